What follows belongs to an exercise in optimizing a design on an open flow for a short achievable clock period and few clock cycles; a production flow would make more cautious choices. In this exercise RTL edits were held to simulation tests only and were not proved equivalent to the original. Runs are listed by start time; runs that overlapped did not see each other's results, and the first one shown may already differ from the original design. The series may have gaps, and a smaller design here may also do less where the tests do not look. Power is estimated from default activity; no workload was simulated.

### flow/config.mk
export PLATFORM = sky130hd
export DESIGN_NAME = processor
export DESIGN_NICKNAME = processor
export VERILOG_FILES = /design/flow/design.v
export SDC_FILE = /design/flow/constraint.sdc
export NUM_CORES = 4
export LEC_CHECK = 0
export CAP_MARGIN = 20
export CORE_MARGIN = 2
export CORE_UTILIZATION = 40
export SETUP_SLACK_MARGIN = 0.5
export SLEW_MARGIN = 20
### flow/constraint.sdc
create_clock -name core_clock -period 11.0 [get_ports {clk}]
set_input_delay 2.2000 -clock core_clock [delete_from_list [all_inputs] [get_ports {clk}]]
set_output_delay 2.2000 -clock core_clock [all_outputs]
set_load 0.01 [all_outputs]
### flow/design.v
module adder(a,b,out);
input [31:0]  a,b;
output [31:0] out;
assign out=a+b;
endmodule
module shift(shout,shin);
output [31:0] shout;
input [31:0] shin;
assign shout=shin<<2;
endmodule
module signext(in1,out1);
input [15:0] in1;
output [31:0] out1;
assign 	 out1 = {{ 16 {in1[15]}}, in1};
endmodule
module zeroext(in1,out1);
input [15:0] in1;
output [31:0] out1;
assign 	 out1 = {{ 16'b0}, in1};
endmodule
module mult2_to_1_32(out, i0,i1,s0);
output [31:0] out;
input [31:0]i0,i1;
input s0;
assign out = s0 ? i1:i0;
endmodule
module mult2_to_1_5(out, i0,i1,s0);
output [4:0] out;
input [4:0]i0,i1;
input s0;
assign out = s0 ? i1:i0;
endmodule
module mult4_to_1_32(out, i0, i1, i2, i3, s0, s1);
    output [31:0] out;
    input [31:0] i0, i1, i2, i3;
    input s0, s1;
    assign out = (s1 == 0 && s0 == 0) ? i0 :
                 (s1 == 0 && s0 == 1) ? i1 :
                 (s1 == 1 && s0 == 0) ? i2 :
                                        i3;
endmodule
module mult4_to_1_5(out, i0, i1, i2, i3, s0, s1);
    output [4:0] out;
    input [4:0] i0, i1, i2, i3;
    input s0, s1;
    assign out = (s1 == 0 && s0 == 0) ? i0 :
                 (s1 == 0 && s0 == 1) ? i1 :
                 (s1 == 1 && s0 == 0) ? i2 :
                                        i3;
endmodule
module control(in,func,regdest,alusrc,memtoreg,regwrite,memread,memwrite,branch,aluop1,aluop2,aluop3,brvControl,jmxorControl,jalpcControl,balnControl,blezalControl,noriControl);  
input [5:0] in; 
input [5:0] func; 
output regdest,alusrc,memtoreg,regwrite,memread,memwrite,branch,aluop1,aluop2,aluop3;
output brvControl,jmxorControl,jalpcControl,balnControl,blezalControl,noriControl;  
wire rformat,lw,sw,beq;
wire nori,blezal,jalpc,baln;
wire jmxor,brv;
assign rformat=~|in;
assign jmxor=(~|in) & (func[5] & (~func[4]) & (~func[3]) & (~func[2]) & (~func[1]) & (func[0]));  
assign brv=(~|in) & ((~func[5]) & (func[4]) & (~func[3]) & func[2] & (~func[1]) & (~func[0]));  
assign lw=in[5]& (~in[4])&(~in[3])&(~in[2])&in[1]&in[0];
assign sw=in[5]& (~in[4])&in[3]&(~in[2])&in[1]&in[0];
assign beq=~in[5]& (~in[4])&(~in[3])&in[2]&(~in[1])&(~in[0]);
assign nori=(~in[5]) & (~in[4]) & in[3] & in[2] & in[1] & in[0];  
assign blezal=in[5] & (~in[4]) & (~in[3]) & in[2] & (~in[1]) & (~in[0]);  
assign jalpc=(~in[5]) & in[4] & in[3] & in[2] & in[1] & in[0];  
assign baln=(~in[5]) & in[4] & in[3] & (~in[2]) & in[1] & in[0];  
assign regdest=rformat;
assign alusrc=lw|sw|nori;  
assign memtoreg=lw;
assign regwrite=rformat|lw|nori|blezal|jalpc|baln|jmxor;  
assign memread=lw;
assign memwrite=sw;
assign branch=beq;
assign aluop1=beq|nori;
assign aluop2=rformat|nori|brv|jmxor;  
assign aluop3=blezal;
assign noriControl=nori;
assign blezalControl=blezal; 
assign jalpcControl=jalpc;
assign balnControl=baln;
assign jmxorControl=jmxor;
assign brvControl=brv;
endmodule
module alucont(aluop2,aluop1,aluop0,f5,f4,f3,f2,f1,f0,gout); 
input aluop2,aluop1,aluop0,f5,f4,f3,f2,f1,f0;
output [3:0] gout;
reg [3:0] gout;
always @(aluop2 or aluop1 or aluop0 or f5 or f4 or f3 or f2 or f1 or f0)
begin
gout = 4'b0010;  
if(aluop2) gout = 4'b1111;
if(~aluop2 & ~aluop1 & ~aluop0)  gout=4'b0010;
if(~aluop2 & ~aluop1 & aluop0)gout=4'b0110;  
if(~aluop2 & aluop1 & aluop0)gout=4'b1010;  
if(~aluop2 & aluop1 & ~aluop0) 
begin
	if (f5&(~(f4|f3|f2|f1|f0)))gout=4'b0010; 	 
	if ((f5)&(~f4)&(~f3)&(~f2)&(f1)&(~f0))gout=4'b0110;		 
	if ((f5)&(~f4)&(~f3)&(f2)&(~f1)&(~f0))gout=4'b0000;		 
	if ((f5)&(~f4)&(~f3)&(f2)&(~f1)&(f0))gout=4'b0001;			 
	if ((f5)&(~f4)&(f3)&(~f2)&(f1)&(~f0))gout=4'b0111;			 
	if ((~f5)&(f4)&(~f3)&(f2)&(~f1)&(~f0))gout=4'b1000;   
	if ((f5)&(~f4)&(~f3)&(~f2)&(~f1)&(f0))gout=4'b1001;	 
end
end
endmodule
module alu32(sum,a,b,zout,gin, statusN,statusV,statusZ,nORv); 
output [31:0] sum;
output nORv;
input [31:0] a,b; 
input [3:0] gin; 
reg [31:0] sum;
reg [31:0] less;
output zout;
reg zout, nORv;
reg nORv_1;
output reg statusZ, statusN, statusV;
reg tempZ, tempN, tempV;
always @(a or b or gin)
begin
    tempZ = 0;
    tempN = 0;
    tempV = 0;
    nORv_1 = 0;
    less = 0;
    case(gin)
    4'b0010: begin
        sum=a+b;          
		if ((a[31]&b[31]&(~sum[31]) )| ((~a[31])&(~b[31])&(sum[31]))) tempV=1;
        end
    4'b0110: begin
        sum=a+1+(~b);     
		if ((a[31]&(~b[31])&(~sum[31])) | ((~a[31])&(b[31])&(sum[31]))) tempV=1;
        end
    4'b0111: begin 
        less=a+1+(~b);     
        if (less[31]) sum=1;
        else sum=0;
        end
    4'b1111: begin
        if (a[31] || a == 0) 
        begin
            sum = a;  
            nORv_1 = 1;
        end
        else sum = 1;
        end 
    4'b0000: sum=a & b;     
    4'b0001: sum=a|b;         
    4'b1010: sum=~(a | b);  
    4'b1001: sum=a^b;         
	4'b1000: sum=a;           
    default: sum=32'b0;
    endcase
    tempZ = (sum == 0) ? 1 : 0;
    tempN = sum[31];
zout=~(|sum);
nORv = nORv_1;
statusZ = tempZ;
statusN = tempN;
statusV = tempV;
end
endmodule
module processor(
input clk,                
input rst,                
output [31:0] imem_addr,  
input  [31:0] imem_data,  
output [31:0] dmem_addr,  
output [31:0] dmem_wdata, 
output dmem_we,           
output dmem_re,           
input  [31:0] dmem_rdata, 
output ret_valid,         
output [31:0] ret_pc,     
output ret_we,            
output [4:0] ret_waddr,   
output [31:0] ret_wdata   
);
reg [31:0] pc;  
wire [31:0] 
dataa,	 
datab,	 
out2,		 
out3,		 
out4, 		 
out4_1, 		 
sum,		 
extad,		 
zextad,		 
adder1out,	 
adder2out,	 
sextad;	 
wire [5:0] inst31_26, inst5_0;	 
wire [4:0] 
inst25_21,	 
inst20_16,	 
inst15_11,	 
out1_1,      
out1;		 
wire [15:0] inst15_0;	 
wire [25:0] inst25_0;	 
wire [31:0] instruc,	 
dpack;	 
wire [3:0] gout;	 
wire zout,	 
regdest,alusrc,memtoreg,regwrite,memread,memwrite,branch,aluop2,aluop1,aluop0,
noriControl, blezalControl, balnControl, jalpcControl, brvControl, jmxorControl,nORv;  
reg statusN, statusV;	 
wire jmxorcORbalnc;
assign jmxorcORbalnc = jmxorControl || balnControl;
wire blezalANDnorv;
wire jmxorcORblezalORjalpcORbaln;
assign jmxorcORblezalORjalpcORbaln = jmxorControl || blezalANDnorv || jalpcControl || balnControl;
wire statusvANDbrv;
assign statusvANDbrv = statusV && brvControl;
assign blezalANDnorv = blezalControl && nORv;
wire pcsrc1;
assign pcsrc1= jmxorControl || statusvANDbrv ;
wire branchANDzout;
assign branchANDzout=branch && zout; 
wire pcsrc0;
assign pcsrc0 = branchANDzout || jalpcControl || blezalANDnorv;
wire statusnANDbaln;
assign statusnANDbaln = statusN && balnControl; 
reg [31:0] registerfile[0:31];
wire rfwrite;
assign rfwrite = regwrite && !(blezalControl && !nORv) && !rst;
assign dmem_addr = sum;
assign dmem_wdata = datab;
assign dmem_we = memwrite && !rst;
assign dmem_re = memread && !rst;
 assign imem_addr = pc;
 assign instruc = imem_data;
 assign inst31_26=instruc[31:26]; 
 assign inst25_21=instruc[25:21];
 assign inst20_16=instruc[20:16];
 assign inst15_11=instruc[15:11];
 assign inst15_0=instruc[15:0];
 assign inst5_0=instruc[5:0];
 assign inst25_0=instruc[25:0];
wire [3:0] first4BitsOfPC;
wire [31:0] pseudoAddress;
wire [27:0] extendedLabelAddress;
assign first4BitsOfPC = adder1out[31:28];
assign extendedLabelAddress = {inst25_0, 2'b00};  
assign pseudoAddress = {first4BitsOfPC,extendedLabelAddress};
assign dataa=registerfile[inst25_21]; 
assign datab=registerfile[inst20_16]; 
always @(posedge clk)
 if (rfwrite) registerfile[out1] <= out3; 
assign dpack = dmem_rdata;
assign ret_valid = !rst;
assign ret_pc = pc;
assign ret_we = rfwrite;
assign ret_waddr = out1;
assign ret_wdata = out3;
wire [4:0] thirtyone;
assign thirtyone=5'b11111;
mult4_to_1_5  mult1(out1_1, inst20_16,inst15_11,thirtyone,thirtyone,regdest,jmxorcORbalnc);
wire [4:0] twentyfive;
assign twentyfive=5'b11001;
mult2_to_1_5 mult5(out1, out1_1, twentyfive, blezalANDnorv);
mult4_to_1_32 mult2(out2, datab,extad,zextad, zextad, alusrc, noriControl);
mult4_to_1_32 mult3(out3, sum,dpack,adder1out,adder1out,memtoreg,jmxorcORblezalORjalpcORbaln);
mult4_to_1_32 mult4(out4_1, adder1out,adder2out,sum, sum ,pcsrc0, pcsrc1);
mult2_to_1_32 mult6(out4, out4_1, pseudoAddress ,statusnANDbaln);
always @(posedge clk)
 if (rst) pc <= 32'b0;
 else pc <= out4;
wire statusN_t, statusV_t, statusZ_t;
alu32 alu1(sum,dataa,out2,zout,gout, statusN_t,statusV_t,statusZ_t,nORv);
always @(posedge clk)
 if (!rst)
 begin
  statusN <= statusN_t;
  statusV <= statusV_t;
 end
adder add1(pc,32'h4,adder1out);
adder add2(adder1out,sextad,adder2out);
control cont(inst31_26,inst5_0,regdest,alusrc,memtoreg,regwrite,memread,memwrite,branch,aluop0,
aluop1,aluop2,brvControl,jmxorControl,jalpcControl,balnControl,blezalControl,noriControl);
signext sext(inst15_0,extad);
zeroext zext(inst15_0,zextad);
alucont acont(aluop2,aluop1,aluop0,instruc[5],instruc[4],instruc[3],instruc[2], instruc[1], instruc[0] ,gout);
shift shift2(sextad,extad);
endmodule
### flow/run.sh
#!/bin/bash
# synth_recipe.tcl (not shown) runs the flow's synth.tcl, then flattens the netlist and writes it again
# the make line also repeats each setting of config.mk as NAME=value (left out here)
make -C /OpenROAD-flow-scripts/flow DESIGN_CONFIG=/design/flow/config.mk WORK_HOME=/design/flow/orfs CLKGATE_MAP_FILE= SYNTH_SCRIPT=/design/flow/synth_recipe.tcl finish
==> results of run 1 <==
cells in the final DEF, fill, tap and decap left out, drive strengths merged, types with 18 or more instances in the layout:
cell type      count
mux4             563
edfxtp          1026
xor2              24
a21oi            137
mux2i            104
a22oi             97
and3              18
o211ai            23
o21ai            120
clkdlybuf4s50    222
a221oi            26
nor4              25
clkinv            46
clkbuf           135
xnor2             54
a21o              31
nand3             59
dfxtp             32
o22ai             28
nor2             250
or3               20
nor3              53
a211oi            30
nor2b             22
buf              413
mux2              34
inv              157
nand4             26
ha               130
nand2            171
nand2b            23
stage by stage:
step	instance area [sq um]	cells	total power (W)	hold WS (ns)	setup slack [ns]
6_report	69000	6267	0.0120	0.557	0.547
5_1_grt	69000	6263	0.0124	0.594	0.302
4_1_cts	68600	6245	0.0120	0.560	0.406
3_5_place_dp	65000	6043	0.00824	0.552	0.0644
3_3_place_gp	65000	6041	0.00823	0.542	0.0419
2_1_floorplan	58000	3798	0.00658	0.541	0.345
report_power, final:
| part | total, W | switching (W) | internal [W] |
|---|---|---|---|
| Sequential | 0.00502 | 0.0000128 | 0.00501 |
| Combinational | 0.00324 | 0.00205 | 0.00118 |
| Clock | 0.00377 | 0.00164 | 0.00213 |
cell type report:
| type | count | area (sq um) | area share [%] |
|---|---|---|---|
| Multi-Input combinational cell | 2303 | 25000 | 36.3 |
| Tap cell | 1903 | 2380 | 3.45 |
| Sequential cell | 1058 | 31500 | 45.6 |
| Clock buffer | 132 | 2840 | 4.11 |
| Clock inverter | 70 | 752 | 1.09 |
| Antenna cell | 7 | 17.5 | 0.0254 |
| Inverter | 153 | 574 | 0.832 |
| Timing Repair Buffer | 641 | 5960 | 8.63 |
sequential cells by signal (all words and copies together), names as in the netlist, named ones only:
signal,count
pc,30
statusV,1
statusN,1
registerfile,1024
what timing repair did:
| item | CTS | global route |
|---|---|---|
| gates cloned | 0 | 2 |
| setup endpoints to repair | 18 | 26 |
| buffers inserted | 0 | 10 |
| pin swaps | 1 | 4 |
| hold buffers | 0 | 0 |
| endpoints found under the hold margin | 0 | 0 |
| gates resized for setup | 8 | 31 |
metal layers:
metal / global-route usage, % / share of wire [%] / routed length [um] / up-vias
li1: - / - / - / 16500
met3: 8.56 / 12 / 28400 / 573
met1: 40.4 / 37 / 84900 / 21500
met5: 0 / 0.050 / 115 / -
met2: 46.9 / 45 / 104000 / 3156
met4: 14.3 / 5.5 / 12600 / 18
final timing paths:
kind,end,slack [ns],cells after the start
hold / removal,flip-flop,0.56,2
hold reg to reg,flip-flop,0.56,2
setup / recovery,ret_wdata[20],0.55,25
setup reg to reg,pc[28],3.57,24
cell families after synthesis:
logic type | after synthesis | synth area share [%]
AOI/OAI and AO/OA | 660 | 7.88
xor gates and xnor gates | 78 | 1.18
adders and majority gates | 133 | 2.91
buffers and inverters | 437 | 3.40
DFF | 1058 | 54.2
muxes | 701 | 24.3
and+or+nand+nor | 731 | 6.06
worst min-delay path: stages, from the launching register on:
cell and delay (ns):
dfxtp_1 0.35, nor2_1 0.11, nor4_1 0.05
==> results.yml, run 1 <==
synthesis:
  syn_inst: 3798
  syn-cell-area_sq_um: 58000
  synth_most_common_cell: "edfxtp_1"
  ys_top_cells_by_count: "edfxtp_1, mux4_2, nor2_1"
  synth_cell_types: 89
  ys_async_sr_fraction_pct: 0
  yosys-top-cells-area: "edfxtp_1, mux4_2, ha_1"
  avgSynthCellArea_sq_um: 15.3
  synth_nets: 3997
  synth_warnings: 3
  ys.flop_type: "edfxtp_1"
  yosysTopAreaCellShare_pct: 53.1
  synth_edf_count: 1026
  synth_seq_cells: 1058
  yosysTopAreaCell: "edfxtp_1"
  ys_seq_area_share_pct: 54.2
final_layout:
  area_growth_pct: 19.0
  fin_nets: 4466
  fin_util_pct: 48.0
  nFillCells: 12300
  drive_above_1_share_pct: 29.6
clock_tree:
  insertion_delay_ns: 0.78
  cts.path.max_buffers: 3
  h-tree-depth: 3
  cts_inserted_buffers: 110
  cts_tree: "built"
  clk_pin_slew_ns: 0.06
  root_buffer: "clkbuf_16"
  cts_sinks: 1058
worst_hold_path:
  hold_class: "flip-flop to flip-flop"
flow_run:
  cap_violations: 0
power_and_ir_drop:
  power.density_nw_per_um2: 174
  p_leak_nw: 23.4
  vdd_drop_max_v: 0.000146
critical_path:
  r2r_start: "registerfile[31][6]"
  critPathSlowestCell: "mux4_2"
  critPathLaunchType: "input port"
  critPathBufInv: 9
  critPathKind: "input port to primary output"
  crit_path_frequent_cell: "buf_4"
  critPathTopFamily: "buffers and inverters"
  cpPeakStageDelay_ns: 0.60
  crit_start: "imem_data[23]"
  critPathMaxFanout: 33
  endpoint_kind: "primary output"
  cp_data_required_time_ns: 8.80
  crit_arrival_ns: 8.25
sta:
  rsz0062_at_grt: "yes"
  timing.final.crit_share_pct: 95.0
  fmax_ghz: 0.0957
  worst_slew_pin_slew_ns: 1.25
  setup_viol: 0
  tns_ns: 0
  worst_clock_skew_ns: 0.0620
  hold_viol: 0
  drv_slew: 0
  slew-limit-headroom_pct: 16.1
  period_minus_slack_ns: 10.45
placement:
  gp_congestion: 0.984
  port_buffers: 234
  dp_hpwl_um: 158000
floorplanning:
  fp.dieW_um: 385
  initial_core_util_pct: 40.4
  rows: 139
  die_area_sq_um: 148000
  fp.coreArea_sq_um: 144000
  ios: 235
  fp.dieH_um: 385
route:
  vias: 41800
  dr.pass1.iters: 7
  drc: 0
  wl_per_cell_um: 36.6
  antenna_left: 0
  viasPerCell: 6.67
  drt_iter0_drc: 6800
  routed_wl_um: 230000
run_status:
  status: "timing/DRC/antenna clean"
grt:
  first_global_vias: 40000
  grt_max_degree: 60
  grt_use_total_pct: 30.6
  antenna_found_initial: 12
  grt_pass1_wl_um: 315000
  overflow: 0
Testbench counts, summed over its fixed seeds: cycles 128,000.
==> run 2: changes to the inputs <==
--- a/flow/design.v
+++ b/flow/design.v
@@ -164,126 +164,171 @@
 end
 endmodule
 module processor(
-input clk,                
-input rst,                
-output [31:0] imem_addr,  
-input  [31:0] imem_data,  
-output [31:0] dmem_addr,  
-output [31:0] dmem_wdata, 
-output dmem_we,           
-output dmem_re,           
-input  [31:0] dmem_rdata, 
-output ret_valid,         
-output [31:0] ret_pc,     
-output ret_we,            
-output [4:0] ret_waddr,   
-output [31:0] ret_wdata   
+input clk,
+input rst,
+output [31:0] imem_addr,
+input  [31:0] imem_data,
+output [31:0] dmem_addr,
+output [31:0] dmem_wdata,
+output dmem_we,
+output dmem_re,
+input  [31:0] dmem_rdata,
+output ret_valid,
+output [31:0] ret_pc,
+output ret_we,
+output [4:0] ret_waddr,
+output [31:0] ret_wdata
 );
-reg [31:0] pc;  
-wire [31:0] 
-dataa,	 
-datab,	 
-out2,		 
-out3,		 
-out4, 		 
-out4_1, 		 
-sum,		 
-extad,		 
-zextad,		 
-adder1out,	 
-adder2out,	 
-sextad;	 
-wire [5:0] inst31_26, inst5_0;	 
-wire [4:0] 
-inst25_21,	 
-inst20_16,	 
-inst15_11,	 
-out1_1,      
-out1;		 
-wire [15:0] inst15_0;	 
-wire [25:0] inst25_0;	 
-wire [31:0] instruc,	 
-dpack;	 
-wire [3:0] gout;	 
-wire zout,	 
-regdest,alusrc,memtoreg,regwrite,memread,memwrite,branch,aluop2,aluop1,aluop0,
-noriControl, blezalControl, balnControl, jalpcControl, brvControl, jmxorControl,nORv;  
-reg statusN, statusV;	 
-wire jmxorcORbalnc;
-assign jmxorcORbalnc = jmxorControl || balnControl;
-wire blezalANDnorv;
-wire jmxorcORblezalORjalpcORbaln;
-assign jmxorcORblezalORjalpcORbaln = jmxorControl || blezalANDnorv || jalpcControl || balnControl;
-wire statusvANDbrv;
-assign statusvANDbrv = statusV && brvControl;
-assign blezalANDnorv = blezalControl && nORv;
-wire pcsrc1;
-assign pcsrc1= jmxorControl || statusvANDbrv ;
-wire branchANDzout;
-assign branchANDzout=branch && zout; 
-wire pcsrc0;
-assign pcsrc0 = branchANDzout || jalpcControl || blezalANDnorv;
-wire statusnANDbaln;
-assign statusnANDbaln = statusN && balnControl; 
-reg [31:0] registerfile[0:31];
-wire rfwrite;
-assign rfwrite = regwrite && !(blezalControl && !nORv) && !rst;
-assign dmem_addr = sum;
-assign dmem_wdata = datab;
-assign dmem_we = memwrite && !rst;
-assign dmem_re = memread && !rst;
- assign imem_addr = pc;
- assign instruc = imem_data;
- assign inst31_26=instruc[31:26]; 
- assign inst25_21=instruc[25:21];
- assign inst20_16=instruc[20:16];
- assign inst15_11=instruc[15:11];
- assign inst15_0=instruc[15:0];
- assign inst5_0=instruc[5:0];
- assign inst25_0=instruc[25:0];
-wire [3:0] first4BitsOfPC;
-wire [31:0] pseudoAddress;
-wire [27:0] extendedLabelAddress;
-assign first4BitsOfPC = adder1out[31:28];
-assign extendedLabelAddress = {inst25_0, 2'b00};  
-assign pseudoAddress = {first4BitsOfPC,extendedLabelAddress};
-assign dataa=registerfile[inst25_21]; 
-assign datab=registerfile[inst20_16]; 
-always @(posedge clk)
- if (rfwrite) registerfile[out1] <= out3; 
-assign dpack = dmem_rdata;
-assign ret_valid = !rst;
-assign ret_pc = pc;
-assign ret_we = rfwrite;
-assign ret_waddr = out1;
-assign ret_wdata = out3;
-wire [4:0] thirtyone;
-assign thirtyone=5'b11111;
-mult4_to_1_5  mult1(out1_1, inst20_16,inst15_11,thirtyone,thirtyone,regdest,jmxorcORbalnc);
-wire [4:0] twentyfive;
-assign twentyfive=5'b11001;
-mult2_to_1_5 mult5(out1, out1_1, twentyfive, blezalANDnorv);
-mult4_to_1_32 mult2(out2, datab,extad,zextad, zextad, alusrc, noriControl);
-mult4_to_1_32 mult3(out3, sum,dpack,adder1out,adder1out,memtoreg,jmxorcORblezalORjalpcORbaln);
-mult4_to_1_32 mult4(out4_1, adder1out,adder2out,sum, sum ,pcsrc0, pcsrc1);
-mult2_to_1_32 mult6(out4, out4_1, pseudoAddress ,statusnANDbaln);
-always @(posedge clk)
- if (rst) pc <= 32'b0;
- else pc <= out4;
-wire statusN_t, statusV_t, statusZ_t;
-alu32 alu1(sum,dataa,out2,zout,gout, statusN_t,statusV_t,statusZ_t,nORv);
-always @(posedge clk)
- if (!rst)
- begin
-  statusN <= statusN_t;
-  statusV <= statusV_t;
- end
-adder add1(pc,32'h4,adder1out);
-adder add2(adder1out,sextad,adder2out);
-control cont(inst31_26,inst5_0,regdest,alusrc,memtoreg,regwrite,memread,memwrite,branch,aluop0,
-aluop1,aluop2,brvControl,jmxorControl,jalpcControl,balnControl,blezalControl,noriControl);
-signext sext(inst15_0,extad);
-zeroext zext(inst15_0,zextad);
-alucont acont(aluop2,aluop1,aluop0,instruc[5],instruc[4],instruc[3],instruc[2], instruc[1], instruc[0] ,gout);
-shift shift2(sextad,extad);
+reg [31:0] pc_f;
+reg        v_d;
+reg [31:0] ir_d, pc_d, pc4_d;
+reg        v_e;
+reg [31:0] a_e, b_e, sd_e, pc_e, pc4_e;
+reg        we_e, lw_e, sw_e, link_e;
+reg [4:0]  wa_e;
+reg        sub_e, s_ar_e, s_and_e, s_or_e, s_xor_e, s_nor_e, s_slt_e, s_pass_e, s_one_e;
+reg        v_m;
+reg [31:0] res_m, sd_m, pc_m;
+reg        we_m, lw_m, dwe_m, dre_m;
+reg [4:0]  wa_m;
+reg        v_w;
+reg [31:0] res_w, pc_w;
+reg        we_w;
+reg [4:0]  wa_w;
+reg        flag_n, flag_v;
+reg [31:0] rf [0:31];
+assign imem_addr = pc_f;
+wire [31:0] pc4_f = pc_f + 32'd4;
+wire [5:0] op_d = ir_d[31:26];
+wire [5:0] fn_d = ir_d[5:0];
+wire [4:0] rs_d = ir_d[25:21];
+wire [4:0] rt_d = ir_d[20:16];
+wire [4:0] rd_d = ir_d[15:11];
+wire rtype_d  = (op_d == 6'h00);
+wire i_brv    = rtype_d & (fn_d == 6'h14);
+wire i_jmxor  = rtype_d & (fn_d == 6'h21);
+wire i_sub    = rtype_d & (fn_d == 6'h22);
+wire i_and    = rtype_d & (fn_d == 6'h24);
+wire i_or     = rtype_d & (fn_d == 6'h25);
+wire i_slt    = rtype_d & (fn_d == 6'h2a);
+wire i_lw     = (op_d == 6'h23);
+wire i_sw     = (op_d == 6'h2b);
+wire i_beq    = (op_d == 6'h04);
+wire i_nori   = (op_d == 6'h0f);
+wire i_blezal = (op_d == 6'h24);
+wire i_jalpc  = (op_d == 6'h1f);
+wire i_baln   = (op_d == 6'h1b);
+wire need_b  = ~(i_lw | i_nori | i_blezal | i_brv);
+wire br_a    = i_beq | i_blezal | i_brv | i_jmxor;   
+wire br_b    = i_beq | i_jmxor;                      
+wire [31:0] bx_e  = sub_e ? ~b_e : b_e;
+wire [31:0] sum_e = a_e + bx_e + {31'd0, sub_e};
+wire [31:0] r_e =
+      ({32{s_ar_e}}   & sum_e)
+    | ({32{s_and_e}}  & (a_e & b_e))
+    | ({32{s_or_e}}   & (a_e | b_e))
+    | ({32{s_xor_e}}  & (a_e ^ b_e))
+    | ({32{s_nor_e}}  & ~(a_e | b_e))
+    | ({32{s_pass_e}} & a_e)
+    | {31'd0, (s_slt_e & sum_e[31]) | s_one_e};
+wire n_e = r_e[31];
+wire v_e_flag = s_ar_e & (a_e[31] == bx_e[31]) & (sum_e[31] != a_e[31]);
+wire [31:0] res_e = link_e ? pc4_e : r_e;
+wire hit_e_a = v_e & we_e & (wa_e == rs_d);
+wire hit_m_a = v_m & we_m & (wa_m == rs_d);
+wire hit_w_a = v_w & we_w & (wa_w == rs_d);
+wire hit_e_b = v_e & we_e & (wa_e == rt_d);
+wire hit_m_b = v_m & we_m & (wa_m == rt_d);
+wire hit_w_b = v_w & we_w & (wa_w == rt_d);
+wire [31:0] m_val = lw_m ? dmem_rdata : res_m;
+wire [31:0] a_old = hit_m_a ? res_m : hit_w_a ? res_w : rf[rs_d];
+wire [31:0] b_old = hit_m_b ? res_m : hit_w_b ? res_w : rf[rt_d];
+wire [31:0] a_fwd = hit_e_a ? res_e : hit_m_a ? m_val : hit_w_a ? res_w : rf[rs_d];
+wire [31:0] b_fwd = hit_e_b ? res_e : hit_m_b ? m_val : hit_w_b ? res_w : rf[rt_d];
+wire load_use = v_e & lw_e & (hit_e_a | (need_b & hit_e_b));
+wire br_haz   = (br_a & (hit_e_a | (hit_m_a & lw_m))) | (br_b & (hit_e_b | (hit_m_b & lw_m)));
+wire stall    = v_d & (load_use | br_haz);
+wire prev_n = v_e ? n_e : flag_n;
+wire prev_v = v_e ? v_e_flag : flag_v;
+wire blez_c = a_old[31] | (a_old == 32'd0);
+wire eq_c   = (a_old == b_old);
+wire [31:0] sext_d = {{16{ir_d[15]}}, ir_d[15:0]};
+wire [31:0] zext_d = {16'd0, ir_d[15:0]};
+wire [31:0] bta_d  = pc4_d + {sext_d[29:0], 2'b00};
+wire [31:0] jta_d  = {pc4_d[31:28], ir_d[25:0], 2'b00};
+wire take_d = v_d & ~stall & (i_jalpc | (i_baln & prev_n) | (i_blezal & blez_c) |
+                               (i_beq & eq_c) | (i_brv & prev_v) | i_jmxor);
+wire [31:0] tgt_d = i_jmxor ? (a_old ^ b_old) : i_brv ? a_old : i_baln ? jta_d : bta_d;
+wire go_d = v_d & ~stall;
+always @(posedge clk) begin
+  if (rst) begin
+    pc_f <= 32'd0;
+    v_d  <= 1'b0;
+  end else if (!stall) begin
+    if (take_d) begin
+      pc_f <= tgt_d;
+      v_d  <= 1'b0;
+    end else begin
+      pc_f  <= pc4_f;
+      v_d   <= 1'b1;
+      ir_d  <= imem_data;
+      pc_d  <= pc_f;
+      pc4_d <= pc4_f;
+    end
+  end
+  v_e <= go_d & ~rst;
+  if (go_d) begin
+    a_e    <= a_fwd;
+    b_e    <= (i_lw | i_sw) ? sext_d : i_nori ? zext_d : b_fwd;
+    sd_e   <= b_fwd;
+    pc_e   <= pc_d;
+    pc4_e  <= pc4_d;
+    we_e   <= rtype_d | i_lw | i_nori | (i_blezal & blez_c) | i_jalpc | i_baln;
+    wa_e   <= i_blezal ? 5'd25 : (i_jmxor | i_baln) ? 5'd31 : rtype_d ? rd_d : rt_d;
+    lw_e   <= i_lw;
+    sw_e   <= i_sw;
+    link_e <= i_jmxor | i_blezal | i_jalpc | i_baln;
+    sub_e  <= i_sub | i_slt | i_beq;
+    s_ar_e <= ~(i_and | i_or | i_slt | i_brv | i_jmxor | i_nori | i_blezal);
+    s_and_e  <= i_and;
+    s_or_e   <= i_or;
+    s_xor_e  <= i_jmxor;
+    s_nor_e  <= i_nori;
+    s_slt_e  <= i_slt;
+    s_pass_e <= i_brv | (i_blezal & blez_c);
+    s_one_e  <= i_blezal & ~blez_c;
+  end
+  v_m   <= v_e & ~rst;
+  dwe_m <= v_e & sw_e & ~rst;
+  dre_m <= v_e & lw_e & ~rst;
+  if (v_e) begin
+    res_m <= res_e;
+    sd_m  <= sd_e;
+    pc_m  <= pc_e;
+    we_m  <= we_e;
+    wa_m  <= wa_e;
+    lw_m  <= lw_e;
+  end
+  if (v_e & ~rst) begin
+    flag_n <= n_e;
+    flag_v <= v_e_flag;
+  end
+  v_w <= v_m & ~rst;
+  if (v_m) begin
+    res_w <= m_val;
+    pc_w  <= pc_m;
+    we_w  <= we_m;
+    wa_w  <= wa_m;
+  end
+  if (v_w & we_w & ~rst) rf[wa_w] <= res_w;
+end
+assign dmem_addr  = res_m;
+assign dmem_wdata = sd_m;
+assign dmem_we    = dwe_m;
+assign dmem_re    = dre_m;
+assign ret_valid = v_w;
+assign ret_pc    = pc_w;
+assign ret_we    = we_w;
+assign ret_waddr = wa_w;
+assign ret_wdata = res_w;
 endmodule
==> results.yml, run 2 <==
critical_path:
  reg2reg_depth: 15
  r2r_slack_ns: 3.65
  cp_data_required_time_ns: 11.70
  critPathMaxFanout: 99
  endpoint_kind: "flip-flop"
  crit_arrival_ns: 8.05
  critPathLaunchType: "flip-flop"
  critPathKind: "flip-flop to flip-flop"
synthesis:
  ys_top_cells_by_count: "edfxtp_1, mux4_2, mux2i_1"
  ys_async_sr_fraction_pct: 0
  synth_top_family_by_area: "multiplexers"
  yosys.area_share.xor_xnor_pct: 1.95
  ys_seq_area_share_pct: 59.3
  ys.flop_type: "edfxtp_1"
  synth_seq_cells: 1517
  synth_most_common_cell: "edfxtp_1"
  muxShareOfSynthArea_pct: 16.7
  yosysTopAreaCellShare_pct: 58.1
  avgSynthCellArea_sq_um: 14.7
  yosys.area_share.simple_pct: 6.32
  syn_inst: 5153
  syn-cell-area_sq_um: 76000
  synth_edf_count: 1469
  synth_warnings: 1
  synth_cell_types: 104
  yosys-top-cells-area: "edfxtp_1, mux4_2, mux2i_1"
  synth-compound-area-share_pct: 10.3
  synth_nets: 5346
  synth_fa_ha_area_share_pct: 2.11
  yosysTopAreaCell: "edfxtp_1"
placement:
  port_buffers: 234
  dp_hpwl_um: 191000
  gp_congestion: 0.994
  placed_cell_area_sq_um: 81200
power_and_ir_drop:
  vdd_drop_max_v: 0.000172
  p_leak_nw: 29.4
  power.density_nw_per_um2: 166
final_layout:
  fin_util_pct: 45.9
  fin_nets: 5573
  nFillCells: 16400
  seq_area_sq_um: 45100
  multi_input_area_sq_um: 28700
  final_cell_mix: "edfxtp_1, mux4_2, mux2i_1"
  largest_register: "rf"
  fin_area_sq_um: 86300
  drive_above_1_share_pct: 17.4
  area_growth_pct: 13.6
  largest_reg_flops: 1024
  mostFrequentLayoutCell: "edfxtp_1"
floorplanning:
  initial_core_util_pct: 40.4
  die_area_sq_um: 193000
  rows: 159
  fp.dieH_um: 440
  fp.dieW_um: 440
  ios: 235
  fp.coreArea_sq_um: 188000
clock_tree:
  root_buffer: "clkbuf_16"
  cts_inserted_buffers: 163
  postCtsSetupBuffers: 0
  cts_resized: 0
  h-tree-depth: 4
  cts_hold_buf: 0
  clk_pin_slew_ns: 0.06
  cts_sinks: 1517
  cts.path.max_buffers: 3
  insertion_delay_ns: 0.85
  cts_tree: "built"
sta:
  fmax_ghz: 0.136
  period_minus_slack_ns: 7.35
  tns_ns: 0
  worst_slew_pin_slew_ns: 1.22
  worst_clock_skew_ns: 0.0461
  hold_viol: 0
  slew-limit-headroom_pct: 18.9
  holdWs_ns: 0.415
  timing.final.crit_share_pct: 66.8
  drv_slew: 0
  rsz0062_at_grt: "no"
  setup_viol: 0
grt:
  first_global_vias: 50500
  overflow: 0
  antenna_found_initial: 9
  grt_use_total_pct: 30.0
  grt_max_degree: 129
  grt_pass1_wl_um: 405000
worst_hold_path:
  hold_class: "flip-flop to flip-flop"
  hold_start: "pc_m[4]"
  min_path_cells: 0
route:
  drt_iter0_drc: 8737
  antenna_left: 0
  vias: 52900
  dr.pass1.iters: 6
  routed_wl_um: 295000
  wl_per_cell_um: 36.9
  drc: 0
  viasPerCell: 6.61
flow_run:
  cap_violations: 0
run_status:
  status: "timing/DRC/antenna clean"
run 2: changes by cell type in the layout (fill, tap and decap cells not counted), sizes merged, moves of 34 or more:
| cell | previous run | this run |
|---|---|---|
| a22oi | 97 | 155 |
| xor2 | 24 | 98 |
| nand3 | 59 | 123 |
| a22o | 3 | 63 |
| edfxtp | 1026 | 1469 |
| mux4 | 563 | 400 |
| a31oi | 10 | 44 |
| clkbuf | 135 | 201 |
| nand2 | 171 | 274 |
| mux2i | 104 | 320 |
| a21oi | 137 | 215 |
| buf | 413 | 178 |
run 2: per-layer routing:
metal | part of all wire (%) | vias up | routed length (um) | global-route usage (%)
met4 | 7.3 | 4 | 21400 | 18.3
met3 | 11 | 804 | 32700 | 6.96
li1 | - | 21300 | - | -
met5 | 0.0085 | - | 25 | 0
met1 | 37 | 27100 | 108000 | 38.7
met2 | 45 | 3743 | 133000 | 46.0
run 2: area by class of cell:
type	count	share of cell area [%]
clock buffers	201	4.94
inverters	139	0.613
multi-input cells	3147	33.3
flip-flops and latches	1517	52.3
diodes	1	0.00290
clock inverters	93	0.876
well taps	2495	3.62
repair buffers	412	4.40
run 2: worst paths after layout:
path,end
setup / recovery,flip-flop
hold / removal,pc_w[4]
setup reg to reg,flip-flop
hold reg to reg,pc_w[4]
run 2: cells by family after synthesis:
| family | Yosys count |
|---|---|
| XOR/XNOR | 169 |
| multiplexers | 759 |
| AO/OA/AOI/OAI | 1092 |
| AND/OR/NAND/NOR | 1000 |
| flip-flops | 1517 |
| buffers and inverters | 489 |
| adder cells (fa/ha/maj) | 127 |
run 2: power by group:
part / leakage, nW / internal, W / total (W) / switching [W]
clock network: 2.45 / 0.00296 / 0.00532 / 0.00236
logic: 13.0 / 0.000878 / 0.00236 / 0.00148
registers: 13.9 / 0.00648 / 0.00666 / 0.000177
run 2: critical path, cell delays in order (launching register included):
cell and delay (ns):
dfxtp_4 0.60, buf_12 0.48, and3_1 1.06, a22oi_1 0.23, a41oi_1 0.79, o221ai_1 0.26, a221oi_1 0.56, a2111oi_0 0.20
nand4_1 0.16, nor4_1 0.08, a211o_2 0.40, o31a_1 0.28, buf_4 0.25, nor2_4 0.51, buf_4 0.59, mux2_2 0.41
run 2: per-stage QoR:
stage / power (W) / cells / worst slack [ns]
5_1_grt: 0.0147 / 8004 / 3.50
4_1_cts: 0.0143 / 8003 / 3.89
3_3_place_gp: 0.00905 / 7708 / 3.80
6_report: 0.0143 / 8005 / 3.65
3_5_place_dp: 0.00906 / 7709 / 3.90
2_1_floorplan: 0.00817 / 5153 / 2.81
Testbench counts for the RTL of run 2, summed over its fixed seeds: cycles 147,831.
==> run 3: changes to the inputs <==
--- a/flow/design.v
+++ b/flow/design.v
@@ -180,8 +180,15 @@
 output [31:0] ret_wdata
 );
 reg [31:0] pc_f;
-reg        v_d;
+reg        v_d, hit_d;
 reg [31:0] ir_d, pc_d, pc4_d;
+reg        btb_v   [0:31];
+reg [6:0]  btb_tag [0:31];
+reg [31:0] btb_tgt [0:31];
+reg        bu_set, bu_clr;
+reg [4:0]  bu_idx;
+reg [6:0]  bu_tag;
+reg [31:0] bu_tgt;
 reg        v_e;
 reg [31:0] a_e, b_e, sd_e, pc_e, pc4_e;
 reg        we_e, lw_e, sw_e, link_e;
@@ -199,6 +206,9 @@
 reg [31:0] rf [0:31];
 assign imem_addr = pc_f;
 wire [31:0] pc4_f = pc_f + 32'd4;
+wire [4:0]  idx_f = pc_f[6:2];
+wire        hit_f = btb_v[idx_f] & (btb_tag[idx_f] == {pc_f[11:7], pc_f[1:0]});
+wire [31:0] pred_f = hit_f ? btb_tgt[idx_f] : pc4_f;
 wire [5:0] op_d = ir_d[31:26];
 wire [5:0] fn_d = ir_d[5:0];
 wire [4:0] rs_d = ir_d[25:21];
@@ -259,23 +269,35 @@
 wire take_d = v_d & ~stall & (i_jalpc | (i_baln & prev_n) | (i_blezal & blez_c) |
                                (i_beq & eq_c) | (i_brv & prev_v) | i_jmxor);
 wire [31:0] tgt_d = i_jmxor ? (a_old ^ b_old) : i_brv ? a_old : i_baln ? jta_d : bta_d;
+wire [31:0] next_d = take_d ? tgt_d : pc4_d;
+wire mis_d = v_d & ~stall & (next_d != pc_f);
 wire go_d = v_d & ~stall;
 always @(posedge clk) begin
   if (rst) begin
     pc_f <= 32'd0;
     v_d  <= 1'b0;
   end else if (!stall) begin
-    if (take_d) begin
-      pc_f <= tgt_d;
+    if (mis_d) begin
+      pc_f <= next_d;
       v_d  <= 1'b0;
     end else begin
-      pc_f  <= pc4_f;
+      pc_f  <= pred_f;
       v_d   <= 1'b1;
+      hit_d <= hit_f;
       ir_d  <= imem_data;
       pc_d  <= pc_f;
       pc4_d <= pc4_f;
     end
   end
+  bu_set <= go_d & take_d & ~rst;
+  bu_clr <= go_d & ~take_d & hit_d & ~rst;
+  bu_idx <= pc_d[6:2];
+  bu_tag <= {pc_d[11:7], pc_d[1:0]};
+  bu_tgt <= tgt_d;
+  if (bu_set) begin
+    btb_tag[bu_idx] <= bu_tag;
+    btb_tgt[bu_idx] <= bu_tgt;
+  end
   v_e <= go_d & ~rst;
   if (go_d) begin
     a_e    <= a_fwd;
@@ -322,6 +344,15 @@
   end
   if (v_w & we_w & ~rst) rf[wa_w] <= res_w;
 end
+integer i;
+always @(posedge clk)
+  if (rst) begin
+    for (i = 0; i < 32; i = i + 1) btb_v[i] <= 1'b0;
+  end else if (bu_set) begin
+    btb_v[bu_idx] <= 1'b1;
+  end else if (bu_clr) begin
+    btb_v[bu_idx] <= 1'b0;
+  end
 assign dmem_addr  = res_m;
 assign dmem_wdata = sd_m;
 assign dmem_we    = dwe_m;
==> flow/flow/run.sh (new file) <==
#!/bin/bash
# Standard ORFS layout (standard.sh, unchanged synthesis), with timing repair
# asked for a larger setup margin so that it keeps shortening the worst paths.
set -euo pipefail
cd "$(dirname "$0")/.."
bash standard.sh SETUP_SLACK_MARGIN=7 TNS_END_PERCENT=20 finish > standard_flow.log 2>&1
==> flow/standard.sh (new file) <==
#!/bin/bash
# synth_recipe.tcl (not shown) runs the flow's synth.tcl, then flattens the netlist and writes it again
# the make line also repeats each setting of config.mk as NAME=value (left out here)
make -C /OpenROAD-flow-scripts/flow DESIGN_CONFIG=/design/flow/config.mk WORK_HOME=/design/flow/orfs CLKGATE_MAP_FILE= SYNTH_SCRIPT=/design/flow/synth_recipe.tcl "${@:-finish}"
removed: flow/run.sh
==> results.yml, run 3 <==
run_status:
  status: "timing/DRC/antenna clean"
synthesis:
  syn-cell-area_sq_um: 127000
  synth_seq_cells: 2849
  ys_top_cells_by_count: "edfxtp_1, mux4_2, mux2i_1, nor2_1, clkbuf_1"
  syn_inst: 7275
  avgSynthCellArea_sq_um: 17.4
  ys_seq_area_share_pct: 66.6
  yosysTopAreaCellShare_pct: 65.1
  synth_warnings: 1
  ys_async_sr_fraction_pct: 0
  synth_most_common_cell: "edfxtp_1"
  synth_edf_count: 2750
  synth_nets: 7468
  yosysTopAreaCell: "edfxtp_1"
  yosys-top-cells-area: "edfxtp_1, mux4_2, mux2i_1"
  synth_cell_types: 101
  ys.flop_type: "edfxtp_1"
worst_hold_path:
  holdPathEnd: "bu_idx[2]"
  hold_class: "flip-flop to flip-flop"
  min_path_cells: 0
  hold_start: "pc_d[4]"
critical_path:
  r2r_slack_ns: 4.16
  critPathMaxFanout: 14
  cp_data_required_time_ns: 11.62
  endpoint_kind: "flip-flop"
  critPathLaunchType: "flip-flop"
  crit_arrival_ns: 7.46
  reg2reg_depth: 26
  reg2reg_to: "pc_d[26]"
  critPathKind: "flip-flop to flip-flop"
grt:
  antenna_found_initial: 29
  grt_max_degree: 118
  grt_use_total_pct: 27.8
  grt_pass1_wl_um: 626000
  overflow: 0
  first_global_vias: 77500
floorplanning:
  fp.dieW_um: 567
  ios: 235
  rows: 206
  fp.dieH_um: 567
  initial_core_util_pct: 40.3
  die_area_sq_um: 322000
  fp.coreArea_sq_um: 315000
final_layout:
  nFillCells: 25900
  seq_area_sq_um: 84600
  multi_input_area_sq_um: 41900
  largest_registers: "btb_tgt x1024, rf x1024, btb_tag x224"
  fin_area_sq_um: 152000
  area_growth_pct: 19.8
  mostFrequentLayoutCell: "edfxtp_1"
  fin_nets: 8132
  final_cell_mix: "edfxtp_1, mux4_2, buf_4"
  drive_above_1_share_pct: 29.4
sta:
  tns_ns: 0
  fmax_ghz: 0.146
  period_minus_slack_ns: 6.84
  timing.final.crit_share_pct: 62.2
  hold_viol: 0
  worst_clock_skew_ns: 0.0910
  setup_viol: 0
  slew-limit-headroom_pct: 24.3
  worst_slew_pin_slew_ns: 1.14
  rsz0062_at_grt: "yes"
  drv_slew: 0
route:
  vias: 80400
  dr.pass1.iters: 8
  drt_iter0_drc: 12300
  drc: 0
  antenna_left: 0
  viasPerCell: 6.51
  routed_wl_um: 463000
  wl_per_cell_um: 37.5
clock_tree:
  insertion_delay_ns: 0.93
  cts_sinks: 2849
  h-tree-depth: 5
  cts_inserted_buffers: 311
  clk_pin_slew_ns: 0.06
  cts_tree: "built"
  root_buffer: "clkbuf_16"
  cts.path.max_buffers: 4
placement:
  placed_cell_area_sq_um: 135000
  gp_congestion: 0.975
  dp_hpwl_um: 271000
  port_buffers: 234
flow_run:
  cap_violations: 0
power_and_ir_drop:
  p_leak_nw: 50.1
  fin_total_pwr_w: 0.0270
  vdd_drop_max_v: 0.000121
  power.density_nw_per_um2: 177
run 3: cell count changes in the layout (fill, tap and decap cells not counted), moves of 40 or more:
| cell | before | now |
|---|---|---|
| buf_6 | 0 | 51 |
| edfxtp_1 | 1469 | 2750 |
| clkbuf_16 | 164 | 331 |
| mux4_2 | 400 | 826 |
| buf_4 | 167 | 386 |
| buf_16 | 0 | 40 |
| a22oi_1 | 155 | 202 |
| buf_12 | 9 | 67 |
| mux2_2 | 30 | 87 |
run 3: cell type report:
class,count,area share [%]
flip-flops and latches,2849,55.6
repair buffers,815,6.07
clock inverters,157,1.23
repair inverters,2,0.0115
clock buffers,409,5.57
inverters,180,0.465
multi-input cells,3780,27.6
diodes,9,0.0148
well taps,4160,3.42
run 3: power breakdown:
group / leakage, nW / switching (W) / internal (W)
Sequential: 25.8 / 0.000384 / 0.0122
Combinational: 19.2 / 0.00216 / 0.00154
Clock: 5.02 / 0.00441 / 0.00623
run 3: critical path, cell delays in order, from the launching register on:
cell and delay, ns:
dfxtp_4 0.43, buf_12 0.20, buf_12 0.18, buf_16 0.17, mux4_2 0.51, mux4_2 0.62
nor4_4 0.47, nor3_2 0.12, buf_4 0.17, o21a_4 0.12, xnor2_2 0.16, or4b_4 0.52
or4_4 0.47, a31oi_4 0.25, buf_12 0.15, buf_16 0.13, mux2i_4 0.24, o2111ai_2 0.13
and4bb_1 0.34, and4_4 0.24, buf_12 0.12, o211ai_4 0.07, buf_6 0.13, clkinvlp_4 0.10
buf_6 0.16, buf_12 0.16, buf_16 0.16
run 3: through the flow:
| step | hold slack, ns | cells | setup slack, ns | utilization [%] |
|---|---|---|---|---|
| 2_1_floorplan | 0.343 | 7275 | 4.10 | - |
| 3_3_place_gp | 0.358 | 11500 | 1.16 | 42.9 |
| 3_5_place_dp | 0.361 | 11500 | 2.07 | 42.9 |
| 4_1_cts | 0.374 | 12200 | 4.44 | 47.4 |
| 5_1_grt | 0.381 | 12400 | 4.19 | 48.2 |
| 6_report | 0.375 | 12400 | 4.16 | 48.2 |
run 3: cell families (layout without fill, tap and decap cells):
family                     after synthesis  in the layout  share of synthesized area (%)
AOI/OAI and AO/OA                     1117           1118                           6.12
xor gates and xnor gates               192            192                           1.32
adders and majority gates              127            127                           1.26
buffers and inverters                  649           1563                           2.35
DFF                                   2849           2849                           66.6
muxes                                 1249           1249                           18.1
other                                    0              9                              0
and+or+nand+nor                       1092           1094                           4.18
run 3: how the worst max path moves through the flow:
stage	slack, ns	startpoint	cells after the start	endpoint
floorplan	4.10	flip-flop	24	hit_d
global placement	1.16	flip-flop	22	pc_d[8]
detailed placement	2.07	ir_d[25]	22	pc_d[8]
CTS	4.44	flip-flop	23	ir_d[19]
global route	4.19	flip-flop	27	pc_d[22]
finish	4.16	flip-flop	26	pc_d[26]
run 3: routing by layer:
metal  vias to the layer above  wire (um)  GRT usage (%)
met1                     42100     172000           37.3
met3                      1266      53200           6.13
met2                      5812     205000           41.8
met5                         -         74              0
li1                      31300          -              -
met4                        10      33000           16.4
run 3: timing repair:
| action | in CTS | in global routing |
|---|---|---|
| endpoints found under the setup margin | 1118 | 1197 |
| hold endpoints to repair | 0 | 0 |
| setup buffers | 140 | 107 |
| resized for setup | 319 | 328 |
| gates cloned | 40 | 20 |
| pin swaps | 76 | 72 |
| hold buffers | 0 | 0 |
Testbench counts for the RTL of run 3, summed over its fixed seeds: cycles 133,758.
==> run 4: changes to the inputs <==
--- a/flow/design.v
+++ b/flow/design.v
@@ -182,18 +182,12 @@
 reg [31:0] pc_f;
 reg        v_d, hit_d;
 reg [31:0] ir_d, pc_d, pc4_d;
-reg        btb_v   [0:31];
-reg [6:0]  btb_tag [0:31];
-reg [31:0] btb_tgt [0:31];
-reg        bu_set, bu_clr;
-reg [4:0]  bu_idx;
-reg [6:0]  bu_tag;
-reg [31:0] bu_tgt;
-reg        v_e;
-reg [31:0] a_e, b_e, sd_e, pc_e, pc4_e;
+reg        v_e, hit_e;
+reg [31:0] a_e, b_e, sd_e, pc_e, pc4_e, st_e, pnx_e;
 reg        we_e, lw_e, sw_e, link_e;
 reg [4:0]  wa_e;
-reg        sub_e, s_ar_e, s_and_e, s_or_e, s_xor_e, s_nor_e, s_slt_e, s_pass_e, s_one_e;
+reg        sub_e, s_ar_e, s_and_e, s_or_e, s_xor_e, s_nor_e, s_slt_e, s_pass_e;
+reg        j_e, jx_e, brv_e, baln_e, blez_e, beq_e, pnx4_e, pnxst_e;
 reg        v_m;
 reg [31:0] res_m, sd_m, pc_m;
 reg        we_m, lw_m, dwe_m, dre_m;
@@ -204,10 +198,17 @@
 reg [4:0]  wa_w;
 reg        flag_n, flag_v;
 reg [31:0] rf [0:31];
+reg        btb_v   [0:31];
+reg [6:0]  btb_tag [0:31];
+reg [31:0] btb_tgt [0:31];
+reg        bu_set, bu_clr;
+reg [4:0]  bu_idx;
+reg [6:0]  bu_tag;
+reg [31:0] bu_tgt;
 assign imem_addr = pc_f;
-wire [31:0] pc4_f = pc_f + 32'd4;
-wire [4:0]  idx_f = pc_f[6:2];
-wire        hit_f = btb_v[idx_f] & (btb_tag[idx_f] == {pc_f[11:7], pc_f[1:0]});
+wire [31:0] pc4_f  = pc_f + 32'd4;
+wire [4:0]  idx_f  = pc_f[6:2];
+wire        hit_f  = btb_v[idx_f] & (btb_tag[idx_f] == {pc_f[11:7], pc_f[1:0]});
 wire [31:0] pred_f = hit_f ? btb_tgt[idx_f] : pc4_f;
 wire [5:0] op_d = ir_d[31:26];
 wire [5:0] fn_d = ir_d[5:0];
@@ -228,9 +229,7 @@
 wire i_blezal = (op_d == 6'h24);
 wire i_jalpc  = (op_d == 6'h1f);
 wire i_baln   = (op_d == 6'h1b);
-wire need_b  = ~(i_lw | i_nori | i_blezal | i_brv);
-wire br_a    = i_beq | i_blezal | i_brv | i_jmxor;   
-wire br_b    = i_beq | i_jmxor;                      
+wire need_b = ~(i_lw | i_nori | i_blezal | i_brv);
 wire [31:0] bx_e  = sub_e ? ~b_e : b_e;
 wire [31:0] sum_e = a_e + bx_e + {31'd0, sub_e};
 wire [31:0] r_e =
@@ -240,10 +239,17 @@
     | ({32{s_xor_e}}  & (a_e ^ b_e))
     | ({32{s_nor_e}}  & ~(a_e | b_e))
     | ({32{s_pass_e}} & a_e)
-    | {31'd0, (s_slt_e & sum_e[31]) | s_one_e};
+    | {31'd0, s_slt_e & sum_e[31]};
 wire n_e = r_e[31];
 wire v_e_flag = s_ar_e & (a_e[31] == bx_e[31]) & (sum_e[31] != a_e[31]);
 wire [31:0] res_e = link_e ? pc4_e : r_e;
+wire blez_c = a_e[31] | (a_e == 32'd0);
+wire take_e = j_e | (baln_e & flag_n) | (brv_e & flag_v) | (blez_e & blez_c) | (beq_e & (a_e == b_e));
+wire [31:0] dyn_e = brv_e ? a_e : (a_e ^ b_e);      
+wire [31:0] tgt_e = jx_e ? dyn_e : st_e;
+wire tgt_ok = jx_e ? (dyn_e == pnx_e) : pnxst_e;
+wire mis_e  = v_e & (take_e ? ~tgt_ok : ~pnx4_e);
+wire [31:0] next_e = take_e ? tgt_e : pc4_e;
 wire hit_e_a = v_e & we_e & (wa_e == rs_d);
 wire hit_m_a = v_m & we_m & (wa_m == rs_d);
 wire hit_w_a = v_w & we_w & (wa_w == rs_d);
@@ -251,74 +257,74 @@
 wire hit_m_b = v_m & we_m & (wa_m == rt_d);
 wire hit_w_b = v_w & we_w & (wa_w == rt_d);
 wire [31:0] m_val = lw_m ? dmem_rdata : res_m;
-wire [31:0] a_old = hit_m_a ? res_m : hit_w_a ? res_w : rf[rs_d];
-wire [31:0] b_old = hit_m_b ? res_m : hit_w_b ? res_w : rf[rt_d];
 wire [31:0] a_fwd = hit_e_a ? res_e : hit_m_a ? m_val : hit_w_a ? res_w : rf[rs_d];
 wire [31:0] b_fwd = hit_e_b ? res_e : hit_m_b ? m_val : hit_w_b ? res_w : rf[rt_d];
 wire load_use = v_e & lw_e & (hit_e_a | (need_b & hit_e_b));
-wire br_haz   = (br_a & (hit_e_a | (hit_m_a & lw_m))) | (br_b & (hit_e_b | (hit_m_b & lw_m)));
-wire stall    = v_d & (load_use | br_haz);
-wire prev_n = v_e ? n_e : flag_n;
-wire prev_v = v_e ? v_e_flag : flag_v;
-wire blez_c = a_old[31] | (a_old == 32'd0);
-wire eq_c   = (a_old == b_old);
+wire blez_use = v_e & blez_e & ((rs_d == 5'd25) | (need_b & (rt_d == 5'd25)));
+wire stall    = v_d & (load_use | blez_use);
+wire go_d     = v_d & ~stall & ~mis_e;
 wire [31:0] sext_d = {{16{ir_d[15]}}, ir_d[15:0]};
 wire [31:0] zext_d = {16'd0, ir_d[15:0]};
 wire [31:0] bta_d  = pc4_d + {sext_d[29:0], 2'b00};
 wire [31:0] jta_d  = {pc4_d[31:28], ir_d[25:0], 2'b00};
-wire take_d = v_d & ~stall & (i_jalpc | (i_baln & prev_n) | (i_blezal & blez_c) |
-                               (i_beq & eq_c) | (i_brv & prev_v) | i_jmxor);
-wire [31:0] tgt_d = i_jmxor ? (a_old ^ b_old) : i_brv ? a_old : i_baln ? jta_d : bta_d;
-wire [31:0] next_d = take_d ? tgt_d : pc4_d;
-wire mis_d = v_d & ~stall & (next_d != pc_f);
-wire go_d = v_d & ~stall;
+wire [31:0] st_d   = i_baln ? jta_d : bta_d;
 always @(posedge clk) begin
   if (rst) begin
     pc_f <= 32'd0;
     v_d  <= 1'b0;
+  end else if (mis_e) begin
+    pc_f <= next_e;
+    v_d  <= 1'b0;
   end else if (!stall) begin
-    if (mis_d) begin
-      pc_f <= next_d;
-      v_d  <= 1'b0;
-    end else begin
-      pc_f  <= pred_f;
-      v_d   <= 1'b1;
-      hit_d <= hit_f;
-      ir_d  <= imem_data;
-      pc_d  <= pc_f;
-      pc4_d <= pc4_f;
-    end
-  end
-  bu_set <= go_d & take_d & ~rst;
-  bu_clr <= go_d & ~take_d & hit_d & ~rst;
-  bu_idx <= pc_d[6:2];
-  bu_tag <= {pc_d[11:7], pc_d[1:0]};
-  bu_tgt <= tgt_d;
-  if (bu_set) begin
-    btb_tag[bu_idx] <= bu_tag;
-    btb_tgt[bu_idx] <= bu_tgt;
+    pc_f <= pred_f;
+    v_d  <= 1'b1;
+  end
+  if (!stall) begin
+    hit_d <= hit_f;
+    ir_d  <= imem_data;
+    pc_d  <= pc_f;
+    pc4_d <= pc4_f;
   end
   v_e <= go_d & ~rst;
-  if (go_d) begin
-    a_e    <= a_fwd;
-    b_e    <= (i_lw | i_sw) ? sext_d : i_nori ? zext_d : b_fwd;
-    sd_e   <= b_fwd;
-    pc_e   <= pc_d;
-    pc4_e  <= pc4_d;
-    we_e   <= rtype_d | i_lw | i_nori | (i_blezal & blez_c) | i_jalpc | i_baln;
-    wa_e   <= i_blezal ? 5'd25 : (i_jmxor | i_baln) ? 5'd31 : rtype_d ? rd_d : rt_d;
-    lw_e   <= i_lw;
-    sw_e   <= i_sw;
-    link_e <= i_jmxor | i_blezal | i_jalpc | i_baln;
-    sub_e  <= i_sub | i_slt | i_beq;
-    s_ar_e <= ~(i_and | i_or | i_slt | i_brv | i_jmxor | i_nori | i_blezal);
+  if (!stall) begin
+    a_e     <= a_fwd;
+    b_e     <= (i_lw | i_sw) ? sext_d : i_nori ? zext_d : b_fwd;
+    sd_e    <= b_fwd;
+    pc_e    <= pc_d;
+    pc4_e   <= pc4_d;
+    st_e    <= st_d;
+    pnx_e   <= pc_f;
+    pnx4_e  <= (pc_f == pc4_d);
+    pnxst_e <= (pc_f == st_d);
+    hit_e   <= hit_d;
+    we_e    <= rtype_d | i_lw | i_nori | i_jalpc | i_baln;
+    wa_e    <= i_blezal ? 5'd25 : (i_jmxor | i_baln) ? 5'd31 : rtype_d ? rd_d : rt_d;
+    lw_e    <= i_lw;
+    sw_e    <= i_sw;
+    link_e  <= i_jmxor | i_blezal | i_jalpc | i_baln;
+    sub_e   <= i_sub | i_slt | i_beq;
+    s_ar_e  <= ~(i_and | i_or | i_slt | i_brv | i_jmxor | i_nori | i_blezal);
     s_and_e  <= i_and;
     s_or_e   <= i_or;
     s_xor_e  <= i_jmxor;
     s_nor_e  <= i_nori;
     s_slt_e  <= i_slt;
-    s_pass_e <= i_brv | (i_blezal & blez_c);
-    s_one_e  <= i_blezal & ~blez_c;
+    s_pass_e <= i_brv | i_blezal;
+    j_e     <= i_jalpc | i_jmxor;
+    jx_e    <= i_jmxor | i_brv;
+    brv_e   <= i_brv;
+    baln_e  <= i_baln;
+    blez_e  <= i_blezal;
+    beq_e   <= i_beq;
+  end
+  bu_set <= v_e & take_e & ~rst;
+  bu_clr <= v_e & ~take_e & hit_e & ~rst;
+  bu_idx <= pc_e[6:2];
+  bu_tag <= {pc_e[11:7], pc_e[1:0]};
+  bu_tgt <= tgt_e;
+  if (bu_set) begin
+    btb_tag[bu_idx] <= bu_tag;
+    btb_tgt[bu_idx] <= bu_tgt;
   end
   v_m   <= v_e & ~rst;
   dwe_m <= v_e & sw_e & ~rst;
@@ -327,11 +333,11 @@
     res_m <= res_e;
     sd_m  <= sd_e;
     pc_m  <= pc_e;
-    we_m  <= we_e;
+    we_m  <= we_e | (blez_e & blez_c);
     wa_m  <= wa_e;
     lw_m  <= lw_e;
   end
-  if (v_e & ~rst) begin
+  if (v_e) begin
     flag_n <= n_e;
     flag_v <= v_e_flag;
   end
@@ -342,7 +348,7 @@
     we_w  <= we_m;
     wa_w  <= wa_m;
   end
-  if (v_w & we_w & ~rst) rf[wa_w] <= res_w;
+  if (v_w & we_w) rf[wa_w] <= res_w;
 end
 integer i;
 always @(posedge clk)
==> flow/run.sh (new file) <==
#!/bin/bash
# synth_recipe.tcl (not shown) runs the flow's synth.tcl, then flattens the netlist and writes it again
# the make line also repeats each setting of config.mk as NAME=value (left out here)
make -C /OpenROAD-flow-scripts/flow DESIGN_CONFIG=/design/flow/config.mk WORK_HOME=/design/flow/orfs CLKGATE_MAP_FILE= SYNTH_SCRIPT=/design/flow/synth_recipe.tcl finish
removed: flow/flow/run.sh
removed: flow/standard.sh
==> results.yml, run 4 <==
run_status:
  status: "timing/DRC/antenna clean"
final_layout:
  multi_input_area_sq_um: 39500
  final_cell_mix: "edfxtp_1, mux4_2, clkbuf_16"
  fin_nets: 7296
  area_growth_pct: 14.5
  largest_registers: "btb_tgt x1024, rf x1024, btb_tag x224"
  seq_area_sq_um: 85800
  final_cells: 11500
  mostFrequentLayoutCell: "edfxtp_1"
  drive_above_1_share_pct: 25.8
  nFillCells: 26400
clock_tree:
  cts_sinks: 2889
  h-tree-depth: 5
  cts_resized: 0
  cts_tree: "built"
  cts.path.max_buffers: 4
  cts_inserted_buffers: 308
  cts_hold_buf: 0
  root_buffer: "clkbuf_16"
  clk_pin_slew_ns: 0.06
  insertion_delay_ns: 0.94
  postCtsSetupBuffers: 0
sta:
  hold_viol: 0
  holdWs_ns: 0.382
  rsz0062_at_grt: "no"
  worst_slew_pin_slew_ns: 1.31
  slew-limit-headroom_pct: 12.9
  fmax_ghz: 0.183
  tns_ns: 0
  timing.final.crit_share_pct: 49.8
  setup_viol: 0
  period_minus_slack_ns: 5.48
  timing.final.ws_setup_ns: 5.52
  worst_clock_skew_ns: 0.103
  drv_slew: 0
route:
  m1WireLength_um: 161000
  wl_per_cell_um: 36.0
  routed_wl_um: 415000
  drt_iter0_drc: 10800
  antenna_left: 0
  dr.pass1.iters: 6
  viasPerCell: 6.29
  wl_met3_um: 40600
  vias: 72500
  drc: 0
  highest_layer: "met5"
  wl_met2_um: 191000
grt:
  grt_use_total_pct: 25.4
  grt_pass1_wl_um: 575000
  grt_max_degree: 122
  antenna_found_initial: 36
  overflow: 0
  first_global_vias: 71400
critical_path:
  r2r_slack_ns: 5.52
  endpoint_kind: "flip-flop"
  critPathKind: "flip-flop to flip-flop"
  crit_arrival_ns: 6.25
  critPathLaunchType: "flip-flop"
  cp_data_required_time_ns: 11.78
  critPathMaxFanout: 121
placement:
  gp_congestion: 0.962
  port_buffers: 234
  dp_hpwl_um: 255000
  pre_cts_slack_ns: 5.56
  post-place-cells: 10900
power_and_ir_drop:
  pwr-share-clk_pct: 39.7
  pwr-share-seq_pct: 49.0
  p_leak_nw: 47.6
  switching_share_pct: 25.5
  power.density_nw_per_um2: 184
  vdd_drop_max_v: 0.000141
  p_switching_w: 0.00680
  power.internal_w: 0.0199
  pwr-share-comb_pct: 11.3
worst_hold_path:
  hold_class: "flip-flop to flip-flop"
floorplanning:
  fp.dieH_um: 567
  fp.coreArea_sq_um: 315000
  ios: 235
  initial_core_util_pct: 40.3
  rows: 206
  die_area_sq_um: 322000
  fp.dieW_um: 567
synthesis:
  avgSynthCellArea_sq_um: 18.7
  syn-cell-area_sq_um: 127000
  yosys-top-cells-area: "edfxtp_1, mux4_2, mux2i_1"
  synth_nets: 6981
  synth_most_common_cell: "edfxtp_1"
  synth_edf_count: 2790
  ys_async_sr_fraction_pct: 0
  yosysTopAreaCell: "edfxtp_1"
  synth_warnings: 1
  synth_cell_types: 83
  ys_top_cells_by_count: "edfxtp_1, mux4_2, nor2_1"
  synth_seq_cells: 2889
  ys_seq_area_share_pct: 67.6
  ys.flop_type: "edfxtp_1"
  yosysTopAreaCellShare_pct: 66.0
  syn_inst: 6782
flow_run:
  cap_violations: 0
[run 4: changes by cell type in the layout (fill, tap and decap cells not counted), sizes merged, moves of 30 or more]
cell,previous run,this run
mux4,826,1020
mux2i,315,214
edfxtp,2750,2790
o21bai,6,40
a22oi,215,38
a221oi,45,9
buf,558,208
clkbuf,431,401
o21ai,175,106
inv,192,154
nand3,138,76
[run 4: worst max-delay path, cell delays in order, from the launching register on]
cell	delay [ns]
edfxtp_1	0.55
nor3_1	0.88
nand4_1	0.38
nand3_1	0.27
o21ai_0	0.11
a22oi_1	0.45
nor2_4	0.06
buf_4	0.33
inv_8	0.68
buf_4	0.96
nor2_1	0.06
mux2_2	0.30
a211oi_1	0.19
[run 4: cells by family (layout without fill, tap and decap cells)]
group | count (synthesis) | count (layout) | synth area share (%)
flip-flops | 2889 | 2889 | 67.6
multiplexers | 1318 | 1318 | 20.5
AND/OR/NAND/NOR | 930 | 930 | 3.49
AO/OA/AOI/OAI | 718 | 718 | 3.77
buffers and inverters | 572 | 1141 | 1.79
XOR/XNOR | 222 | 222 | 1.53
adder cells (fa/ha/maj) | 133 | 133 | 1.32
other | 0 | 17 | 0
[run 4: path summary, 6_finish.rpt]
kind	startpoint	to	cells after the start
worst max register to register	ir_d[29]	pc_f[27]	12
worst min-delay path	pc_e[6]	bu_idx[4]	0
worst min register to register	pc_e[6]	bu_idx[4]	0
worst max-delay path	ir_d[29]	pc_f[27]	12
[run 4: area by class of cell]
| type | count | area share (%) |
|---|---|---|
| Clock buffer | 401 | 5.72 |
| Inverter | 136 | 0.356 |
| Tap cell | 4160 | 3.58 |
| Antenna cell | 17 | 0.0293 |
| Timing Repair Buffer | 441 | 2.79 |
| Clock inverter | 163 | 1.31 |
| Sequential cell | 2889 | 59.1 |
| Multi-Input combinational cell | 3321 | 27.2 |
[run 4: power groups by stage]
stage	logic (W)	registers, W	clock network [W]
global placement	0.00297	0.0133	0
finish	0.00302	0.0131	0.0106
CTS	0.00299	0.0131	0.0107
global route	0.00316	0.0131	0.0111
floorplan	0.00185	0.0130	0
detailed placement	0.00297	0.0133	0
[run 4: stage by stage]
stage	total power [W]	instance area (sq um)	util, %
floorplan	0.0149	127000	-
global placement	0.0163	135000	42.8
detailed placement	0.0163	135000	42.8
CTS	0.0268	145000	46.1
global route	0.0274	145000	46.1
finish	0.0267	145000	46.1
[run 4: layer usage]
metal,track usage (%),vias up
li1,-,28700
met1,34.6,38800
met2,39.3,4156
met3,5.32,808
met4,11.7,8
met5,0,-
Testbench counts for the RTL of run 4, summed over its fixed seeds: cycles 136,589.
==> run 5: changes to the inputs <==
--- a/flow/design.v
+++ b/flow/design.v
@@ -286,7 +286,7 @@
     pc4_d <= pc4_f;
   end
   v_e <= go_d & ~rst;
-  if (!stall) begin
+  begin
     a_e     <= a_fwd;
     b_e     <= (i_lw | i_sw) ? sext_d : i_nori ? zext_d : b_fwd;
     sd_e    <= b_fwd;
@@ -329,7 +329,7 @@
   v_m   <= v_e & ~rst;
   dwe_m <= v_e & sw_e & ~rst;
   dre_m <= v_e & lw_e & ~rst;
-  if (v_e) begin
+  begin
     res_m <= res_e;
     sd_m  <= sd_e;
     pc_m  <= pc_e;
@@ -342,7 +342,7 @@
     flag_v <= v_e_flag;
   end
   v_w <= v_m & ~rst;
-  if (v_m) begin
+  begin
     res_w <= m_val;
     pc_w  <= pc_m;
     we_w  <= we_m;
==> flow/flow/run.sh (new file) <==
#!/bin/bash
# Standard ORFS layout (standard.sh, unchanged synthesis), with timing repair
# asked for a larger setup margin so that it keeps shortening the worst paths.
set -euo pipefail
cd "$(dirname "$0")/.."
bash standard.sh SETUP_SLACK_MARGIN=7.5 TNS_END_PERCENT=20 finish > standard_flow.log 2>&1
==> flow/standard.sh (new file) <==
#!/bin/bash
# synth_recipe.tcl (not shown) runs the flow's synth.tcl, then flattens the netlist and writes it again
# the make line also repeats each setting of config.mk as NAME=value (left out here)
make -C /OpenROAD-flow-scripts/flow DESIGN_CONFIG=/design/flow/config.mk WORK_HOME=/design/flow/orfs CLKGATE_MAP_FILE= SYNTH_SCRIPT=/design/flow/synth_recipe.tcl "${@:-finish}"
removed: flow/run.sh
==> results.yml, run 5 <==
synthesis:
  syn-cell-area_sq_um: 124000
  avgSynthCellArea_sq_um: 18.0
  ys.flop_type: "edfxtp_1"
  synth_cell_types: 100
  yosysTopAreaCellShare_pct: 58.2
  ys_top_cells_by_count: "edfxtp_1, mux4_2, dfxtp_1"
  yosys-top-cells-area: "edfxtp_1, mux4_2, dfxtp_1"
  synth_most_common_cell: "edfxtp_1"
  synth_warnings: 1
  yosysTopAreaCell: "edfxtp_1"
  synth_edf_count: 2401
  synth_seq_cells: 2909
  ys_async_sr_fraction_pct: 0
  ys_seq_area_share_pct: 66.4
  synth_nets: 7072
  syn_inst: 6873
floorplanning:
  fp.dieW_um: 560
  rows: 204
  fp.dieH_um: 560
  initial_core_util_pct: 40.2
  fp.coreArea_sq_um: 308000
  die_area_sq_um: 314000
  ios: 235
power_and_ir_drop:
  p_leak_nw: 50.3
  pwr-share-clk_pct: 35.1
  vdd_drop_max_v: 0.000140
  fin_total_pwr_w: 0.0300
  power.internal_w: 0.0217
  power.density_nw_per_um2: 202
  pwr-share-comb_pct: 19.2
  p_switching_w: 0.00834
  pwr-share-seq_pct: 45.7
  switching_share_pct: 27.7
critical_path:
  path_cells: "clkdlybuf4s15_1"
  cpPeakStageDelay_ns: 0.38
  critPathSlowestCell: "dfxtp_2"
  critPathMaxFanout: 2
  critPathLaunchType: "flip-flop"
  reg2reg_depth: 4
  critPathBufInv: 1
  r2r_slack_ns: 7.32
  critPathTopFamily: "flip-flops"
  r2r_start: "wa_w[1]"
  cp_data_required_time_ns: 8.80
  reg2reg_to: "rf[7][8]"
  endpoint_kind: "primary output"
  critPathKind: "flip-flop to primary output"
  crit_arrival_ns: 1.54
clock_tree:
  cts.path.max_buffers: 4
  cts_tree: "built"
  cts_sinks: 2909
  cts_inserted_buffers: 311
  insertion_delay_ns: 0.95
  clk_pin_slew_ns: 0.08
  h-tree-depth: 5
  root_buffer: "clkbuf_16"
route:
  viasPerCell: 6.19
  routed_wl_um: 430000
  drt_iter0_drc: 10500
  drc: 0
  vias: 73800
  antenna_left: 0
  dr.pass1.iters: 6
  wl_per_cell_um: 36.0
final_layout:
  area_growth_pct: 20.2
  fin_util_pct: 48.3
  largest_registers: "btb_tgt x1024, rf x1024, btb_tag x224"
  drive_above_1_share_pct: 34.1
  final_cell_mix: "edfxtp_1, mux4_2, buf_4"
  fin_nets: 7731
  mostFrequentLayoutCell: "edfxtp_1"
run_status:
  status: "timing/DRC/antenna clean"
grt:
  grt_max_degree: 67
  antenna_found_initial: 25
  grt_pass1_wl_um: 584000
  first_global_vias: 72000
  overflow: 0
  grt_use_total_pct: 26.6
sta:
  hold_viol: 0
  tns_ns: 0
  fmax_ghz: 0.267
  timing.final.crit_share_pct: 34.0
  worst_slew_pin_slew_ns: 1.32
  worst_clock_skew_ns: 0.117
  rsz0062_at_grt: "yes"
  setup_viol: 0
  slew-limit-headroom_pct: 11.7
  period_minus_slack_ns: 3.74
  drv_slew: 0
worst_hold_path:
  min_path_cells: 0
  hold_class: "flip-flop to flip-flop"
  holdPathEnd: "pc_w[18]"
  hold_start: "pc_m[18]"
flow_run:
  cap_violations: 0
placement:
  gp_congestion: 0.978
  dp_hpwl_um: 243000
  port_buffers: 234
## run 5: cell types whose count changed in the layout (fill, tap and decap cells not counted), moves of 38 or more
| cell | before | now |
|---|---|---|
| o21ai_1 | 6 | 44 |
| edfxtp_1 | 2790 | 2401 |
| dfxtp_4 | 14 | 83 |
| bufbuf_16 | 0 | 44 |
| buf_12 | 10 | 69 |
| dlygate4sd2_1 | 0 | 58 |
| dfxtp_2 | 6 | 85 |
| dfxtp_1 | 79 | 340 |
| clkdlybuf4s50_1 | 233 | 64 |
| buf_4 | 194 | 372 |
| buf_6 | 0 | 84 |
## run 5: cell type report
class	count	area, sq um
diodes	11	27.5
clock buffers	427	8700
clock inverters	143	1490
fillers	25600	159000
inverters	168	652
multi-input cells	3354	41000
flip-flops and latches	2909	82700
well taps	4120	5150
repair buffers	787	9230
repair inverters	1	8.76
## run 5: stage by stage
| stage | setup slack, ns | std cells | hold WS [ns] | instance area [sq um] |
|---|---|---|---|---|
| 6_report | 7.26 | 11900 | 0.305 | 149000 |
| 5_1_grt | 7.24 | 11900 | 0.322 | 149000 |
| 3_5_place_dp | 5.90 | 11000 | 0.312 | 132000 |
| 4_1_cts | 7.22 | 11800 | 0.305 | 147000 |
| 2_1_floorplan | 7.35 | 6873 | 0.310 | 124000 |
| 3_3_place_gp | 5.82 | 11000 | 0.310 | 132000 |
## run 5: how the worst max path moves through the flow
stage               from  cells after the start            to
3_3_place_gp   flip-flop                     10        b_e[9]
4_1_cts          wa_w[4]                      2  ret_waddr[4]
2_1_floorplan      sub_e                     15       b_e[26]
6_report         pc_f[5]                      1  imem_addr[5]
5_1_grt          wa_w[3]                      2  ret_waddr[3]
3_5_place_dp   flip-flop                      9        b_e[1]
## run 5: what timing repair did
item / 4_1_cts / 5_1_grt
endpoints found under the hold margin: 0 / 0
gates resized for setup: 997 / 357
gates cloned: 48 / 15
pin swaps: 44 / 62
setup buffers: 163 / 105
endpoints found under the setup margin: 773 / 369
hold buffers: 0 / 0
## run 5: cell families after synthesis
kind of cell / Yosys count / share of synthesized area, %
flip-flops: 2909 / 66.4
AO/OA/AOI/OAI: 782 / 4.06
multiplexers: 1325 / 21.1
adder cells (fa/ha/maj): 133 / 1.36
XOR/XNOR: 213 / 1.53
AND/OR/NAND/NOR: 901 / 3.48
buffers and inverters: 610 / 2.04
## run 5: power by group through the flow
stage               sequential, W  combinational [W]  clock [W]
global placement           0.0139            0.00405          0
CTS                        0.0137            0.00533     0.0106
floorplan                  0.0139            0.00195          0
finish                     0.0137            0.00577     0.0105
global route               0.0138            0.00592     0.0111
detailed placement         0.0140            0.00409          0
## run 5: metal layers
layer  part of all wire [%]  up-vias  track usage (%)  wire length [um]
met5                  0.020        -                0                88
met4                    5.9       12             13.4             25300
met3                    9.4      832             5.00             40400
met2                     47     4296             41.8            201000
met1                     38    39300             35.5            163000
li1                       -    29300                -                 -
Testbench counts for the RTL of run 5, summed over its fixed seeds: cycles 136,589.
==> run 6: changes to the inputs <==
--- a/flow/config.mk
+++ b/flow/config.mk
@@ -7,6 +7,6 @@
 export LEC_CHECK = 0
 export CAP_MARGIN = 20
 export CORE_MARGIN = 2
-export CORE_UTILIZATION = 40
+export CORE_UTILIZATION = 55
 export SETUP_SLACK_MARGIN = 0.5
 export SLEW_MARGIN = 20
==> results.yml, run 6 <==
floorplanning:
  initial_core_util_pct: 55.2
  rows: 174
  fp.coreArea_sq_um: 224000
  fp.dieW_um: 479
  die_area_sq_um: 229000
  fp.dieH_um: 479
  ios: 235
synthesis:
  synth_fa_ha_area_share_pct: 1.36
  avgSynthCellArea_sq_um: 18.0
  syn_inst: 6873
  synth_warnings: 1
  yosysTopAreaCellShare_pct: 58.2
  ys_top_cells_by_count: "edfxtp_1, mux4_2, dfxtp_1"
  synth-compound-area-share_pct: 4.06
  muxShareOfSynthArea_pct: 21.1
  yosys.area_share.simple_pct: 3.48
  syn-cell-area_sq_um: 124000
  ys.flop_type: "edfxtp_1"
  yosys.area_share.xor_xnor_pct: 1.53
  synth_cell_types: 100
  synth_most_common_cell: "edfxtp_1"
  yosys-top-cells-area: "edfxtp_1, mux4_2, dfxtp_1"
  synth_nets: 7072
  synth_top_family_by_area: "multiplexers"
  ys_async_sr_fraction_pct: 0
  synth_edf_count: 2401
  ys_seq_area_share_pct: 66.4
  synth_seq_cells: 2909
  yosysTopAreaCell: "edfxtp_1"
grt:
  overflow: 0
  first_global_vias: 71200
  antenna_found_initial: 27
  grt_use_total_pct: 36.3
  grt_max_degree: 70
  grt_pass1_wl_um: 571000
critical_path:
  critPathMaxFanout: 29
  crit_arrival_ns: 4.66
  r2r_slack_ns: 7.15
  critPathKind: "flip-flop to flip-flop"
  endpoint_kind: "flip-flop"
  critPathLaunchType: "flip-flop"
  cp_data_required_time_ns: 11.81
route:
  wl_per_cell_um: 38.8
  antenna_left: 0
  routed_wl_um: 417000
  drt_iter0_drc: 9877
  dr.pass1.iters: 8
  drc: 0
  vias: 73200
  viasPerCell: 6.81
power_and_ir_drop:
  p_switching_w: 0.00799
  power.density_nw_per_um2: 201
  pwr-share-clk_pct: 35.4
  pwr-share-comb_pct: 18.1
  switching_share_pct: 27.1
  vdd_drop_max_v: 0.000156
  pwr-share-seq_pct: 46.6
  power.internal_w: 0.0215
  p_leak_nw: 49.9
clock_tree:
  clk_pin_slew_ns: 0.07
  cts_tree: "built"
  cts_inserted_buffers: 320
  h-tree-depth: 5
  cts_sinks: 2909
  insertion_delay_ns: 0.96
  root_buffer: "clkbuf_16"
  cts.path.max_buffers: 4
sta:
  slew-limit-headroom_pct: 13.9
  setup_viol: 0
  drv_slew: 0
  hold_viol: 0
  rsz0062_at_grt: "yes"
  fmax_ghz: 0.259
  timing.final.crit_share_pct: 35.0
  worst_clock_skew_ns: 0.0645
  worst_slew_pin_slew_ns: 1.29
  period_minus_slack_ns: 3.85
  holdWs_ns: 0.297
  tns_ns: 0
flow_run:
  cap_violations: 0
final_layout:
  final_cell_mix: "edfxtp_1, mux4_2, dfxtp_1"
  fin_nets: 7693
  drive_above_1_share_pct: 33.0
  area_growth_pct: 18.3
  mostFrequentLayoutCell: "edfxtp_1"
  largest_registers: "btb_tgt x1024, rf x1024, btb_tag x224"
worst_hold_path:
  hold_start: "pc_d[27]"
  hold_class: "flip-flop to flip-flop"
run_status:
  status: "timing/DRC/antenna clean"
placement:
  dp_hpwl_um: 230000
  gp_congestion: 0.976
  port_buffers: 234
run 6: changes by cell type in the layout (fill, tap and decap cells not counted), sizes merged:
cell and delta:
clkdlybuf4s15 +15, dlygate4sd2 -3, buf -44, clkinv +9, clkinvlp -4, or3 +1, clkbuf -8, bufbuf -2
bufinv -1, diode +10, inv -12
run 6: path summary, 6_finish.rpt:
kind / endpoint / cells past startpoint
max: b_e[15] / 8
min: pc_e[27] / 0
max reg2reg: b_e[15] / 8
min reg2reg: pc_e[27] / 0
run 6: cell type report:
| type | instances | area (sq um) |
|---|---|---|
| Antenna cell | 21 | 52.6 |
| Clock buffer | 432 | 8920 |
| Clock inverter | 136 | 1180 |
| Fill cell | 15400 | 77700 |
| Inverter | 168 | 651 |
| Multi-Input combinational cell | 3355 | 40800 |
| Sequential cell | 2909 | 82700 |
| Tap cell | 2992 | 3740 |
| Timing Repair Buffer | 740 | 8510 |
run 6: per-layer routing:
metal	up-vias	global-route usage (%)	wire [um]
met2	4139	59.0	204000
met1	38900	47.6	152000
met3	855	6.24	36900
li1	29300	-	-
met4	12	18.5	24000
met5	-	0	70
run 6: repair_timing:
action                                  in CTS  in global routing
setup buffers                              193                 67
endpoints found under the setup margin     410                280
cloned                                      48                  4
gates resized for setup                    918                266
pin swaps                                   30                 48
hold buffers                                 0                  0
run 6: power by group through the flow:
stage / logic, W / registers (W) / clock network, W
6_report: 0.00532 / 0.0137 / 0.0104
3_5_place_dp: 0.00389 / 0.0141 / 0
3_3_place_gp: 0.00385 / 0.0140 / 0
2_1_floorplan: 0.00195 / 0.0139 / 0
4_1_cts: 0.00505 / 0.0137 / 0.0105
5_1_grt: 0.00549 / 0.0138 / 0.0110
run 6: cells by family after synthesis:
logic type | after synthesis
buffers and inverters | 610
AOI/OAI and AO/OA | 782
DFF | 2909
and+or+nand+nor | 901
xor gates and xnor gates | 213
adders and majority gates | 133
muxes | 1325
run 6: critical path: stages, from the launching register on:
cell and delay, ns:
dfxtp_4 0.87, buf_4 0.64, mux4_2 0.44, mux2i_1 0.16, nand2_1 0.07, o211ai_1 0.46, o211ai_1 0.39, o21a_1 0.29
mux2_2 0.29
run 6: per-stage QoR:
| stage | instances | power, W | setup WS, ns | cell area, sq um | utilization, % |
|---|---|---|---|---|---|
| 3_3_place_gp | 9852 | 0.0179 | 5.76 | 130000 | 58.0 |
| 4_1_cts | 10700 | 0.0293 | 7.19 | 145000 | 64.7 |
| 5_1_grt | 10700 | 0.0302 | 7.21 | 147000 | 65.3 |
| 6_report | 10800 | 0.0295 | 7.15 | 147000 | 65.4 |
| 2_1_floorplan | 6873 | 0.0159 | 7.35 | 124000 | - |
| 3_5_place_dp | 9852 | 0.0180 | 5.76 | 130000 | 58.0 |
==> run 7: changes to the inputs <==
--- a/flow/design.v
+++ b/flow/design.v
@@ -180,22 +180,27 @@
 output [31:0] ret_wdata
 );
 reg [31:0] pc_f;
-reg        v_d, hit_d;
+reg        v_d, hit_d, stall_q;
 reg [31:0] ir_d, pc_d, pc4_d;
+reg [31:0] rs_oh_d, rt_oh_d;    
 reg        v_e, hit_e;
 reg [31:0] a_e, b_e, sd_e, pc_e, pc4_e, st_e, pnx_e;
 reg        we_e, lw_e, sw_e, link_e;
 reg [4:0]  wa_e;
 reg        sub_e, s_ar_e, s_and_e, s_or_e, s_xor_e, s_nor_e, s_slt_e, s_pass_e;
-reg        j_e, jx_e, brv_e, baln_e, blez_e, beq_e, pnx4_e, pnxst_e;
+reg        j_e, jx_e, brv_e, baln_e, blez_e, beq_e;
 reg        v_m;
-reg [31:0] res_m, sd_m, pc_m;
-reg        we_m, lw_m, dwe_m, dre_m;
+reg [31:0] res_m, pc_m;
+reg        we_m, lw_m;
 reg [4:0]  wa_m;
-reg        v_w;
-reg [31:0] res_w, pc_w;
-reg        we_w;
+reg        wen_w;            
+reg [31:0] res_w;
 reg [4:0]  wa_w;
+reg [31:0] dmem_addr_q, dmem_wdata_q;
+reg        dmem_we_q, dmem_re_q;
+reg        ret_valid_q, ret_we_q;
+reg [31:0] ret_pc_q, ret_wdata_q;
+reg [4:0]  ret_waddr_q;
 reg        flag_n, flag_v;
 reg [31:0] rf [0:31];
 reg        btb_v   [0:31];
@@ -230,6 +235,8 @@
 wire i_jalpc  = (op_d == 6'h1f);
 wire i_baln   = (op_d == 6'h1b);
 wire need_b = ~(i_lw | i_nori | i_blezal | i_brv);
+wire [31:0] sext_d = {{16{ir_d[15]}}, ir_d[15:0]};
+wire [31:0] zext_d = {16'd0, ir_d[15:0]};
 wire [31:0] bx_e  = sub_e ? ~b_e : b_e;
 wire [31:0] sum_e = a_e + bx_e + {31'd0, sub_e};
 wire [31:0] r_e =
@@ -247,27 +254,52 @@
 wire take_e = j_e | (baln_e & flag_n) | (brv_e & flag_v) | (blez_e & blez_c) | (beq_e & (a_e == b_e));
 wire [31:0] dyn_e = brv_e ? a_e : (a_e ^ b_e);      
 wire [31:0] tgt_e = jx_e ? dyn_e : st_e;
-wire tgt_ok = jx_e ? (dyn_e == pnx_e) : pnxst_e;
-wire mis_e  = v_e & (take_e ? ~tgt_ok : ~pnx4_e);
+wire tgt_ok = jx_e ? (dyn_e == pnx_e) : (st_e == pnx_e);
+wire mis_e  = v_e & (take_e ? ~tgt_ok : (pc4_e != pnx_e));
 wire [31:0] next_e = take_e ? tgt_e : pc4_e;
 wire hit_e_a = v_e & we_e & (wa_e == rs_d);
 wire hit_m_a = v_m & we_m & (wa_m == rs_d);
-wire hit_w_a = v_w & we_w & (wa_w == rs_d);
+wire hit_w_a = wen_w & (wa_w == rs_d);
 wire hit_e_b = v_e & we_e & (wa_e == rt_d);
 wire hit_m_b = v_m & we_m & (wa_m == rt_d);
-wire hit_w_b = v_w & we_w & (wa_w == rt_d);
+wire hit_w_b = wen_w & (wa_w == rt_d);
+reg [31:0] rf_a, rf_b;
+integer k;
+always @(*) begin
+  rf_a = 32'd0;
+  rf_b = 32'd0;
+  for (k = 0; k < 32; k = k + 1) begin
+    rf_a = rf_a | ({32{rs_oh_d[k]}} & rf[k]);
+    rf_b = rf_b | ({32{rt_oh_d[k]}} & rf[k]);
+  end
+end
 wire [31:0] m_val = lw_m ? dmem_rdata : res_m;
-wire [31:0] a_fwd = hit_e_a ? res_e : hit_m_a ? m_val : hit_w_a ? res_w : rf[rs_d];
-wire [31:0] b_fwd = hit_e_b ? res_e : hit_m_b ? m_val : hit_w_b ? res_w : rf[rt_d];
-wire load_use = v_e & lw_e & (hit_e_a | (need_b & hit_e_b));
-wire blez_use = v_e & blez_e & ((rs_d == 5'd25) | (need_b & (rt_d == 5'd25)));
-wire stall    = v_d & (load_use | blez_use);
+wire [31:0] a_old = hit_m_a ? m_val : hit_w_a ? res_w : rf_a;
+wire [31:0] b_old = hit_m_b ? m_val : hit_w_b ? res_w : rf_b;
+wire [31:0] a_pre = (hit_e_a & link_e) ? pc4_e : a_old;
+wire [31:0] b_pre = (hit_e_b & link_e) ? pc4_e : b_old;
+wire        a_alu = hit_e_a & ~link_e;
+wire        b_alu = hit_e_b & ~link_e;
+wire        use_imm = i_lw | i_sw | i_nori;
+wire [31:0] imm_d   = i_nori ? zext_d : sext_d;
+wire [31:0] a_fwd = a_alu ? r_e : a_pre;
+wire [31:0] b_fwd = b_alu ? r_e : b_pre;
+wire [31:0] bi_fwd = (b_alu & ~use_imm) ? r_e : (use_imm ? imm_d : b_pre);
+wire [5:0] op_f = imem_data[31:26];
+wire [5:0] fn_f = imem_data[5:0];
+wire [4:0] rs_f = imem_data[25:21];
+wire [4:0] rt_f = imem_data[20:16];
+wire need_b_f = ~((op_f == 6'h23) | (op_f == 6'h0f) | (op_f == 6'h24) |
+                  ((op_f == 6'h00) & (fn_f == 6'h14)));
+wire haz_f = (i_lw & ((rt_d == rs_f) | (need_b_f & (rt_d == rt_f)))) |
+             (i_blezal & ((rs_f == 5'd25) | (need_b_f & (rt_f == 5'd25))));
+wire stall = v_d & stall_q;
 wire go_d     = v_d & ~stall & ~mis_e;
-wire [31:0] sext_d = {{16{ir_d[15]}}, ir_d[15:0]};
-wire [31:0] zext_d = {16'd0, ir_d[15:0]};
 wire [31:0] bta_d  = pc4_d + {sext_d[29:0], 2'b00};
 wire [31:0] jta_d  = {pc4_d[31:28], ir_d[25:0], 2'b00};
 wire [31:0] st_d   = i_baln ? jta_d : bta_d;
+wire redir_d = v_d & ~stall & i_jalpc & ~hit_d;
+integer i;
 always @(posedge clk) begin
   if (rst) begin
     pc_f <= 32'd0;
@@ -275,27 +307,33 @@
   end else if (mis_e) begin
     pc_f <= next_e;
     v_d  <= 1'b0;
+  end else if (redir_d) begin
+    pc_f <= bta_d;
+    v_d  <= 1'b0;
   end else if (!stall) begin
     pc_f <= pred_f;
     v_d  <= 1'b1;
   end
+  stall_q <= ~rst & v_d & ~stall & haz_f;
   if (!stall) begin
     hit_d <= hit_f;
     ir_d  <= imem_data;
+    for (i = 0; i < 32; i = i + 1) begin
+      rs_oh_d[i] <= (rs_f == i);
+      rt_oh_d[i] <= (rt_f == i);
+    end
     pc_d  <= pc_f;
     pc4_d <= pc4_f;
   end
   v_e <= go_d & ~rst;
   begin
     a_e     <= a_fwd;
-    b_e     <= (i_lw | i_sw) ? sext_d : i_nori ? zext_d : b_fwd;
+    b_e     <= bi_fwd;
     sd_e    <= b_fwd;
     pc_e    <= pc_d;
     pc4_e   <= pc4_d;
     st_e    <= st_d;
-    pnx_e   <= pc_f;
-    pnx4_e  <= (pc_f == pc4_d);
-    pnxst_e <= (pc_f == st_d);
+    pnx_e   <= redir_d ? bta_d : pc_f;
     hit_e   <= hit_d;
     we_e    <= rtype_d | i_lw | i_nori | i_jalpc | i_baln;
     wa_e    <= i_blezal ? 5'd25 : (i_jmxor | i_baln) ? 5'd31 : rtype_d ? rd_d : rt_d;
@@ -327,11 +365,12 @@
     btb_tgt[bu_idx] <= bu_tgt;
   end
   v_m   <= v_e & ~rst;
-  dwe_m <= v_e & sw_e & ~rst;
-  dre_m <= v_e & lw_e & ~rst;
+  dmem_we_q <= v_e & sw_e & ~rst;
+  dmem_re_q <= v_e & lw_e & ~rst;
+  if (v_e & (lw_e | sw_e)) dmem_addr_q <= sum_e;
+  if (v_e & sw_e) dmem_wdata_q <= sd_e;
   begin
     res_m <= res_e;
-    sd_m  <= sd_e;
     pc_m  <= pc_e;
     we_m  <= we_e | (blez_e & blez_c);
     wa_m  <= wa_e;
@@ -341,16 +380,18 @@
     flag_n <= n_e;
     flag_v <= v_e_flag;
   end
-  v_w <= v_m & ~rst;
-  begin
-    res_w <= m_val;
-    pc_w  <= pc_m;
-    we_w  <= we_m;
-    wa_w  <= wa_m;
+  wen_w <= v_m & we_m & ~rst;
+  res_w <= m_val;
+  wa_w  <= wa_m;
+  ret_valid_q <= v_m & ~rst;
+  if (v_m) begin
+    ret_pc_q    <= pc_m;
+    ret_we_q    <= we_m;
+    ret_waddr_q <= wa_m;
+    ret_wdata_q <= m_val;
   end
-  if (v_w & we_w) rf[wa_w] <= res_w;
+  if (wen_w) rf[wa_w] <= res_w;
 end
-integer i;
 always @(posedge clk)
   if (rst) begin
     for (i = 0; i < 32; i = i + 1) btb_v[i] <= 1'b0;
@@ -359,13 +400,13 @@
   end else if (bu_clr) begin
     btb_v[bu_idx] <= 1'b0;
   end
-assign dmem_addr  = res_m;
-assign dmem_wdata = sd_m;
-assign dmem_we    = dwe_m;
-assign dmem_re    = dre_m;
-assign ret_valid = v_w;
-assign ret_pc    = pc_w;
-assign ret_we    = we_w;
-assign ret_waddr = wa_w;
-assign ret_wdata = res_w;
+assign dmem_addr  = dmem_addr_q;
+assign dmem_wdata = dmem_wdata_q;
+assign dmem_we    = dmem_we_q;
+assign dmem_re    = dmem_re_q;
+assign ret_valid = ret_valid_q;
+assign ret_pc    = ret_pc_q;
+assign ret_we    = ret_we_q;
+assign ret_waddr = ret_waddr_q;
+assign ret_wdata = ret_wdata_q;
 endmodule
==> flow/flow/run.sh (replaced) <==
#!/bin/bash
# Standard ORFS layout (standard.sh, unchanged synthesis), with timing repair
# asked for a larger setup margin so that it keeps shortening the worst paths.
set -euo pipefail
cd "$(dirname "$0")/.."
bash standard.sh SETUP_SLACK_MARGIN=8 TNS_END_PERCENT=20 finish > standard_flow.log 2>&1
--- a/flow/config.mk
+++ b/flow/config.mk
@@ -7,6 +7,6 @@
 export LEC_CHECK = 0
 export CAP_MARGIN = 20
 export CORE_MARGIN = 2
-export CORE_UTILIZATION = 55
+export CORE_UTILIZATION = 40
 export SETUP_SLACK_MARGIN = 0.5
 export SLEW_MARGIN = 20
==> results.yml, run 7 <==
critical_path:
  r2r_slack_ns: 7.32
  critPathLaunchType: "flip-flop"
  critPathMaxFanout: 1
  endpoint_kind: "primary output"
  critPathTopFamily: "flip-flops"
  crit_arrival_ns: 1.68
  cp_data_required_time_ns: 8.80
  critPathKind: "flip-flop to primary output"
  critPathSlowestCell: "edfxtp_1"
  critPathBufInv: 1
  path_cells: "buf_2"
  cpPeakStageDelay_ns: 0.56
sta:
  slew-limit-headroom_pct: 10.4
  tns_ns: 0
  setup_viol: 0
  worst_clock_skew_ns: 0.0887
  timing.final.crit_share_pct: 35.3
  worst_slew_pin_slew_ns: 1.34
  drv_slew: 0
  hold_viol: 0
  rsz0062_at_grt: "yes"
  period_minus_slack_ns: 3.88
  fmax_ghz: 0.257
final_layout:
  mostFrequentLayoutCell: "edfxtp_1"
  area_growth_pct: 20.6
  final_cells: 12700
  fin_area_sq_um: 148000
  drive_above_1_share_pct: 25.5
  largest_registers: "btb_tgt x1024, rf x1024, btb_tag x224"
  fin_util_pct: 48.5
  nFillCells: 25500
  fin_nets: 8542
  final_cell_mix: "edfxtp_1, a22oi_1, buf_4"
synthesis:
  ys_top_cells_by_count: "edfxtp_1, a22oi_1, dfxtp_1"
  yosysTopAreaCellShare_pct: 63.6
  avgSynthCellArea_sq_um: 16.0
  yosys.area_share.xor_xnor_pct: 1.64
  synth_top_family_by_area: "compound AO/OA/AOI/OAI gates"
  ys_async_sr_fraction_pct: 0
  yosysTopAreaCell: "edfxtp_1"
  synth_most_common_cell: "edfxtp_1"
  synth_warnings: 1
  synth_fa_ha_area_share_pct: 1.30
  syn_inst: 7671
  synth-compound-area-share_pct: 10.3
  yosys-top-cells-area: "edfxtp_1, mux4_2, dfxtp_1"
  ys.flop_type: "edfxtp_1"
  synth_cell_types: 77
  synth_seq_cells: 3032
  syn-cell-area_sq_um: 123000
  synth_nets: 7863
  ys_seq_area_share_pct: 70.6
  synth_edf_count: 2599
  muxShareOfSynthArea_pct: 8.97
  yosys.area_share.simple_pct: 5.20
power_and_ir_drop:
  p_leak_nw: 50.1
  power.density_nw_per_um2: 209
  fin_total_pwr_w: 0.0310
  vdd_drop_max_v: 0.000168
grt:
  antenna_found_initial: 29
  first_global_vias: 81400
  overflow: 0
  grt_use_total_pct: 31.6
  grt_pass1_wl_um: 677000
  grt_max_degree: 120
run_status:
  status: "timing/DRC/antenna clean"
clock_tree:
  cts.path.max_buffers: 4
  cts_sinks: 3032
  cts_inserted_buffers: 320
  insertion_delay_ns: 0.98
  root_buffer: "clkbuf_16"
  clk_pin_slew_ns: 0.06
  cts_tree: "built"
  h-tree-depth: 5
flow_run:
  cap_violations: 0
route:
  drc: 0
  wl_per_cell_um: 39.8
  antenna_left: 0
  viasPerCell: 6.72
  drt_iter0_drc: 16800
  dr.pass1.iters: 17
  routed_wl_um: 507000
  vias: 85500
floorplanning:
  fp.dieH_um: 558
  ios: 235
  fp.coreArea_sq_um: 306000
  fp.dieW_um: 558
  die_area_sq_um: 311000
  rows: 203
  initial_core_util_pct: 40.2
placement:
  gp_congestion: 0.990
  post-place-cells: 11800
  port_buffers: 234
  dp_hpwl_um: 279000
  placed_cell_area_sq_um: 131000
worst_hold_path:
  hold_class: "flip-flop to flip-flop"
==> run 7: cell types whose count changed in the layout (fill, tap and decap cells not counted), sizes merged, moves of 55 or more <==
cell,before,now
a22oi,42,798
mux4,1022,388
edfxtp,2401,2599
buf,547,699
a221oi,10,144
a22o,8,138
nand4,49,174
nand3,68,178
nor2,295,385
mux2i,246,169
dfxtp,508,433
nor4,37,95
dlygate4sd2,55,0
==> run 7: worst paths after layout <==
kind,start,endpoint,cells after the start
worst max register to register,a_e[25],pc_f[14],12
worst max-delay path,ret_pc_q[9],ret_pc[9],1
worst min register to register,pc_e[3],bu_idx[1],0
worst min-delay path,pc_e[3],bu_idx[1],0
==> run 7: kinds of logic (layout without fill, tap and decap cells) <==
kind of cell / count (synthesis) / count (layout)
flops: 3032 / 3032
simple gates: 1316 / 1318
xor+xnor: 230 / 230
other cells: 0 / 21
compound gates: 1742 / 1742
buf+inv: 616 / 1560
fa+ha+maj: 126 / 126
mux: 609 / 609
==> run 7: where the power goes <==
| group | total, W | internal (W) | leakage, nW | switching, W |
|---|---|---|---|---|
| combinational | 0.00485 | 0.00203 | 17.3 | 0.00282 |
| clock | 0.0113 | 0.00655 | 5.22 | 0.00473 |
| sequential | 0.0149 | 0.0138 | 27.6 | 0.00109 |
==> run 7: layer usage <==
metal / track usage, % / vias up / wire length, um
li1: - / 32500 / -
met1: 40.5 / 43200 / 176000
met2: 46.2 / 7944 / 216000
met3: 10.4 / 1905 / 74700
met4: 19.8 / 14 / 40100
met5: 0 / - / 84
==> run 7: worst reg2reg max path: stages (launching register included) <==
cell and delay, ns:
dfxtp_4 0.40, inv_1 0.06, ha_1 0.38, mux2i_2 0.53, a21oi_1 0.24, a222oi_1 0.40, nand4_1 0.16, nor2_1 0.21
a21oi_4 0.15, buf_4 0.17, clkbuf_16 0.16, o311ai_0 0.63, a31oi_1 0.08
==> run 7: repair_timing <==
action | in CTS | in global routing
hold buffers | 0 | 0
gates resized for setup | 1193 | 336
setup buffers | 226 | 81
gates cloned | 21 | 6
endpoints found under the setup margin | 1214 | 1300
pin swaps | 170 | 115
==> run 7: area by class of cell <==
| type | count | area, sq um | share of cell area (%) |
|---|---|---|---|
| flip-flops and latches | 3032 | 87000 | 58.7 |
| multi-input cells | 4025 | 36500 | 24.7 |
| clock buffers | 408 | 8530 | 5.76 |
| repair buffers | 816 | 8020 | 5.42 |
| well taps | 4100 | 5130 | 3.46 |
| clock inverters | 181 | 2250 | 1.52 |
| inverters | 155 | 596 | 0.402 |
| diodes | 21 | 52.6 | 0.0355 |
==> run 7: metrics by stage <==
step                      setup slack, ns  hold WS (ns)
after global routing                 7.05         0.316
after floorplan                      7.70         0.310
final                                7.12         0.314
after global placement               5.52         0.310
after CTS                            6.97         0.322
after detailed placement             5.51         0.312
Testbench counts for the RTL of run 7, summed over its fixed seeds: cycles 135,889.
==> run 8: changes to the inputs <==
--- a/flow/design.v
+++ b/flow/design.v
@@ -194,6 +194,7 @@
 reg        we_m, lw_m;
 reg [4:0]  wa_m;
 reg        wen_w;            
+reg [31:0] wsel_w;           
 reg [31:0] res_w;
 reg [4:0]  wa_w;
 reg [31:0] dmem_addr_q, dmem_wdata_q;
@@ -207,6 +208,7 @@
 reg [6:0]  btb_tag [0:31];
 reg [31:0] btb_tgt [0:31];
 reg        bu_set, bu_clr;
+reg [31:0] bu_oh;            
 reg [4:0]  bu_idx;
 reg [6:0]  bu_tag;
 reg [31:0] bu_tgt;
@@ -356,14 +358,16 @@
     beq_e   <= i_beq;
   end
   bu_set <= v_e & take_e & ~rst;
+  for (i = 0; i < 32; i = i + 1) bu_oh[i] <= v_e & take_e & ~rst & (pc_e[6:2] == i);
   bu_clr <= v_e & ~take_e & hit_e & ~rst;
   bu_idx <= pc_e[6:2];
   bu_tag <= {pc_e[11:7], pc_e[1:0]};
   bu_tgt <= tgt_e;
-  if (bu_set) begin
-    btb_tag[bu_idx] <= bu_tag;
-    btb_tgt[bu_idx] <= bu_tgt;
-  end
+  for (i = 0; i < 32; i = i + 1)
+    if (bu_oh[i]) begin
+      btb_tag[i] <= bu_tag;
+      btb_tgt[i] <= bu_tgt;
+    end
   v_m   <= v_e & ~rst;
   dmem_we_q <= v_e & sw_e & ~rst;
   dmem_re_q <= v_e & lw_e & ~rst;
@@ -381,6 +385,7 @@
     flag_v <= v_e_flag;
   end
   wen_w <= v_m & we_m & ~rst;
+  for (i = 0; i < 32; i = i + 1) wsel_w[i] <= v_m & we_m & ~rst & (wa_m == i);
   res_w <= m_val;
   wa_w  <= wa_m;
   ret_valid_q <= v_m & ~rst;
@@ -390,15 +395,16 @@
     ret_waddr_q <= wa_m;
     ret_wdata_q <= m_val;
   end
-  if (wen_w) rf[wa_w] <= res_w;
+  for (i = 0; i < 32; i = i + 1)
+    if (wsel_w[i]) rf[i] <= res_w;
 end
 always @(posedge clk)
   if (rst) begin
     for (i = 0; i < 32; i = i + 1) btb_v[i] <= 1'b0;
-  end else if (bu_set) begin
-    btb_v[bu_idx] <= 1'b1;
-  end else if (bu_clr) begin
-    btb_v[bu_idx] <= 1'b0;
+  end else begin
+    for (i = 0; i < 32; i = i + 1)
+      if (bu_oh[i]) btb_v[i] <= 1'b1;
+      else if (bu_clr & (bu_idx == i)) btb_v[i] <= 1'b0;
   end
 assign dmem_addr  = dmem_addr_q;
 assign dmem_wdata = dmem_wdata_q;
==> results.yml, run 8 <==
run_status:
  status: "timing/DRC/antenna clean"
grt:
  top_usage_layer: "met2"
  use_met2_pct: 49.6
  use_met1_pct: 43.2
  grt_use_total_pct: 33.6
  overflow: 0
  first_global_vias: 85300
  grt_max_degree: 77
  grt_pass1_wl_um: 717000
  met3_usage_pct: 9.76
  antenna_found_initial: 19
clock_tree:
  h-tree-depth: 5
  cts.path.max_buffers: 4
  insertion_delay_ns: 0.95
  root_buffer: "clkbuf_16"
  cts_sinks: 3090
  cts_inserted_buffers: 326
  cts_tree: "built"
  cts_hold_buf: 0
  clk_pin_slew_ns: 0.06
critical_path:
  crit_path_frequent_cell: "a21oi_1"
  reg2reg_to: "a_e[4]"
  crit_arrival_ns: 4.95
  r2r_slack_ns: 6.81
  path_cells: "buf_4 > a22o_1 > a221oi_1 > nand3_1 > nor4_1 > a21oi_1 > mux2i_1 > a21oi_1"
  cp_data_required_time_ns: 11.76
  cp_num_cells: 8
  critPathLaunchType: "flip-flop"
  critPathMaxFanout: 23
  cpPeakStageDelay_ns: 1.00
  critPathTopFamily: "simple AND/OR/NAND/NOR gates"
  critPathKind: "flip-flop to flip-flop"
  r2r_start: "rs_oh_d[18]"
  critPathBufInv: 1
  endpoint_kind: "flip-flop"
  critPathSlowestCell: "nor4_1"
  reg2reg_depth: 8
synthesis:
  synth_edf_count: 2567
  syn-cell-area_sq_um: 121000
  synth_nets: 8326
  ys_seq_area_share_pct: 72.2
  ys_top_cells_by_count: "edfxtp_1, a22oi_1, dfxtp_1"
  synth_cell_types: 83
  yosysTopAreaCellShare_pct: 63.6
  yosysTopAreaCell: "edfxtp_1"
  syn_inst: 8129
  avgSynthCellArea_sq_um: 14.9
  synth_seq_cells: 3090
  synth_warnings: 5
  ys_async_sr_fraction_pct: 0
  yosys-top-cells-area: "edfxtp_1, dfxtp_1, a22oi_1"
  ys.flop_type: "edfxtp_1"
  synth_most_common_cell: "edfxtp_1"
final_layout:
  drive_above_1_share_pct: 18.1
  mostFrequentLayoutCell: "edfxtp_1"
  fin_area_sq_um: 145000
  final_cells: 13000
  final_cell_mix: "edfxtp_1, a22oi_1, buf_4"
  fin_nets: 8916
  area_growth_pct: 19.8
  fin_util_pct: 48.1
  nFillCells: 25600
  largest_registers: "btb_tgt x1024, rf x1024, btb_tag x224"
sta:
  rsz0062_at_grt: "yes"
  period_minus_slack_ns: 4.19
  hold_viol: 0
  drv_slew: 0
  holdWs_ns: 0.289
  fmax_ghz: 0.238
  timing.final.crit_share_pct: 38.1
  worst_clock_skew_ns: 0.0740
  worst_slew_pin_slew_ns: 1.26
  slew-limit-headroom_pct: 15.8
  tns_ns: 0
  setup_viol: 0
floorplanning:
  initial_core_util_pct: 40.1
  fp.dieW_um: 555
  die_area_sq_um: 308000
  fp.dieH_um: 555
  fp.coreArea_sq_um: 302000
  ios: 235
  rows: 202
route:
  viasPerCell: 6.95
  routed_wl_um: 538000
  dr.pass1.iters: 12
  antenna_left: 0
  wl_per_cell_um: 41.5
  vias: 90200
  drc: 0
  drt_iter0_drc: 18900
placement:
  post-place-cells: 12100
  dp_hpwl_um: 295000
  port_buffers: 234
  placed_cell_area_sq_um: 129000
  gp_congestion: 0.954
power_and_ir_drop:
  p_switching_w: 0.00791
  pwr-share-clk_pct: 37.5
  pwr-share-comb_pct: 12.0
  power.internal_w: 0.0213
  power.density_nw_per_um2: 201
  vdd_drop_max_v: 0.000143
  switching_share_pct: 27.0
  pwr-share-seq_pct: 50.4
  p_leak_nw: 49.6
worst_hold_path:
  min_path_cells: 0
  holdPathEnd: "bu_tag[3]"
  hold_start: "pc_e[8]"
  hold_class: "flip-flop to flip-flop"
flow_run:
  cap_violations: 0
run 8: changes by cell type in the layout (fill, tap and decap cells not counted), moves of 86 or more:
cell and change:
clkdlybuf4s50_1 +88, a22oi_1 +166, a221oi_1 +165, a22o_1 +163, mux4_2 -388, a21oi_1 +86
run 8: timing repair:
action | 4_1_cts | 5_1_grt
pin swaps | 118 | 69
buffers inserted | 150 | 66
resized for setup | 591 | 353
setup endpoints to repair | 442 | 429
cloned | 26 | 6
run 8: layer usage:
layer	wire (um)	vias up
li1	-	34300
met1	185000	44800
met2	229000	8965
met3	80500	2194
met4	44200	4
met5	37	-
run 8: how the worst max path moves through the flow:
stage | from | end | slack (ns)
CTS | ret_wdata_q[23] | ret_wdata[23] | 6.84
global placement | pc_f[4] | pc_f[11] | 5.06
floorplan | sub_e | b_e[30] | 7.24
finish | rs_oh_d[18] | a_e[4] | 6.81
global route | ret_wdata_q[23] | ret_wdata[23] | 6.90
detailed placement | pc_f[4] | pc_f[22] | 5.14
run 8: metrics by stage:
stage / setup slack, ns / power, W
final: 6.81 / 0.0293
after floorplan: 7.24 / 0.0159
after detailed placement: 5.14 / 0.0177
after global routing: 6.90 / 0.0298
after global placement: 5.06 / 0.0176
after CTS: 6.84 / 0.0289
run 8: cells by family (layout without fill, tap and decap cells):
kind of cell    after synthesis  count (layout)  synth area share [%]
flops                      3090            3090                  72.2
compound gates             2412            2412                  15.0
simple gates               1363            1365                  5.79
buf+inv                     697            1549                  2.23
mux                         219             219                  1.89
xor+xnor                    217             217                  1.57
fa+ha+maj                   131             131                  1.36
other cells                   0              16                     0
run 8: final cells by class:
| cell class | count | area, sq um | area share, % |
|---|---|---|---|
| timing repair buffer | 781 | 7820 | 5.38 |
| clock buffer | 433 | 8980 | 6.18 |
| antenna | 16 | 40.0 | 0.0276 |
| inverter | 173 | 671 | 0.462 |
| timing repair inverter | 3 | 43.8 | 0.0301 |
| sequential | 3090 | 87800 | 60.4 |
| clock inverter | 159 | 1510 | 1.04 |
| multi-input combinational | 4344 | 33500 | 23.0 |
| tap | 3978 | 4980 | 3.43 |
run 8: power by group through the flow:
stage                     clock (W)  sequential [W]  combinational (W)
after global routing         0.0114          0.0148            0.00358
after CTS                    0.0110          0.0147            0.00324
final                        0.0110          0.0148            0.00352
after floorplan                   0          0.0146            0.00130
after global placement            0          0.0149            0.00272
after detailed placement          0          0.0150            0.00274
Testbench counts for the RTL of run 8, summed over its fixed seeds: cycles 135,889.
==> run 9: changes to the inputs <==
--- a/flow/design.v
+++ b/flow/design.v
@@ -180,6 +180,7 @@
 output [31:0] ret_wdata
 );
 reg [31:0] pc_f;
+reg [31:0] pcoh_f;           
 reg        v_d, hit_d, stall_q;
 reg [31:0] ir_d, pc_d, pc4_d;
 reg [31:0] rs_oh_d, rt_oh_d;    
@@ -193,10 +194,7 @@
 reg [31:0] res_m, pc_m;
 reg        we_m, lw_m;
 reg [4:0]  wa_m;
-reg        wen_w;            
-reg [31:0] wsel_w;           
-reg [31:0] res_w;
-reg [4:0]  wa_w;
+reg [31:0] wsel_m;           
 reg [31:0] dmem_addr_q, dmem_wdata_q;
 reg        dmem_we_q, dmem_re_q;
 reg        ret_valid_q, ret_we_q;
@@ -207,16 +205,30 @@
 reg        btb_v   [0:31];
 reg [6:0]  btb_tag [0:31];
 reg [31:0] btb_tgt [0:31];
+reg        btb_abs [0:31];   
 reg        bu_set, bu_clr;
 reg [31:0] bu_oh;            
 reg [4:0]  bu_idx;
 reg [6:0]  bu_tag;
 reg [31:0] bu_tgt;
+reg        bu_abs;
 assign imem_addr = pc_f;
 wire [31:0] pc4_f  = pc_f + 32'd4;
-wire [4:0]  idx_f  = pc_f[6:2];
-wire        hit_f  = btb_v[idx_f] & (btb_tag[idx_f] == {pc_f[11:7], pc_f[1:0]});
-wire [31:0] pred_f = hit_f ? btb_tgt[idx_f] : pc4_f;
+reg        bv_f, babs_f;
+reg [6:0]  btag_f;
+reg [31:0] btgt_f;
+integer j;
+always @(*) begin
+  bv_f = 1'b0; babs_f = 1'b0; btag_f = 7'd0; btgt_f = 32'd0;
+  for (j = 0; j < 32; j = j + 1) begin
+    bv_f   = bv_f   | (pcoh_f[j] & btb_v[j]);
+    babs_f = babs_f | (pcoh_f[j] & btb_abs[j]);
+    btag_f = btag_f | ({7{pcoh_f[j]}} & btb_tag[j]);
+    btgt_f = btgt_f | ({32{pcoh_f[j]}} & btb_tgt[j]);
+  end
+end
+wire        hit_f  = bv_f & (btag_f == {pc_f[11:7], pc_f[1:0]});
+wire [31:0] pred_f = hit_f ? {babs_f ? btgt_f[31:12] : pc_f[31:12], btgt_f[11:0]} : pc4_f;
 wire [5:0] op_d = ir_d[31:26];
 wire [5:0] fn_d = ir_d[5:0];
 wire [4:0] rs_d = ir_d[25:21];
@@ -261,10 +273,8 @@
 wire [31:0] next_e = take_e ? tgt_e : pc4_e;
 wire hit_e_a = v_e & we_e & (wa_e == rs_d);
 wire hit_m_a = v_m & we_m & (wa_m == rs_d);
-wire hit_w_a = wen_w & (wa_w == rs_d);
 wire hit_e_b = v_e & we_e & (wa_e == rt_d);
 wire hit_m_b = v_m & we_m & (wa_m == rt_d);
-wire hit_w_b = wen_w & (wa_w == rt_d);
 reg [31:0] rf_a, rf_b;
 integer k;
 always @(*) begin
@@ -276,8 +286,8 @@
   end
 end
 wire [31:0] m_val = lw_m ? dmem_rdata : res_m;
-wire [31:0] a_old = hit_m_a ? m_val : hit_w_a ? res_w : rf_a;
-wire [31:0] b_old = hit_m_b ? m_val : hit_w_b ? res_w : rf_b;
+wire [31:0] a_old = hit_m_a ? m_val : rf_a;
+wire [31:0] b_old = hit_m_b ? m_val : rf_b;
 wire [31:0] a_pre = (hit_e_a & link_e) ? pc4_e : a_old;
 wire [31:0] b_pre = (hit_e_b & link_e) ? pc4_e : b_old;
 wire        a_alu = hit_e_a & ~link_e;
@@ -301,21 +311,13 @@
 wire [31:0] jta_d  = {pc4_d[31:28], ir_d[25:0], 2'b00};
 wire [31:0] st_d   = i_baln ? jta_d : bta_d;
 wire redir_d = v_d & ~stall & i_jalpc & ~hit_d;
+wire [31:0] pc_n = rst ? 32'd0 : mis_e ? next_e : stall ? pc_f : redir_d ? bta_d : pred_f;
 integer i;
 always @(posedge clk) begin
-  if (rst) begin
-    pc_f <= 32'd0;
-    v_d  <= 1'b0;
-  end else if (mis_e) begin
-    pc_f <= next_e;
-    v_d  <= 1'b0;
-  end else if (redir_d) begin
-    pc_f <= bta_d;
-    v_d  <= 1'b0;
-  end else if (!stall) begin
-    pc_f <= pred_f;
-    v_d  <= 1'b1;
-  end
+  pc_f <= pc_n;
+  for (i = 0; i < 32; i = i + 1) pcoh_f[i] <= (pc_n[6:2] == i);
+  if (rst | mis_e | redir_d) v_d <= 1'b0;
+  else if (!stall) v_d <= 1'b1;
   stall_q <= ~rst & v_d & ~stall & haz_f;
   if (!stall) begin
     hit_d <= hit_f;
@@ -363,40 +365,36 @@
   bu_idx <= pc_e[6:2];
   bu_tag <= {pc_e[11:7], pc_e[1:0]};
   bu_tgt <= tgt_e;
+  bu_abs <= (tgt_e[31:12] != pc_e[31:12]);
   for (i = 0; i < 32; i = i + 1)
     if (bu_oh[i]) begin
       btb_tag[i] <= bu_tag;
       btb_tgt[i] <= bu_tgt;
+      btb_abs[i] <= bu_abs;
     end
   v_m   <= v_e & ~rst;
   dmem_we_q <= v_e & sw_e & ~rst;
   dmem_re_q <= v_e & lw_e & ~rst;
-  if (v_e & (lw_e | sw_e)) dmem_addr_q <= sum_e;
-  if (v_e & sw_e) dmem_wdata_q <= sd_e;
-  begin
-    res_m <= res_e;
-    pc_m  <= pc_e;
-    we_m  <= we_e | (blez_e & blez_c);
-    wa_m  <= wa_e;
-    lw_m  <= lw_e;
-  end
+  dmem_addr_q  <= sum_e;
+  dmem_wdata_q <= sd_e;
+  res_m <= res_e;
+  pc_m  <= pc_e;
+  we_m  <= we_e | (blez_e & blez_c);
+  wa_m  <= wa_e;
+  lw_m  <= lw_e;
+  for (i = 0; i < 32; i = i + 1)
+    wsel_m[i] <= v_e & ~rst & (we_e | (blez_e & blez_c)) & (wa_e == i);
   if (v_e) begin
     flag_n <= n_e;
     flag_v <= v_e_flag;
   end
-  wen_w <= v_m & we_m & ~rst;
-  for (i = 0; i < 32; i = i + 1) wsel_w[i] <= v_m & we_m & ~rst & (wa_m == i);
-  res_w <= m_val;
-  wa_w  <= wa_m;
   ret_valid_q <= v_m & ~rst;
-  if (v_m) begin
-    ret_pc_q    <= pc_m;
-    ret_we_q    <= we_m;
-    ret_waddr_q <= wa_m;
-    ret_wdata_q <= m_val;
-  end
+  ret_pc_q    <= pc_m;
+  ret_we_q    <= we_m;
+  ret_waddr_q <= wa_m;
+  ret_wdata_q <= m_val;
   for (i = 0; i < 32; i = i + 1)
-    if (wsel_w[i]) rf[i] <= res_w;
+    if (wsel_m[i]) rf[i] <= m_val;
 end
 always @(posedge clk)
   if (rst) begin
==> flow/flow/run.sh (replaced) <==
#!/bin/bash
# Standard ORFS layout (standard.sh, unchanged synthesis), with timing repair
# asked for a larger setup margin so that it keeps shortening the worst paths.
set -euo pipefail
cd "$(dirname "$0")/.."
bash standard.sh SETUP_SLACK_MARGIN=7.5 TNS_END_PERCENT=20 finish > standard_flow.log 2>&1
==> results.yml, run 9 <==
clock_tree:
  cts.path.max_buffers: 4
  insertion_delay_ns: 0.95
  root_buffer: "clkbuf_16"
  cts_hold_buf: 0
  cts_tree: "built"
  h-tree-depth: 5
  cts_sinks: 3117
  clk_pin_slew_ns: 0.07
  cts_inserted_buffers: 326
route:
  viasPerCell: 6.95
  routed_wl_um: 539000
  vias: 90200
  wl_per_cell_um: 41.5
  drc: 0
  drt_iter0_drc: 18400
  antenna_left: 0
  dr.pass1.iters: 9
sta:
  period_minus_slack_ns: 3.90
  rsz0062_at_grt: "yes"
  setup_viol: 0
  worst_slew_pin_slew_ns: 1.28
  tns_ns: 0
  drv_slew: 0
  fmax_ghz: 0.257
  hold_viol: 0
  worst_clock_skew_ns: 0.0648
  timing.final.crit_share_pct: 35.4
  slew-limit-headroom_pct: 13.8
synthesis:
  synth_nets: 8348
  syn-cell-area_sq_um: 120000
  synth_most_common_cell: "edfxtp_1"
  yosysTopAreaCell: "edfxtp_1"
  synth_seq_cells: 3117
  synth_warnings: 6
  synth_cell_types: 78
  yosysTopAreaCellShare_pct: 61.6
  avgSynthCellArea_sq_um: 14.7
  ys_seq_area_share_pct: 72.5
  synth_edf_count: 2465
  ys.flop_type: "edfxtp_1"
  syn_inst: 8156
  ys_top_cells_by_count: "edfxtp_1, a22oi_1, dfxtp_1"
  yosys-top-cells-area: "edfxtp_1, dfxtp_1, a22oi_1"
  ys_async_sr_fraction_pct: 0
placement:
  port_buffers: 234
  gp_congestion: 0.975
  dp_hpwl_um: 304000
grt:
  grt_use_total_pct: 34.2
  antenna_found_initial: 52
  grt_pass1_wl_um: 713000
  first_global_vias: 84800
  overflow: 0
  grt_max_degree: 73
floorplanning:
  die_area_sq_um: 305000
  initial_core_util_pct: 40.1
  ios: 235
  rows: 201
  fp.coreArea_sq_um: 299000
  fp.dieW_um: 552
  fp.dieH_um: 552
power_and_ir_drop:
  fin_total_pwr_w: 0.0297
  power.density_nw_per_um2: 206
  vdd_drop_max_v: 0.000138
  p_leak_nw: 48.5
final_layout:
  final_cell_mix: "edfxtp_1, a22oi_1, dfxtp_1"
  drive_above_1_share_pct: 18.2
  area_growth_pct: 19.6
  fin_nets: 8923
  nFillCells: 25500
  seq_area_sq_um: 87700
  multi_input_area_sq_um: 32600
  largest_registers: "btb_tgt x1024, rf x1024, btb_tag x224"
  mostFrequentLayoutCell: "edfxtp_1"
critical_path:
  crit_start: "rs_oh_d[1]"
  cp_data_required_time_ns: 11.73
  crit_arrival_ns: 4.63
  r2r_slack_ns: 7.10
  endpoint_kind: "flip-flop"
  critPathKind: "flip-flop to flip-flop"
  critPathMaxFanout: 24
  critPathLaunchType: "flip-flop"
  reg2reg_depth: 7
  reg2reg_to: "a_e[23]"
  r2r_start: "rs_oh_d[1]"
worst_hold_path:
  holdPathEnd: "dmem_wdata_q[18]"
  hold_start: "sd_e[18]"
  min_path_cells: 0
  hold_class: "flip-flop to flip-flop"
run_status:
  status: "timing/DRC/antenna clean"
flow_run:
  cap_violations: 0
[run 9: how the worst max path moves through the flow]
stage | endpoint | slack (ns) | depth (start not counted)
floorplan | b_e[31] | 7.04 | 15
global placement | b_e[0] | 5.94 | 13
detailed placement | pcoh_f[12] | 5.89 | 14
CTS | imem_addr[20] | 7.20 | 1
global route | pcoh_f[27] | 7.16 | 14
finish | a_e[23] | 7.10 | 7
[run 9: cell families after synthesis]
| group | Yosys count | share of synthesized area [%] |
|---|---|---|
| compound gates | 2373 | 14.7 |
| xor+xnor | 236 | 1.72 |
| fa+ha+maj | 126 | 1.33 |
| buf+inv | 663 | 2.11 |
| flops | 3117 | 72.5 |
| mux | 176 | 1.55 |
| simple gates | 1465 | 6.11 |
[run 9: area by class of cell]
type / instances / area share, %
Antenna cell: 20 / 0.0348
Clock buffer: 436 / 6.30
Clock inverter: 166 / 1.34
Inverter: 178 / 0.474
Multi-Input combinational cell: 4378 / 22.7
Sequential cell: 3117 / 61.0
Tap cell: 3958 / 3.45
Timing Repair Buffer: 728 / 4.66
Timing Repair inverter: 2 / 0.00697
[run 9: repair_timing]
action	4_1_cts	5_1_grt
pin swaps	82	49
setup endpoints to repair	434	389
cloned	12	5
gates resized for setup	801	209
setup buffers	121	55
[run 9: critical path, cell delays in order, from the launching register on]
cell and delay [ns]:
edfxtp_1 0.82, buf_4 0.55, a22oi_1 0.30, nand3_1 0.12, nor4_1 0.98, nand2_1 0.42
o211ai_1 0.21, o21ai_0 0.23
[run 9: metrics by stage]
step | instance area, sq um | utilization (%) | hold slack (ns) | setup WS (ns) | std cells
after detailed placement | 128000 | 42.9 | 0.312 | 5.89 | 12200
after floorplan | 120000 | - | 0.310 | 7.04 | 8156
after global placement | 128000 | 42.8 | 0.312 | 5.94 | 12200
after global routing | 144000 | 48.0 | 0.320 | 7.16 | 13000
final | 144000 | 48.0 | 0.314 | 7.10 | 13000
after CTS | 142000 | 47.6 | 0.316 | 7.20 | 12900
[run 9: layer usage]
metal	vias up	part of all wire (%)	routed length (um)	GRT usage, %
met4	53	8.7	47100	23.4
met2	8857	41	221000	48.5
li1	34000	-	-	-
met1	44900	34	185000	43.3
met3	2308	16	86300	12.5
met5	-	0.085	458	0.0625
[run 9: report_power, final]
group | switching [W] | internal, W | leakage, nW | total [W]
clock network | 0.00481 | 0.00658 | 5.35 | 0.0114
registers | 0.000505 | 0.0138 | 28.1 | 0.0143
logic | 0.00275 | 0.00123 | 15.1 | 0.00398
total | 0.00806 | 0.0216 | 48.5 | 0.0297
Testbench counts for the RTL of run 9, summed over its fixed seeds: cycles 135,275.
==> run 10: changes to the inputs <==
--- a/flow/design.v
+++ b/flow/design.v
@@ -312,10 +312,20 @@
 wire [31:0] st_d   = i_baln ? jta_d : bta_d;
 wire redir_d = v_d & ~stall & i_jalpc & ~hit_d;
 wire [31:0] pc_n = rst ? 32'd0 : mis_e ? next_e : stall ? pc_f : redir_d ? bta_d : pred_f;
+reg [31:0] oh_tgt, oh_pc4, oh_bta, oh_pred, oh_n;
+always @(*) begin
+  for (k = 0; k < 32; k = k + 1) begin
+    oh_tgt[k]  = (tgt_e[6:2] == k);
+    oh_pc4[k]  = (pc4_e[6:2] == k);
+    oh_bta[k]  = (bta_d[6:2] == k);
+    oh_pred[k] = hit_f ? (btgt_f[6:2] == k) : pcoh_f[(k + 31) % 32];    
+  end
+  oh_n = rst ? 32'd1 : mis_e ? (take_e ? oh_tgt : oh_pc4) : stall ? pcoh_f : redir_d ? oh_bta : oh_pred;
+end
 integer i;
 always @(posedge clk) begin
   pc_f <= pc_n;
-  for (i = 0; i < 32; i = i + 1) pcoh_f[i] <= (pc_n[6:2] == i);
+  pcoh_f <= oh_n;
   if (rst | mis_e | redir_d) v_d <= 1'b0;
   else if (!stall) v_d <= 1'b1;
   stall_q <= ~rst & v_d & ~stall & haz_f;
==> results.yml, run 10 <==
route:
  drt_iter0_drc: 20500
  wl_met3_um: 99200
  wl_per_cell_um: 42.8
  m1WireLength_um: 196000
  dr.pass1.iters: 10
  vias: 94200
  wl_met2_um: 229000
  antenna_left: 0
  drc: 0
  viasPerCell: 7.09
  routed_wl_um: 568000
  highest_layer: "met5"
synthesis:
  ys.flop_type: "edfxtp_1"
  ys_top_cells_by_count: "edfxtp_1, a22oi_1, dfxtp_1"
  yosys.area_share.xor_xnor_pct: 1.81
  synth_most_common_cell: "edfxtp_1"
  syn-cell-area_sq_um: 122000
  synth_nets: 8615
  avgSynthCellArea_sq_um: 14.5
  synth_cell_types: 85
  synth_edf_count: 2465
  synth-compound-area-share_pct: 15.2
  yosysTopAreaCell: "edfxtp_1"
  synth_top_family_by_area: "compound AO/OA/AOI/OAI gates"
  synth_seq_cells: 3117
  yosysTopAreaCellShare_pct: 60.7
  yosys.area_share.simple_pct: 6.40
  yosys-top-cells-area: "edfxtp_1, dfxtp_1, a22oi_1"
  syn_inst: 8423
  ys_async_sr_fraction_pct: 0
  synth_fa_ha_area_share_pct: 1.31
  ys_seq_area_share_pct: 71.5
  muxShareOfSynthArea_pct: 1.47
  synth_warnings: 6
final_layout:
  final_cell_mix: "edfxtp_1, a22oi_1, dfxtp_1"
  drive_above_1_share_pct: 18.3
  fin_nets: 9163
  nFillCells: 25600
  largest_registers: "btb_tgt x1024, rf x1024, btb_tag x224"
  mostFrequentLayoutCell: "edfxtp_1"
  area_growth_pct: 19.9
  fin_util_pct: 48.2
critical_path:
  critPathMaxFanout: 24
  crit_arrival_ns: 4.77
  critPathKind: "flip-flop to flip-flop"
  cp_data_required_time_ns: 11.80
  crit_path_frequent_cell: "nor2_1"
  path_cells: "buf_4 > a22o_1 > a221oi_1 > nand4_1 > nor3_1 > a21oi_1 > mux2_2 > nor2_1 > nor2_1"
  critPathLaunchType: "flip-flop"
  critPathSlowestCell: "nor3_1"
  endpoint_kind: "flip-flop"
  cpPeakStageDelay_ns: 0.94
grt:
  grt_use_total_pct: 35.3
  antenna_found_initial: 50
  overflow: 0
  grt_max_degree: 82
  first_global_vias: 86700
  grt_pass1_wl_um: 750000
placement:
  gp_congestion: 1.00
  dp_hpwl_um: 315000
  port_buffers: 234
floorplanning:
  fp.coreArea_sq_um: 303000
  initial_core_util_pct: 40.2
  die_area_sq_um: 309000
  ios: 235
  fp.dieH_um: 556
  fp.dieW_um: 556
  rows: 202
clock_tree:
  cts_sinks: 3117
  cts_inserted_buffers: 327
  clk_pin_slew_ns: 0.07
  h-tree-depth: 5
  root_buffer: "clkbuf_16"
  cts_tree: "built"
  insertion_delay_ns: 0.95
  cts.path.max_buffers: 4
flow_run:
  cap_violations: 0
sta:
  rsz0062_at_grt: "yes"
  drv_slew: 0
  hold_viol: 0
  fmax_ghz: 0.251
  worst_clock_skew_ns: 0.0495
  timing.final.crit_share_pct: 36.2
  setup_viol: 0
  period_minus_slack_ns: 3.98
  slew-limit-headroom_pct: 9.35
  tns_ns: 0
  worst_slew_pin_slew_ns: 1.36
power_and_ir_drop:
  vdd_drop_max_v: 0.000138
  p_leak_nw: 49.2
  power.density_nw_per_um2: 207
worst_hold_path:
  hold_class: "flip-flop to flip-flop"
run_status:
  status: "timing/DRC/antenna clean"
[run 10: cell types whose count changed after synthesis, moves of 23 or more]
cell / change
a22oi_1: -113
a221oi_1: +68
nand2_1: +56
a22o_1: +49
nor2_1: -43
nand3_1: -33
a21oi_1: +30
buf_2: +25
o21ai_0: +25
clkbuf_1: +23
[run 10: path summary, 6_finish.rpt]
check,start,to,slack (ns),cells past startpoint
max,rt_oh_d[10],b_e[3],7.02,9
min,pc_m[26],ret_pc_q[26],0.33,0
max reg2reg,rt_oh_d[10],b_e[3],7.02,9
min reg2reg,pc_m[26],ret_pc_q[26],0.33,0
[run 10: stage by stage]
step | setup slack (ns) | cells | cell area, sq um | power (W) | hold WS [ns]
global route | 7.17 | 13300 | 146000 | 0.0307 | 0.331
CTS | 7.23 | 13100 | 144000 | 0.0296 | 0.326
floorplan | 7.21 | 8423 | 122000 | 0.0161 | 0.310
global placement | 5.46 | 12400 | 130000 | 0.0182 | 0.311
detailed placement | 5.35 | 12400 | 130000 | 0.0183 | 0.313
finish | 7.02 | 13300 | 146000 | 0.0302 | 0.325
[run 10: cells by family (layout without fill, tap and decap cells)]
kind of cell / count (synthesis) / count (layout)
adders and majority gates: 126 / 126
AOI/OAI and AO/OA: 2499 / 2499
xor gates and xnor gates: 252 / 252
muxes: 171 / 172
and+or+nand+nor: 1523 / 1528
other: 0 / 60
DFF: 3117 / 3117
buffers and inverters: 735 / 1554
[run 10: critical path, delay by kind of cell, from the launching register on]
kind,cells,cell delay (ns)
muxes,1,0.36
DFF,1,0.84
AOI/OAI and AO/OA,3,0.71
buffers and inverters,1,0.58
and+or+nand+nor,4,1.34
[run 10: where the power goes]
group,internal (W),switching [W],total [W]
combinational,0.00128,0.00297,0.00425
sequential,0.0139,0.000590,0.0145
clock,0.00655,0.00491,0.0115
[run 10: layout make-up]
class | count | area, sq um | area share [%]
diodes | 60 | 150 | 0.103
clock buffers | 434 | 9060 | 6.20
clock inverters | 172 | 1930 | 1.32
inverters | 196 | 777 | 0.532
multi-input cells | 4577 | 34000 | 23.3
flip-flops and latches | 3117 | 87600 | 60.0
well taps | 3978 | 4980 | 3.41
repair buffers | 745 | 7480 | 5.12
repair inverters | 7 | 37.5 | 0.0257
[run 10: layer usage]
layer,vias to the layer above,GRT usage [%]
met5,-,0.109
met2,10200,49.2
met1,46500,46.3
li1,35100,-
met3,2395,13.8
met4,26,21.2
[run 10: timing repair]
| item | in CTS | in global routing |
|---|---|---|
| gates resized for setup | 872 | 262 |
| setup buffers | 106 | 85 |
| endpoints found under the setup margin | 416 | 435 |
| pin swaps | 49 | 62 |
| hold buffers | 0 | 0 |
| gates cloned | 25 | 14 |
Testbench counts for the RTL of run 10, summed over its fixed seeds: cycles 135,275.
==> run 11: changes to the inputs <==
==> flow/flow/run.sh (replaced) <==
#!/bin/bash
# Standard ORFS layout (standard.sh, unchanged synthesis), with timing repair
# asked for a larger setup margin so that it keeps shortening the worst paths, and
# the port buffers made plain buffers (buf_4) rather than the smallest buffer-like cell.
set -euo pipefail
cd "$(dirname "$0")/.."
bash standard.sh SETUP_SLACK_MARGIN=7.5 TNS_END_PERCENT=20 \
  "BUFFER_PORTS_ARGS=-buffer_cell sky130_fd_sc_hd__buf_4" finish > standard_flow.log 2>&1
==> results.yml, run 11 <==
floorplanning:
  fp.coreArea_sq_um: 303000
  die_area_sq_um: 309000
  fp.dieH_um: 556
  initial_core_util_pct: 40.2
  fp.dieW_um: 556
  rows: 202
  ios: 235
grt:
  use_met1_pct: 46.1
  grt_max_degree: 71
  met3_usage_pct: 13.1
  antenna_found_initial: 52
  top_usage_layer: "met2"
  first_global_vias: 86100
  grt_use_total_pct: 35.0
  use_met2_pct: 48.7
  grt_pass1_wl_um: 743000
  overflow: 0
sta:
  slew-limit-headroom_pct: 8.64
  worst_clock_skew_ns: 0.0754
  period_minus_slack_ns: 3.98
  setup_viol: 0
  hold_viol: 0
  fmax_ghz: 0.251
  timing.final.ws_setup_ns: 7.02
  drv_slew: 0
  worst_slew_pin_slew_ns: 1.37
  tns_ns: 0
  timing.final.crit_share_pct: 36.2
  rsz0062_at_grt: "yes"
route:
  routed_wl_um: 561000
  drc: 0
  wl_per_cell_um: 42.7
  vias: 93300
  antenna_left: 0
  viasPerCell: 7.09
  dr.pass1.iters: 14
  drt_iter0_drc: 19800
synthesis:
  yosysTopAreaCellShare_pct: 60.7
  synth_fa_ha_area_share_pct: 1.31
  ys_async_sr_fraction_pct: 0
  yosys.area_share.simple_pct: 6.40
  synth_warnings: 6
  synth_most_common_cell: "edfxtp_1"
  muxShareOfSynthArea_pct: 1.47
  ys.flop_type: "edfxtp_1"
  avgSynthCellArea_sq_um: 14.5
  syn-cell-area_sq_um: 122000
  synth-compound-area-share_pct: 15.2
  yosysTopAreaCell: "edfxtp_1"
  yosys-top-cells-area: "edfxtp_1, dfxtp_1, a22oi_1"
  ys_seq_area_share_pct: 71.5
  syn_inst: 8423
  ys_top_cells_by_count: "edfxtp_1, a22oi_1, dfxtp_1"
  synth_nets: 8615
  yosys.area_share.xor_xnor_pct: 1.81
  synth_edf_count: 2465
  synth_top_family_by_area: "compound AO/OA/AOI/OAI gates"
  synth_cell_types: 85
  synth_seq_cells: 3117
final_layout:
  mostFrequentLayoutCell: "edfxtp_1"
  drive_above_1_share_pct: 18.9
  largest_registers: "btb_tgt x1024, rf x1024, btb_tag x224"
  final_cell_mix: "edfxtp_1, a22oi_1, buf_4"
  fin_nets: 9060
  area_growth_pct: 18.4
  nFillCells: 26000
run_status:
  status: "timing/DRC/antenna clean"
critical_path:
  critPathTopFamily: "compound AO/OA/AOI/OAI gates"
  critPathBufInv: 1
  cp_data_required_time_ns: 11.81
  crit_arrival_ns: 4.80
  endpoint_kind: "flip-flop"
  cpPeakStageDelay_ns: 1.08
  path_cells: "buf_4 > a22o_1 > a221oi_1 > nand3_1 > nor4_1 > a21oi_1 > mux2_2"
  critPathLaunchType: "flip-flop"
  critPathSlowestCell: "edfxtp_1"
  critPathKind: "flip-flop to flip-flop"
  critPathMaxFanout: 24
clock_tree:
  root_buffer: "clkbuf_16"
  cts_tree: "built"
  cts_hold_buf: 0
  cts.path.max_buffers: 4
  h-tree-depth: 5
  clk_pin_slew_ns: 0.06
  insertion_delay_ns: 0.96
  cts_inserted_buffers: 323
  cts_sinks: 3117
power_and_ir_drop:
  p_leak_nw: 48.5
  power.density_nw_per_um2: 210
  vdd_drop_max_v: 0.000125
flow_run:
  cap_violations: 0
placement:
  port_buffers: 234
  gp_congestion: 1.02
  pre_cts_slack_ns: 5.22
  dp_hpwl_um: 317000
worst_hold_path:
  hold_class: "flip-flop to flip-flop"
-- run 11: cell counts after synthesis --
Identical to the previous run, type by type.
-- run 11: per-layer routing --
layer | vias to the layer above | wire length [um]
met1 | 46400 | 197000
met4 | 36 | 43900
met2 | 9675 | 227000
met5 | - | 397
li1 | 34800 | -
met3 | 2294 | 93800
-- run 11: layout make-up --
| class | count | area, sq um | area share (%) |
|---|---|---|---|
| diodes | 43 | 108 | 0.0746 |
| clock buffers | 414 | 8790 | 6.10 |
| clock inverters | 183 | 2400 | 1.66 |
| inverters | 196 | 777 | 0.538 |
| multi-input cells | 4578 | 34000 | 23.6 |
| flip-flops and latches | 3117 | 87600 | 60.7 |
| well taps | 3978 | 4980 | 3.45 |
| repair buffers | 648 | 5590 | 3.87 |
| repair inverters | 4 | 30.0 | 0.0208 |
-- run 11: logic make-up (layout without fill, tap and decap cells) --
| logic type | Yosys count | count (layout) |
|---|---|---|
| fa+ha+maj | 126 | 126 |
| compound gates | 2499 | 2499 |
| simple gates | 1523 | 1530 |
| xor+xnor | 252 | 252 |
| other cells | 0 | 43 |
| buf+inv | 735 | 1445 |
| mux | 171 | 171 |
| flops | 3117 | 3117 |
-- run 11: worst register-to-register path: cells and delay by family, from the launching register on --
kind,cells,cell delay (ns)
AO/OA/AOI/OAI,3,1.32
flip-flops,1,1.08
buffers and inverters,1,0.80
multiplexers,1,0.48
AND/OR/NAND/NOR,2,0.22
-- run 11: final timing paths --
| kind | from | end | slack [ns] | depth (start not counted) |
|---|---|---|---|---|
| max | rs_oh_d[2] | a_e[7] | 7.02 | 7 |
| min | sd_e[3] | dmem_wdata_q[3] | 0.32 | 0 |
| min reg2reg | sd_e[3] | dmem_wdata_q[3] | 0.32 | 0 |
| max reg2reg | rs_oh_d[2] | a_e[7] | 7.02 | 7 |
-- run 11: where the power goes --
part | switching (W) | internal, W | total [W]
clock | 0.00493 | 0.00671 | 0.0116
combinational | 0.00293 | 0.00125 | 0.00418
sequential | 0.000588 | 0.0139 | 0.0145
total | 0.00844 | 0.0219 | 0.0303
-- run 11: metrics by stage --
| stage | total power (W) | std cells | hold WS, ns | cell area, sq um | utilization [%] |
|---|---|---|---|---|---|
| finish | 0.0303 | 13200 | 0.323 | 144000 | 47.6 |
| global route | 0.0309 | 13100 | 0.328 | 144000 | 47.6 |
| CTS | 0.0299 | 13100 | 0.325 | 143000 | 47.1 |
| detailed placement | 0.0182 | 12400 | 0.312 | 129000 | 42.5 |
| global placement | 0.0182 | 12400 | 0.311 | 129000 | 42.5 |
| floorplan | 0.0161 | 8423 | 0.310 | 122000 | - |
-- run 11: what timing repair did --
action / 4_1_cts / 5_1_grt
buffers inserted: 75 / 56
endpoints found under the setup margin: 419 / 321
pin swaps: 51 / 63
gates resized for setup: 417 / 187
gates cloned: 15 / 8
==> run 12: changes to the inputs <==
--- a/flow/design.v
+++ b/flow/design.v
@@ -183,7 +183,6 @@
 reg [31:0] pcoh_f;           
 reg        v_d, hit_d, stall_q;
 reg [31:0] ir_d, pc_d, pc4_d;
-reg [31:0] rs_oh_d, rt_oh_d;    
 reg        v_e, hit_e;
 reg [31:0] a_e, b_e, sd_e, pc_e, pc4_e, st_e, pnx_e;
 reg        we_e, lw_e, sw_e, link_e;
@@ -251,7 +250,7 @@
 wire need_b = ~(i_lw | i_nori | i_blezal | i_brv);
 wire [31:0] sext_d = {{16{ir_d[15]}}, ir_d[15:0]};
 wire [31:0] zext_d = {16'd0, ir_d[15:0]};
-wire [31:0] bx_e  = sub_e ? ~b_e : b_e;
+wire [31:0] bx_e  = b_e;
 wire [31:0] sum_e = a_e + bx_e + {31'd0, sub_e};
 wire [31:0] r_e =
       ({32{s_ar_e}}   & sum_e)
@@ -265,7 +264,7 @@
 wire v_e_flag = s_ar_e & (a_e[31] == bx_e[31]) & (sum_e[31] != a_e[31]);
 wire [31:0] res_e = link_e ? pc4_e : r_e;
 wire blez_c = a_e[31] | (a_e == 32'd0);
-wire take_e = j_e | (baln_e & flag_n) | (brv_e & flag_v) | (blez_e & blez_c) | (beq_e & (a_e == b_e));
+wire take_e = j_e | (baln_e & flag_n) | (brv_e & flag_v) | (blez_e & blez_c) | (beq_e & ((a_e ^ b_e) == 32'hffffffff));
 wire [31:0] dyn_e = brv_e ? a_e : (a_e ^ b_e);      
 wire [31:0] tgt_e = jx_e ? dyn_e : st_e;
 wire tgt_ok = jx_e ? (dyn_e == pnx_e) : (st_e == pnx_e);
@@ -275,16 +274,8 @@
 wire hit_m_a = v_m & we_m & (wa_m == rs_d);
 wire hit_e_b = v_e & we_e & (wa_e == rt_d);
 wire hit_m_b = v_m & we_m & (wa_m == rt_d);
-reg [31:0] rf_a, rf_b;
-integer k;
-always @(*) begin
-  rf_a = 32'd0;
-  rf_b = 32'd0;
-  for (k = 0; k < 32; k = k + 1) begin
-    rf_a = rf_a | ({32{rs_oh_d[k]}} & rf[k]);
-    rf_b = rf_b | ({32{rt_oh_d[k]}} & rf[k]);
-  end
-end
+wire [31:0] rf_a = rf[rs_d];
+wire [31:0] rf_b = rf[rt_d];
 wire [31:0] m_val = lw_m ? dmem_rdata : res_m;
 wire [31:0] a_old = hit_m_a ? m_val : rf_a;
 wire [31:0] b_old = hit_m_b ? m_val : rf_b;
@@ -296,7 +287,8 @@
 wire [31:0] imm_d   = i_nori ? zext_d : sext_d;
 wire [31:0] a_fwd = a_alu ? r_e : a_pre;
 wire [31:0] b_fwd = b_alu ? r_e : b_pre;
-wire [31:0] bi_fwd = (b_alu & ~use_imm) ? r_e : (use_imm ? imm_d : b_pre);
+wire        sub_d  = i_sub | i_slt | i_beq;
+wire [31:0] bi_fwd = (b_alu & ~use_imm) ? (r_e ^ {32{sub_d}}) : ((use_imm ? imm_d : b_pre) ^ {32{sub_d}});
 wire [5:0] op_f = imem_data[31:26];
 wire [5:0] fn_f = imem_data[5:0];
 wire [4:0] rs_f = imem_data[25:21];
@@ -312,6 +304,7 @@
 wire [31:0] st_d   = i_baln ? jta_d : bta_d;
 wire redir_d = v_d & ~stall & i_jalpc & ~hit_d;
 wire [31:0] pc_n = rst ? 32'd0 : mis_e ? next_e : stall ? pc_f : redir_d ? bta_d : pred_f;
+integer k;
 reg [31:0] oh_tgt, oh_pc4, oh_bta, oh_pred, oh_n;
 always @(*) begin
   for (k = 0; k < 32; k = k + 1) begin
@@ -332,10 +325,6 @@
   if (!stall) begin
     hit_d <= hit_f;
     ir_d  <= imem_data;
-    for (i = 0; i < 32; i = i + 1) begin
-      rs_oh_d[i] <= (rs_f == i);
-      rt_oh_d[i] <= (rt_f == i);
-    end
     pc_d  <= pc_f;
     pc4_d <= pc4_f;
   end
@@ -354,7 +343,7 @@
     lw_e    <= i_lw;
     sw_e    <= i_sw;
     link_e  <= i_jmxor | i_blezal | i_jalpc | i_baln;
-    sub_e   <= i_sub | i_slt | i_beq;
+    sub_e   <= sub_d;
     s_ar_e  <= ~(i_and | i_or | i_slt | i_brv | i_jmxor | i_nori | i_blezal);
     s_and_e  <= i_and;
     s_or_e   <= i_or;
==> results.yml, run 12 <==
route:
  drt_iter0_drc: 19600
  antenna_left: 0
  drc: 0
  viasPerCell: 7.12
  vias: 95000
  dr.pass1.iters: 9
  routed_wl_um: 587000
  wl_per_cell_um: 44.0
sta:
  hold_viol: 0
  worst_clock_skew_ns: 0.0547
  rsz0062_at_grt: "yes"
  worst_slew_pin_slew_ns: 1.30
  tns_ns: 0
  setup_viol: 0
  timing.final.crit_share_pct: 36.6
  slew-limit-headroom_pct: 12.9
  drv_slew: 0
  fmax_ghz: 0.248
  period_minus_slack_ns: 4.03
  holdWs_ns: 0.321
synthesis:
  syn_inst: 8499
  yosysTopAreaCell: "edfxtp_1"
  ys_seq_area_share_pct: 70.7
  ys_async_sr_fraction_pct: 0
  synth_cell_types: 83
  synth_most_common_cell: "edfxtp_1"
  synth_warnings: 6
  yosys-top-cells-area: "edfxtp_1, dfxtp_1, a22oi_1"
  synth_nets: 8662
  yosysTopAreaCellShare_pct: 59.9
  synth_seq_cells: 3053
  avgSynthCellArea_sq_um: 14.2
  ys_top_cells_by_count: "edfxtp_1, a22oi_1, dfxtp_1"
  syn-cell-area_sq_um: 120000
  synth_edf_count: 2401
  ys.flop_type: "edfxtp_1"
grt:
  overflow: 0
  grt_max_degree: 63
  antenna_found_initial: 58
  grt_use_total_pct: 36.9
  grt_pass1_wl_um: 771000
  first_global_vias: 87600
critical_path:
  endpoint_kind: "flip-flop"
  cp_data_required_time_ns: 11.63
  crit_start: "a_e[22]"
  path_cells: "inv_1 > ha_1 > mux2i_1 > a21oi_1 > xnor2_1 > nand4_1 > nor3_1 > nand3_1"
  critPathTopFamily: "simple AND/OR/NAND/NOR gates"
  crit_arrival_ns: 4.65
  critPathLaunchType: "flip-flop"
  critPathKind: "flip-flop to flip-flop"
  critPathBufInv: 1
  r2r_start: "a_e[22]"
  critPathSlowestCell: "a21oi_1"
  cpPeakStageDelay_ns: 0.86
  critPathMaxFanout: 9
power_and_ir_drop:
  vdd_drop_max_v: 0.000136
  p_switching_w: 0.00836
  pwr-share-comb_pct: 14.6
  switching_share_pct: 28.2
  power.density_nw_per_um2: 203
  p_leak_nw: 50.2
  pwr-share-clk_pct: 38.1
  pwr-share-seq_pct: 47.4
  power.internal_w: 0.0213
flow_run:
  cap_violations: 0
final_layout:
  drive_above_1_share_pct: 21.3
  largest_registers: "btb_tgt x1024, rf x1024, btb_tag x224"
  seq_area_sq_um: 85600
  multi_input_area_sq_um: 35000
  fin_nets: 9252
  area_growth_pct: 21.1
  fin_area_sq_um: 146000
  nFillCells: 25300
  mostFrequentLayoutCell: "edfxtp_1"
  final_cell_mix: "edfxtp_1, a22oi_1, buf_4"
clock_tree:
  root_buffer: "clkbuf_16"
  cts_sinks: 3053
  cts_tree: "built"
  cts_inserted_buffers: 323
  h-tree-depth: 5
  clk_pin_slew_ns: 0.06
  cts_hold_buf: 0
  cts.path.max_buffers: 4
  insertion_delay_ns: 0.96
placement:
  dp_hpwl_um: 322000
  gp_congestion: 0.994
  port_buffers: 234
  placed_cell_area_sq_um: 128000
floorplanning:
  initial_core_util_pct: 40.2
  fp.dieW_um: 553
  ios: 235
  rows: 201
  fp.coreArea_sq_um: 300000
  die_area_sq_um: 305000
  fp.dieH_um: 553
run_status:
  status: "timing/DRC/antenna clean"
worst_hold_path:
  hold_start: "pc_m[19]"
  hold_class: "flip-flop to flip-flop"
-- run 12: changes by cell type after synthesis, sizes merged, moves of 32 or more --
| cell | change |
|---|---|
| a21oi | +91 |
| a22oi | -144 |
| and3 | +75 |
| buf | +41 |
| edfxtp | -64 |
| inv | -47 |
| nand2 | +141 |
| nand3 | -38 |
| nand4 | -34 |
| nor3 | +37 |
| nor4 | -56 |
| o211ai | -37 |
| o21ai | -33 |
| o32a | +32 |
-- run 12: area by class of cell --
type / count / area share [%]
timing repair buffer: 830 / 6.00
tap: 3958 / 3.40
clock inverter: 167 / 1.23
sequential: 3053 / 58.7
clock buffer: 420 / 6.18
inverter: 150 / 0.398
antenna: 29 / 0.0498
multi-input combinational: 4731 / 24.0
-- run 12: through the flow --
stage                     utilization, %  cells  setup WS [ns]  power [W]
after CTS                           48.2  13300           7.12     0.0293
after floorplan                        -   8499           7.48     0.0158
after detailed placement            42.6  12400           5.39     0.0179
after global placement              42.6  12400           5.42     0.0178
final                               48.7  13300           6.97     0.0296
after global routing                48.6  13300           6.98     0.0301
-- run 12: cells by family after synthesis --
logic type | synth area share, %
AO/OA/AOI/OAI | 15.4
XOR/XNOR | 1.83
adder cells (fa/ha/maj) | 1.03
buffers and inverters | 2.33
flip-flops | 70.7
multiplexers | 1.71
AND/OR/NAND/NOR | 6.94
-- run 12: worst paths after layout --
path                            slack, ns  cells after the start           end
worst max-delay path                 6.97                      8        bu_abs
worst min-delay path                 0.32                      0  ret_pc_q[19]
worst min register to register       0.32                      0  ret_pc_q[19]
worst max register to register       6.97                      8        bu_abs
-- run 12: power by group through the flow --
| stage | clock, W | sequential [W] | combinational [W] |
|---|---|---|---|
| 3_3_place_gp | 0 | 0.0143 | 0.00360 |
| 5_1_grt | 0.0117 | 0.0141 | 0.00437 |
| 2_1_floorplan | 0 | 0.0141 | 0.00173 |
| 4_1_cts | 0.0112 | 0.0140 | 0.00403 |
| 6_report | 0.0113 | 0.0140 | 0.00431 |
| 3_5_place_dp | 0 | 0.0143 | 0.00362 |
-- run 12: routing by layer --
metal / vias up / wire, um / GRT usage [%]
li1: 35300 / - / -
met1: 47100 / 199000 / 46.2
met2: 9847 / 236000 / 51.2
met3: 2716 / 98300 / 15.9
met4: 50 / 52800 / 25.4
met5: - / 528 / 0.453
-- run 12: what timing repair did --
action	4_1_cts	5_1_grt
setup endpoints to repair	399	355
pin swaps	151	76
cloned	37	5
buffers inserted	251	45
gates resized for setup	687	176
Testbench counts for the RTL of run 12, summed over its fixed seeds: cycles 135,275.
==> run 13: changes to the inputs <==
--- a/flow/design.v
+++ b/flow/design.v
@@ -303,31 +303,29 @@
 wire [31:0] jta_d  = {pc4_d[31:28], ir_d[25:0], 2'b00};
 wire [31:0] st_d   = i_baln ? jta_d : bta_d;
 wire redir_d = v_d & ~stall & i_jalpc & ~hit_d;
-wire [31:0] pc_n = rst ? 32'd0 : mis_e ? next_e : stall ? pc_f : redir_d ? bta_d : pred_f;
+wire [31:0] pc_n = rst ? 32'd0 : mis_e ? next_e : stall ? pc_d : redir_d ? bta_d : pred_f;
 integer k;
-reg [31:0] oh_tgt, oh_pc4, oh_bta, oh_pred, oh_n;
+reg [31:0] oh_tgt, oh_pc4, oh_bta, oh_pcd, oh_pred, oh_n;
 always @(*) begin
   for (k = 0; k < 32; k = k + 1) begin
     oh_tgt[k]  = (tgt_e[6:2] == k);
     oh_pc4[k]  = (pc4_e[6:2] == k);
     oh_bta[k]  = (bta_d[6:2] == k);
+    oh_pcd[k]  = (pc_d[6:2] == k);
     oh_pred[k] = hit_f ? (btgt_f[6:2] == k) : pcoh_f[(k + 31) % 32];    
   end
-  oh_n = rst ? 32'd1 : mis_e ? (take_e ? oh_tgt : oh_pc4) : stall ? pcoh_f : redir_d ? oh_bta : oh_pred;
+  oh_n = rst ? 32'd1 : mis_e ? (take_e ? oh_tgt : oh_pc4) : stall ? oh_pcd : redir_d ? oh_bta : oh_pred;
 end
 integer i;
 always @(posedge clk) begin
   pc_f <= pc_n;
   pcoh_f <= oh_n;
-  if (rst | mis_e | redir_d) v_d <= 1'b0;
-  else if (!stall) v_d <= 1'b1;
+  v_d <= ~(rst | mis_e | redir_d | stall);
   stall_q <= ~rst & v_d & ~stall & haz_f;
-  if (!stall) begin
-    hit_d <= hit_f;
-    ir_d  <= imem_data;
-    pc_d  <= pc_f;
-    pc4_d <= pc4_f;
-  end
+  hit_d <= hit_f;
+  ir_d  <= imem_data;
+  pc_d  <= pc_f;
+  pc4_d <= pc4_f;
   v_e <= go_d & ~rst;
   begin
     a_e     <= a_fwd;
==> results.yml, run 13 <==
run_status:
  status: "timing/DRC/antenna clean"
synthesis:
  synth_warnings: 6
  ys_seq_area_share_pct: 70.3
  synth_fa_ha_area_share_pct: 1.03
  yosys-top-cells-area: "edfxtp_1, dfxtp_1, a22oi_1"
  synth_seq_cells: 3053
  avgSynthCellArea_sq_um: 14.0
  synth_nets: 8718
  muxShareOfSynthArea_pct: 1.68
  synth_most_common_cell: "edfxtp_1"
  syn-cell-area_sq_um: 120000
  ys_async_sr_fraction_pct: 0
  yosys.area_share.xor_xnor_pct: 1.84
  synth_cell_types: 91
  yosysTopAreaCell: "edfxtp_1"
  yosys.area_share.simple_pct: 7.33
  synth_edf_count: 2306
  yosysTopAreaCellShare_pct: 57.8
  synth-compound-area-share_pct: 15.5
  ys_top_cells_by_count: "edfxtp_1, a22oi_1, dfxtp_1"
  ys.flop_type: "edfxtp_1"
  synth_top_family_by_area: "compound AO/OA/AOI/OAI gates"
  syn_inst: 8555
critical_path:
  critPathLaunchType: "flip-flop"
  critPathBufInv: 4
  r2r_slack_ns: 7.14
  critPathKind: "flip-flop to flip-flop"
  reg2reg_to: "b_e[2]"
  r2r_start: "ir_d[16]"
  critPathTopFamily: "buffers and inverters"
  cp_data_required_time_ns: 11.82
  reg2reg_depth: 14
  crit_arrival_ns: 4.68
  critPathMaxFanout: 21
  cpPeakStageDelay_ns: 0.46
  path_cells: "buf_12 > nand3b_1 > buf_4 > buf_4 > nor2_4 > buf_6 > a22oi_1 > nand2_1 > nor3_1 > a21oi_2 > mux2i_1 > o21ai_1 > mux2i_1 > xnor2_1"
  critPathSlowestCell: "buf_6"
  endpoint_kind: "flip-flop"
floorplanning:
  fp.dieH_um: 551
  fp.dieW_um: 551
  die_area_sq_um: 304000
  fp.coreArea_sq_um: 298000
  initial_core_util_pct: 40.3
  rows: 200
  ios: 235
sta:
  period_minus_slack_ns: 3.86
  worst_slew_pin_slew_ns: 1.25
  setup_viol: 0
  drv_slew: 0
  tns_ns: 0
  fmax_ghz: 0.259
  slew-limit-headroom_pct: 16.3
  worst_clock_skew_ns: 0.0893
  timing.final.crit_share_pct: 35.1
  hold_viol: 0
  rsz0062_at_grt: "yes"
clock_tree:
  h-tree-depth: 5
  cts_inserted_buffers: 322
  cts_tree: "built"
  cts_hold_buf: 0
  cts_sinks: 3053
  insertion_delay_ns: 0.99
  clk_pin_slew_ns: 0.06
  cts.path.max_buffers: 4
  root_buffer: "clkbuf_16"
power_and_ir_drop:
  p_leak_nw: 49.2
  pwr-share-clk_pct: 38.5
  vdd_drop_max_v: 0.000145
  fin_total_pwr_w: 0.0289
  power.internal_w: 0.0209
  pwr-share-seq_pct: 48.1
  switching_share_pct: 27.7
  p_switching_w: 0.00800
  power.density_nw_per_um2: 202
  pwr-share-comb_pct: 13.4
worst_hold_path:
  holdPathEnd: "dmem_wdata_q[22]"
  hold_start: "sd_e[22]"
  hold_class: "flip-flop to flip-flop"
  min_path_cells: 0
final_layout:
  largest_registers: "btb_tgt x1024, rf x1024, btb_tag x224"
  drive_above_1_share_pct: 19.9
  fin_area_sq_um: 143000
  area_growth_pct: 19.4
  final_cell_mix: "edfxtp_1, a22oi_1, buf_4"
  fin_util_pct: 48.1
  mostFrequentLayoutCell: "edfxtp_1"
  fin_nets: 9217
grt:
  antenna_found_initial: 55
  grt_use_total_pct: 35.7
  overflow: 0
  first_global_vias: 86500
  grt_pass1_wl_um: 744000
  grt_max_degree: 70
placement:
  gp_congestion: 0.999
  port_buffers: 234
  placed_cell_area_sq_um: 127000
  dp_hpwl_um: 321000
route:
  wl_per_cell_um: 42.5
  vias: 93500
  drt_iter0_drc: 20200
  viasPerCell: 7.03
  routed_wl_um: 565000
  drc: 0
  antenna_left: 0
  dr.pass1.iters: 13
flow_run:
  cap_violations: 0
## run 13: cell count changes in the layout (fill, tap and decap cells not counted), moves of 26 or more
cell,before,now
a22o_1,300,267
a22oi_1,959,1053
edfxtp_1,2401,2306
buf_4,626,540
a221oi_1,306,274
nor2_1,292,266
nand3_1,143,205
dfxtp_2,87,128
buf_12,64,36
buf_6,52,89
and3_1,93,137
dfxtp_1,485,537
## run 13: cell type report
cell class | count | area [sq um]
Fill cell | 25500 | 154000
Sequential cell | 3053 | 84700
Multi-Input combinational cell | 4807 | 35500
Clock buffer | 419 | 8720
Timing Repair Buffer | 709 | 6650
Tap cell | 3939 | 4930
Clock inverter | 172 | 1920
Inverter | 159 | 624
Antenna cell | 36 | 90.1
Timing Repair inverter | 2 | 50.0
## run 13: power groups by stage
| stage | registers, W | logic, W | clock network, W |
|---|---|---|---|
| after global routing | 0.0139 | 0.00396 | 0.0115 |
| after global placement | 0.0141 | 0.00329 | 0 |
| after CTS | 0.0139 | 0.00356 | 0.0111 |
| final | 0.0139 | 0.00386 | 0.0111 |
| after floorplan | 0.0140 | 0.00154 | 0 |
| after detailed placement | 0.0141 | 0.00332 | 0 |
## run 13: cell families after synthesis
group	after synthesis
DFF	3053
muxes	193
and+or+nand+nor	1751
buffers and inverters	700
adders and majority gates	97
xor gates and xnor gates	252
AOI/OAI and AO/OA	2509
## run 13: stage by stage
stage | hold WS (ns) | setup WS, ns | instances
final | 0.325 | 7.14 | 13300
after global routing | 0.326 | 7.21 | 13300
after CTS | 0.319 | 7.24 | 13200
after detailed placement | 0.312 | 5.68 | 12500
after global placement | 0.312 | 5.58 | 12500
after floorplan | 0.310 | 7.48 | 8555
## run 13: worst max-delay path by stage
stage / cells past startpoint / slack, ns / startpoint / end
6_report: 14 / 7.14 / ir_d[16] / b_e[2]
4_1_cts: 2 / 7.24 / pc_f[0] / imem_addr[0]
5_1_grt: 14 / 7.21 / ir_d[16] / b_e[18]
3_5_place_dp: 11 / 5.68 / pcoh_f[11] / pc_f[30]
2_1_floorplan: 5 / 7.48 / dmem_rdata[14] / b_e[14]
3_3_place_gp: 12 / 5.58 / pcoh_f[6] / pc_f[30]
## run 13: layer usage
layer	global-route usage [%]	share of wire [%]
met1	46.2	35
met2	50.4	41
met3	13.5	16
met4	22.2	8.1
met5	0	0.041
## run 13: what timing repair did
| item | CTS | global route |
|---|---|---|
| gates cloned | 10 | 12 |
| buffers inserted | 96 | 95 |
| pin swaps | 54 | 49 |
| endpoints found under the setup margin | 406 | 341 |
| gates resized for setup | 527 | 273 |
Testbench counts for the RTL of run 13, summed over its fixed seeds: cycles 136,030.
==> run 14: changes to the inputs <==
==> flow/design.v: back to that of run 5 <==
==> results.yml, run 14 <==
run_status:
  status: "timing/DRC/antenna clean"
sta:
  hold_viol: 0
  fmax_ghz: 0.267
  worst_clock_skew_ns: 0.0805
  period_minus_slack_ns: 3.75
  holdWs_ns: 0.310
  worst_slew_pin_slew_ns: 1.24
  rsz0062_at_grt: "yes"
  drv_slew: 0
  slew-limit-headroom_pct: 17.3
  timing.final.crit_share_pct: 34.1
  tns_ns: 0
  setup_viol: 0
route:
  vias: 74200
  routed_wl_um: 427000
  drc: 0
  drt_iter0_drc: 10600
  antenna_left: 0
  wl_per_cell_um: 35.9
  viasPerCell: 6.25
  dr.pass1.iters: 8
placement:
  dp_hpwl_um: 244000
  port_buffers: 234
  gp_congestion: 0.934
  placed_cell_area_sq_um: 131000
synthesis:
  ys.flop_type: "edfxtp_1"
  syn-cell-area_sq_um: 124000
  synth_seq_cells: 2909
  ys_top_cells_by_count: "edfxtp_1, mux4_2, dfxtp_1"
  yosysTopAreaCell: "edfxtp_1"
  yosys-top-cells-area: "edfxtp_1, mux4_2, dfxtp_1"
  yosysTopAreaCellShare_pct: 58.2
  synth_nets: 7072
  ys_async_sr_fraction_pct: 0
  syn_inst: 6873
  synth_edf_count: 2401
  synth_cell_types: 100
  synth_warnings: 1
  ys_seq_area_share_pct: 66.4
  avgSynthCellArea_sq_um: 18.0
  synth_most_common_cell: "edfxtp_1"
final_layout:
  fin_util_pct: 47.8
  area_growth_pct: 19.1
  seq_area_sq_um: 82700
  drive_above_1_share_pct: 34.4
  multi_input_area_sq_um: 40500
  largest_registers: "btb_tgt x1024, rf x1024, btb_tag x224"
  fin_nets: 7694
  final_cell_mix: "edfxtp_1, mux4_2, buf_4"
  nFillCells: 25800
  fin_area_sq_um: 147000
  mostFrequentLayoutCell: "edfxtp_1"
critical_path:
  cp_data_required_time_ns: 8.80
  path_cells: "buf_6"
  reg2reg_depth: 11
  critPathSlowestCell: "dfxtp_4"
  endpoint_kind: "primary output"
  crit_arrival_ns: 1.55
  critPathTopFamily: "flip-flops"
  r2r_slack_ns: 7.31
  critPathBufInv: 1
  critPathMaxFanout: 4
  critPathKind: "flip-flop to primary output"
  critPathLaunchType: "flip-flop"
  r2r_start: "ir_d[14]"
  reg2reg_to: "pnxst_e"
  cpPeakStageDelay_ns: 0.48
flow_run:
  cap_violations: 0
worst_hold_path:
  holdPathEnd: "sd_m[24]"
  min_path_cells: 0
  hold_class: "flip-flop to flip-flop"
  hold_start: "sd_e[24]"
floorplanning:
  fp.dieH_um: 560
  fp.dieW_um: 560
  ios: 235
  rows: 204
  die_area_sq_um: 314000
  fp.coreArea_sq_um: 308000
  initial_core_util_pct: 40.2
grt:
  grt_pass1_wl_um: 582000
  grt_use_total_pct: 26.3
  grt_max_degree: 73
  first_global_vias: 72900
  overflow: 0
  antenna_found_initial: 32
clock_tree:
  cts_sinks: 2909
  cts_inserted_buffers: 307
  root_buffer: "clkbuf_16"
  cts.path.max_buffers: 4
  h-tree-depth: 5
  insertion_delay_ns: 0.93
  cts_hold_buf: 0
  clk_pin_slew_ns: 0.07
  cts_tree: "built"
power_and_ir_drop:
  vdd_drop_max_v: 0.000129
  fin_total_pwr_w: 0.0296
  p_leak_nw: 49.8
  power.density_nw_per_um2: 201
run 14: worst max path at each step:
stage                          from      endpoint  slack (ns)  depth (start not counted)
after detailed placement  flip-flop       b_e[26]        5.78                         10
after global routing       ir_d[29]       pnxst_e        7.22                         12
final                       wa_w[3]  ret_waddr[3]        7.25                          1
after global placement    flip-flop       b_e[26]        5.66                         10
after CTS                   wa_w[3]  ret_waddr[3]        7.20                          1
after floorplan               sub_e       b_e[26]        7.35                         15
run 14: what timing repair did:
item                       4_1_cts  5_1_grt
gates resized for setup        525      187
buffers inserted               156       87
setup endpoints to repair      907      351
cloned                          40       17
hold endpoints to repair         0        0
pin swaps                       38       39
run 14: layout make-up:
cell class | count | area share [%]
flip-flops and latches | 2909 | 56.1
repair buffers | 752 | 5.74
multi-input cells | 3356 | 27.4
inverters | 168 | 0.440
diodes | 5 | 0.00848
well taps | 4120 | 3.50
clock inverters | 140 | 0.966
repair inverters | 1 | 0.00594
clock buffers | 423 | 5.82
run 14: cells by family after synthesis:
family                     synth area share (%)
DFF                                        66.4
xor gates and xnor gates                   1.53
AOI/OAI and AO/OA                          4.06
and+or+nand+nor                            3.48
muxes                                      21.1
buffers and inverters                      2.04
adders and majority gates                  1.36
run 14: where the power goes:
| group | total (W) | internal, W | switching (W) |
|---|---|---|---|
| Sequential | 0.0138 | 0.0131 | 0.000669 |
| Combinational | 0.00546 | 0.00235 | 0.00311 |
| Clock | 0.0104 | 0.00589 | 0.00449 |
run 14: per-stage QoR:
step	worst slack [ns]	cells
after floorplan	7.35	6873
after global placement	5.66	11000
after detailed placement	5.78	11000
after CTS	7.20	11800
after global routing	7.22	11900
final	7.25	11900
run 14: layer usage:
metal  GRT usage (%)  wire length (um)  vias up
met3            4.85             41500      940
met1            35.3            162000    39500
met5               0               130        -
met4            13.7             25900       20
met2            41.2            197000     4541
li1                -                 -    29200
Testbench counts for the RTL of run 14, summed over its fixed seeds: cycles 136,589.
==> run 15: changes to the inputs <==
--- a/flow/design.v
+++ b/flow/design.v
@@ -180,36 +180,52 @@
 output [31:0] ret_wdata
 );
 reg [31:0] pc_f;
-reg        v_d, hit_d;
+reg [31:0] pcoh_f;           
+reg        v_d, hit_d, stall_q;
 reg [31:0] ir_d, pc_d, pc4_d;
 reg        v_e, hit_e;
 reg [31:0] a_e, b_e, sd_e, pc_e, pc4_e, st_e, pnx_e;
 reg        we_e, lw_e, sw_e, link_e;
 reg [4:0]  wa_e;
 reg        sub_e, s_ar_e, s_and_e, s_or_e, s_xor_e, s_nor_e, s_slt_e, s_pass_e;
-reg        j_e, jx_e, brv_e, baln_e, blez_e, beq_e, pnx4_e, pnxst_e;
+reg        j_e, jx_e, brv_e, baln_e, blez_e, beq_e;
 reg        v_m;
-reg [31:0] res_m, sd_m, pc_m;
-reg        we_m, lw_m, dwe_m, dre_m;
+reg [31:0] res_m, pc_m;
+reg        we_m, lw_m;
 reg [4:0]  wa_m;
-reg        v_w;
-reg [31:0] res_w, pc_w;
-reg        we_w;
-reg [4:0]  wa_w;
+reg [31:0] wsel_m;           
+reg [31:0] dmem_addr_q, dmem_wdata_q;
+reg        dmem_we_q, dmem_re_q;
+reg        ret_valid_q, ret_we_q;
+reg [31:0] ret_pc_q, ret_wdata_q;
+reg [4:0]  ret_waddr_q;
 reg        flag_n, flag_v;
 reg [31:0] rf [0:31];
 reg        btb_v   [0:31];
 reg [6:0]  btb_tag [0:31];
 reg [31:0] btb_tgt [0:31];
+reg        btb_abs [0:31];   
 reg        bu_set, bu_clr;
+reg [31:0] bu_oh;            
 reg [4:0]  bu_idx;
 reg [6:0]  bu_tag;
 reg [31:0] bu_tgt;
+reg [19:0] bu_pch;           
 assign imem_addr = pc_f;
 wire [31:0] pc4_f  = pc_f + 32'd4;
-wire [4:0]  idx_f  = pc_f[6:2];
-wire        hit_f  = btb_v[idx_f] & (btb_tag[idx_f] == {pc_f[11:7], pc_f[1:0]});
-wire [31:0] pred_f = hit_f ? btb_tgt[idx_f] : pc4_f;
+reg        bv_f, babs_f;
+reg [31:0] btgt_f;
+integer j;
+always @(*) begin
+  bv_f = 1'b0; babs_f = 1'b0; btgt_f = 32'd0;
+  for (j = 0; j < 32; j = j + 1) begin
+    bv_f   = bv_f   | (pcoh_f[j] & btb_v[j] & (btb_tag[j] == {pc_f[11:7], pc_f[1:0]}));
+    babs_f = babs_f | (pcoh_f[j] & btb_abs[j]);
+    btgt_f = btgt_f | ({32{pcoh_f[j]}} & btb_tgt[j]);
+  end
+end
+wire        hit_f  = bv_f;    
+wire [31:0] pred_f = hit_f ? {babs_f ? btgt_f[31:12] : pc_f[31:12], btgt_f[11:0]} : pc4_f;
 wire [5:0] op_d = ir_d[31:26];
 wire [5:0] fn_d = ir_d[5:0];
 wire [4:0] rs_d = ir_d[25:21];
@@ -230,7 +246,9 @@
 wire i_jalpc  = (op_d == 6'h1f);
 wire i_baln   = (op_d == 6'h1b);
 wire need_b = ~(i_lw | i_nori | i_blezal | i_brv);
-wire [31:0] bx_e  = sub_e ? ~b_e : b_e;
+wire [31:0] sext_d = {{16{ir_d[15]}}, ir_d[15:0]};
+wire [31:0] zext_d = {16'd0, ir_d[15:0]};
+wire [31:0] bx_e  = b_e;
 wire [31:0] sum_e = a_e + bx_e + {31'd0, sub_e};
 wire [31:0] r_e =
       ({32{s_ar_e}}   & sum_e)
@@ -244,65 +262,84 @@
 wire v_e_flag = s_ar_e & (a_e[31] == bx_e[31]) & (sum_e[31] != a_e[31]);
 wire [31:0] res_e = link_e ? pc4_e : r_e;
 wire blez_c = a_e[31] | (a_e == 32'd0);
-wire take_e = j_e | (baln_e & flag_n) | (brv_e & flag_v) | (blez_e & blez_c) | (beq_e & (a_e == b_e));
+wire take_e = j_e | (baln_e & flag_n) | (brv_e & flag_v) | (blez_e & blez_c) | (beq_e & ((a_e ^ b_e) == 32'hffffffff));
 wire [31:0] dyn_e = brv_e ? a_e : (a_e ^ b_e);      
 wire [31:0] tgt_e = jx_e ? dyn_e : st_e;
-wire tgt_ok = jx_e ? (dyn_e == pnx_e) : pnxst_e;
-wire mis_e  = v_e & (take_e ? ~tgt_ok : ~pnx4_e);
+wire tgt_ok = jx_e ? (dyn_e == pnx_e) : (st_e == pnx_e);
+wire mis_e  = v_e & (take_e ? ~tgt_ok : (pc4_e != pnx_e));
 wire [31:0] next_e = take_e ? tgt_e : pc4_e;
 wire hit_e_a = v_e & we_e & (wa_e == rs_d);
 wire hit_m_a = v_m & we_m & (wa_m == rs_d);
-wire hit_w_a = v_w & we_w & (wa_w == rs_d);
 wire hit_e_b = v_e & we_e & (wa_e == rt_d);
 wire hit_m_b = v_m & we_m & (wa_m == rt_d);
-wire hit_w_b = v_w & we_w & (wa_w == rt_d);
+wire [31:0] rf_a = rf[rs_d];
+wire [31:0] rf_b = rf[rt_d];
 wire [31:0] m_val = lw_m ? dmem_rdata : res_m;
-wire [31:0] a_fwd = hit_e_a ? res_e : hit_m_a ? m_val : hit_w_a ? res_w : rf[rs_d];
-wire [31:0] b_fwd = hit_e_b ? res_e : hit_m_b ? m_val : hit_w_b ? res_w : rf[rt_d];
-wire load_use = v_e & lw_e & (hit_e_a | (need_b & hit_e_b));
-wire blez_use = v_e & blez_e & ((rs_d == 5'd25) | (need_b & (rt_d == 5'd25)));
-wire stall    = v_d & (load_use | blez_use);
+wire [31:0] a_old = hit_m_a ? m_val : rf_a;
+wire [31:0] b_old = hit_m_b ? m_val : rf_b;
+wire [31:0] a_pre = (hit_e_a & link_e) ? pc4_e : a_old;
+wire [31:0] b_pre = (hit_e_b & link_e) ? pc4_e : b_old;
+wire        a_alu = hit_e_a & ~link_e;
+wire        b_alu = hit_e_b & ~link_e;
+wire        use_imm = i_lw | i_sw | i_nori;
+wire [31:0] imm_d   = i_nori ? zext_d : sext_d;
+wire [31:0] a_fwd = a_alu ? r_e : a_pre;
+wire [31:0] b_fwd = b_alu ? r_e : b_pre;
+wire        sub_d  = i_sub | i_slt | i_beq;
+wire [31:0] bi_fwd = (b_alu & ~use_imm) ? (r_e ^ {32{sub_d}}) : ((use_imm ? imm_d : b_pre) ^ {32{sub_d}});
+wire [5:0] op_f = imem_data[31:26];
+wire [5:0] fn_f = imem_data[5:0];
+wire [4:0] rs_f = imem_data[25:21];
+wire [4:0] rt_f = imem_data[20:16];
+wire need_b_f = ~((op_f == 6'h23) | (op_f == 6'h0f) | (op_f == 6'h24) |
+                  ((op_f == 6'h00) & (fn_f == 6'h14)));
+wire haz_f = (i_lw & ((rt_d == rs_f) | (need_b_f & (rt_d == rt_f)))) |
+             (i_blezal & ((rs_f == 5'd25) | (need_b_f & (rt_f == 5'd25))));
+wire stall = v_d & stall_q;
 wire go_d     = v_d & ~stall & ~mis_e;
-wire [31:0] sext_d = {{16{ir_d[15]}}, ir_d[15:0]};
-wire [31:0] zext_d = {16'd0, ir_d[15:0]};
 wire [31:0] bta_d  = pc4_d + {sext_d[29:0], 2'b00};
 wire [31:0] jta_d  = {pc4_d[31:28], ir_d[25:0], 2'b00};
 wire [31:0] st_d   = i_baln ? jta_d : bta_d;
-always @(posedge clk) begin
-  if (rst) begin
-    pc_f <= 32'd0;
-    v_d  <= 1'b0;
-  end else if (mis_e) begin
-    pc_f <= next_e;
-    v_d  <= 1'b0;
-  end else if (!stall) begin
-    pc_f <= pred_f;
-    v_d  <= 1'b1;
-  end
-  if (!stall) begin
-    hit_d <= hit_f;
-    ir_d  <= imem_data;
-    pc_d  <= pc_f;
-    pc4_d <= pc4_f;
+wire redir_d = v_d & ~stall & i_jalpc & ~hit_d;
+wire [31:0] pc_n = rst ? 32'd0 : mis_e ? next_e : stall ? pc_d : redir_d ? bta_d : pred_f;
+integer k;
+reg [31:0] oh_tgt, oh_pc4, oh_bta, oh_pcd, oh_pred, oh_n;
+always @(*) begin
+  for (k = 0; k < 32; k = k + 1) begin
+    oh_tgt[k]  = (tgt_e[6:2] == k);
+    oh_pc4[k]  = (pc4_e[6:2] == k);
+    oh_bta[k]  = (bta_d[6:2] == k);
+    oh_pcd[k]  = (pc_d[6:2] == k);
+    oh_pred[k] = hit_f ? (btgt_f[6:2] == k) : pcoh_f[(k + 31) % 32];    
   end
+  oh_n = rst ? 32'd1 : mis_e ? (take_e ? oh_tgt : oh_pc4) : stall ? oh_pcd : redir_d ? oh_bta : oh_pred;
+end
+integer i;
+always @(posedge clk) begin
+  pc_f <= pc_n;
+  pcoh_f <= oh_n;
+  v_d <= ~(rst | mis_e | redir_d | stall);
+  stall_q <= ~rst & v_d & ~stall & haz_f;
+  hit_d <= hit_f;
+  ir_d  <= imem_data;
+  pc_d  <= pc_f;
+  pc4_d <= pc4_f;
   v_e <= go_d & ~rst;
   begin
     a_e     <= a_fwd;
-    b_e     <= (i_lw | i_sw) ? sext_d : i_nori ? zext_d : b_fwd;
+    b_e     <= bi_fwd;
     sd_e    <= b_fwd;
     pc_e    <= pc_d;
     pc4_e   <= pc4_d;
     st_e    <= st_d;
-    pnx_e   <= pc_f;
-    pnx4_e  <= (pc_f == pc4_d);
-    pnxst_e <= (pc_f == st_d);
+    pnx_e   <= redir_d ? bta_d : pc_f;
     hit_e   <= hit_d;
     we_e    <= rtype_d | i_lw | i_nori | i_jalpc | i_baln;
     wa_e    <= i_blezal ? 5'd25 : (i_jmxor | i_baln) ? 5'd31 : rtype_d ? rd_d : rt_d;
     lw_e    <= i_lw;
     sw_e    <= i_sw;
     link_e  <= i_jmxor | i_blezal | i_jalpc | i_baln;
-    sub_e   <= i_sub | i_slt | i_beq;
+    sub_e   <= sub_d;
     s_ar_e  <= ~(i_and | i_or | i_slt | i_brv | i_jmxor | i_nori | i_blezal);
     s_and_e  <= i_and;
     s_or_e   <= i_or;
@@ -318,54 +355,57 @@
     beq_e   <= i_beq;
   end
   bu_set <= v_e & take_e & ~rst;
+  for (i = 0; i < 32; i = i + 1) bu_oh[i] <= v_e & take_e & ~rst & (pc_e[6:2] == i);
   bu_clr <= v_e & ~take_e & hit_e & ~rst;
   bu_idx <= pc_e[6:2];
   bu_tag <= {pc_e[11:7], pc_e[1:0]};
   bu_tgt <= tgt_e;
-  if (bu_set) begin
-    btb_tag[bu_idx] <= bu_tag;
-    btb_tgt[bu_idx] <= bu_tgt;
-  end
+  bu_pch <= pc_e[31:12];
+  for (i = 0; i < 32; i = i + 1)
+    if (bu_oh[i]) begin
+      btb_tag[i] <= bu_tag;
+      btb_tgt[i] <= bu_tgt;
+      btb_abs[i] <= (bu_tgt[31:12] != bu_pch);
+    end
   v_m   <= v_e & ~rst;
-  dwe_m <= v_e & sw_e & ~rst;
-  dre_m <= v_e & lw_e & ~rst;
-  begin
-    res_m <= res_e;
-    sd_m  <= sd_e;
-    pc_m  <= pc_e;
-    we_m  <= we_e | (blez_e & blez_c);
-    wa_m  <= wa_e;
-    lw_m  <= lw_e;
-  end
+  dmem_we_q <= v_e & sw_e & ~rst;
+  dmem_re_q <= v_e & lw_e & ~rst;
+  dmem_addr_q  <= sum_e;
+  dmem_wdata_q <= sd_e;
+  res_m <= res_e;
+  pc_m  <= pc_e;
+  we_m  <= we_e | (blez_e & blez_c);
+  wa_m  <= wa_e;
+  lw_m  <= lw_e;
+  for (i = 0; i < 32; i = i + 1)
+    wsel_m[i] <= v_e & ~rst & (we_e | (blez_e & blez_c)) & (wa_e == i);
   if (v_e) begin
     flag_n <= n_e;
     flag_v <= v_e_flag;
   end
-  v_w <= v_m & ~rst;
-  begin
-    res_w <= m_val;
-    pc_w  <= pc_m;
-    we_w  <= we_m;
-    wa_w  <= wa_m;
-  end
-  if (v_w & we_w) rf[wa_w] <= res_w;
+  ret_valid_q <= v_m & ~rst;
+  ret_pc_q    <= pc_m;
+  ret_we_q    <= we_m;
+  ret_waddr_q <= wa_m;
+  ret_wdata_q <= m_val;
+  for (i = 0; i < 32; i = i + 1)
+    if (wsel_m[i]) rf[i] <= m_val;
 end
-integer i;
 always @(posedge clk)
   if (rst) begin
     for (i = 0; i < 32; i = i + 1) btb_v[i] <= 1'b0;
-  end else if (bu_set) begin
-    btb_v[bu_idx] <= 1'b1;
-  end else if (bu_clr) begin
-    btb_v[bu_idx] <= 1'b0;
-  end
-assign dmem_addr  = res_m;
-assign dmem_wdata = sd_m;
-assign dmem_we    = dwe_m;
-assign dmem_re    = dre_m;
-assign ret_valid = v_w;
-assign ret_pc    = pc_w;
-assign ret_we    = we_w;
-assign ret_waddr = wa_w;
-assign ret_wdata = res_w;
+  end else begin
+    for (i = 0; i < 32; i = i + 1)
+      if (bu_oh[i]) btb_v[i] <= 1'b1;
+      else if (bu_clr & (bu_idx == i)) btb_v[i] <= 1'b0;
+  end
+assign dmem_addr  = dmem_addr_q;
+assign dmem_wdata = dmem_wdata_q;
+assign dmem_we    = dmem_we_q;
+assign dmem_re    = dmem_re_q;
+assign ret_valid = ret_valid_q;
+assign ret_pc    = ret_pc_q;
+assign ret_we    = ret_we_q;
+assign ret_waddr = ret_waddr_q;
+assign ret_wdata = ret_wdata_q;
 endmodule
==> results.yml, run 15 <==
sta:
  worst_clock_skew_ns: 0.0792
  slew-limit-headroom_pct: 18.6
  rsz0062_at_grt: "yes"
  hold_viol: 0
  drv_slew: 0
  timing.final.crit_share_pct: 34.9
  fmax_ghz: 0.261
  period_minus_slack_ns: 3.84
  worst_slew_pin_slew_ns: 1.22
  setup_viol: 0
  tns_ns: 0
  holdWs_ns: 0.318
  timing.final.ws_setup_ns: 7.16
route:
  antenna_left: 0
  drt_iter0_drc: 18700
  viasPerCell: 6.97
  dr.pass1.iters: 20
  routed_wl_um: 572000
  wl_per_cell_um: 42.5
  vias: 93900
  drc: 0
synthesis:
  synth_cell_types: 86
  syn_inst: 8670
  yosys-top-cells-area: "edfxtp_1, dfxtp_1, a22oi_1"
  avgSynthCellArea_sq_um: 13.9
  ys.flop_type: "edfxtp_1"
  synth_edf_count: 2306
  syn-cell-area_sq_um: 121000
  yosysTopAreaCell: "edfxtp_1"
  ys_async_sr_fraction_pct: 0
  ys_seq_area_share_pct: 69.7
  synth_most_common_cell: "edfxtp_1"
  synth_warnings: 6
  yosysTopAreaCellShare_pct: 57.3
  synth_seq_cells: 3052
  ys_top_cells_by_count: "edfxtp_1, a22oi_1, dfxtp_1"
  synth_nets: 8833
critical_path:
  cp_num_cells: 7
  cpPeakStageDelay_ns: 0.65
  cp_data_required_time_ns: 11.78
  crit_arrival_ns: 4.62
  endpoint_kind: "flip-flop"
  critPathMaxFanout: 42
  reg2reg_depth: 12
  critPathBufInv: 3
  critPathSlowestCell: "clkinvlp_4"
  critPathKind: "input port to flip-flop"
  path_cells: "buf_4 > clkinvlp_4 > nand2_1 > inv_1 > and3_1 > nand3b_1 > nor2_1"
  critPathTopFamily: "buffers and inverters"
  critPathLaunchType: "input port"
final_layout:
  largest_registers: "btb_tgt x1024, rf x1024, btb_tag x224"
  fin_util_pct: 48.1
  final_cell_mix: "edfxtp_1, a22oi_1, buf_4"
  mostFrequentLayoutCell: "edfxtp_1"
  drive_above_1_share_pct: 19.9
  fin_nets: 9368
  area_growth_pct: 19.4
power_and_ir_drop:
  pwr-share-comb_pct: 14.8
  p_switching_w: 0.00829
  pwr-share-clk_pct: 37.6
  vdd_drop_max_v: 0.000139
  power.density_nw_per_um2: 203
  switching_share_pct: 28.3
  power.internal_w: 0.0210
  pwr-share-seq_pct: 47.6
  p_leak_nw: 49.4
floorplanning:
  rows: 201
  fp.dieH_um: 554
  fp.coreArea_sq_um: 300000
  fp.dieW_um: 554
  initial_core_util_pct: 40.2
  ios: 235
  die_area_sq_um: 306000
worst_hold_path:
  hold_class: "flip-flop to flip-flop"
  min_path_cells: 0
clock_tree:
  insertion_delay_ns: 0.99
  clk_pin_slew_ns: 0.06
  cts_sinks: 3052
  cts_inserted_buffers: 324
  root_buffer: "clkbuf_16"
  cts_hold_buf: 0
  h-tree-depth: 5
  cts_tree: "built"
  cts.path.max_buffers: 4
run_status:
  status: "timing/DRC/antenna clean"
placement:
  pre_cts_slack_ns: 5.68
  port_buffers: 234
  gp_congestion: 1.01
  dp_hpwl_um: 327000
grt:
  overflow: 0
  grt_pass1_wl_um: 759000
  antenna_found_initial: 47
  grt_use_total_pct: 36.0
  grt_max_degree: 72
  first_global_vias: 87200
flow_run:
  cap_violations: 0
[run 15: changes by cell type in the layout (fill, tap and decap cells not counted), moves of 106 or more]
cell      previous run  this run
mux4_2            1021         0
a22oi_1             37       931
a221oi_1             9       275
a22o_1               8       270
nand4_1             48       275
xnor2_1             89       310
nand2_1            252       461
dfxtp_1            361       548
mux2i_1            223       117
[run 15: metal layers]
| metal | vias up | track usage, % | share of wire (%) | wire length (um) |
|---|---|---|---|---|
| met1 | 46600 | 45.5 | 35 | 198000 |
| met3 | 2608 | 12.5 | 15 | 85600 |
| met4 | 36 | 25.6 | 9.2 | 52600 |
| li1 | 35400 | - | - | - |
| met5 | - | 0.141 | 0.072 | 414 |
| met2 | 9245 | 51.5 | 41 | 236000 |
[run 15: timing repair]
action	in CTS	in global routing
buffers inserted	118	106
endpoints found under the setup margin	402	383
resized for setup	448	244
pin swaps	71	46
cloned	23	3
[run 15: worst reg2reg max path, stage by stage (launching register included)]
cell	delay, ns
dfxtp_1	0.30
buf_4	0.21
or3_4	0.47
nor2_4	0.44
buf_8	0.45
a22oi_1	0.20
nand2_1	0.10
nor3_1	0.05
a21oi_2	0.53
mux2i_1	0.28
a21oi_4	0.35
mux2i_1	0.14
xnor2_1	0.15
[run 15: area by class of cell]
class,count,area [sq um]
diodes,34,85.1
clock buffers,428,8910
clock inverters,160,1570
fillers,25900,156000
inverters,148,589
multi-input cells,4915,36500
flip-flops and latches,3052,84600
well taps,3958,4950
repair buffers,764,7120
[run 15: cell families (layout without fill, tap and decap cells)]
family | Yosys count | in the layout | synth area share (%)
compound gates | 2382 | 2385 | 14.5
xor+xnor | 481 | 481 | 3.49
fa+ha+maj | 97 | 97 | 1.02
buf+inv | 707 | 1500 | 2.34
flops | 3052 | 3052 | 69.7
mux | 224 | 224 | 1.93
other cells | 0 | 34 | 0
simple gates | 1727 | 1728 | 7.09
[run 15: final timing paths]
kind / from / endpoint / slack (ns)
worst max-delay path: rst / wsel_m[21] / 7.16
worst max register to register: ir_d[20] / b_e[2] / 7.20
worst min-delay path: pc_e[28] / bu_pch[16] / 0.32
worst min register to register: pc_e[28] / bu_pch[16] / 0.32
[run 15: power groups by stage]
stage / Combinational [W] / Clock, W / Sequential (W)
2_1_floorplan: 0.00175 / 0 / 0.0140
3_3_place_gp: 0.00370 / 0 / 0.0141
3_5_place_dp: 0.00372 / 0 / 0.0141
4_1_cts: 0.00406 / 0.0110 / 0.0139
5_1_grt: 0.00443 / 0.0114 / 0.0139
6_report: 0.00434 / 0.0110 / 0.0139
[run 15: per-stage QoR]
step / power [W] / instances / area [sq um]
after CTS: 0.0290 / 13300 / 142000
after detailed placement: 0.0179 / 12600 / 128000
after floorplan: 0.0157 / 8670 / 121000
final: 0.0293 / 13500 / 144000
after global routing: 0.0298 / 13400 / 144000
after global placement: 0.0178 / 12600 / 128000
Testbench counts for the RTL of run 15, summed over its fixed seeds: cycles 136,030.
==> run 16: changes to the inputs <==
--- a/flow/design.v
+++ b/flow/design.v
@@ -182,6 +182,7 @@
 reg [31:0] pc_f;
 reg [31:0] pcoh_f;           
 reg        v_d, hit_d, stall_q;
+reg [31:0] rs_oh_d, rt_oh_d;    
 reg [31:0] ir_d, pc_d, pc4_d;
 reg        v_e, hit_e;
 reg [31:0] a_e, b_e, sd_e, pc_e, pc4_e, st_e, pnx_e;
@@ -272,8 +273,16 @@
 wire hit_m_a = v_m & we_m & (wa_m == rs_d);
 wire hit_e_b = v_e & we_e & (wa_e == rt_d);
 wire hit_m_b = v_m & we_m & (wa_m == rt_d);
-wire [31:0] rf_a = rf[rs_d];
-wire [31:0] rf_b = rf[rt_d];
+reg [31:0] rf_a, rf_b;
+integer q;
+always @(*) begin
+  rf_a = 32'd0;
+  rf_b = 32'd0;
+  for (q = 0; q < 32; q = q + 1) begin
+    rf_a = rf_a | ({32{rs_oh_d[q]}} & rf[q]);
+    rf_b = rf_b | ({32{rt_oh_d[q]}} & rf[q]);
+  end
+end
 wire [31:0] m_val = lw_m ? dmem_rdata : res_m;
 wire [31:0] a_old = hit_m_a ? m_val : rf_a;
 wire [31:0] b_old = hit_m_b ? m_val : rf_b;
@@ -322,6 +331,10 @@
   stall_q <= ~rst & v_d & ~stall & haz_f;
   hit_d <= hit_f;
   ir_d  <= imem_data;
+  for (i = 0; i < 32; i = i + 1) begin
+    rs_oh_d[i] <= (imem_data[25:21] == i);
+    rt_oh_d[i] <= (imem_data[20:16] == i);
+  end
   pc_d  <= pc_f;
   pc4_d <= pc4_f;
   v_e <= go_d & ~rst;
==> results.yml, run 16 <==
grt:
  antenna_found_initial: 46
  grt_pass1_wl_um: 742000
  top_usage_layer: "met2"
  first_global_vias: 85900
  met3_usage_pct: 11.3
  use_met2_pct: 51.8
  overflow: 0
  use_met1_pct: 43.8
  grt_use_total_pct: 35.0
  grt_max_degree: 73
clock_tree:
  cts_tree: "built"
  cts_inserted_buffers: 328
  cts.path.max_buffers: 4
  cts_sinks: 3116
  root_buffer: "clkbuf_16"
  insertion_delay_ns: 0.95
  clk_pin_slew_ns: 0.06
  h-tree-depth: 5
floorplanning:
  fp.coreArea_sq_um: 303000
  initial_core_util_pct: 40.2
  die_area_sq_um: 308000
  fp.dieH_um: 555
  rows: 202
  fp.dieW_um: 555
  ios: 235
sta:
  tns_ns: 0
  fmax_ghz: 0.265
  slew-limit-headroom_pct: 3.71
  worst_clock_skew_ns: 0.0452
  worst_slew_pin_slew_ns: 1.43
  drv_slew: 0
  timing.final.crit_share_pct: 34.3
  timing.final.ws_setup_ns: 7.23
  hold_viol: 0
  period_minus_slack_ns: 3.77
  rsz0062_at_grt: "yes"
  setup_viol: 0
flow_run:
  cap_violations: 0
route:
  vias: 92700
  routed_wl_um: 562000
  antenna_left: 0
  wl_per_cell_um: 42.2
  viasPerCell: 6.95
  dr.pass1.iters: 13
  drc: 0
  drt_iter0_drc: 18100
critical_path:
  path_cells: "buf_4"
  cpPeakStageDelay_ns: 0.47
  critPathSlowestCell: "dfxtp_4"
  cp_data_required_time_ns: 8.80
  critPathLaunchType: "flip-flop"
  critPathMaxFanout: 7
  critPathTopFamily: "flip-flops"
  endpoint_kind: "primary output"
  crit_arrival_ns: 1.57
  critPathKind: "flip-flop to primary output"
  critPathBufInv: 1
power_and_ir_drop:
  power.density_nw_per_um2: 207
  fin_total_pwr_w: 0.0297
  vdd_drop_max_v: 0.000146
  p_leak_nw: 48.1
final_layout:
  area_growth_pct: 18.1
  final_cell_mix: "edfxtp_1, a22oi_1, dfxtp_1"
  mostFrequentLayoutCell: "edfxtp_1"
  fin_nets: 9224
  drive_above_1_share_pct: 18.7
  largest_registers: "btb_tgt x1024, rf x1024, btb_tag x224"
placement:
  gp_congestion: 0.959
  port_buffers: 234
  pre_cts_slack_ns: 5.61
  dp_hpwl_um: 321000
synthesis:
  synth_seq_cells: 3116
  synth_warnings: 6
  syn_inst: 8639
  yosysTopAreaCell: "edfxtp_1"
  ys_top_cells_by_count: "edfxtp_1, a22oi_1, dfxtp_1"
  ys.flop_type: "edfxtp_1"
  yosysTopAreaCellShare_pct: 57.0
  synth_most_common_cell: "edfxtp_1"
  synth_edf_count: 2306
  avgSynthCellArea_sq_um: 14.1
  ys_async_sr_fraction_pct: 0
  yosys-top-cells-area: "edfxtp_1, dfxtp_1, a22oi_1"
  syn-cell-area_sq_um: 122000
  ys_seq_area_share_pct: 70.3
  synth_nets: 8802
  synth_cell_types: 80
worst_hold_path:
  hold_class: "flip-flop to flip-flop"
run_status:
  status: "timing/DRC/antenna clean"
-- run 16: worst paths after layout --
check / from / end / slack [ns] / cells past startpoint
min: sd_e[4] / dmem_wdata_q[4] / 0.31 / 0
min reg2reg: sd_e[4] / dmem_wdata_q[4] / 0.31 / 0
max reg2reg: wa_m[2] / b_e[21] / 7.24 / 11
max: pc_f[29] / imem_addr[29] / 7.23 / 1
-- run 16: report_power, final --
group / switching [W] / total, W / internal (W) / leakage [nW]
clock network: 0.00486 / 0.0114 / 0.00659 / 5.35
logic: 0.00298 / 0.00418 / 0.00119 / 15.3
registers: 0.000446 / 0.0141 / 0.0137 / 27.5
-- run 16: cell type report --
class	count	area (sq um)
fill	25900	159000
sequential	3116	85900
multi-input combinational	4814	35200
clock buffer	441	9060
timing repair buffer	643	5760
tap	3978	4980
clock inverter	158	1930
inverter	157	616
antenna	30	75.1
timing repair inverter	1	11.3
-- run 16: layer usage --
| metal | vias up | share of wire [%] |
|---|---|---|
| met5 | - | 0.043 |
| met4 | 24 | 8.5 |
| met3 | 2368 | 15 |
| met2 | 8998 | 42 |
| met1 | 46200 | 34 |
| li1 | 35100 | - |
-- run 16: per-stage QoR --
stage / util (%) / cell area (sq um) / std cells / hold WS, ns
detailed placement: 42.5 / 129000 / 12600 / 0.312
floorplan: - / 122000 / 8639 / 0.310
global placement: 42.5 / 129000 / 12600 / 0.311
finish: 47.5 / 144000 / 13300 / 0.312
global route: 47.4 / 144000 / 13300 / 0.325
CTS: 46.8 / 142000 / 13200 / 0.312
-- run 16: logic make-up after synthesis --
family,after synthesis,synth area share (%)
AOI/OAI and AO/OA,2361,14.2
buffers and inverters,714,2.36
muxes,203,1.73
xor gates and xnor gates,470,3.39
and+or+nand+nor,1678,6.98
DFF,3116,70.3
adders and majority gates,97,1.02
-- run 16: what timing repair did --
item                       CTS  global route
gates cloned                16            10
buffers inserted            45            61
hold buffers                 0             0
gates resized for setup    272           272
pin swaps                   21            72
setup endpoints to repair  337           315
Testbench counts for the RTL of run 16, summed over its fixed seeds: cycles 136,030.
==> run 17: changes to the inputs <==
--- a/flow/design.v
+++ b/flow/design.v
@@ -180,53 +180,41 @@
 output [31:0] ret_wdata
 );
 reg [31:0] pc_f;
-reg [31:0] pcoh_f;           
-reg        v_d, hit_d, stall_q;
-reg [31:0] rs_oh_d, rt_oh_d;    
+reg        v_d, hit_d;
 reg [31:0] ir_d, pc_d, pc4_d;
 reg        v_e, hit_e;
 reg [31:0] a_e, b_e, sd_e, pc_e, pc4_e, st_e, pnx_e;
 reg        we_e, lw_e, sw_e, link_e;
 reg [4:0]  wa_e;
 reg        sub_e, s_ar_e, s_and_e, s_or_e, s_xor_e, s_nor_e, s_slt_e, s_pass_e;
-reg        j_e, jx_e, brv_e, baln_e, blez_e, beq_e;
+reg        j_e, jx_e, brv_e, baln_e, blez_e, beq_e, pnx4_e, pnxst_e;
 reg        v_m;
-reg [31:0] res_m, pc_m;
-reg        we_m, lw_m;
+reg [31:0] res_m, sd_m, pc_m;
+reg        we_m, lw_m, dwe_m, dre_m;
 reg [4:0]  wa_m;
-reg [31:0] wsel_m;           
-reg [31:0] dmem_addr_q, dmem_wdata_q;
-reg        dmem_we_q, dmem_re_q;
-reg        ret_valid_q, ret_we_q;
-reg [31:0] ret_pc_q, ret_wdata_q;
-reg [4:0]  ret_waddr_q;
+reg        v_w;
+reg [31:0] res_w, pc_w;
+reg        we_w;
+reg [4:0]  wa_w;
 reg        flag_n, flag_v;
 reg [31:0] rf [0:31];
-reg        btb_v   [0:31];
-reg [6:0]  btb_tag [0:31];
-reg [31:0] btb_tgt [0:31];
-reg        btb_abs [0:31];   
+localparam BW = 5;
+localparam TW = 12 - BW;
+reg        btb_v   [0:(1<<BW)-1];
+reg [TW-1:0] btb_tag [0:(1<<BW)-1];
+reg [31:0] btb_tgt [0:(1<<BW)-1];
+reg        btb_abs [0:(1<<BW)-1];   
 reg        bu_set, bu_clr;
-reg [31:0] bu_oh;            
-reg [4:0]  bu_idx;
-reg [6:0]  bu_tag;
+reg [BW-1:0] bu_idx;
+reg [TW-1:0] bu_tag;
 reg [31:0] bu_tgt;
 reg [19:0] bu_pch;           
 assign imem_addr = pc_f;
 wire [31:0] pc4_f  = pc_f + 32'd4;
-reg        bv_f, babs_f;
-reg [31:0] btgt_f;
-integer j;
-always @(*) begin
-  bv_f = 1'b0; babs_f = 1'b0; btgt_f = 32'd0;
-  for (j = 0; j < 32; j = j + 1) begin
-    bv_f   = bv_f   | (pcoh_f[j] & btb_v[j] & (btb_tag[j] == {pc_f[11:7], pc_f[1:0]}));
-    babs_f = babs_f | (pcoh_f[j] & btb_abs[j]);
-    btgt_f = btgt_f | ({32{pcoh_f[j]}} & btb_tgt[j]);
-  end
-end
-wire        hit_f  = bv_f;    
-wire [31:0] pred_f = hit_f ? {babs_f ? btgt_f[31:12] : pc_f[31:12], btgt_f[11:0]} : pc4_f;
+wire [BW-1:0] idx_f = pc_f[BW+1:2];
+wire        hit_f  = btb_v[idx_f] & (btb_tag[idx_f] == {pc_f[11:BW+2], pc_f[1:0]});
+wire [31:0] btgt_f = btb_tgt[idx_f];
+wire [31:0] pred_f = hit_f ? {btb_abs[idx_f] ? btgt_f[31:12] : pc_f[31:12], btgt_f[11:0]} : pc4_f;
 wire [5:0] op_d = ir_d[31:26];
 wire [5:0] fn_d = ir_d[5:0];
 wire [4:0] rs_d = ir_d[25:21];
@@ -247,9 +235,7 @@
 wire i_jalpc  = (op_d == 6'h1f);
 wire i_baln   = (op_d == 6'h1b);
 wire need_b = ~(i_lw | i_nori | i_blezal | i_brv);
-wire [31:0] sext_d = {{16{ir_d[15]}}, ir_d[15:0]};
-wire [31:0] zext_d = {16'd0, ir_d[15:0]};
-wire [31:0] bx_e  = b_e;
+wire [31:0] bx_e  = sub_e ? ~b_e : b_e;
 wire [31:0] sum_e = a_e + bx_e + {31'd0, sub_e};
 wire [31:0] r_e =
       ({32{s_ar_e}}   & sum_e)
@@ -263,96 +249,69 @@
 wire v_e_flag = s_ar_e & (a_e[31] == bx_e[31]) & (sum_e[31] != a_e[31]);
 wire [31:0] res_e = link_e ? pc4_e : r_e;
 wire blez_c = a_e[31] | (a_e == 32'd0);
-wire take_e = j_e | (baln_e & flag_n) | (brv_e & flag_v) | (blez_e & blez_c) | (beq_e & ((a_e ^ b_e) == 32'hffffffff));
+wire take_e = j_e | (baln_e & flag_n) | (brv_e & flag_v) | (blez_e & blez_c) | (beq_e & (a_e == b_e));
 wire [31:0] dyn_e = brv_e ? a_e : (a_e ^ b_e);      
 wire [31:0] tgt_e = jx_e ? dyn_e : st_e;
-wire tgt_ok = jx_e ? (dyn_e == pnx_e) : (st_e == pnx_e);
-wire mis_e  = v_e & (take_e ? ~tgt_ok : (pc4_e != pnx_e));
+wire tgt_ok = jx_e ? (dyn_e == pnx_e) : pnxst_e;
+wire mis_e  = v_e & (take_e ? ~tgt_ok : ~pnx4_e);
 wire [31:0] next_e = take_e ? tgt_e : pc4_e;
 wire hit_e_a = v_e & we_e & (wa_e == rs_d);
 wire hit_m_a = v_m & we_m & (wa_m == rs_d);
+wire hit_w_a = v_w & we_w & (wa_w == rs_d);
 wire hit_e_b = v_e & we_e & (wa_e == rt_d);
 wire hit_m_b = v_m & we_m & (wa_m == rt_d);
-reg [31:0] rf_a, rf_b;
-integer q;
-always @(*) begin
-  rf_a = 32'd0;
-  rf_b = 32'd0;
-  for (q = 0; q < 32; q = q + 1) begin
-    rf_a = rf_a | ({32{rs_oh_d[q]}} & rf[q]);
-    rf_b = rf_b | ({32{rt_oh_d[q]}} & rf[q]);
-  end
-end
+wire hit_w_b = v_w & we_w & (wa_w == rt_d);
 wire [31:0] m_val = lw_m ? dmem_rdata : res_m;
-wire [31:0] a_old = hit_m_a ? m_val : rf_a;
-wire [31:0] b_old = hit_m_b ? m_val : rf_b;
-wire [31:0] a_pre = (hit_e_a & link_e) ? pc4_e : a_old;
-wire [31:0] b_pre = (hit_e_b & link_e) ? pc4_e : b_old;
-wire        a_alu = hit_e_a & ~link_e;
-wire        b_alu = hit_e_b & ~link_e;
-wire        use_imm = i_lw | i_sw | i_nori;
-wire [31:0] imm_d   = i_nori ? zext_d : sext_d;
-wire [31:0] a_fwd = a_alu ? r_e : a_pre;
-wire [31:0] b_fwd = b_alu ? r_e : b_pre;
-wire        sub_d  = i_sub | i_slt | i_beq;
-wire [31:0] bi_fwd = (b_alu & ~use_imm) ? (r_e ^ {32{sub_d}}) : ((use_imm ? imm_d : b_pre) ^ {32{sub_d}});
-wire [5:0] op_f = imem_data[31:26];
-wire [5:0] fn_f = imem_data[5:0];
-wire [4:0] rs_f = imem_data[25:21];
-wire [4:0] rt_f = imem_data[20:16];
-wire need_b_f = ~((op_f == 6'h23) | (op_f == 6'h0f) | (op_f == 6'h24) |
-                  ((op_f == 6'h00) & (fn_f == 6'h14)));
-wire haz_f = (i_lw & ((rt_d == rs_f) | (need_b_f & (rt_d == rt_f)))) |
-             (i_blezal & ((rs_f == 5'd25) | (need_b_f & (rt_f == 5'd25))));
-wire stall = v_d & stall_q;
+wire [31:0] a_fwd = hit_e_a ? res_e : hit_m_a ? m_val : hit_w_a ? res_w : rf[rs_d];
+wire [31:0] b_fwd = hit_e_b ? res_e : hit_m_b ? m_val : hit_w_b ? res_w : rf[rt_d];
+wire load_use = v_e & lw_e & (hit_e_a | (need_b & hit_e_b));
+wire blez_use = v_e & blez_e & ((rs_d == 5'd25) | (need_b & (rt_d == 5'd25)));
+wire stall    = v_d & (load_use | blez_use);
 wire go_d     = v_d & ~stall & ~mis_e;
+wire [31:0] sext_d = {{16{ir_d[15]}}, ir_d[15:0]};
+wire [31:0] zext_d = {16'd0, ir_d[15:0]};
 wire [31:0] bta_d  = pc4_d + {sext_d[29:0], 2'b00};
 wire [31:0] jta_d  = {pc4_d[31:28], ir_d[25:0], 2'b00};
 wire [31:0] st_d   = i_baln ? jta_d : bta_d;
-wire redir_d = v_d & ~stall & i_jalpc & ~hit_d;
-wire [31:0] pc_n = rst ? 32'd0 : mis_e ? next_e : stall ? pc_d : redir_d ? bta_d : pred_f;
-integer k;
-reg [31:0] oh_tgt, oh_pc4, oh_bta, oh_pcd, oh_pred, oh_n;
-always @(*) begin
-  for (k = 0; k < 32; k = k + 1) begin
-    oh_tgt[k]  = (tgt_e[6:2] == k);
-    oh_pc4[k]  = (pc4_e[6:2] == k);
-    oh_bta[k]  = (bta_d[6:2] == k);
-    oh_pcd[k]  = (pc_d[6:2] == k);
-    oh_pred[k] = hit_f ? (btgt_f[6:2] == k) : pcoh_f[(k + 31) % 32];    
-  end
-  oh_n = rst ? 32'd1 : mis_e ? (take_e ? oh_tgt : oh_pc4) : stall ? oh_pcd : redir_d ? oh_bta : oh_pred;
-end
-integer i;
+wire redir_d = go_d & i_jalpc & ~hit_d;
 always @(posedge clk) begin
-  pc_f <= pc_n;
-  pcoh_f <= oh_n;
-  v_d <= ~(rst | mis_e | redir_d | stall);
-  stall_q <= ~rst & v_d & ~stall & haz_f;
-  hit_d <= hit_f;
-  ir_d  <= imem_data;
-  for (i = 0; i < 32; i = i + 1) begin
-    rs_oh_d[i] <= (imem_data[25:21] == i);
-    rt_oh_d[i] <= (imem_data[20:16] == i);
+  if (rst) begin
+    pc_f <= 32'd0;
+    v_d  <= 1'b0;
+  end else if (mis_e) begin
+    pc_f <= next_e;
+    v_d  <= 1'b0;
+  end else if (redir_d) begin
+    pc_f <= bta_d;
+    v_d  <= 1'b0;
+  end else if (!stall) begin
+    pc_f <= pred_f;
+    v_d  <= 1'b1;
+  end
+  if (!stall) begin
+    hit_d <= hit_f;
+    ir_d  <= imem_data;
+    pc_d  <= pc_f;
+    pc4_d <= pc4_f;
   end
-  pc_d  <= pc_f;
-  pc4_d <= pc4_f;
   v_e <= go_d & ~rst;
   begin
     a_e     <= a_fwd;
-    b_e     <= bi_fwd;
+    b_e     <= (i_lw | i_sw) ? sext_d : i_nori ? zext_d : b_fwd;
     sd_e    <= b_fwd;
     pc_e    <= pc_d;
     pc4_e   <= pc4_d;
     st_e    <= st_d;
-    pnx_e   <= redir_d ? bta_d : pc_f;
+    pnx_e   <= pc_f;
+    pnx4_e  <= (pc_f == pc4_d);
+    pnxst_e <= (pc_f == st_d) | redir_d;
     hit_e   <= hit_d;
     we_e    <= rtype_d | i_lw | i_nori | i_jalpc | i_baln;
     wa_e    <= i_blezal ? 5'd25 : (i_jmxor | i_baln) ? 5'd31 : rtype_d ? rd_d : rt_d;
     lw_e    <= i_lw;
     sw_e    <= i_sw;
     link_e  <= i_jmxor | i_blezal | i_jalpc | i_baln;
-    sub_e   <= sub_d;
+    sub_e   <= i_sub | i_slt | i_beq;
     s_ar_e  <= ~(i_and | i_or | i_slt | i_brv | i_jmxor | i_nori | i_blezal);
     s_and_e  <= i_and;
     s_or_e   <= i_or;
@@ -368,57 +327,56 @@
     beq_e   <= i_beq;
   end
   bu_set <= v_e & take_e & ~rst;
-  for (i = 0; i < 32; i = i + 1) bu_oh[i] <= v_e & take_e & ~rst & (pc_e[6:2] == i);
   bu_clr <= v_e & ~take_e & hit_e & ~rst;
-  bu_idx <= pc_e[6:2];
-  bu_tag <= {pc_e[11:7], pc_e[1:0]};
+  bu_idx <= pc_e[BW+1:2];
+  bu_tag <= {pc_e[11:BW+2], pc_e[1:0]};
   bu_tgt <= tgt_e;
   bu_pch <= pc_e[31:12];
-  for (i = 0; i < 32; i = i + 1)
-    if (bu_oh[i]) begin
-      btb_tag[i] <= bu_tag;
-      btb_tgt[i] <= bu_tgt;
-      btb_abs[i] <= (bu_tgt[31:12] != bu_pch);
-    end
+  if (bu_set) begin
+    btb_tag[bu_idx] <= bu_tag;
+    btb_tgt[bu_idx] <= bu_tgt;
+    btb_abs[bu_idx] <= (bu_tgt[31:12] != bu_pch);
+  end
   v_m   <= v_e & ~rst;
-  dmem_we_q <= v_e & sw_e & ~rst;
-  dmem_re_q <= v_e & lw_e & ~rst;
-  dmem_addr_q  <= sum_e;
-  dmem_wdata_q <= sd_e;
-  res_m <= res_e;
-  pc_m  <= pc_e;
-  we_m  <= we_e | (blez_e & blez_c);
-  wa_m  <= wa_e;
-  lw_m  <= lw_e;
-  for (i = 0; i < 32; i = i + 1)
-    wsel_m[i] <= v_e & ~rst & (we_e | (blez_e & blez_c)) & (wa_e == i);
+  dwe_m <= v_e & sw_e & ~rst;
+  dre_m <= v_e & lw_e & ~rst;
+  begin
+    res_m <= res_e;
+    sd_m  <= sd_e;
+    pc_m  <= pc_e;
+    we_m  <= we_e | (blez_e & blez_c);
+    wa_m  <= wa_e;
+    lw_m  <= lw_e;
+  end
   if (v_e) begin
     flag_n <= n_e;
     flag_v <= v_e_flag;
   end
-  ret_valid_q <= v_m & ~rst;
-  ret_pc_q    <= pc_m;
-  ret_we_q    <= we_m;
-  ret_waddr_q <= wa_m;
-  ret_wdata_q <= m_val;
-  for (i = 0; i < 32; i = i + 1)
-    if (wsel_m[i]) rf[i] <= m_val;
+  v_w <= v_m & ~rst;
+  begin
+    res_w <= m_val;
+    pc_w  <= pc_m;
+    we_w  <= we_m;
+    wa_w  <= wa_m;
+  end
+  if (v_w & we_w) rf[wa_w] <= res_w;
 end
+integer i;
 always @(posedge clk)
   if (rst) begin
-    for (i = 0; i < 32; i = i + 1) btb_v[i] <= 1'b0;
-  end else begin
-    for (i = 0; i < 32; i = i + 1)
-      if (bu_oh[i]) btb_v[i] <= 1'b1;
-      else if (bu_clr & (bu_idx == i)) btb_v[i] <= 1'b0;
-  end
-assign dmem_addr  = dmem_addr_q;
-assign dmem_wdata = dmem_wdata_q;
-assign dmem_we    = dmem_we_q;
-assign dmem_re    = dmem_re_q;
-assign ret_valid = ret_valid_q;
-assign ret_pc    = ret_pc_q;
-assign ret_we    = ret_we_q;
-assign ret_waddr = ret_waddr_q;
-assign ret_wdata = ret_wdata_q;
+    for (i = 0; i < (1<<BW); i = i + 1) btb_v[i] <= 1'b0;
+  end else if (bu_set) begin
+    btb_v[bu_idx] <= 1'b1;
+  end else if (bu_clr) begin
+    btb_v[bu_idx] <= 1'b0;
+  end
+assign dmem_addr  = res_m;
+assign dmem_wdata = sd_m;
+assign dmem_we    = dwe_m;
+assign dmem_re    = dre_m;
+assign ret_valid = v_w;
+assign ret_pc    = pc_w;
+assign ret_we    = we_w;
+assign ret_waddr = wa_w;
+assign ret_wdata = res_w;
 endmodule
==> results.yml, run 17 <==
sta:
  timing.final.crit_share_pct: 34.6
  holdWs_ns: 0.320
  tns_ns: 0
  period_minus_slack_ns: 3.80
  slew-limit-headroom_pct: 22.5
  drv_slew: 0
  setup_viol: 0
  rsz0062_at_grt: "yes"
  worst_clock_skew_ns: 0.0426
  hold_viol: 0
  fmax_ghz: 0.263
  worst_slew_pin_slew_ns: 1.16
route:
  viasPerCell: 6.21
  drc: 0
  wl_met2_um: 201000
  antenna_left: 0
  m1WireLength_um: 158000
  vias: 75000
  wl_per_cell_um: 34.7
  wl_met3_um: 39700
  highest_layer: "met5"
  dr.pass1.iters: 6
  drt_iter0_drc: 10400
  routed_wl_um: 419000
floorplanning:
  die_area_sq_um: 318000
  fp.dieW_um: 564
  rows: 205
  fp.coreArea_sq_um: 312000
  ios: 235
  fp.dieH_um: 564
  initial_core_util_pct: 40.2
power_and_ir_drop:
  power.density_nw_per_um2: 196
  fin_total_pwr_w: 0.0294
  vdd_drop_max_v: 0.000136
  p_leak_nw: 50.4
final_layout:
  drive_above_1_share_pct: 34.5
  mostFrequentLayoutCell: "edfxtp_1"
  fin_nets: 7851
  nFillCells: 25900
  fin_area_sq_um: 150000
  area_growth_pct: 19.5
  largest_registers: "btb_tgt x1024, rf x1024, btb_tag x224"
  final_cell_mix: "edfxtp_1, mux4_2, buf_4"
synthesis:
  yosysTopAreaCell: "edfxtp_1"
  avgSynthCellArea_sq_um: 17.8
  synth_edf_count: 2433
  synth_cell_types: 90
  synth_seq_cells: 2941
  synth_most_common_cell: "edfxtp_1"
  syn_inst: 7044
  syn-cell-area_sq_um: 125000
  yosys-top-cells-area: "edfxtp_1, mux4_2, dfxtp_1"
  synth_warnings: 1
  ys_seq_area_share_pct: 66.4
  ys.flop_type: "edfxtp_1"
  ys_async_sr_fraction_pct: 0
  ys_top_cells_by_count: "edfxtp_1, mux4_2, dfxtp_1"
  synth_nets: 7243
  yosysTopAreaCellShare_pct: 58.3
placement:
  dp_hpwl_um: 233000
  port_buffers: 234
  placed_cell_area_sq_um: 133000
  gp_congestion: 0.910
critical_path:
  critPathKind: "flip-flop to flip-flop"
  crit_arrival_ns: 4.63
  cp_data_required_time_ns: 11.82
  critPathLaunchType: "flip-flop"
  endpoint_kind: "flip-flop"
  critPathMaxFanout: 7
grt:
  first_global_vias: 73400
  grt_pass1_wl_um: 579000
  grt_use_total_pct: 26.0
  overflow: 0
  grt_max_degree: 114
  antenna_found_initial: 22
clock_tree:
  clk_pin_slew_ns: 0.06
  insertion_delay_ns: 0.94
  h-tree-depth: 5
  cts.path.max_buffers: 4
  cts_tree: "built"
  root_buffer: "clkbuf_16"
  cts_hold_buf: 0
  cts_inserted_buffers: 321
  cts_sinks: 2941
worst_hold_path:
  hold_class: "flip-flop to flip-flop"
run_status:
  status: "timing/DRC/antenna clean"
flow_run:
  cap_violations: 0
## run 17: changes by cell type in the layout (fill, tap and decap cells not counted), sizes merged, moves of 74 or more
cell,before,now
a21oi,292,195
a221oi,265,7
a22o,256,12
a22oi,1069,33
buf,628,702
dfxtp,810,508
edfxtp,2306,2433
mux2i,141,228
mux4,0,1036
nand3,209,81
nand4,323,44
nor2,431,335
xnor2,317,129
## run 17: final timing paths
kind,from,end,slack [ns],depth (start not counted)
worst max-delay path,flip-flop,pc_f[20],7.20,13
worst min-delay path,pc_e[24],bu_pch[12],0.32,0
worst max register to register,flip-flop,pc_f[20],7.20,13
worst min register to register,pc_e[24],bu_pch[12],0.32,0
## run 17: per-stage QoR
step / util [%] / worst slack (ns) / std cells
floorplan: - / 7.06 / 7044
global placement: 42.6 / 5.56 / 11200
detailed placement: 42.6 / 5.58 / 11200
CTS: 47.8 / 7.21 / 12000
global route: 48.0 / 7.15 / 12100
finish: 48.0 / 7.20 / 12100
## run 17: cells by family after synthesis
logic type      synth area share [%]
simple gates                    3.75
buf+inv                         1.98
flops                           66.4
fa+ha+maj                       1.34
mux                             20.7
compound gates                  4.20
xor+xnor                        1.63
## run 17: what timing repair did
action | CTS | global route
buffers inserted | 210 | 31
resized for setup | 654 | 117
pin swaps | 92 | 63
setup endpoints to repair | 463 | 286
cloned | 52 | 2
## run 17: where the power goes
| group | switching [W] | internal (W) |
|---|---|---|
| clock | 0.00451 | 0.00612 |
| sequential | 0.000554 | 0.0132 |
| combinational | 0.00284 | 0.00219 |
## run 17: cell type report
cell class                 instances  area, sq um  area share [%]
clock buffer                     434         8970            5.98
antenna                           18         45.0          0.0301
timing repair inverter             1         8.76         0.00585
timing repair buffer             738         8220            5.49
tap                             4140         5180            3.46
sequential                      2941        83600            55.8
multi-input combinational       3479        41900            27.9
clock inverter                   146         1310           0.873
inverter                         170          671           0.448
## run 17: per-layer routing
metal / vias up / GRT usage [%]
li1: 29900 / -
met1: 39900 / 34.6
met2: 4393 / 42.1
met3: 850 / 4.58
met4: 2 / 11.2
met5: - / 0
## run 17: critical path, stage by stage, from the launching register on
cell	delay [ns]
dfxtp_4	0.46
buf_16	0.15
mux4_2	0.51
o211ai_1	0.26
a21oi_2	0.09
or4_1	0.54
a22o_1	0.23
nor4_4	0.25
buf_4	0.19
buf_12	0.15
nand2b_4	0.20
o211ai_4	0.16
buf_6	0.17
a311o_1	0.30
Testbench counts for the RTL of run 17, summed over its fixed seeds: cycles 135,275.
==> run 18: changes to the inputs <==
==> flow/design.v: back to that of run 16 <==
--- a/flow/flow/run.sh
+++ b/flow/flow/run.sh
@@ -4,5 +4,5 @@
 # the port buffers made plain buffers (buf_4) rather than the smallest buffer-like cell.
 set -euo pipefail
 cd "$(dirname "$0")/.."
-bash standard.sh SETUP_SLACK_MARGIN=7.5 TNS_END_PERCENT=20 \
+bash standard.sh SETUP_SLACK_MARGIN=7.5 TNS_END_PERCENT=100 \
   "BUFFER_PORTS_ARGS=-buffer_cell sky130_fd_sc_hd__buf_4" finish > standard_flow.log 2>&1
==> results.yml, run 18 <==
worst_hold_path:
  min_path_cells: 0
  hold_class: "flip-flop to flip-flop"
  holdPathEnd: "dmem_wdata_q[4]"
  hold_start: "sd_e[4]"
placement:
  gp_congestion: 0.959
  dp_hpwl_um: 321000
  post-place-cells: 12600
  port_buffers: 234
  pre_cts_slack_ns: 5.61
floorplanning:
  fp.coreArea_sq_um: 303000
  die_area_sq_um: 308000
  rows: 202
  ios: 235
  initial_core_util_pct: 40.2
  fp.dieW_um: 555
  fp.dieH_um: 555
synthesis:
  syn-cell-area_sq_um: 122000
  synth_edf_count: 2306
  synth_cell_types: 80
  synth_most_common_cell: "edfxtp_1"
  synth_warnings: 6
  ys_async_sr_fraction_pct: 0
  synth_seq_cells: 3116
  ys_seq_area_share_pct: 70.3
  yosysTopAreaCell: "edfxtp_1"
  yosys-top-cells-area: "edfxtp_1, dfxtp_1, a22oi_1"
  yosysTopAreaCellShare_pct: 57.0
  avgSynthCellArea_sq_um: 14.1
  ys.flop_type: "edfxtp_1"
  ys_top_cells_by_count: "edfxtp_1, a22oi_1, dfxtp_1"
  synth_nets: 8802
  syn_inst: 8639
power_and_ir_drop:
  vdd_drop_max_v: 0.000142
  power.density_nw_per_um2: 207
  p_leak_nw: 48.5
critical_path:
  critPathLaunchType: "flip-flop"
  cp_data_required_time_ns: 8.80
  critPathMaxFanout: 2
  r2r_slack_ns: 7.32
  endpoint_kind: "primary output"
  reg2reg_depth: 11
  critPathKind: "flip-flop to primary output"
  crit_arrival_ns: 1.55
  reg2reg_to: "b_e[16]"
  r2r_start: "rt_oh_d[21]"
grt:
  grt_use_total_pct: 35.1
  grt_max_degree: 73
  overflow: 0
  first_global_vias: 86100
  antenna_found_initial: 41
  grt_pass1_wl_um: 745000
clock_tree:
  cts_inserted_buffers: 328
  cts_sinks: 3116
  h-tree-depth: 5
  cts_tree: "built"
  cts_hold_buf: 0
  insertion_delay_ns: 0.95
  clk_pin_slew_ns: 0.06
  cts.path.max_buffers: 4
  root_buffer: "clkbuf_16"
sta:
  drv_slew: 0
  slew-limit-headroom_pct: 9.79
  hold_viol: 0
  timing.final.crit_share_pct: 34.1
  rsz0062_at_grt: "yes"
  fmax_ghz: 0.267
  worst_slew_pin_slew_ns: 1.34
  worst_clock_skew_ns: 0.0505
  period_minus_slack_ns: 3.75
  timing.final.ws_setup_ns: 7.25
  tns_ns: 0
  setup_viol: 0
route:
  drc: 0
  routed_wl_um: 564000
  wl_per_cell_um: 42.1
  viasPerCell: 6.96
  drt_iter0_drc: 17900
  vias: 93000
  antenna_left: 0
  dr.pass1.iters: 15
flow_run:
  cap_violations: 0
final_layout:
  mostFrequentLayoutCell: "edfxtp_1"
  largest_registers: "btb_tgt x1024, rf x1024, btb_tag x224"
  drive_above_1_share_pct: 20.8
  final_cell_mix: "edfxtp_1, a22oi_1, dfxtp_1"
  fin_nets: 9259
  area_growth_pct: 19.3
  final_cells: 13400
run_status:
  status: "timing/DRC/antenna clean"
[run 18: power breakdown]
part,total [W],switching (W),internal (W)
Clock,0.0115,0.00487,0.00659
Combinational,0.00433,0.00301,0.00132
Sequential,0.0142,0.000470,0.0137
[run 18: cell type report]
type / count / area (sq um)
Multi-Input combinational cell: 4814 / 35500
Clock buffer: 441 / 9060
Sequential cell: 3116 / 86100
Clock inverter: 158 / 1930
Antenna cell: 35 / 87.6
Fill cell: 25800 / 158000
Inverter: 157 / 616
Timing Repair Buffer: 678 / 6740
Timing Repair inverter: 1 / 11.3
Tap cell: 3978 / 4980
[run 18: metrics by stage]
| stage | hold WS [ns] | utilization, % | cell area (sq um) | total power, W |
|---|---|---|---|---|
| floorplan | 0.310 | - | 122000 | 0.0159 |
| global placement | 0.311 | 42.5 | 129000 | 0.0180 |
| detailed placement | 0.312 | 42.5 | 129000 | 0.0180 |
| CTS | 0.310 | 47.3 | 143000 | 0.0296 |
| global route | 0.322 | 47.9 | 145000 | 0.0305 |
| finish | 0.311 | 47.9 | 145000 | 0.0300 |
[run 18: cell families (layout without fill, tap and decap cells)]
logic type | after synthesis | after routing | synth area share (%)
compound gates | 2361 | 2362 | 14.2
xor+xnor | 470 | 470 | 3.39
fa+ha+maj | 97 | 97 | 1.02
buf+inv | 714 | 1435 | 2.36
flops | 3116 | 3116 | 70.3
mux | 203 | 203 | 1.73
other cells | 0 | 35 | 0
simple gates | 1678 | 1682 | 6.98
[run 18: what timing repair did]
action / 4_1_cts / 5_1_grt
resized for setup: 622 / 316
pin swaps: 30 / 83
endpoints found under the hold margin: 0 / 0
buffers inserted: 84 / 54
setup endpoints to repair: 337 / 296
cloned: 16 / 13
[run 18: routing by layer]
layer  share of wire, %  global-route usage (%)
met1                 34                    44.0
met2                 42                    51.9
met3                 14                    11.2
met4                8.7                    23.5
met5              0.045                  0.0469
[run 18: worst max-delay path by stage]
stage                    from       endpoint  slack [ns]  depth (start not counted)
2_1_floorplan  dmem_rdata[16]        b_e[16]        7.52                          7
3_3_place_gp            brv_e       pc_f[21]        5.63                         13
3_5_place_dp            brv_e       pc_f[21]        5.61                         13
4_1_cts              pc_f[10]  imem_addr[10]        7.22                          2
5_1_grt               pc_f[9]   imem_addr[9]        7.24                          2
6_report              pc_f[9]   imem_addr[9]        7.25                          2
[run 18: worst max-delay path, stage by stage, from the launching register on]
cell and delay, ns:
dfxtp_4 0.36, buf_12 0.13, buf_6 0.11
Testbench counts for the RTL of run 18, summed over its fixed seeds: cycles 136,030.
==> run 19: changes to the inputs <==
==> flow/design.v: back to that of run 17 <==
==> results.yml, run 19 <==
sta:
  timing.final.ws_setup_ns: 7.23
  setup_viol: 0
  worst_clock_skew_ns: 0.0549
  worst_slew_pin_slew_ns: 1.27
  rsz0062_at_grt: "yes"
  hold_viol: 0
  fmax_ghz: 0.265
  period_minus_slack_ns: 3.77
  timing.final.crit_share_pct: 34.3
  slew-limit-headroom_pct: 15.2
  drv_slew: 0
  tns_ns: 0
floorplanning:
  initial_core_util_pct: 40.2
  fp.dieH_um: 564
  fp.coreArea_sq_um: 312000
  ios: 235
  rows: 205
  fp.dieW_um: 564
  die_area_sq_um: 318000
power_and_ir_drop:
  vdd_drop_max_v: 0.000133
  p_leak_nw: 50.9
  power.density_nw_per_um2: 196
route:
  dr.pass1.iters: 7
  antenna_left: 0
  drc: 0
  routed_wl_um: 421000
  wl_per_cell_um: 34.8
  vias: 74800
  viasPerCell: 6.18
  drt_iter0_drc: 9692
grt:
  grt_max_degree: 91
  overflow: 0
  first_global_vias: 74700
  antenna_found_initial: 19
  grt_pass1_wl_um: 582000
  grt_use_total_pct: 26.0
critical_path:
  cpPeakStageDelay_ns: 0.53
  reg2reg_depth: 14
  crit_arrival_ns: 4.59
  endpoint_kind: "flip-flop"
  crit_path_frequent_cell: "buf_16"
  critPathLaunchType: "flip-flop"
  path_cells: "buf_12 > buf_16 > mux4_2 > a22oi_2 > o21ai_2 > or4_1 > a22o_1 > nor4_4 > buf_6 > buf_16 > nand2b_4 > o211a_4 > a211oi_2 > a32o_1"
  critPathKind: "flip-flop to flip-flop"
  critPathSlowestCell: "or4_1"
  critPathMaxFanout: 8
  cp_data_required_time_ns: 11.82
clock_tree:
  cts_hold_buf: 0
  clk_pin_slew_ns: 0.06
  root_buffer: "clkbuf_16"
  cts_sinks: 2941
  cts_tree: "built"
  h-tree-depth: 5
  cts_inserted_buffers: 319
  cts.path.max_buffers: 4
  insertion_delay_ns: 0.94
run_status:
  status: "timing/DRC/antenna clean"
synthesis:
  ys_seq_area_share_pct: 66.4
  yosys.area_share.xor_xnor_pct: 1.63
  ys_top_cells_by_count: "edfxtp_1, mux4_2, dfxtp_1"
  synth-compound-area-share_pct: 4.20
  yosys-top-cells-area: "edfxtp_1, mux4_2, dfxtp_1"
  synth_warnings: 1
  synth_top_family_by_area: "multiplexers"
  synth_cell_types: 90
  synth_fa_ha_area_share_pct: 1.34
  yosysTopAreaCell: "edfxtp_1"
  avgSynthCellArea_sq_um: 17.8
  synth_edf_count: 2433
  muxShareOfSynthArea_pct: 20.7
  yosys.area_share.simple_pct: 3.75
  yosysTopAreaCellShare_pct: 58.3
  synth_nets: 7243
  synth_seq_cells: 2941
  syn_inst: 7044
  ys.flop_type: "edfxtp_1"
  syn-cell-area_sq_um: 125000
  ys_async_sr_fraction_pct: 0
  synth_most_common_cell: "edfxtp_1"
final_layout:
  fin_nets: 7890
  drive_above_1_share_pct: 36.8
  final_cell_mix: "edfxtp_1, mux4_2, buf_4"
  largest_registers: "btb_tgt x1024, rf x1024, btb_tag x224"
  mostFrequentLayoutCell: "edfxtp_1"
  area_growth_pct: 20.8
  fin_area_sq_um: 151000
worst_hold_path:
  hold_start: "pc_d[28]"
  min_path_cells: 0
  hold_class: "flip-flop to flip-flop"
placement:
  port_buffers: 234
  pre_cts_slack_ns: 4.75
  gp_congestion: 0.908
  dp_hpwl_um: 234000
  placed_cell_area_sq_um: 133000
flow_run:
  cap_violations: 0
[run 19: cell count changes in the layout (fill, tap and decap cells not counted), moves of 130 or more]
cell,change
a22o_1,-244
dfxtp_2,-162
nor2_1,-158
nand3_1,-130
dfxtp_1,-157
mux4_2,+1036
a221oi_1,-259
xnor2_1,-179
nand4_1,-279
a22oi_1,-1044
[run 19: cells by family (layout without fill, tap and decap cells)]
kind of cell | after synthesis | after routing
DFF | 2941 | 2941
muxes | 1299 | 1299
and+or+nand+nor | 1012 | 1012
AOI/OAI and AO/OA | 799 | 803
buffers and inverters | 626 | 1541
xor gates and xnor gates | 234 | 234
adders and majority gates | 133 | 133
other | 0 | 6
[run 19: where the power goes]
| group | switching, W | internal, W | leakage [nW] | total, W |
|---|---|---|---|---|
| logic | 0.00288 | 0.00222 | 19.4 | 0.00511 |
| clock network | 0.00452 | 0.00628 | 5.14 | 0.0108 |
| registers | 0.000535 | 0.0132 | 26.4 | 0.0137 |
[run 19: per-stage QoR]
step	hold slack, ns	cells	power (W)	utilization (%)
2_1_floorplan	0.310	7044	0.0159	-
3_3_place_gp	0.311	11200	0.0177	42.6
3_5_place_dp	0.312	11200	0.0178	42.6
4_1_cts	0.320	12000	0.0295	48.0
5_1_grt	0.323	12100	0.0305	48.6
6_report	0.315	12100	0.0296	48.6
[run 19: path summary, 6_finish.rpt]
| path | to | slack, ns |
|---|---|---|
| max | pc_f[27] | 7.23 |
| min | pc_e[28] | 0.31 |
| max reg2reg | pc_f[27] | 7.23 |
| min reg2reg | pc_e[28] | 0.31 |
[run 19: timing repair]
action,4_1_cts,5_1_grt
buffers inserted,230,55
gates resized for setup,959,199
gates cloned,37,12
pin swaps,87,94
endpoints found under the setup margin,492,293
[run 19: worst max-delay path, delay by kind of cell (launching register included)]
kind | cells | cell delay, ns
and+or+nand+nor | 3 | 0.89
DFF | 1 | 0.37
muxes | 1 | 0.52
AOI/OAI and AO/OA | 6 | 1.17
buffers and inverters | 4 | 0.67
[run 19: per-layer routing]
metal | global-route usage (%) | share of wire (%)
met5 | 0 | 0.014
met4 | 9.83 | 4.3
met3 | 5.08 | 9.5
met2 | 42.4 | 48
met1 | 34.6 | 38
[run 19: area by class of cell]
cell class / instances / area [sq um]
Clock buffer: 441 / 9060
Clock inverter: 152 / 1440
Multi-Input combinational cell: 3481 / 42300
Inverter: 170 / 657
Tap cell: 4140 / 5180
Timing Repair Buffer: 777 / 9040
Fill cell: 25800 / 160000
Timing Repair inverter: 1 / 8.76
Antenna cell: 6 / 15.0
Sequential cell: 2941 / 83800
Testbench counts for the RTL of run 19, summed over its fixed seeds: cycles 135,275.

port drivers added, routing unchanged:
In the flow no input, the clock included, has a driving cell. The finished layouts below were timed again as built, in two steps. Step 1, drivers: a clkbuf_16 drives clk and a buf_2 each remaining input, both assumed. Step 2 adds t to the input delays and takes it off the output delays; t is the mean of the earliest and latest rising clock arrival at the registers after step 1. Input paths then give back, and output paths get back, about the clock's delay inside the block. a / b / c = ideal ports / drivers / drivers and shift; a / b = the first two.
run	t, ns	setup WS [ns]	slew at the worst register clock pin (ns)	cell pins on the clock port's net
run 1	0.822	0.547 / 0.487 / 0.487	0.07 / 0.07	1
run 2	0.909	3.648 / 3.648 / 3.648	0.07 / 0.07	1
run 3	0.988	4.157 / 4.157 / 4.157	0.07 / 0.07	1
run 4	0.985	5.525 / 5.525 / 5.525	0.07 / 0.07	1
run 5	0.982	7.257 / 7.158 / 6.375	0.08 / 0.08	1
run 6	1.015	7.146 / 7.132 / 6.560	0.07 / 0.07	1
run 7	1.024	7.116 / 7.017 / 6.754	0.07 / 0.07	1
run 8	1.016	6.807 / 6.748 / 6.331	0.07 / 0.07	1
run 9	1.034	7.102 / 7.073 / 6.177	0.07 / 0.07	1
run 10	1.027	7.023 / 7.023 / 6.146	0.07 / 0.07	1
run 11	1.038	7.018 / 7.018 / 6.251	0.07 / 0.07	1
run 12	1.041	6.972 / 6.949 / 6.087	0.07 / 0.07	1
run 13	1.052	7.141 / 7.124 / 6.565	0.07 / 0.07	1
run 14	0.993	7.250 / 7.154 / 6.880	0.07 / 0.07	1
run 15	1.065	7.164 / 7.090 / 6.186	0.07 / 0.07	1
run 16	1.046	7.232 / 7.108 / 6.326	0.07 / 0.07	1
run 17	1.010	7.197 / 7.155 / 6.578	0.07 / 0.07	1
run 18	1.046	7.253 / 7.132 / 6.570	0.07 / 0.07	1
run 19	1.010	7.227 / 7.143 / 6.982	0.07 / 0.07	1
After both steps every run listed still meets setup and hold. The setup slack of run 15, which loses most, moves by -0.074 ns with the drivers and by -0.978 ns with both steps.
